This design comes from an exercise in tuning for small area on the open sky130 flow, not from production work.
At most, simulation tests tie the RTL to the original design; equivalence was not proved.
The runs stand in the order in which they began. Some may have run side by side, so a run need not build on the results above it, and the first need not be the original design.
Some runs may be left out. An edit can pass the tests and still lose a function that they never use.
Only the layout flow was run in runs 10 to 12; the RTL was not checked for function there.

$ cat flow/config.mk
export PLATFORM = sky130hd
export DESIGN_NAME = i2c_master
export DESIGN_NICKNAME = i2c_master
export VERILOG_FILES = /design/flow/design.v
export SDC_FILE = /design/flow/constraint.sdc
export NUM_CORES = 4
export LEC_CHECK = 0
export CAP_MARGIN = 20
export CORE_MARGIN = 2
export CORE_UTILIZATION = 40
export SLEW_MARGIN = 20
$ cat flow/constraint.sdc
create_clock -name core_clock -period 10.0 [get_ports {i_clk}]
set_input_delay 2.0000 -clock core_clock [delete_from_list [all_inputs] [get_ports {i_clk}]]
set_output_delay 2.0000 -clock core_clock [all_outputs]
set_load 0.01 [all_outputs]
$ cat flow/design.v
`timescale 1ns / 1ps
module flex_counter #(
    parameter MAX_COUNT = 255,
    parameter WIDTH = 8 
)(
    input wire clk,
    input wire rst,
    input wire cen,     
    output reg maxcnt,  
    output reg [WIDTH-1 : 0] count
);
always @(posedge clk) begin
    if(rst) begin
        count <= 0;
        maxcnt <= 1'b0;
    end else begin
        if(cen) begin
            if(count < MAX_COUNT) begin
                count <= count + 1;
                maxcnt <= 1'b0;
            end else begin
                count <= 0;
                maxcnt <= 1'b1;
            end
        end
    end
end
endmodule
`timescale 1ns / 1ps
module i2c_filter (
    input wire i_clk,
    input wire i_rst,
    input wire i_in,
    output wire o_out
);
reg ff1,ff2,ff3,out_inv;
assign o_out = ~out_inv;
always @(posedge i_clk) begin
    if(i_rst) begin
        ff1 <= 1'b0;
        ff2 <= 1'b0;
        ff3 <= 1'b0;
    end else begin
        ff1 <= ~i_in;
        ff2 <= ff1;
        ff3 <= ff2;
    end
end
always @(posedge i_clk) begin
    if(i_rst) begin
        out_inv <= 1'b0;
    end else begin
        if(ff3 == ff2) out_inv <= ff3;
    end
end
endmodule
`timescale 1ns / 1ps
module i2c_start_generator (
    input wire i_clk,
    input wire i_rst,
    input wire i_tick,
    input wire i_start,
    output reg o_sda,
    output reg o_scl,
    output reg o_done
);
localparam IDLE  = 3'b000;     
localparam STEP1 = 3'b001;     
localparam STEP2 = 3'b010;
localparam STEP3 = 3'b011;
localparam STEP4 = 3'b100;
localparam STEP5 = 3'b101;
reg[2:0] state;
always @(*) begin
    o_done = 1'b0;
    o_scl  = 1'b1;
    o_sda  = 1'b1;
    case(state)
        STEP2:  o_sda = 1'b0;
        STEP3:  begin
                    o_sda = 1'b0;
                    o_scl = 1'b0;
                end
        STEP4:  begin
                    o_sda  = 1'b0;
                    o_scl  = 1'b0;
                    o_done = 1'b1;
                end
        STEP5:  begin
                    o_sda  = 1'b0;
                    o_scl  = 1'b0;
                    o_done = 1'b0;
                end
        default: ;
    endcase
end
always @(posedge i_clk) begin
    if(i_rst) begin
        state  <= IDLE;
    end else begin
        case(state)
            IDLE:   if(i_start) state <= STEP1;
            STEP1:  if(i_tick) state <= STEP2;
            STEP2:  if(i_tick) state <= STEP3;
            STEP3:  if(i_tick) state <= STEP4;
            STEP4:  state <= STEP5;
            STEP5:  state <= IDLE;
            default: state <= IDLE;
        endcase
    end
end
endmodule
`timescale 1ns / 1ps
module i2c_stop_generator (
    input wire i_clk,
    input wire i_rst,
    input wire i_tick,
    input wire i_start,
    output reg o_sda,
    output reg o_scl,
    output reg o_done
);
localparam IDLE  = 3'b000;     
localparam STEP1 = 3'b001;     
localparam STEP2 = 3'b010;
localparam STEP3 = 3'b011;
localparam STEP4 = 3'b100;
localparam STEP5 = 3'b101;
reg[2:0] state;
always @(*) begin
    o_done = 1'b0;
    o_scl  = 1'b0;
    o_sda  = 1'b0;
    case(state)
        STEP2:  begin
                    o_sda = 1'b0;
                    o_scl = 1'b0;
                end
        STEP3:  begin
                    o_sda = 1'b0;
                    o_scl = 1'b1;
                end
        STEP4:  begin
                    o_sda  = 1'b1;
                    o_scl  = 1'b1;
                    o_done = 1'b1;
                end
        STEP5:  begin
                    o_done = 1'b0;
                end
        default: ;
    endcase
end
always @(posedge i_clk) begin
    if(i_rst) begin
        state  <= IDLE;
    end else begin
        case(state)
            IDLE:   if(i_start) state <= STEP1;
            STEP1:  if(i_tick) state <= STEP2;
            STEP2:  if(i_tick) state <= STEP3;
            STEP3:  if(i_tick) state <= STEP4;
            STEP4:  state <= STEP5;
            STEP5:  state <= IDLE;
            default: state <= IDLE;
        endcase
    end
end
endmodule
`timescale 1ns / 1ps
module i2c_tx_byte_controller (
    input wire i_clk,
    input wire i_rst,
    input wire i_tick,
    input wire i_tx_start,
    input wire [7:0] i_tx_data,
    input wire i_scl,
    input wire i_sda,
    output reg o_tx_done,
    output reg o_tx_error,     
    output reg o_sda_disable,  
    output reg o_scl_disable,
    output reg o_sda,
    output reg o_scl
);
localparam integer TOTAL_BITS = 8;
reg [1:0] step;
reg [3:0] state;   
reg [7:0] tx_data;
reg ack_recv;
always @(*) begin
    if(step == 1 || step == 2) begin
        o_scl_disable = 1'b1;
    end else begin
        o_scl_disable = 1'b0;
    end
    if(state == 9) begin
        o_sda_disable = 1'b1;
    end else begin
        o_sda_disable = 1'b0;
    end
end
always @(posedge i_clk) begin
    if(i_rst) begin
        step          <= 0;
        state         <= 0;
        o_sda         <= 1'b0;
        o_scl         <= 1'b0;
        o_tx_done     <= 1'b0;
        o_tx_error    <= 1'b0;
        ack_recv      <= 1'b0;
        tx_data       <= 1'b0;
    end else begin
        if(state == 0) begin
            o_tx_done     <= 1'b0;
            o_tx_error    <= 1'b0;
            o_sda         <= 1'b1;
            o_scl         <= 1'b0;
            ack_recv      <= 1'b0;
            if(i_tx_start) begin
                step     <= 0;
                tx_data  <= i_tx_data << 1;
                state    <= state + 1;
                o_sda    <= i_tx_data[TOTAL_BITS-1];
            end
        end else if(state >= 1 && state <= 8) begin
            if(i_tick) begin
                case(step)
                    2'd0:   begin
                                o_scl <= 1'b1;
                                step <= step + 1;
                            end
                    2'd1:   if(i_scl) step <= step + 1;  
                    2'd2:   begin
                                o_scl <= 1'b0;
                                step <= step + 1;
                            end
                    2'd3:   begin
                                state <= state + 1;
                                step <= step + 1;
                                tx_data <= tx_data << 1;
                                if(state < 8) o_sda <= tx_data[TOTAL_BITS-1];
                            end
                    default: ;
                endcase
            end
        end else if(state == 9) begin  
            if(i_tick) begin
                case(step)
                    2'd0:   begin
                                o_scl <= 1'b1;
                                step <= step + 1;
                            end
                    2'd1:   begin
                                if(i_scl) step <= step + 1;  
                            end
                    2'd2:   begin
                                if(~i_sda) ack_recv <= 1'b1;
                                o_scl <= 1'b0;
                                step <= step + 1;
                            end
                    2'd3:   begin
                                state <= 0;
                                step <= step + 1;
                                if(ack_recv) begin
                                    o_sda <= 1'b1;
                                    o_tx_done <= 1'b1;
                                end else begin
                                    o_tx_error <= 1'b1;
                                end
                            end
                    default: ;
                endcase
            end
        end else begin
            state <= 0;
        end
    end
end
endmodule
`timescale 1ns / 1ps
module i2c_rx_byte_controller (
    input wire i_clk,
    input wire i_rst,
    input wire i_tick,
    input wire i_rx_start,  
    input wire i_scl,
    input wire i_sda,
    input wire i_send_nack,  
    output reg o_rx_done,    
    output reg o_rx_error,    
    output reg o_sda_disable,  
    output reg o_scl_disable,
    output reg o_sda,
    output reg o_scl,
    output reg [7:0] o_rx_data
);
localparam integer TOTAL_BITS = 8;
reg [1:0] step;
reg [3:0] state;   
always @(*) begin
    if(step == 1 || step == 2) begin
        o_scl_disable = 1'b1;
    end else begin
        o_scl_disable = 1'b0;
    end
    if(state == 9) begin
        o_sda_disable = 1'b0;
    end else begin
        o_sda_disable = 1'b1;
    end
end
always @(posedge i_clk) begin
    if(i_rst) begin
        step          <= 0;
        state         <= 0;
        o_sda         <= 1'b0;
        o_scl         <= 1'b0;
        o_rx_done     <= 1'b0;
        o_rx_error    <= 1'b0;
        o_rx_data     <= 0;
    end else begin
        if(state == 0) begin
            o_rx_done     <= 1'b0;
            o_rx_error    <= 1'b0;
            o_sda         <= 1'b1;
            o_scl         <= 1'b0;
            if(i_rx_start) begin
                step     <= 0;
                state    <= state + 1;
            end
        end else if(state >= 1 && state <= 8) begin
            if(i_tick) begin
                case(step)
                    2'd0:   begin
                                o_scl <= 1'b1;
                                step <= step + 1;
                            end
                    2'd1:   if(i_scl) step <= step + 1;  
                    2'd2:   begin
                                o_rx_data <= {o_rx_data[6:0], i_sda};
                                o_scl <= 1'b0;
                                step <= step + 1;
                            end
                    2'd3:   begin
                                state <= state + 1;
                                step <= step + 1;
                            end
                    default: ;
                endcase
            end
        end else if(state == 9) begin  
            if(i_tick) begin
                case(step)
                    2'd0:   begin
                                o_scl <= 1'b1;
                                if(i_send_nack) begin
                                    o_sda <= 1'b1;
                                end else begin
                                    o_sda <= 1'b0;
                                end
                                step <= step + 1;
                            end
                    2'd1:   begin
                                if(i_scl) step <= step + 1;  
                            end
                    2'd2:   begin
                                o_scl <= 1'b0;
                                step <= step + 1;
                            end
                    2'd3:   begin
                                state <= 0;
                                step <= step + 1;
                                o_rx_done <= 1'b1;
                            end
                    default: ;
                endcase
            end
        end else begin
            state <= 0;
        end
    end
end
endmodule
`timescale 1ns / 1ps
module i2c_master #(
    parameter SYS_CLOCK_FREQ_HZ = 100_000_000,   
    parameter FAST_MODE_ENABLED = 0              
)(
    input wire       i_clk,
    input wire       i_rst,
    input wire [9:0] i_slave_addr,        
    input wire [7:0] i_byte_cnt,          
    input wire [3:0] i_control_reg,       
    input wire [3:0] i_mode_reg,          
    input wire [7:0] i_tx_data,           
    output reg        o_rx_data_valid,
    output reg        o_tx_data_needed,   
    output wire [7:0] o_rx_data,
    output reg  [4:0] o_status_reg,       
    output wire o_sda,
    output wire o_sda_oe,
    input  wire i_sda,
    output wire o_scl,
    output wire o_scl_oe,
    input  wire i_scl
);
localparam integer I2C_STANDARD_MODE_FREQ_HZ = 100_000;
localparam integer I2C_FAST_MODE_FREQ_HZ     = 400_000;
localparam integer MODE_FREQ  = (FAST_MODE_ENABLED) ? I2C_FAST_MODE_FREQ_HZ : I2C_STANDARD_MODE_FREQ_HZ;
localparam integer TICK_MAX   = (SYS_CLOCK_FREQ_HZ / (4*MODE_FREQ)) - 1;
localparam integer TICK_WIDTH = $clog2(TICK_MAX + 1);
wire tick;
flex_counter #(.MAX_COUNT(TICK_MAX), .WIDTH(TICK_WIDTH)) tick_generator 
    (.clk(i_clk), .rst(i_rst), .cen(1'b1), .maxcnt(tick), .count());
reg sda;
reg scl;
wire sda_in, scl_in, sda_flt, scl_flt;
assign sda_in = i_sda;
assign scl_in = i_scl;
i2c_filter sda_filter (.i_clk(i_clk), .i_rst(i_rst), .i_in(sda_in), .o_out(sda_flt));
i2c_filter scl_filter (.i_clk(i_clk), .i_rst(i_rst), .i_in(scl_in), .o_out(scl_flt));
localparam [4:0] BUSY_MASK     = 5'b10000;
localparam [4:0] TX_DONE_MASK  = 5'b01000;
localparam [4:0] RX_DONE_MASK  = 5'b00100;
localparam [4:0] TX_ERROR_MASK = 5'b00010;
localparam [4:0] RX_ERROR_MASK = 5'b00001;
localparam IDLE  = 8'd0;
localparam START = 8'd1;
localparam STOP  = 8'd2;
localparam OP_WRITE_7BIT_START    = 8'd3;
localparam OP_WRITE_7BIT_ADDR     = 8'd4;
localparam OP_WRITE_7BIT_DATA     = 8'd5;
localparam OP_WRITE_7BIT_REQ_DATA = 8'd6;
localparam OP_READ_7BIT_START        = 8'd7;
localparam OP_READ_7BIT_DEV_ADDR_1   = 8'd8;
localparam OP_READ_7BIT_DEV_ADDR_2   = 8'd9;
localparam OP_READ_7BIT_REG_ADDR     = 8'd10;
localparam OP_READ_7BIT_REPEAT_START = 8'd11;
localparam OP_READ_7BIT_DATA_1       = 8'd12;
localparam OP_READ_7BIT_DATA_2       = 8'd13;
reg [9:0] slave_addr;
reg [7:0] byte_cnt;
reg [7:0] tx_data;
reg [7:0] state;
reg [3:0] mode_reg;
wire start_trans, clear_status, addr_10bit_mode, read_mode, raw_read;
assign start_trans     = i_control_reg[3];   
assign clear_status    = i_control_reg[2];   
assign addr_10bit_mode = mode_reg[3];        
assign read_mode       = mode_reg[2];        
assign raw_read        = mode_reg[1];        
wire [7:0] addr10_byte1, addr10_byte2, addr10_read;
assign addr10_byte1 = {5'b11110, slave_addr[9:8], 1'b0};
assign addr10_byte2 = slave_addr[7:0];
assign addr10_read  = {5'b11110, slave_addr[9:8], read_mode};
wire tx_ctrl_sda_out, tx_ctrl_scl_out;
wire tx_ctrl_sda_disable, tx_ctrl_scl_disable;
wire tx_ctrl_done, tx_ctrl_error;
reg tx_ctrl_start;
reg [7:0] tx_ctrl_tx_data;
i2c_tx_byte_controller tx_controller (
    .i_clk(i_clk),
    .i_rst(i_rst),
    .i_tick(tick),
    .i_tx_start(tx_ctrl_start),
    .i_tx_data(tx_ctrl_tx_data),
    .i_scl(scl_flt),
    .i_sda(sda_flt),
    .o_tx_done(tx_ctrl_done),
    .o_tx_error(tx_ctrl_error),
    .o_sda_disable(tx_ctrl_sda_disable),
    .o_scl_disable(tx_ctrl_scl_disable),
    .o_sda(tx_ctrl_sda_out),
    .o_scl(tx_ctrl_scl_out)
);
wire rx_ctrl_sda_out, rx_ctrl_scl_out;
wire rx_ctrl_sda_disable, rx_ctrl_scl_disable;
wire rx_ctrl_done, rx_ctrl_error;
reg rx_ctrl_start;
reg rx_ctrl_send_nack;
i2c_rx_byte_controller rx_controller (
    .i_clk(i_clk),
    .i_rst(i_rst),
    .i_tick(tick),
    .i_rx_start(rx_ctrl_start),
    .i_scl(scl_flt),
    .i_sda(sda_flt),
    .i_send_nack(rx_ctrl_send_nack),
    .o_rx_done(rx_ctrl_done),
    .o_rx_error(rx_ctrl_error),
    .o_sda_disable(rx_ctrl_sda_disable),
    .o_scl_disable(rx_ctrl_scl_disable),
    .o_sda(rx_ctrl_sda_out),
    .o_scl(rx_ctrl_scl_out),
    .o_rx_data(o_rx_data)
);
reg start_gen_start;
wire start_gen_sda, start_gen_scl, start_gen_done;
i2c_start_generator start_gen (
    .i_clk(i_clk),
    .i_rst(i_rst),
    .i_tick(tick),
    .i_start(start_gen_start),
    .o_sda(start_gen_sda),
    .o_scl(start_gen_scl),
    .o_done(start_gen_done)
);
reg stop_gen_start;
wire stop_gen_sda, stop_gen_scl, stop_gen_done;
i2c_stop_generator stop_gen (
    .i_clk(i_clk),
    .i_rst(i_rst),
    .i_tick(tick),
    .i_start(stop_gen_start),
    .o_sda(stop_gen_sda),
    .o_scl(stop_gen_scl),
    .o_done(stop_gen_done)
);
wire sda_disable_on_read, scl_disable_on_read;
assign sda_disable_on_read = ((state == OP_READ_7BIT_DATA_1) && rx_ctrl_sda_disable);
assign scl_disable_on_read = ((state == OP_READ_7BIT_DATA_1) && rx_ctrl_scl_disable);
assign o_sda_oe = ((state != IDLE) && ~tx_ctrl_sda_disable && ~sda_disable_on_read);
assign o_scl_oe = ((state != IDLE) && ~tx_ctrl_scl_disable && ~scl_disable_on_read);
assign o_sda    = sda;
assign o_scl    = scl;
always @(*) begin
    sda = 1'b1;
    scl = 1'b1;
    case(state)
        OP_WRITE_7BIT_START,
        OP_READ_7BIT_DATA_2,
        OP_READ_7BIT_START: 
        begin
            sda = 1'b0;
            scl = 1'b0;
        end
        START,
        OP_READ_7BIT_REPEAT_START:
        begin
            sda = start_gen_sda;
            scl = start_gen_scl;
        end
        OP_WRITE_7BIT_ADDR,
        OP_WRITE_7BIT_DATA,
        OP_WRITE_7BIT_REQ_DATA,
        OP_READ_7BIT_DEV_ADDR_1,
        OP_READ_7BIT_DEV_ADDR_2,
        OP_READ_7BIT_REG_ADDR:
        begin
            sda = tx_ctrl_sda_out;
            scl = tx_ctrl_scl_out;
        end
        OP_READ_7BIT_DATA_1:
        begin
            sda = rx_ctrl_sda_out;
            scl = rx_ctrl_scl_out;
        end
        STOP:   
        begin
            sda = stop_gen_sda;
            scl = stop_gen_scl;
        end
        default: ;
    endcase
end
always @(posedge i_clk) begin
    if(state == IDLE && start_trans) begin
        mode_reg   <= i_mode_reg;
        slave_addr <= i_slave_addr;
        tx_data    <= i_tx_data;
    end
end
always @(posedge i_clk) begin
    if(i_rst) begin
        state <= IDLE;
        o_tx_data_needed  <= 1'b0;
        o_rx_data_valid   <= 1'b0;
        start_gen_start   <= 1'b0;
        stop_gen_start    <= 1'b0;
        byte_cnt          <= 0;  
        tx_ctrl_start     <= 1'b0;
        tx_ctrl_tx_data   <= 0;
        o_status_reg      <= 5'b00000;
        rx_ctrl_send_nack <= 1'b0;
        rx_ctrl_start     <= 1'b0;
    end else begin
        case(state)
            IDLE: begin
                o_status_reg[4:2] <= 3'b000;
                o_tx_data_needed <= 1'b0;
                o_rx_data_valid <= 1'b0;
                if(start_trans) begin
                    byte_cnt <= i_byte_cnt;
                    state <= START;
                    start_gen_start <= 1'b1;
                    o_status_reg <= (o_status_reg | BUSY_MASK);
                end
            end
            START: begin
                start_gen_start <= 1'b0;
                if(start_gen_done) begin
                    case({addr_10bit_mode, read_mode})
                        2'b00: state <= OP_WRITE_7BIT_START;   
                        2'b01: state <= OP_READ_7BIT_START;    
                        default: state <= IDLE;
                    endcase
                end
            end
            STOP: begin
                stop_gen_start <= 1'b0;
                if(stop_gen_done) begin
                    state <= IDLE;
                end
            end
            OP_WRITE_7BIT_START: begin  
                tx_ctrl_start   <= 1'b1;
                tx_ctrl_tx_data <= {slave_addr[6:0], 1'b0};
                state           <= OP_WRITE_7BIT_ADDR;
            end
            OP_WRITE_7BIT_ADDR: begin
                tx_ctrl_start <= 1'b0;
                if(tx_ctrl_done) begin
                    tx_ctrl_start <= 1'b1;
                    tx_ctrl_tx_data <= tx_data;
                    byte_cnt <= byte_cnt - 1;
                    state <= OP_WRITE_7BIT_DATA;
                end
                if(tx_ctrl_error) begin
                    state <= STOP;
                    stop_gen_start <= 1'b1;
                    o_status_reg <= o_status_reg | TX_ERROR_MASK;
                end
            end
            OP_WRITE_7BIT_DATA: begin
                tx_ctrl_start <= 1'b0;
                if(tx_ctrl_done) begin
                    if(byte_cnt != 0) begin
                        o_tx_data_needed <= 1'b1;
                        state <= OP_WRITE_7BIT_REQ_DATA;
                    end else begin
                        state <= STOP;
                        stop_gen_start <= 1'b1;
                        o_status_reg <= o_status_reg | TX_DONE_MASK;
                    end
                end
                if(tx_ctrl_error) begin
                    state <= STOP;
                    stop_gen_start <= 1'b1;
                    o_status_reg <= o_status_reg | TX_ERROR_MASK;
                end
            end
            OP_WRITE_7BIT_REQ_DATA: begin
                o_tx_data_needed <= 1'b0;
                tx_ctrl_tx_data <= i_tx_data;
                tx_ctrl_start <= 1'b1;
                byte_cnt <= byte_cnt - 1;
                state <= OP_WRITE_7BIT_DATA;
            end
            OP_READ_7BIT_START: begin
                tx_ctrl_start <= 1'b1;
                if(raw_read) begin
                    tx_ctrl_tx_data <= {slave_addr[6:0], 1'b1};
                end else begin
                    tx_ctrl_tx_data <= {slave_addr[6:0], 1'b0};
                end
                state <= OP_READ_7BIT_DEV_ADDR_1;
            end
            OP_READ_7BIT_DEV_ADDR_1: begin
                tx_ctrl_start <= 1'b0;
                if(tx_ctrl_done) begin
                    if(raw_read) begin
                        if(byte_cnt == 1) begin
                            rx_ctrl_send_nack <= 1'b1;
                        end else begin
                            rx_ctrl_send_nack <= 1'b0;
                        end
                        state <= OP_READ_7BIT_DATA_1;
                        rx_ctrl_start <= 1'b1;
                        byte_cnt <= byte_cnt - 1;
                    end else begin
                        state <= OP_READ_7BIT_REG_ADDR;
                        tx_ctrl_start <= 1'b1;
                        tx_ctrl_tx_data <= tx_data;
                    end
                end
                if(tx_ctrl_error) begin
                    state <= STOP;
                    stop_gen_start <= 1'b1;
                    o_status_reg <= o_status_reg | TX_ERROR_MASK;
                end
            end
            OP_READ_7BIT_REG_ADDR: begin
                tx_ctrl_start <= 1'b0;
                if(tx_ctrl_done) begin
                    state <= OP_READ_7BIT_REPEAT_START;
                    start_gen_start <= 1'b1;
                end
                if(tx_ctrl_error) begin
                    state <= STOP;
                    stop_gen_start <= 1'b1;
                    o_status_reg <= o_status_reg | TX_ERROR_MASK;
                end
            end
            OP_READ_7BIT_REPEAT_START: begin
                start_gen_start <= 1'b0;
                if(start_gen_done) begin
                    tx_ctrl_start <= 1'b1;
                    tx_ctrl_tx_data <= {slave_addr[6:0], 1'b1};
                    state <= OP_READ_7BIT_DEV_ADDR_2;
                end
            end
            OP_READ_7BIT_DEV_ADDR_2: begin
                tx_ctrl_start <= 1'b0;
                if(tx_ctrl_done) begin
                    if(byte_cnt == 1) begin
                        rx_ctrl_send_nack <= 1'b1;
                    end else begin
                        rx_ctrl_send_nack <= 1'b0;
                    end
                    state <= OP_READ_7BIT_DATA_1;
                    rx_ctrl_start <= 1'b1;
                    byte_cnt <= byte_cnt - 1;
                end
                if(tx_ctrl_error) begin
                    state <= STOP;
                    stop_gen_start <= 1'b1;
                    o_status_reg <= o_status_reg | TX_ERROR_MASK;
                end
            end
            OP_READ_7BIT_DATA_1: begin
                rx_ctrl_start <= 1'b0;
                if(rx_ctrl_done) begin
                    o_rx_data_valid <= 1'b1;
                    state <= OP_READ_7BIT_DATA_2;
                end
                if(rx_ctrl_error) begin
                    state <= STOP;
                    o_rx_data_valid <= 1'b0;
                    stop_gen_start <= 1'b1;
                    o_status_reg <= o_status_reg | RX_ERROR_MASK;
                end
            end
            OP_READ_7BIT_DATA_2: begin
                o_rx_data_valid <= 1'b0;
                byte_cnt <= byte_cnt - 1;
                if(byte_cnt != 0) begin
                    rx_ctrl_start <= 1'b1;
                    state <= OP_READ_7BIT_DATA_1;
                    if(byte_cnt == 1) begin
                        rx_ctrl_send_nack <= 1'b1;
                    end else begin
                        rx_ctrl_send_nack <= 1'b0;
                    end
                end else begin
                    state <= STOP;
                    stop_gen_start <= 1'b1;
                    o_status_reg <= o_status_reg | RX_DONE_MASK;
                end
            end
            default: state <= IDLE;
        endcase
    end
end
endmodule
$ cat flow/run.sh
#!/bin/bash
# synth_recipe.tcl (not shown) runs the flow's synth.tcl, then flattens the netlist and writes it again
# the make line also repeats each setting of config.mk as NAME=value (left out here)
make -C /OpenROAD-flow-scripts/flow DESIGN_CONFIG=/design/flow/config.mk WORK_HOME=/design/flow/orfs CLKGATE_MAP_FILE= SYNTH_SCRIPT=/design/flow/synth_recipe.tcl finish
==> impl_results.md, run 1 <==
* Fraction of layout cells with a size suffix above 1 at 8.21%
* Net Count, Synth at about 700
* EDFF count, synth at 18
* DRT Pass-1 Iters at 5
* Min-delay worst type: register to register
* Largest net degree at the start of global routing at 73
* P&R area growth vs syn at 14.0%
* Yosys warnings at 7
* Vias per inst at 5.59
* Synthesized area at 0.00571 mm^2
* CP required at approximately 8000 ps
* Vias post-DR at ~4,700
* Synth Area per Inst at 8.86 um^2
* GRT overflow at 0
* CP endpoint kind: output pin
* CTS root buffer: clkbuf_16
* Final setup fails at 0
* Placer Congestion at roughly 0.85
* Fill cells at about 1,400
* H-tree depth at 3
* DRC viols at 0
* Final Hold Fails at 0
* Max-Cap Viols at 0
* M3 GR Usage at 4.61%
* Post-Synth Simple-Gate Area at between 20 and 25%
* Hold depth at 1
* First-pass GRT wire length at 21.3 mm
* Post-CTS Repair Setup Buffers at 0
* CTS tree: done
* Sequential share of the synthesized area at 40.7%
* GR Util met1 at 22.5%
* GR peak layer: met2
* Post-synthesis mux area share at 3.88%
* Setup Skew at 9.06 ps
* Post-synth cell types at between 80 and 90
* Die W at 123 um
* Yosys reg bits at 107
* # IOs at 57
* Placeable core area at between 0.01 and 0.015 mm^2
* Hold_buf cts at 0
* TNS Setup at 0 ps
* Compound-gate portion of the synthesized area at 22.3%
* Adder-cell share of the synthesized area at between 4 and 5%
* Max_slew headroom at about a third
* Outcome: no timing/DRC/antenna violations
* Critical path class: register to output pin
* Initial Utilization at 41.0%
* Fmax at 202 MHz
* Storage element area at between 0.002 and 0.0025 mm^2
* PortBufs at 48
* Startpoint Class: register
* Post-cts resize count at 0
* # rows at 43
* All-layer global routing usage at between 10% and 20%
* Commonest non-fill, non-tap cell in the layout: dfxtp_1
* Number of global-route vias before repair at 4,437
* Post-synthesis instance total at 645
* Reg clk slew, reported paths at 70 ps
* Xor/xnor share of the synthesized area at 1.38%
* Clk sinks at about 110
* Worst Max-Slew Pin Slew at approximately 1000 ps
* Worst EP arrival at about 3000 ps
* Die H at 123 um
* DRT iter0 DRCs at 259
* Die area at 0.0153 mm^2
* Multi-input gate area at 0.00305 mm^2
* Met2 Use GR at 29.2%
* Fin crit period at 4960 ps
* Post-DRT Antenna Nets at 0
* CTS Buf Count at 9
* WL/cell at 15.5 um
* Reg2reg path depth at 2
* HPWL Detailed at 9.16 mm
* Crit share post-route at between 40% and 50%
* Final net count at 723
* Unrepaired setup endpoints after global routing: no
* Post-Route WL at 13.2 mm
* N_diodes at 0
* Initial antenna violation count at 0
* Clock Path Buffers at 2
* Clk latency of the worst-skew pair at roughly 360 ps
* Critical path peak fanout at 30
* Post-synth ARST share at 0%
* Largest family of logic cells by synthesized area: compound AO/OA/AOI/OAI gates
* Commonest non-fill, non-tap cells in the layout: 89 x dfxtp_1, 87 x nor2_1, 47 x nand2_1, 47 x clkdlybuf4s50_1, 42 x a21oi_1
* Final slew viol count at 0
* Commonest register cell after synthesis: dfxtp_1
-- final cells by class --
cell class                      instances  area share (%)
Timing Repair Buffer                   54            7.99
Clock inverter                          7           0.980
Clock buffer                            9            3.46
Sequential cell                       107            35.7
Inverter                               28            1.61
Tap cell                              180            3.46
Multi-Input combinational cell        465            46.8
-- routing by layer --
| metal | share of wire, % | wire, um |
|---|---|---|
| met1 | 47 | 6140 |
| met2 | 47 | 6210 |
| met3 | 4.4 | 586 |
| met4 | 1.9 | 247 |
| met5 | 0 | 0 |
-- kinds of logic (layout without fill, tap and decap cells) --
kind of cell               count (synthesis)  count (layout)
other                                      1               1
DFF                                      107             107
AOI/OAI and AO/OA                        174             174
adders and majority gates                 20              20
and+or+nand+nor                          240             240
muxes                                     21              21
xor gates and xnor gates                   9               9
buffers and inverters                     73              98
-- worst paths after layout --
check	startpoint	slack (ps)	to
worst max-delay path	state[1]	5040	o_sda
worst min-delay path	scl_filter.ff1	440	scl_filter.ff2
worst max register to register	state[1]	7350	tx_data[5]
worst min register to register	scl_filter.ff1	440	scl_filter.ff2
-- cell usage after synthesis (10+ instances only) --
library cell  number  area (um^2)
dfxtp_1           89         1780
nor2_1            87          327
nand2_1           47          176
a21oi_1           42          210
inv_1             27          101
o21ai_0           23          115
clkbuf_1          20         75.1
ha_1              20          250
edfxtp_1          18          541
a211oi_1          17          128
buf_2             16         80.1
mux2i_1           15          150
nand2b_1          15         93.8
nor3_1            12         60.1
nand3_1           10         50.1
nor2b_1           10         62.6
-- critical path: stages (launching register included) --
cell             delay (ps)
dfxtp_1                 640
nor2_1                  560
o21ai_0                 230
o31a_1                  330
o22ai_1                 150
a21o_1                  150
clkdlybuf4s50_1         540
-- through the flow --
stage | cell area [um^2] | setup WS, ps | utilization [%] | instances | hold WS [ps]
after CTS | 6510 | 5080 | 46.7 | 850 | 452
after global placement | 6220 | 5510 | 44.7 | 834 | 430
final | 6510 | 5040 | 46.7 | 850 | 445
after global routing | 6510 | 4840 | 46.7 | 850 | 456
after detailed placement | 6220 | 5490 | 44.7 | 834 | 428
after floorplan | 5710 | 6460 | - | 645 | 414
Power of run 1 is not shown: the default activity estimate is doubtful for this run.
==> run 2: changes to the inputs <==
==> flow/design.v (replaced) <==
`timescale 1ns / 1ps
module i2c_master #(
    parameter SYS_CLOCK_FREQ_HZ = 100_000_000,
    parameter FAST_MODE_ENABLED = 0
)(
    input wire       i_clk,
    input wire       i_rst,
    input wire [9:0] i_slave_addr,
    input wire [7:0] i_byte_cnt,
    input wire [3:0] i_control_reg,
    input wire [3:0] i_mode_reg,
    input wire [7:0] i_tx_data,
    output wire       o_rx_data_valid,
    output wire       o_tx_data_needed,
    output wire [7:0] o_rx_data,
    output wire [4:0] o_status_reg,
    output wire o_sda,
    output wire o_sda_oe,
    input  wire i_sda,
    output wire o_scl,
    output wire o_scl_oe,
    input  wire i_scl
);
reg [7:0] tcnt;
wire tick = (tcnt == 8'd250);
always @(posedge i_clk) begin
    if (i_rst)     tcnt <= 8'd0;
    else if (tick) tcnt <= 8'd1;
    else           tcnt <= tcnt + 8'd1;
end
reg [2:0] sf, cf;
reg sflt, cflt;
always @(posedge i_clk) begin
    if (i_rst) begin
        sf <= 3'b000; cf <= 3'b000; sflt <= 1'b1; cflt <= 1'b1;
    end else begin
        sf <= {sf[1:0], ~i_sda};
        cf <= {cf[1:0], ~i_scl};
        if (sf[2] == sf[1]) sflt <= ~sf[2];
        if (cf[2] == cf[1]) cflt <= ~cf[2];
    end
end
wire start_trans = i_control_reg[3];
localparam [3:0] IDLE = 4'd0, START = 4'd1, STOP = 4'd2, WS = 4'd3, RS = 4'd4,
                 WADDR = 4'd5, WDATA = 4'd6, REQ = 4'd7, DEV = 4'd8, REGA = 4'd9,
                 RSTART = 4'd10, RD1 = 4'd11, RD2 = 4'd12;
reg [3:0] m;
reg [3:0] b;      
reg [1:0] s;      
reg [7:0] h;      
reg [7:0] l;      
reg [7:0] cnt;
reg rd, ten, ack;
reg busy, txd, rxd, txe;
wire gen    = (m == START) || (m == RSTART) || (m == STOP);
wire addr_s = (m == WADDR) || (m == DEV);
wire data_s = (m == WDATA) || (m == REGA);
wire tx_s   = addr_s || data_s;
wire bit_s  = tx_s || (m == RD1);
wire cnt0   = (cnt == 8'd0);
wire g4     = (b == 4'd1) && (s == 2'd3);
wire b10    = (b == 4'd10);
assign o_tx_data_needed = (m == REQ);
assign o_rx_data_valid  = (m == RD2);
assign o_rx_data        = l;
assign o_status_reg     = {busy, txd, rxd, txe, 1'b0};
assign o_sda_oe = (m != IDLE) && !(tx_s && b == 4'd9) && !((m == RD1) && b != 4'd9);
assign o_scl_oe = (m != IDLE) && !(bit_s && (s == 2'd1 || s == 2'd2));
reg sda;
always @(*) begin
    case (m)
        START, RSTART: sda = (s == 2'd0);
        STOP:          sda = (s == 2'd3);
        WADDR, DEV:    sda = (b == 4'd0 || (b10 && ack)) ? 1'b1 : h[7];
        WDATA, REGA:   sda = (b == 4'd0 || (b10 && ack)) ? 1'b1 : l[7];
        REQ:           sda = 1'b1;
        RD1:           sda = (s == 2'd0) || cnt0;
        default:       sda = 1'b0;
    endcase
end
assign o_sda = sda;
assign o_scl = (m == START || m == RSTART) ? ~s[1] : (m == STOP) ? s[1] : 1'b0;
wire adv = tick && (s != 2'd1 || cflt || gen);
always @(posedge i_clk) begin
    if (i_rst) begin
        m <= IDLE; b <= 4'd0; s <= 2'd0;
        busy <= 1'b0; txd <= 1'b0; rxd <= 1'b0; txe <= 1'b0;
    end else begin
        if (m == IDLE || m == WS || m == RS || m == REQ || m == RD2) begin
            b <= 4'd0; s <= 2'd0;
        end else if (b == 4'd0) begin
            b <= 4'd1; s <= 2'd0;
        end else if (adv && !(gen && g4)) begin
            s <= s + 2'd1;
            if (s == 2'd3) b <= b + 4'd1;
        end
        case (m)
            IDLE: begin
                busy <= start_trans;
                if (!start_trans) begin txd <= 1'b0; rxd <= 1'b0; end
                if (start_trans) m <= START;
            end
            START: if (g4) begin
                m <= ten ? IDLE : rd ? RS : WS;
                b <= 4'd0; s <= 2'd0;
            end
            RSTART: if (g4) begin
                m <= DEV; b <= 4'd0; s <= 2'd0;
            end
            STOP: if (g4) begin
                m <= IDLE; b <= 4'd0; s <= 2'd0;
            end
            WS: m <= WADDR;
            RS: m <= DEV;
            REQ: m <= WDATA;
            RD2: begin
                if (cnt0) begin m <= STOP; rxd <= 1'b1; end
                else m <= RD1;
            end
            RD1: if (b10) begin m <= RD2; b <= 4'd0; s <= 2'd0; end
            default: ;
        endcase
        if (tx_s && b10) begin
            b <= 4'd0; s <= 2'd0;
            if (!ack) begin
                m <= STOP; txe <= 1'b1;
            end else begin
                case (m)
                    WADDR: m <= WDATA;
                    WDATA: if (cnt0) begin m <= STOP; txd <= 1'b1; end else m <= REQ;
                    DEV:   m <= h[7] ? RD1 : REGA;
                    default: m <= RSTART;    
                endcase
            end
        end
    end
end
wire tx_shift = adv && s == 2'd3 && b != 4'd0 && b < 4'd8;
always @(posedge i_clk) begin
    if (m == IDLE && start_trans) begin
        h   <= {i_slave_addr[6:0], i_mode_reg[2] & i_mode_reg[1]};
        l   <= i_tx_data;
        cnt <= i_byte_cnt;
        rd  <= i_mode_reg[2];
        ten <= i_mode_reg[3];
    end else begin
        if (addr_s && tx_shift) h <= {h[6:0], h[7]};
        if (addr_s && b10)      h <= {h[6:0], 1'b1};
        if (data_s && tx_shift) l <= {l[6:0], 1'b0};
        if (m == RD1 && adv && s == 2'd2 && b != 4'd0 && b < 4'd9) l <= {l[6:0], sflt};
        if (m == REQ) l <= i_tx_data;
        if (tx_s && b == 4'd9 && adv && s == 2'd2) ack <= ~sflt;
        if ((m == WADDR && b10 && ack) || (m == DEV && b10 && ack && h[7]) || m == REQ || (m == RD2 && !cnt0)) cnt <= cnt - 8'd1;
    end
end
endmodule
==> run 2 against run 1 <==
Effect of this change:
- sequential share of layout area is 0.17 points higher
- routed wire length is 47% lower
- global-route usage is 1.1 points lower
- critical path depth stayed put
- design area is 40% lower
- synthesized cell count is 48% lower
- die area is 43% lower
- hold slack worse by 3.2 ps
- highest routed layer unchanged
==> impl_results.md, run 2 <==
* Outcome: no timing/DRC/antenna violations
* WL/cell at between 10 and 15 um
* Hold Crit Endpoint: cf[1]
* R2r endpoint: l[6]
* DRT iter0 DRCs at 228
* H-tree depth at 3
* Post-synth cell types at 60
* Post-synth ARST share at 0%
* Clk latency of the worst-skew pair at 340 ps
* Most common cell in the netlist: nor2_1
* Startpoint Class: register
* Inst Count DP at between 400 and 500
* CTS tree: done
* Number of global-route vias before repair at 2,309
* Area contributors post-synth: edfxtp_1 25%, dfxtp_1 19%, nor2_1 4.8%
* Commonest register cell after synthesis: dfxtp_1
* Yosys top cell by area: edfxtp_1
* Sequential share of the synthesized area at 44.2%
* Fmax at 210 MHz
* Synth top area share at 25.4%
* Final cell count without fillers at ~480
* Placer Congestion at approximately 0.91
* Commonest cells in the synthesized netlist: 41 x nor2_1, 30 x dfxtp_1, 28 x a21oi_1
* R2R setup slack at 6820 ps
* Final Hold Fails at 0
* Commonest non-fill, non-tap cells in the layout: 48 x clkdlybuf4s50_1, 41 x nor2_1, 30 x dfxtp_1, 28 x a21oi_1, 27 x edfxtp_1
* GRT overflow at 0
* Critical path class: register to output pin
* Net Count, Synth at approximately 390
* Clock Path Buffers at 2
* Max_slew headroom at 50.7%
* Die area at 0.00871 mm^2
* Fraction of layout cells with a size suffix above 1 at 10.5%
* Vias post-DR at 2,528
* Final setup fails at 0
* Post-CTS Repair Setup Buffers at 0
* CTS root buffer: clkbuf_8
* EDFF count, synth at 27
* Commonest non-fill, non-tap cell in the layout: clkdlybuf4s50_1
* Worst EP arrival at approximately 2800 ps
* Max-Cap Viols at 0
* Post-DRT Antenna Nets at 0
* Worst Max-Slew Pin Slew at 737 ps
* HPWL Detailed at between 5 and 6 mm
* Critical path peak fanout at 20
* Die W at 93.3 um
* Synth Area per Inst at between 9 and 10 um^2
* First-pass GRT wire length at 11.3 mm
* DRC viols at 0
* CP endpoint kind: output pin
* All-layer global routing usage at 16.7%
* Reg2reg path depth at 6
* Unrepaired setup endpoints after global routing: no
* DRT Pass-1 Iters at 4
* Yosys warnings at 1
* P&R area growth vs syn at 23.4%
* Post-synthesis instance total at 335
* Post-cts resize count at 0
* Setup Skew at 7.33 ps
* CP required at 8000 ps
* Vias per inst at roughly 5.2
* # IOs at 57
* Final net count at roughly 430
* Hold depth at 1
* Die H at 93.3 um
* Placeable core area at 0.00773 mm^2
* PortBufs at 48
* Min-delay worst type: register to register
* Synthesized area at 0.00319 mm^2
* Final slew viol count at 0
* TNS Setup at 0 ps
* N_diodes at 0
* Fin crit period at between 4000 and 5000 ps
* Largest net degree at the start of global routing at 23
* Yosys reg bits at 57
* Reg clk slew, reported paths at 70 ps
* Initial antenna violation count at 0
* Crit share post-route at 47.7%
* # rows at 32
* CTS Buf Count at 9
* Initial Utilization at between 40% and 50%
* Post-Route WL at 6.93 mm
* Post-layout util at between 50% and 60%
* Hold_buf cts at 0
* Min-delay src: cf[0]
* Worst r2r src: m[1]
* Clk sinks at 57
[run 2: cell types whose count changed in the layout (fill, tap and decap cells not counted), sizes merged, moves of 11 or more]
cell and change:
dfxtp -59, nor2 -46, nand2 -28, inv -18
o21ai -18, a211oi -16, a21oi -15, mux2i -11
[run 2: worst max-delay path by stage]
stage                           from    end  slack (ps)  depth (start not counted)
floorplan                       m[2]  o_sda        6410                          6
global placement    i_control_reg[3]   l[4]        5270                          5
detailed placement  i_control_reg[3]   l[5]        5240                          5
CTS                             m[1]  o_sda        5230                          6
global route                    m[1]  o_sda        5080                          6
finish                          m[1]  o_sda        5230                          6
[run 2: critical path, stage by stage (launching register included)]
cell and delay, ps:
dfxtp_1 760, nor4bb_1 450, a31oi_1 120, mux2i_1 220
a31oi_1 100, a211o_1 310, clkdlybuf4s50_1 490
[run 2: through the flow]
step	hold slack, ps	setup WS [ps]	area [um^2]
finish	442	5230	3940
global route	460	5080	3940
detailed placement	428	5240	3710
global placement	416	5270	3710
CTS	445	5230	3940
floorplan	414	6410	3190
[run 2: routing by layer]
layer,wire (um),track usage (%),up-vias
met3,389,4.92,10
met2,3120,24.5,65
li1,-,-,1275
met4,98,5.64,0
met1,3320,23.5,1178
met5,0,0,-
[run 2: cells by family after synthesis]
family / synth area share (%)
AOI/OAI and AO/OA: 14.9
xor gates and xnor gates: 4.39
adders and majority gates: 5.02
buffers and inverters: 4.55
DFF: 44.2
muxes: 6.19
other: 0.117
and+or+nand+nor: 20.6
[run 2: final cells by class]
| type | instances | area [um^2] |
|---|---|---|
| clock buffer | 9 | 124 |
| clock inverter | 7 | 103 |
| fill | 735 | 3790 |
| inverter | 14 | 52.6 |
| multi-input combinational | 245 | 1640 |
| sequential | 57 | 1410 |
| tap | 102 | 128 |
| timing repair buffer | 48 | 480 |
Power of run 2 is not shown: the default activity estimate is doubtful for this run.
==> run 3: changes to the inputs <==
==> flow/design.v (replaced) <==
`timescale 1ns / 1ps
module i2c_master #(
    parameter SYS_CLOCK_FREQ_HZ = 100_000_000,
    parameter FAST_MODE_ENABLED = 0
)(
    input wire       i_clk,
    input wire       i_rst,
    input wire [9:0] i_slave_addr,
    input wire [7:0] i_byte_cnt,
    input wire [3:0] i_control_reg,
    input wire [3:0] i_mode_reg,
    input wire [7:0] i_tx_data,
    output wire       o_rx_data_valid,
    output wire       o_tx_data_needed,
    output wire [7:0] o_rx_data,
    output wire [4:0] o_status_reg,
    output wire o_sda,
    output wire o_sda_oe,
    input  wire i_sda,
    output wire o_scl,
    output wire o_scl_oe,
    input  wire i_scl
);
reg [7:0] lf;
wire tick = (lf == 8'h27);
always @(posedge i_clk) begin
    if (i_rst)     lf <= 8'hff;
    else if (tick) lf <= 8'hfe;
    else           lf <= {lf[6:0], lf[7] ^ lf[5] ^ lf[4] ^ lf[3]};
end
reg [2:0] sf, cf;
reg sflt, cflt;
always @(posedge i_clk) begin
    if (i_rst) begin
        sf <= 3'b000; cf <= 3'b000; sflt <= 1'b1; cflt <= 1'b1;
    end else begin
        sf <= {sf[1:0], ~i_sda};
        cf <= {cf[1:0], ~i_scl};
        if (sf[2] == sf[1]) sflt <= ~sf[2];
        if (cf[2] == cf[1]) cflt <= ~cf[2];
    end
end
wire start_trans = i_control_reg[3];
localparam [2:0] IDLE = 3'b000, START = 3'b001, STOP = 3'b010, RSTART = 3'b011,
                 ADDR = 3'b100, DATA = 3'b101, RD = 3'b110;
localparam [1:0] S0 = 2'b00, S1 = 2'b01, S2 = 2'b11, S3 = 2'b10;
reg [2:0] m;
reg [3:0] b;      
reg [1:0] s;      
reg [6:0] h;      
reg [7:0] l;      
reg [7:0] cnt;
reg rd, rw, ack;
reg txd, rxd, txe;
wire idle  = (m == IDLE);
wire gen   = ~m[2] & (m[1] | m[0]);
wire bits  = m[2];
wire tx    = m[2] & ~m[1];
wire isrd  = m[2] & m[1];
wire cnt0  = (cnt == 8'd0);
wire bz    = (b == 4'd0);
wire b9    = (b == 4'd9);
wire b10   = (b == 4'd10);
wire ten   = ~rd & rw;
wire adv   = (bz && s == S3) || (tick && (s != S1 || cflt || gen));
wire done  = bits && b10 && s == S0;
wire nxt   = bits && b10 && s == S3;
assign o_tx_data_needed = (m == DATA) && nxt;
assign o_rx_data_valid  = isrd && nxt;
assign o_rx_data        = l;
assign o_status_reg     = {~idle | b[0], txd, rxd, txe, 1'b0};
assign o_sda_oe = ~idle && !(tx && b9) && !(isrd && !b9 && !nxt);
assign o_scl_oe = ~idle && !(bits && s[0]);
wire g01  = (bz && s == S3) || (b[0] && s == S0);
wire abit = b[3] ? rw : h[3'd7 - b[2:0]];
reg sda;
always @(*) begin
    case (m)
        START, RSTART: sda = g01;
        STOP:          sda = b[0] && s == S3;
        ADDR:          sda = (bz || (b10 && ack)) ? 1'b1 : abit;
        DATA:          sda = (bz || (b10 && ack)) ? 1'b1 : l[7];
        RD:            sda = b9 && (s == S0 || cnt0);
        default:       sda = 1'b0;
    endcase
end
assign o_sda = sda;
assign o_scl = (m == STOP) ? (b[0] && s[1]) : (gen && (g01 || (b[0] && s == S1)));
always @(posedge i_clk) begin
    if (i_rst) begin
        m <= IDLE; b <= 4'd0; s <= S3;
        txd <= 1'b0; rxd <= 1'b0; txe <= 1'b0;
    end else begin
        if (adv) begin
            s <= {s[0], ~s[1]};
            if (s == S3) b <= b + 4'd1;
        end
        if (idle) begin
            b <= 4'd0; s <= S3;
            if (start_trans) m <= START;
            else begin txd <= 1'b0; rxd <= 1'b0; end
        end
        if (gen && b[0] && s == S3) begin           
            if (m == STOP || (m == START && ten)) begin
                m <= IDLE; b <= 4'd1; s <= S3;
            end else if (m == START) begin
                b <= 4'd0; s <= S0;
            end else begin
                m <= ADDR; b <= 4'd0; s <= S3;
            end
        end
        if (m == START && bz && s == S0) begin      
            m <= ADDR; b <= 4'd0; s <= S3;
        end
        if (done) begin
            b <= 4'd0; s <= S3;
            if (tx && !ack) begin
                m <= STOP; txe <= 1'b1;
            end else if (m == ADDR) begin
                m <= (rd && rw) ? RD : DATA;
            end else if (m == DATA && rd) begin
                m <= RSTART;
            end else if (m == DATA && cnt0) begin
                m <= STOP; txd <= 1'b1;
            end else begin
                b <= 4'd10; s <= S3;
            end
        end
        if (nxt) begin
            b <= 4'd0; s <= S3;
            if (isrd && cnt0) begin m <= STOP; rxd <= 1'b1; end
        end
    end
end
wire ld = idle && start_trans;
always @(posedge i_clk) begin
    if (ld) begin
        h   <= i_slave_addr[6:0];
        cnt <= i_byte_cnt;
        rd  <= ~i_mode_reg[3] & i_mode_reg[2];
        rw  <= i_mode_reg[3] | (i_mode_reg[2] & i_mode_reg[1]);
    end else begin
        if (m == RSTART) rw <= 1'b1;
        if (tx && b9 && s == S2 && tick) ack <= ~sflt;
        if ((m == ADDR && done && ack && !(rd && !rw)) || nxt) cnt <= cnt - 8'd1;
    end
    if (ld || (m == DATA && nxt)) l <= i_tx_data;
    else if (adv && !bz && ((m == DATA && s == S3 && !b[3]) ||
                            (isrd && s == S2 && (!b[3] || b == 4'd8))))
        l <= {l[6:0], sflt};
end
endmodule
==> flow/flow/run.sh (new file) <==
#!/bin/bash
# Standard ORFS layout, with the port buffers made from the smallest buffer cell.
set -euo pipefail
bash standard.sh BUFFER_PORTS_ARGS="-buffer_cell sky130_fd_sc_hd__buf_1" finish > flow_standard.log 2>&1
==> flow/standard.sh (new file) <==
#!/bin/bash
# synth_recipe.tcl (not shown) runs the flow's synth.tcl, then flattens the netlist and writes it again
# the make line also repeats each setting of config.mk as NAME=value (left out here)
make -C /OpenROAD-flow-scripts/flow DESIGN_CONFIG=/design/flow/config.mk WORK_HOME=/design/flow/orfs CLKGATE_MAP_FILE= SYNTH_SCRIPT=/design/flow/synth_recipe.tcl "${@:-finish}"
--- a/flow/config.mk
+++ b/flow/config.mk
@@ -8,4 +8,5 @@
 export CAP_MARGIN = 20
 export CORE_MARGIN = 2
 export CORE_UTILIZATION = 40
+export CTS_BUF_LIST = sky130_fd_sc_hd__clkbuf_8
 export SLEW_MARGIN = 20
removed: flow/run.sh
==> run 3 against run 2 <==
Effect of this change:
- routed wire length is 11% lower
- via count shrank 11%
- hold slack gained 3.3 ps
- fmax decreased by 2.5%
- cell count fell by 11%
- core utilization shrank 4.9 points
- register-to-register slack is essentially flat
- largest cell class unchanged
- die area fell by 10%
- clock skew is 2.2 ps higher
- worst setup slack got worse by 120 ps
==> impl_results.md, run 3 <==
* Post-synthesis instance total at around 300
* Reg clk slew, reported paths at 90 ps
* Vias per inst at 5.27
* Commonest non-fill, non-tap cell in the layout: buf_1
* Max Used Layer: met4
* CP required at 8000 ps
* Worst r2r src: m[0]
* Commonest register cell after synthesis: dfxtp_1
* Finished Cell Area at 0.00314 mm^2
* WL/cell at 14.4 um
* Min-delay src: sf[0]
* Worst Max-Slew Pin Slew at 937 ps
* Placer Congestion at approximately 0.9
* Net Count, Synth at ~340
* Yosys top cell by area: edfxtp_1
* Biggest regs: cnt (8), l (8), lf (8)
* Die area at approximately 0.0078 mm^2
* CTS root buffer: clkbuf_8
* Final Hold Fails at 0
* TNS Setup at 0 ps
* Post-synth cell types at 69
* DRC viols at 0
* Crit-path slowest cell: or4b_2
* Outcome: no timing/DRC/antenna violations
* CTS tree: done
* Final slew viol count at 0
* N_diodes at 0
* Largest net degree at the start of global routing at 27
* Placeable core area at a little under 0.007 mm^2
* Clock Path Buffers at 2
* Crit path buffers/inverters at 2
* Post-Route WL at 6.14 mm
* Vias post-DR at between 2,000 and 2,500
* Fraction of layout cells with a size suffix above 1 at 9.64%
* HPWL Detailed at 4.32 mm
* Commonest cells in the synthesized netlist: 31 x nand2_1, 29 x nor2_1, 28 x dfxtp_1
* Number of global-route vias before repair at 2,124
* DRT Pass-1 Iters at 4
* Unrepaired setup endpoints after global routing: no
* Post-DP Area at 0.00306 mm^2
* Clk sinks at 54
* CTS Buf Count at 5
* Initial Utilization at 41.7%
* Synth top area share at 27.4%
* P&R area growth vs syn at 10.4%
* PortBufs at between 40 and 50
* Startpoint Class: register
* GRT overflow at 0
* EDFF count, synth at 26
* Min-delay worst type: register to register
* Metal2 WL at 2.84 mm
* Synthesized area at about 0.0028 mm^2
* Post-synth ARST share at 0%
* Die W at 88.4 um
* Max-Cap Viols at 0
* Yosys reg bits at 54
* Post-CTS Repair Setup Buffers at 0
* CP endpoint kind: output pin
* Final setup fails at 0
* DRT iter0 DRCs at 158
* Clk latency of the worst-skew pair at 310 ps
* # IOs at 57
* Fin crit period at approximately 4900 ps
* Critical-path cell list: inv_1 -> ha_1 -> or4b_2 -> nor4_2 -> nor2_1 -> o32ai_1 -> a311o_1 -> buf_1
* Hold depth at 1
* Area contributors post-synth: edfxtp_1 27%, dfxtp_1 20%, nand2_1 4.1%
* Critical path peak fanout at 7
* All-layer global routing usage at 17.0%
* Top delay family on crit path: simple AND/OR/NAND/NOR gates
* Post-cts resize count at 0
* R2r endpoint: l[1]
* R2R setup slack at just under 7000 ps
* Reg2reg path depth at 5
* Fmax at 204 MHz
* Yosys warnings at 1
* Max incr delay on CP at 630 ps
* Synth Area per Inst at 9.65 um^2
* Setup Skew at approximately 9.5 ps
* Hold_buf cts at 0
* Sequential share of the synthesized area at 47.1%
* Critical path class: register to output pin
* Max_slew headroom at 37.1%
* Hold Crit Endpoint: sf[1]
* Initial antenna violation count at 0
* Worst EP arrival at 2890 ps
* Crit share post-route at a little under 50%
* Met3 WL at 285 um
* Commonest non-fill, non-tap cells in the layout: 48 x buf_1, 31 x nand2_1, 29 x nor2_1, 28 x dfxtp_1, 26 x edfxtp_1
* Final net count at 374
* Die H at roughly 90 um
* Post-DRT Antenna Nets at 0
* H-tree depth at 2
* Hold slack final at 445 ps
* First-pass GRT wire length at 10.3 mm
* Most common cell in the netlist: nand2_1
* M1 WL at between 2 and 3 mm
* # rows at 30
[run 3: layout make-up]
class	instances	area [um^2]
Fill cell	690	3690
Sequential cell	54	1340
Clock buffer	5	68.8
Inverter	8	30.0
Clock inverter	3	17.5
Multi-Input combinational cell	214	1390
Tap cell	96	120
Timing Repair Buffer	48	180
[run 3: kinds of logic after synthesis]
kind of cell,Yosys count,synth area share (%)
and+or+nand+nor,125,23.5
DFF,54,47.1
muxes,11,4.66
adders and majority gates,6,2.55
buffers and inverters,27,4.22
xor gates and xnor gates,9,2.77
AOI/OAI and AO/OA,62,15.1
other,1,0.132
[run 3: worst register-to-register path: stages, from the launching register on]
cell      delay, ps
dfxtp_1         770
nor3_1          330
nand2_1         190
clkinv_1        610
or2_2           670
a41o_1          370
[run 3: per-layer routing]
layer,track usage [%],vias up
li1,-,1134
met1,24.5,1056
met2,25.9,58
met3,3.54,6
met4,4.96,0
met5,0,-
[run 3: worst max-delay path by stage]
| stage | from | to | slack (ps) | cells past startpoint |
|---|---|---|---|---|
| floorplan | cnt[0] | o_sda | 5900 | 7 |
| global placement | cnt[0] | o_sda | 5470 | 8 |
| detailed placement | cnt[0] | o_sda | 5490 | 8 |
| CTS | cnt[0] | o_sda | 5110 | 8 |
| global route | cnt[0] | o_sda | 4920 | 8 |
| finish | cnt[0] | o_sda | 5110 | 8 |
[run 3: stage by stage]
step / setup WS [ps] / std cells / util, %
floorplan: 5900 / 295 / -
global placement: 5470 / 420 / 44.8
detailed placement: 5490 / 420 / 44.8
CTS: 5110 / 428 / 46.0
global route: 4920 / 428 / 46.0
finish: 5110 / 428 / 46.0
Power of run 3 is not shown: the default activity estimate is doubtful for this run.
==> run 4: changes to the inputs <==
==> flow/run.sh (new file) <==
#!/bin/bash
# synth_recipe.tcl (not shown) runs the flow's synth.tcl, then flattens the netlist and writes it again
# the make line also repeats each setting of config.mk as NAME=value (left out here)
make -C /OpenROAD-flow-scripts/flow DESIGN_CONFIG=/design/flow/config.mk WORK_HOME=/design/flow/orfs CLKGATE_MAP_FILE= SYNTH_SCRIPT=/design/flow/synth_recipe.tcl finish
removed: flow/flow/run.sh
removed: flow/standard.sh
==> run 4 against run 3 <==
Effect of this change:
- fmax decreased by 1.9%
- die area unchanged
- flip-flop and latch count unchanged
- critical path depth increased by 1
- synthesized area unchanged
- core utilization increased by 4.9 points
- first-iteration DRC count increased by 58%
- highest routed layer unchanged
- via count decreased by 0.13%
==> impl_results.md, run 4 <==
* Outcome: no timing/DRC/antenna violations
* Yosys warnings at 1
* Final Hold Fails at 0
* Sequential share of the synthesized area at 47.1%
* Final slew viol count at 0
* Commonest non-fill, non-tap cell in the layout: clkdlybuf4s50_1
* # rows at 30
* CTS tree: done
* Hold_buf cts at 0
* Area contributors post-synth: edfxtp_1 27%, dfxtp_1 20%, nand2_1 4.1%
* Hold Crit Endpoint: cf[1]
* Post-synth cell types at 69
* R2r endpoint: l[6]
* Adder-cell share of the synthesized area at 2.55%
* First-pass GRT wire length at 10.6 mm
* HPWL Detailed at 4.56 mm
* GRT overflow at 0
* Clock Path Buffers at 2
* Final setup fails at 0
* All-layer global routing usage at between 10% and 20%
* Max incr delay on CP at 630 ps
* Crit-path slowest cell: or4b_2
* EDFF count, synth at 26
* Initial antenna violation count at 0
* Compound-gate portion of the synthesized area at around 15%
* CP Depth at 9
* Die H at 88.4 um
* Clk latency of the worst-skew pair at 310 ps
* Synth top area share at between 20% and 30%
* Hold depth at 1
* Die area at 0.00781 mm^2
* Crit path buffers/inverters at 3
* Finished Cell Area at 0.00348 mm^2
* Post-Route WL at 6.43 mm
* Vias per inst at 5.25
* Post-DRT Antenna Nets at 0
* WL/cell at 15.0 um
* Reg2reg path depth at 5
* Fmax at roughly 200 MHz
* Clk sinks at between 50 and 60
* Post-Synth Simple-Gate Area at 23.5%
* Max_slew headroom at 37.9%
* Hold slack final at 451 ps
* Critical-path cell list: inv_1 -> ha_1 -> or4b_2 -> nor4_2 -> buf_4 -> nor2_1 -> o32ai_1 -> a311o_1 -> clkdlybuf4s50_1
* Fraction of layout cells with a size suffix above 1 at 10.2%
* Min-delay src: cf[0]
* # IOs at 57
* Commonest cells in the synthesized netlist: 31 x nand2_1, 29 x nor2_1, 28 x dfxtp_1
* Net Count, Synth at 338
* Post-CTS Repair Setup Buffers at 0
* Critical path peak fanout at 7
* Crit share post-route at roughly half
* Fin crit period at roughly 5000 ps
* Number of global-route vias before repair at 2,176
* Worst Max-Slew Pin Slew at 924 ps
* TNS Setup at 0 ps
* Most common cell in the netlist: nand2_1
* Die W at 88.4 um
* PortBufs at 48
* H-tree depth at 2
* Largest family of logic cells by synthesized area: simple AND/OR/NAND/NOR gates
* Placeable core area at 0.00683 mm^2
* Yosys top cell by area: edfxtp_1
* Synthesized area at 0.00285 mm^2
* Critical path class: register to output pin
* Largest net degree at the start of global routing at 27
* Biggest regs: cnt (8), l (8), lf (8)
* Synth Area per Inst at 9.65 um^2
* DRT Pass-1 Iters at 4
* Xor/xnor share of the synthesized area at 2.77%
* Worst EP arrival at 2990 ps
* Commonest register cell after synthesis: dfxtp_1
* Post-synthesis mux area share at 4.66%
* CTS Buf Count at 5
* Final net count at 375
* DRT iter0 DRCs at approximately 250
* Unrepaired setup endpoints after global routing: no
* Commonest non-fill, non-tap cells in the layout: 48 x clkdlybuf4s50_1, 31 x nand2_1, 29 x nor2_1, 28 x dfxtp_1, 26 x edfxtp_1
* Vias post-DR at approximately 2,300
* Yosys reg bits at 54
* Min-delay worst type: register to register
* Post-cts resize count at 0
* R2R setup slack at slightly below 7000 ps
* Top delay family on crit path: simple AND/OR/NAND/NOR gates
* P&R area growth vs syn at 22.3%
* Post-DP Area at between 0.003 and 0.004 mm^2
* CTS root buffer: clkbuf_8
* Initial Utilization at 41.7%
* DRC viols at 0
* Reg clk slew, reported paths at roughly 100 ps
* Setup Skew at 7.01 ps
* Post-synthesis instance total at 295
* Startpoint Class: register
* Worst r2r src: m[2]
* Post-layout util at just over 50%
* Max-Cap Viols at 0
* Post-synth ARST share at 0%
* Placer Congestion at approximately 0.87
* N_diodes at 0
* CP endpoint kind: output pin
* CP required at 8000 ps
run 4: worst max-delay path by stage:
stage | endpoint | start
2_1_floorplan | o_sda | cnt[0]
3_3_place_gp | o_sda | cnt[0]
3_5_place_dp | o_sda | cnt[0]
4_1_cts | o_sda | cnt[0]
5_1_grt | o_sda | cnt[0]
6_report | o_sda | cnt[0]
run 4: worst reg2reg max path, delay by kind of cell (launching register included):
family	cells	cell delay (ps)
compound gates	1	370
buf+inv	1	580
flops	1	750
simple gates	3	1170
run 4: metrics by stage:
step,cells,worst slack (ps)
2_1_floorplan,295,5900
3_3_place_gp,421,5360
3_5_place_dp,421,5390
4_1_cts,429,5000
5_1_grt,429,4830
6_report,429,5010
run 4: layout make-up:
| type | instances | area, um^2 |
|---|---|---|
| fillers | 691 | 3350 |
| inverters | 8 | 30.0 |
| flip-flops and latches | 54 | 1340 |
| repair buffers | 49 | 488 |
| well taps | 96 | 120 |
| multi-input cells | 214 | 1390 |
| clock inverters | 3 | 47.5 |
| clock buffers | 5 | 68.8 |
run 4: kinds of logic after synthesis:
group	Yosys count
fa+ha+maj	6
compound gates	62
xor+xnor	9
buf+inv	27
other cells	1
simple gates	125
flops	54
mux	11
run 4: per-layer routing:
layer / track usage, % / part of all wire, % / vias to the layer above
met4: 5.79 / 0.96 / 0
met1: 24.3 / 48 / 1043
met5: 0 / 0 / -
met3: 3.17 / 5.0 / 4
met2: 27.8 / 46 / 64
li1: - / - / 1140
Power of run 4 is not shown: the default activity estimate is doubtful for this run.
==> run 5: changes to the inputs <==
==> flow/flow/run.sh (new file) <==
#!/bin/bash
# Standard ORFS layout with two changes: the combinational logic of the standard synthesis is
# re-mapped by ABC for area (flip-flops untouched), and the port buffers use the smallest buffer.
set -euo pipefail
R=orfs/results/sky130hd/i2c_master/base
LIB=$FLOW_HOME/platforms/sky130hd/lib/sky130_fd_sc_hd__tt_025C_1v80.lib
YOSYS=$FLOW_HOME/../tools/install/yosys/bin/yosys
[[ -x $YOSYS ]] || YOSYS=yosys
bash standard.sh synth > log_synth.log 2>&1
python3 flow/filtlib.py "$LIB" lib.lib > log_filtlib.log 2>&1
cp $R/1_2_yosys.v in.v
"$YOSYS" -s flow/resyn.ys > log_resyn.log 2>&1
cp out.v $R/1_2_yosys.v
rm -f $R/1_synth.odb $R/1_synth.sdc
bash standard.sh BUFFER_PORTS_ARGS="-buffer_cell sky130_fd_sc_hd__buf_1" finish > log_finish.log 2>&1
==> flow/flow/area.abc (new file) <==
strash
dch -f
map -a
mfs2
strash
dch -f
map -a
topo
==> flow/flow/filtlib.py (new file) <==
import re,sys
# usage: filtlib.py in.lib out.lib : drop cells matching dont-use patterns
src=open(sys.argv[1]).read()
bad=re.compile(r'sky130_fd_sc_hd__(lpflow_|probe|probec_)')
out=[];i=0
for m in re.finditer(r'\n\s*cell\s*\(\s*"?([\w]+)"?\s*\)\s*\{',src):
    pass
pos=0;res=[]
pat=re.compile(r'\n(\s*)cell\s*\(\s*"?([\w]+)"?\s*\)\s*\{')
while True:
    m=pat.search(src,pos)
    if not m: res.append(src[pos:]); break
    # find matching brace
    depth=0;j=m.end()-1
    while True:
        c=src[j]
        if c=='{': depth+=1
        elif c=='}':
            depth-=1
            if depth==0: break
        j+=1
    if bad.match(m.group(2)):
        res.append(src[pos:m.start()])
    else:
        res.append(src[pos:j+1])
    pos=j+1
open(sys.argv[2],'w').write(''.join(res))
==> flow/flow/resyn.ys (new file) <==
# Re-map the combinational logic of the standard synthesis for area.
# The flip-flop cells are kept as they are (same instances, names and types).
read_liberty -overwrite -ignore_miss_func lib.lib
read_verilog in.v
hierarchy -top i2c_master
setattr -mod -set keep_hierarchy 1 sky130_fd_sc_hd__df* sky130_fd_sc_hd__edf* sky130_fd_sc_hd__sdf* sky130_fd_sc_hd__dl* sky130_fd_sc_hd__sedf*
flatten
rename -hide w:*.*
opt -purge
abc -liberty lib.lib -script flow/area.abc
opt_clean -purge
hilomap -singleton -hicell sky130_fd_sc_hd__conb_1 HI -locell sky130_fd_sc_hd__conb_1 LO
insbuf -buf sky130_fd_sc_hd__buf_1 A X
splitnets
opt_clean -purge
setattr -mod -set blackbox 1 sky130_fd_sc_hd__*
hierarchy -top i2c_master
stat -liberty lib.lib
write_verilog -noattr -noexpr -nohex -nodec out.v
==> flow/standard.sh (new file) <==
#!/bin/bash
# synth_recipe.tcl (not shown) runs the flow's synth.tcl, then flattens the netlist and writes it again
# the make line also repeats each setting of config.mk as NAME=value (left out here)
make -C /OpenROAD-flow-scripts/flow DESIGN_CONFIG=/design/flow/config.mk WORK_HOME=/design/flow/orfs CLKGATE_MAP_FILE= SYNTH_SCRIPT=/design/flow/synth_recipe.tcl "${@:-finish}"
removed: flow/run.sh
==> run 5 against run 4 <==
Effect of this change:
- still clean
- highest routed layer unchanged
- sequential share of layout area is 7.7 points higher
- die area down 10%
- design area is 17% lower
- clock skew is 2.6 ps higher
- critical path type unchanged
==> impl_results.md, run 5 <==
* Metal2 WL at 2.61 mm
* Met3 WL at 384 um
* Clock Path Buffers at 2
* Worst Max-Slew Pin Slew at about 950 ps
* Net Count, Synth at 344
* Die area at 0.00701 mm^2
* Clk sinks at 54
* Crit path buffers/inverters at 8
* Vias per inst at 5.28
* P&R area growth vs syn at 14.1%
* CTS Buf Count at 5
* Critical path peak fanout at 4
* Post-CTS Repair Setup Buffers at 0
* Commonest non-fill, non-tap cells in the layout: 57 x nor2_1, 49 x clkinv_1, 48 x buf_1, 39 x nand2_1, 34 x a21oi_1
* Post-layout util at 46.5%
* Worst EP arrival at a little under 3000 ps
* DRT iter0 DRCs at 224
* Post-cts resize count at 0
* DRT Pass-1 Iters at 6
* Setup Skew at 9.58 ps
* # IOs at 57
* Commonest non-fill, non-tap cell in the layout: nor2_1
* Initial Utilization at 40.8%
* Unrepaired setup endpoints after global routing: no
* Final net count at around 400
* Post-DRT Antenna Nets at 0
* Fin crit period at 4980 ps
* Final cell count without fillers at approximately 440
* Max Used Layer: met4
* Reg clk slew, reported paths at about 100 ps
* Min-delay worst type: register to register
* Post-Route WL at 5.91 mm
* Max incr delay on CP at 430 ps
* CTS root buffer: clkbuf_8
* CTS tree: done
* Fill cells at 640
* Die W at 83.7 um
* Die H at around 84 um
* TNS Setup at 0 ps
* Largest net degree at the start of global routing at 18
* GRT overflow at 0
* N_diodes at 0
* CP required at 8000 ps
* Number of global-route vias before repair at 2,063
* Placeable core area at 0.00624 mm^2
* Initial antenna violation count at 0
* Final setup fails at 0
* Crit share post-route at 49.8%
* H-tree depth at 2
* Startpoint Class: register
* Post-synthesis instance total at 306
* Fraction of layout cells with a size suffix above 1 at 5.31%
* PortBufs at 48
* DRC viols at 0
* All-layer global routing usage at ~17%
* Placer Congestion at roughly 0.97
* Clk latency of the worst-skew pair at 320 ps
* Final Hold Fails at 0
* Hold_buf cts at 0
* CP endpoint kind: output pin
* Synthesized area at between 0.002 and 0.003 mm^2
* Post-DP Area at 0.00281 mm^2
* Vias post-DR at 2,297
* Synth Area per Inst at 8.31 um^2
* Finished Cell Area at 0.00290 mm^2
* Outcome: no timing/DRC/antenna violations
* Critical-path cell list: nor2_1 -> clkinv_1 -> nor2_1 -> clkinv_1 -> nor2_1 -> clkinv_1 -> nor2_1 -> clkinv_1 -> nor2_1 -> clkinv_1 -> nor2_1 -> clkinv_1 -> nor2_1 -> clkinv_1 -> nand2_1 -> nand4_1 -> o311ai_0 -> buf_1
* WL/cell at 13.6 um
* HPWL Detailed at ~4.4 mm
* Biggest regs: cnt (8), l (8), lf (8)
* Final slew viol count at 0
* Critical path class: register to output pin
* First-pass GRT wire length at just under 10 mm
* Crit-path slowest cell: edfxtp_1
* Inst Count DP at 427
* Max_slew headroom at between 30% and 40%
* Yosys warnings at 1
* Fmax at 201 MHz
* # rows at 29
* M1 WL at around 2.7 mm
* Top delay family on crit path: simple AND/OR/NAND/NOR gates
* Max-Cap Viols at 0
-- run 5: layout make-up --
| cell class | instances | area (um^2) | area share (%) |
|---|---|---|---|
| Sequential cell | 54 | 1340 | 46.2 |
| Multi-Input combinational cell | 199 | 1010 | 34.8 |
| Inverter | 49 | 184 | 6.34 |
| Timing Repair Buffer | 48 | 180 | 6.21 |
| Tap cell | 77 | 96.3 | 3.32 |
| Clock buffer | 5 | 68.8 | 2.37 |
| Clock inverter | 3 | 20.0 | 0.690 |
-- run 5: metal layers --
layer	up-vias	global-route usage [%]
li1	1149	-
met1	1019	23.4
met2	106	27.1
met3	23	3.56
met4	0	6.74
met5	-	0
-- run 5: final timing paths --
path	startpoint	end	slack (ps)	cells past startpoint
min	sf[0]	sf[1]	400	2
min reg2reg	sf[0]	sf[1]	400	2
max reg2reg	m[2]	l[7]	6010	7
max	cnt[0]	o_sda	5020	18
-- run 5: metrics by stage --
stage               setup WS (ps)  hold slack, ps
floorplan                    5930             383
global placement             5330             387
detailed placement           5260             393
CTS                          5030             408
global route                 4570             425
finish                       5020             403
-- run 5: worst min-delay path: cells and delay by family, from the launching register on --
kind	cells	cell delay, ps
DFF	1	310
and+or+nand+nor	1	30
buffers and inverters	1	30
Power of run 5 is not shown: the default activity estimate is doubtful for this run.
==> run 6: changes to the inputs <==
==> flow/flow/run.sh (replaced) <==
#!/bin/bash
# Standard ORFS layout with two changes: the combinational logic of the standard synthesis is
# re-mapped by ABC for area (flip-flops untouched, result proven equal to the standard
# synthesis, else the standard netlist is kept), and the port buffers use the smallest buffer.
set -euo pipefail
R=orfs/results/sky130hd/i2c_master/base
LIB=$FLOW_HOME/platforms/sky130hd/lib/sky130_fd_sc_hd__tt_025C_1v80.lib
YOSYS=$FLOW_HOME/../tools/install/yosys/bin/yosys
[[ -x $YOSYS ]] || YOSYS=yosys
bash standard.sh synth > log_synth.log 2>&1
python3 flow/filtlib.py "$LIB" lib.lib > log_filtlib.log 2>&1
cp $R/1_2_yosys.v in.v
best=in.v
besta=$(grep -h "Chip area" $R/../../../../reports/sky130hd/i2c_master/base/synth_stat.txt 2>/dev/null | awk '{print $NF}' | tail -1)
besta=${besta:-1e9}
for i in 1 2 3; do
  sed -e "s#@SCRIPT@#flow/s$i.abc#; s#@OUT@#out$i.v#" flow/resyn.ys > resyn$i.ys
  "$YOSYS" -s resyn$i.ys > log_resyn$i.log 2>&1 || continue
  sed -e "s#@OUT@#out$i.v#" flow/eq.ys > eq$i.ys
  "$YOSYS" -s eq$i.ys > log_eq$i.log 2>&1 || continue
  a=$(grep "Chip area" log_resyn$i.log | awk '{print $NF}' | tail -1)
  if python3 -c "import sys; sys.exit(0 if float('$a') < float('$besta') else 1)"; then
    best=out$i.v; besta=$a
  fi
done
echo "netlist used: $best ($besta)" > log_choice.log
cp $best $R/1_2_yosys.v
rm -f $R/1_synth.odb $R/1_synth.sdc
bash standard.sh BUFFER_PORTS_ARGS="-buffer_cell sky130_fd_sc_hd__buf_1" finish > log_finish.log 2>&1
==> flow/flow/eq.ys (new file) <==
# Prove the re-mapped netlist equal to the standard synthesis, flip-flop for flip-flop.
read_liberty -ignore_miss_func lib.lib
read_verilog in.v
rename i2c_master gold
read_verilog @OUT@
rename i2c_master gate
hierarchy -check
flatten gold gate
rename -hide w:_*
opt_clean
equiv_make gold gate equiv
hierarchy -top equiv
equiv_simple -undef
equiv_induct -undef
equiv_status -assert
--- a/flow/flow/resyn.ys
+++ b/flow/flow/resyn.ys
@@ -7,7 +7,7 @@
 flatten
 rename -hide w:*.*
 opt -purge
-abc -liberty lib.lib -script flow/area.abc
+abc -liberty lib.lib -script @SCRIPT@
 opt_clean -purge
 hilomap -singleton -hicell sky130_fd_sc_hd__conb_1 HI -locell sky130_fd_sc_hd__conb_1 LO
 insbuf -buf sky130_fd_sc_hd__buf_1 A X
@@ -16,4 +16,4 @@
 setattr -mod -set blackbox 1 sky130_fd_sc_hd__*
 hierarchy -top i2c_master
 stat -liberty lib.lib
-write_verilog -noattr -noexpr -nohex -nodec out.v
+write_verilog -noattr -noexpr -nohex -nodec @OUT@
==> flow/flow/s1.abc (new file) <==
strash
dch -f
amap
mfs2
strash
dch -f
amap
topo
==> flow/flow/s2.abc (new file) <==
strash
dch -f
map -a
mfs2
strash
dch -f
map -a
topo
==> flow/flow/s3.abc (new file) <==
strash
dch -f
map -a
mfs2
strash
dch -f
map -a
&get -n
&nf -R 1000
&put
topo
removed: flow/flow/area.abc
==> run 6 against run 5 <==
Effect of this change:
- clock skew up 0.79 ps
- first-iteration DRC count down 45%
- core utilization up 1.4 points
- register-to-register slack better by 150 ps
- still clean
==> impl_results.md, run 6 <==
* Startpoint Class: register
* First-pass GRT wire length at just over 9 mm
* Vias per inst at 5.25
* Outcome: no timing/DRC/antenna violations
* Initial antenna violation count at 0
* Fill cells at 587
* Post-synthesis instance total at about 280
* HPWL Detailed at around 4 mm
* Post-cts resize count at 0
* All-layer global routing usage at 16.1%
* Worst setup margin at 5120 ps
* Post-DRT Antenna Nets at 0
* H-tree depth at 2
* Clk sinks at 54
* CTS root buffer: clkbuf_8
* Final Hold Fails at 0
* Synthesized area at between 0.002 and 0.003 mm^2
* Fin crit period at ~4900 ps
* Critical path class: register to output pin
* Reg clk slew, reported paths at approximately 100 ps
* Post-Route WL at 5.48 mm
* CP endpoint kind: output pin
* # rows at 28
* PortBufs at 48
* Placeable core area at 0.00599 mm^2
* DRC viols at 0
* Synth Area per Inst at between 8 and 9 um^2
* Largest net degree at the start of global routing at 18
* Die W at about 83 um
* Die H at roughly 83 um
* DRT iter0 DRCs at roughly 120
* WL/cell at 13.4 um
* Final slew viol count at 0
* CTS Buf Count at 5
* Critical path peak fanout at 5
* DRT Pass-1 Iters at 4
* Worst EP arrival at 2880 ps
* TNS Setup at 0 ps
* P&R area growth vs syn at 14.5%
* Clock Path Buffers at 2
* Clk latency of the worst-skew pair at 310 ps
* Commonest non-fill, non-tap cell in the layout: nor2_1
* Critical-path cell list: or2_0 -> nor3_1 -> nand2_1 -> nor2_1 -> nand2_1 -> nor2_1 -> a21oi_1 -> o41ai_1 -> buf_1
* CP required at about 8000 ps
* Vias post-DR at 2,153
* Die area at 0.00691 mm^2
* Post-layout util at between 40 and 50%
* Final cell count without fillers at approximately 400
* GRT overflow at 0
* Placer Congestion at 0.900
* Fmax at 205 MHz
* Post-CTS Repair Setup Buffers at 0
* CTS tree: done
* Net Count, Synth at 319
* Fraction of layout cells with a size suffix above 1 at 2.99%
* Max-Cap Viols at 0
* Setup Skew at 10.4 ps
* Worst Max-Slew Pin Slew at 771 ps
* Number of global-route vias before repair at 2,043
* Final setup fails at 0
* Final net count at 372
* # IOs at 57
* Crit-path slowest cell: o41ai_1
* Crit share post-route at between 40% and 50%
* Initial Utilization at 41.8%
* Commonest non-fill, non-tap cells in the layout: 50 x nor2_1, 48 x buf_1, 37 x clkinv_1, 28 x dfxtp_1, 26 x edfxtp_1
* Pre-CTS setup slack at 5350 ps
* Yosys warnings at 1
* N_diodes at 0
* Hold_buf cts at 0
* Biggest regs: cnt (8), l (8), lf (8)
* Unrepaired setup endpoints after global routing: no
* Max incr delay on CP at 500 ps
* Min-delay worst type: register to register
* Max_slew headroom at about half
* Inst Count DP at 402
## run 6: final timing paths
kind,start,cells after the start,end,slack [ps]
worst min register to register,lf[6],1,lf[7],430
worst max-delay path,cnt[0],9,o_sda,5120
worst min-delay path,lf[6],1,lf[7],430
worst max register to register,m[1],8,l[1],6160
## run 6: final cells by class
type / instances / area, um^2 / area share [%]
flip-flops and latches: 54 / 1340 / 46.8
well taps: 75 / 93.8 / 3.27
clock inverters: 3 / 21.3 / 0.742
clock buffers: 5 / 68.8 / 2.40
multi-input cells: 186 / 1010 / 35.2
inverters: 37 / 139 / 4.84
repair buffers: 50 / 195 / 6.81
## run 6: per-layer routing
metal / GRT usage, % / share of wire [%] / up-vias
met4: 6.41 / 2.0 / 0
met3: 3.58 / 4.7 / 10
li1: - / - / 1115
met1: 21.8 / 51 / 963
met2: 25.1 / 43 / 65
met5: 0 / 0 / -
## run 6: stage by stage
step / hold slack [ps] / cell area [um^2]
floorplan: 399 / 2500
global placement: 418 / 2780
detailed placement: 423 / 2780
CTS: 441 / 2870
global route: 447 / 2870
finish: 428 / 2870
## run 6: worst max-delay path, delay by kind of cell (launching register included)
family / cells / cell delay [ps]
buf+inv: 1 / 200
compound gates: 2 / 580
flops: 1 / 420
simple gates: 6 / 1370
Power of run 6 is not shown: the default activity estimate is doubtful for this run.
==> run 7: changes to the inputs <==
--- a/flow/config.mk
+++ b/flow/config.mk
@@ -8,5 +8,7 @@
 export CAP_MARGIN = 20
 export CORE_MARGIN = 2
 export CORE_UTILIZATION = 40
-export CTS_BUF_LIST = sky130_fd_sc_hd__clkbuf_8
+export CTS_BUF_LIST = sky130_fd_sc_hd__clkbuf_16
+export CTS_CLUSTER_DIAMETER = 300
+export CTS_CLUSTER_SIZE = 60
 export SLEW_MARGIN = 20
==> run 7 against run 6 <==
Effect of this change:
- still clean
- design area rose by 2.0%
- cell count unchanged
- core utilization rose by 0.94 points
- critical path depth unchanged
- count of clock-buffer cells in the layout unchanged
- synthesized area did not move
- first-iteration DRC count up 18%
- critical path type unchanged
==> impl_results.md, run 7 <==
* Outcome: no timing/DRC/antenna violations
* DRT iter0 DRCs at 145
* Worst Max-Slew Pin Slew at slightly above 700 ps
* DRC viols at 0
* Clock Path Buffers at 2
* Fmax at 207 MHz
* Die area at 0.00691 mm^2
* Placeable core area at 0.00599 mm^2
* Commonest non-fill, non-tap cells in the layout: 50 x nor2_1, 48 x buf_1, 37 x clkinv_1, 28 x dfxtp_1, 26 x edfxtp_1
* Fin crit period at 4840 ps
* Synth Area per Inst at 8.91 um^2
* N_diodes at 0
* CTS Buf Count at 5
* GRT overflow at 0
* Worst r2r src: m[0]
* Critical path class: register to output pin
* CTS tree: done
* H-tree depth at 2
* WL/cell at 13.3 um
* HPWL Detailed at 4.11 mm
* Post-Route WL at 5.47 mm
* Unrepaired setup endpoints after global routing: no
* Post-synthesis instance total at 281
* Fraction of layout cells with a size suffix above 1 at 2.99%
* Final Hold Fails at 0
* Setup Skew at 6.93 ps
* Max-Cap Viols at 0
* Placer Congestion at ~0.9
* Largest net degree at the start of global routing at 18
* CTS root buffer: clkbuf_16
* # IOs at 57
* Final setup fails at 0
* Yosys warnings at 1
* Startpoint Class: register
* Die W at 83.1 um
* Final slew viol count at 0
* Commonest non-fill, non-tap cell in the layout: nor2_1
* Vias post-DR at 2,151
* First-pass GRT wire length at about 9.1 mm
* Clk latency of the worst-skew pair at around 290 ps
* Initial antenna violation count at 0
* Hold_buf cts at 0
* All-layer global routing usage at between 10% and 20%
* Max_slew headroom at 52.3%
* Number of global-route vias before repair at 2,029
* CP endpoint kind: output pin
* Post-DRT Antenna Nets at 0
* PortBufs at 48
* Min-delay src: lf[6]
* Vias per inst at 5.25
* Critical path launch point: cnt[0]
* # rows at 28
* DRT Pass-1 Iters at 4
* Net Count, Synth at 319
* Fill cells at 583
* Worst EP arrival at 2840 ps
* Biggest regs: cnt (8), l (8), lf (8)
* Post-cts resize count at 0
* Reg clk slew, reported paths at around 70 ps
* Crit share post-route at 48.4%
* Initial Utilization at 41.8%
* Die H at 83.1 um
* TNS Setup at 0 ps
* P&R area growth vs syn at 16.8%
* Final net count at 372
* Synthesized area at 0.00250 mm^2
* Critical path peak fanout at 5
* Clk sinks at 54
* Min-delay worst type: register to register
* CP required at 8000 ps
* Post-CTS Repair Setup Buffers at 0
run 7: area by class of cell:
cell class | count | area (um^2) | share of cell area, %
tap | 75 | 93.8 | 3.21
multi-input combinational | 186 | 1010 | 34.5
sequential | 54 | 1340 | 45.9
timing repair buffer | 50 | 195 | 6.68
inverter | 37 | 139 | 4.75
clock inverter | 3 | 21.3 | 0.727
clock buffer | 5 | 125 | 4.28
run 7: final timing paths:
check             endpoint  slack, ps  cells after the start
setup / recovery     o_sda       5160                      9
hold / removal       lf[7]        430                      1
setup reg to reg      l[1]       6210                      8
hold reg to reg      lf[7]        430                      1
run 7: worst max-delay path: stages (launching register included):
cell and delay, ps:
edfxtp_1 410, or2_0 290, nor3_1 280, nand2_1 140, nor2_1 190, nand2_1 110
nor2_1 340, a21oi_1 80, o41ai_1 500, buf_1 200
run 7: per-stage QoR:
stage | std cells | util [%] | instance area (um^2) | setup slack [ps] | hold WS [ps]
floorplan | 281 | - | 2500 | 5970 | 399
global placement | 402 | 46.4 | 2780 | 5360 | 418
detailed placement | 402 | 46.4 | 2780 | 5350 | 423
CTS | 410 | 48.8 | 2920 | 5220 | 434
global route | 410 | 48.8 | 2920 | 4930 | 445
finish | 410 | 48.8 | 2920 | 5160 | 428
run 7: per-layer routing:
metal / track usage (%) / vias up / share of wire [%]
met4: 6.41 / 0 / 1.8
met2: 25.3 / 70 / 43
met1: 21.9 / 960 / 48
li1: - / 1114 / -
met5: 0 / - / 0
met3: 3.58 / 7 / 6.8
Power of run 7 is not shown: the default activity estimate is doubtful for this run.
==> run 8: changes to the inputs <==
--- a/flow/config.mk
+++ b/flow/config.mk
@@ -8,7 +8,7 @@
 export CAP_MARGIN = 20
 export CORE_MARGIN = 2
 export CORE_UTILIZATION = 40
-export CTS_BUF_LIST = sky130_fd_sc_hd__clkbuf_16
-export CTS_CLUSTER_DIAMETER = 300
-export CTS_CLUSTER_SIZE = 60
+export CTS_BUF_LIST = sky130_fd_sc_hd__clkbuf_4 sky130_fd_sc_hd__clkbuf_8
+export CTS_CLUSTER_DIAMETER = 100
+export CTS_CLUSTER_SIZE = 20
 export SLEW_MARGIN = 20
==> run 8 against run 7 <==
Effect of this change:
- non-clock buffer count did not move
- critical path depth unchanged
- synthesized cell count stayed put
- hold slack is essentially flat
- core utilization is 0.94 points lower
- clock skew is 3.4 ps higher
- routed wire length grew 0.26%
- design area fell by 1.9%
- flip-flop and latch count did not move
- sequential share of layout area is 0.90 points higher
==> impl_results.md, run 8 <==
* Net Count, Synth at 319
* Biggest regs: cnt (8), l (8), lf (8)
* Yosys warnings at 1
* TNS Setup at 0 ps
* Placer Congestion at 0.900
* Crit path buffers/inverters at 1
* Final slew viol count at 0
* Hold_buf cts at 0
* WL/cell at 13.4 um
* Crit-path slowest cell: o41ai_1
* Largest net degree at the start of global routing at 18
* Max-Cap Viols at 0
* H-tree depth at 2
* CP endpoint kind: output pin
* Critical path class: register to output pin
* Initial antenna violation count at 0
* Die H at 83.1 um
* Clk sinks at 54
* All-layer global routing usage at roughly 16%
* Critical-path cell list: or2_0 -> nor3_1 -> nand2_1 -> nor2_1 -> nand2_1 -> nor2_1 -> a21oi_1 -> o41ai_1 -> buf_1
* Max_slew headroom at 48.4%
* Startpoint Class: register
* Inst Count DP at 402
* GRT overflow at 0
* Final cell count without fillers at 410
* Commonest non-fill, non-tap cell in the layout: nor2_1
* Critical path peak fanout at 5
* Min-delay worst type: register to register
* Max incr delay on CP at 500 ps
* Synthesized area at 0.00250 mm^2
* Post-layout util at 47.9%
* Post-cts resize count at 0
* P&R area growth vs syn at 14.5%
* Post-synthesis instance total at approximately 280
* Post-DRT Antenna Nets at 0
* Synth Area per Inst at 8.91 um^2
* Unrepaired setup endpoints after global routing: no
* Post-CTS Repair Setup Buffers at 0
* Fraction of layout cells with a size suffix above 1 at 2.99%
* Placeable core area at 0.00599 mm^2
* # IOs at 57
* CTS root buffer: clkbuf_8
* CP required at around 8000 ps
* Final Hold Fails at 0
* Initial Utilization at 41.8%
* Top delay family on crit path: simple AND/OR/NAND/NOR gates
* # rows at 28
* N_diodes at 0
* DRT iter0 DRCs at 123
* Final setup fails at 0
* Setup Skew at 10.4 ps
* Vias post-DR at 2,153
* Number of global-route vias before repair at 2,043
* Die area at 0.00691 mm^2
* Die W at 83.1 um
* Post-Route WL at 5.48 mm
* PortBufs at between 40 and 50
* Fin crit period at 4880 ps
* Clock Path Buffers at 2
* Final net count at 372
* Outcome: no timing/DRC/antenna violations
* Crit share post-route at 48.8%
* Reg clk slew, reported paths at around 100 ps
* First-pass GRT wire length at 9.12 mm
* Commonest non-fill, non-tap cells in the layout: 50 x nor2_1, 48 x buf_1, 37 x clkinv_1, 28 x dfxtp_1, 26 x edfxtp_1
* DRT Pass-1 Iters at 4
* HPWL Detailed at 4.11 mm
* CTS tree: done
* CTS Buf Count at 5
* Worst Max-Slew Pin Slew at 771 ps
* DRC viols at 0
* Fmax at 205 MHz
* Vias per inst at 5.25
* Worst EP arrival at 2880 ps
* Clk latency of the worst-skew pair at 310 ps
-- run 8: per-layer routing --
layer  vias to the layer above  track usage (%)  wire length [um]
met5                         -                0                 0
met4                         0             6.41               110
met3                        10             3.58               258
met2                        65             25.1              2340
met1                       963             21.8              2770
li1                       1115                -                 -
-- run 8: through the flow --
step / hold WS [ps] / instance area [um^2] / worst slack (ps)
finish: 428 / 2870 / 5120
global route: 447 / 2870 / 4910
CTS: 441 / 2870 / 5190
detailed placement: 423 / 2780 / 5350
global placement: 418 / 2780 / 5360
floorplan: 399 / 2500 / 5970
-- run 8: worst register-to-register path: stages (launching register included) --
cell      delay (ps)
dfxtp_1          470
clkinv_1         340
nand2_1          210
nor2_1           170
nand2_1          460
clkinv_1         550
nor2_1           760
clkinv_1         370
o22a_1           260
-- run 8: layout make-up --
class                      instances  area (um^2)
clock inverter                     3         21.3
sequential                        54         1340
timing repair buffer              50          195
multi-input combinational        186         1010
tap                               75         93.8
inverter                          37          139
fill                             587         3120
clock buffer                       5         68.8
-- run 8: path summary, 6_finish.rpt --
path,start,end,slack (ps),cells after the start
hold / removal,lf[6],lf[7],430,1
hold reg to reg,lf[6],lf[7],430,1
setup / recovery,cnt[0],o_sda,5120,9
setup reg to reg,m[1],l[1],6160,8
Power of run 8 is not shown: the default activity estimate is doubtful for this run.
==> run 9: changes to the inputs <==
--- a/flow/config.mk
+++ b/flow/config.mk
@@ -8,7 +8,7 @@
 export CAP_MARGIN = 20
 export CORE_MARGIN = 2
 export CORE_UTILIZATION = 40
-export CTS_BUF_LIST = sky130_fd_sc_hd__clkbuf_4 sky130_fd_sc_hd__clkbuf_8
-export CTS_CLUSTER_DIAMETER = 100
-export CTS_CLUSTER_SIZE = 20
+export CTS_BUF_LIST = sky130_fd_sc_hd__clkbuf_8
+export CTS_CLUSTER_DIAMETER = 200
+export CTS_CLUSTER_SIZE = 30
 export SLEW_MARGIN = 20
==> run 9 against run 8 <==
Effect of this change:
- critical path depth did not move
- via count did not move
- first-iteration DRC count is the same
- register-to-register slack about the same
- fmax unchanged
- synthesized area did not move
- cell count is the same
- sequential share of layout area unchanged
- critical endpoint unchanged
- highest routed layer unchanged
==> impl_results.md, run 9 <==
* Outcome: no timing/DRC/antenna violations
* Final slew viol count at 0
* Fill cells at a little under 600
* PortBufs at 48
* Biggest regs: cnt (8), l (8), lf (8)
* Commonest non-fill, non-tap cells in the layout: 50 x nor2_1, 48 x buf_1, 37 x clkinv_1, 28 x dfxtp_1, 26 x edfxtp_1
* Final setup fails at 0
* Synth Area per Inst at 8.91 um^2
* Post-Route WL at 5.48 mm
* DRT Pass-1 Iters at 4
* Post-cts resize count at 0
* Largest net degree at the start of global routing at 18
* Critical path class: register to output pin
* H-tree depth at 2
* Max-Cap Viols at 0
* Post-DRT Antenna Nets at 0
* Critical path peak fanout at 5
* Die area at just under 0.007 mm^2
* TNS Setup at 0 ps
* Fmax at 205 MHz
* First-pass GRT wire length at 9.12 mm
* CP endpoint kind: output pin
* Vias post-DR at 2,153
* Fin crit period at 4880 ps
* DRC viols at 0
* Yosys warnings at 1
* Max_slew headroom at 48.4%
* Commonest non-fill, non-tap cell in the layout: nor2_1
* CP required at ~8000 ps
* Worst EP arrival at 2880 ps
* Hold slack final at ~430 ps
* Clk sinks at 54
* HPWL Detailed at 4.11 mm
* # rows at 28
* Startpoint Class: register
* Number of global-route vias before repair at 2,043
* Post-layout util at 47.9%
* Multi-input gate area at 0.00101 mm^2
* Min-delay worst type: register to register
* Reg clk slew, reported paths at 100 ps
* All-layer global routing usage at 16.1%
* Die H at 83.1 um
* Fraction of layout cells with a size suffix above 1 at 2.99%
* Placer Congestion at 0.900
* Die W at 83.1 um
* Clock Path Buffers at 2
* N_diodes at 0
* Post-CTS Repair Setup Buffers at 0
* Final net count at ~370
* DRT iter0 DRCs at 123
* Unrepaired setup endpoints after global routing: no
* Crit share post-route at 48.8%
* Final Hold Fails at 0
* Hold_buf cts at 0
* # IOs at between 50 and 60
* CTS Buf Count at 5
* WL/cell at 13.4 um
* Worst Max-Slew Pin Slew at 771 ps
* Initial antenna violation count at 0
* Initial Utilization at between 40% and 50%
* CTS tree: done
* Net Count, Synth at approximately 320
* Vias per inst at 5.25
* CTS root buffer: clkbuf_8
* P&R area growth vs syn at 14.5%
* Post-synthesis instance total at 281
* Placeable core area at about 0.0060 mm^2
* Storage element area at 0.00134 mm^2
* Synthesized area at 0.00250 mm^2
* Clk latency of the worst-skew pair at between 300 and 400 ps
* Setup Skew at 10.4 ps
* GRT overflow at 0
## run 9: cell counts in the layout (fill, tap and decap cells not counted)
Identical to the previous run, type by type.
## run 9: layer usage
layer  up-vias  part of all wire, %  global-route usage [%]
met1       963                   51                    21.8
met5         -                    0                       0
met4         0                  2.0                    6.41
met2        65                   43                    25.1
met3        10                  4.7                    3.58
li1       1115                    -                       -
## run 9: area by class of cell
| cell class | count | area share, % |
|---|---|---|
| inverter | 37 | 4.84 |
| tap | 75 | 3.27 |
| multi-input combinational | 186 | 35.2 |
| sequential | 54 | 46.8 |
| clock buffer | 5 | 2.40 |
| timing repair buffer | 50 | 6.81 |
| clock inverter | 3 | 0.742 |
## run 9: final timing paths
kind | endpoint | cells past startpoint | from | slack (ps)
max | o_sda | 9 | cnt[0] | 5120
min | lf[7] | 1 | lf[6] | 430
max reg2reg | l[1] | 8 | m[1] | 6160
min reg2reg | lf[7] | 1 | lf[6] | 430
## run 9: per-stage QoR
step,instance area [um^2],cells,worst slack (ps)
final,2870,410,5120
after global routing,2870,410,4910
after CTS,2870,410,5190
after detailed placement,2780,402,5350
after global placement,2780,402,5360
after floorplan,2500,281,5970
## run 9: critical path: stages, from the launching register on
cell      delay [ps]
edfxtp_1         420
or2_0            290
nor3_1           290
nand2_1          140
nor2_1           190
nand2_1          110
nor2_1           350
a21oi_1           80
o41ai_1          500
buf_1            200
Power of run 9 is not shown: the default activity estimate is doubtful for this run.
==> run 10: changes to the inputs <==
--- a/flow/design.v
+++ b/flow/design.v
@@ -50,7 +50,7 @@
 reg [6:0] h;      
 reg [7:0] l;      
 reg [7:0] cnt;
-reg rd, rw, ack;
+reg rd, rw;
 reg txd, rxd, txe;
 wire idle  = (m == IDLE);
 wire gen   = ~m[2] & (m[1] | m[0]);
@@ -59,8 +59,9 @@
 wire isrd  = m[2] & m[1];
 wire cnt0  = (cnt == 8'd0);
 wire bz    = (b == 4'd0);
-wire b9    = (b == 4'd9);
-wire b10   = (b == 4'd10);
+wire b9    = b[3] & b[0];           
+wire ack   = ~b[2];
+wire b10   = b[3] & b[1];           
 wire ten   = ~rd & rw;
 wire adv   = (bz && s == S3) || (tick && (s != S1 || cflt || gen));
 wire done  = bits && b10 && s == S0;
@@ -94,6 +95,7 @@
         if (adv) begin
             s <= {s[0], ~s[1]};
             if (s == S3) b <= b + 4'd1;
+            if (tx && b9 && s == S2) b[2] <= sflt;    
         end
         if (idle) begin
             b <= 4'd0; s <= S3;
@@ -132,21 +134,20 @@
         end
     end
 end
-wire ld = idle && start_trans;
+wire ld   = idle && start_trans;
+wire ldl  = ld || (m == DATA && nxt);
+wire shl  = adv && !bz && ((m == DATA && s == S3 && !b[3]) ||
+                           (isrd && s == S2 && (!b[3] || b == 4'd8)));
+wire decc = (m == ADDR && done && ack && !(rd && !rw)) || nxt;
 always @(posedge i_clk) begin
     if (ld) begin
         h   <= i_slave_addr[6:0];
-        cnt <= i_byte_cnt;
         rd  <= ~i_mode_reg[3] & i_mode_reg[2];
         rw  <= i_mode_reg[3] | (i_mode_reg[2] & i_mode_reg[1]);
     end else begin
         if (m == RSTART) rw <= 1'b1;
-        if (tx && b9 && s == S2 && tick) ack <= ~sflt;
-        if ((m == ADDR && done && ack && !(rd && !rw)) || nxt) cnt <= cnt - 8'd1;
     end
-    if (ld || (m == DATA && nxt)) l <= i_tx_data;
-    else if (adv && !bz && ((m == DATA && s == S3 && !b[3]) ||
-                            (isrd && s == S2 && (!b[3] || b == 4'd8))))
-        l <= {l[6:0], sflt};
+    l   <= ({8{ldl}} & i_tx_data) | ({8{shl}} & {l[6:0], sflt}) | ({8{~(ldl | shl)}} & l);
+    cnt <= ({8{ld}} & i_byte_cnt) | ({8{decc}} & (cnt - 8'd1)) | ({8{~(ld | decc)}} & cnt);
 end
 endmodule
--- a/flow/flow/run.sh
+++ b/flow/flow/run.sh
@@ -26,4 +26,4 @@
 echo "netlist used: $best ($besta)" > log_choice.log
 cp $best $R/1_2_yosys.v
 rm -f $R/1_synth.odb $R/1_synth.sdc
-bash standard.sh BUFFER_PORTS_ARGS="-buffer_cell sky130_fd_sc_hd__buf_1" finish > log_finish.log 2>&1
+bash standard.sh BUFFER_PORTS_ARGS="-buffer_cell sky130_fd_sc_hd__buf_1" "CTS_ARGS=-sink_clustering_enable -repair_clock_nets -buf_list sky130_fd_sc_hd__clkbuf_8 -root_buf sky130_fd_sc_hd__clkbuf_8 -dont_use_dummy_load -sink_clustering_size 30 -sink_clustering_max_diameter 200" finish > log_finish.log 2>&1
--- a/flow/config.mk
+++ b/flow/config.mk
@@ -9,6 +9,4 @@
 export CORE_MARGIN = 2
 export CORE_UTILIZATION = 40
 export CTS_BUF_LIST = sky130_fd_sc_hd__clkbuf_8
-export CTS_CLUSTER_DIAMETER = 200
-export CTS_CLUSTER_SIZE = 30
 export SLEW_MARGIN = 20
==> run 10 against run 9 <==
Effect of this change:
- still clean on timing, DRC and antenna
- die area decreased by 4.0%
- global-route usage up 2.2 points
- core utilization decreased by 0.99 points
- worst setup slack better by 360 ps
- routed wire length is 5.6% higher
- count of clock-buffer cells in the layout stayed put
- sequential share of layout area shrank 4.8 points
- via count increased by 6.1%
- critical endpoint unchanged
==> impl_results.md, run 10 <==
* HPWL Detailed at 4.21 mm
* Number of global-route vias before repair at roughly 2,000
* TNS Setup at 0 ps
* Clock Path Buffers at 2
* Post-DRT Antenna Nets at 0
* Crit share post-route at 45.2%
* CP required at 8000 ps
* Clk latency of the worst-skew pair at 310 ps
* Final slew viol count at 0
* Max-Cap Viols at 0
* Commonest non-fill, non-tap cell in the layout: buf_1
* Net Count, Synth at 338
* DRT Pass-1 Iters at 5
* Critical path peak fanout at 4
* Final Hold Fails at 0
* Critical path class: register to output pin
* Final setup fails at 0
* Finished Cell Area at 0.00274 mm^2
* Max_slew headroom at 50.3%
* Vias per inst at 5.36
* Vias post-DR at 2,284
* Reg clk slew, reported paths at ~100 ps
* Die W at roughly 80 um
* Post-synthesis instance total at 300
* Synthesized area at 0.00240 mm^2
* Unrepaired setup endpoints after global routing: no
* Fin crit period at around 4500 ps
* GRT overflow at 0
* Yosys warnings at 1
* DRT iter0 DRCs at approximately 310
* Post-layout util at a little under half
* Placer Congestion at 1.01
* Post-DP Area at between 0.002 and 0.003 mm^2
* Min-delay worst type: register to register
* Outcome: no timing/DRC/antenna violations
* Setup Skew at ~22 ps
* Fraction of layout cells with a size suffix above 1 at 1.99%
* CTS root buffer: clkbuf_8
* # rows at 28
* Fmax at 221 MHz
* Hold_buf cts at 0
* Post-Route WL at 5.79 mm
* CTS tree: done
* DRC viols at 0
* First-pass GRT wire length at 9.33 mm
* Post-CTS Repair Setup Buffers at 0
* P&R area growth vs syn at 14.3%
* CTS Buf Count at 5
* Initial antenna violation count at 0
* Die area at about 0.0066 mm^2
* H-tree depth at 2
* All-layer global routing usage at 18.3%
* # IOs at 57
* Worst Max-Slew Pin Slew at approximately 740 ps
* N_diodes at 0
* Final net count at 391
* WL/cell at 13.6 um
* Biggest regs: cnt (8), l (8), lf (8)
* Clk sinks at between 50 and 60
* Startpoint Class: register
* Post-cts resize count at 0
* Worst EP arrival at 2520 ps
* CP endpoint kind: output pin
* Placeable core area at 0.00585 mm^2
* Synth Area per Inst at 8.00 um^2
* Largest net degree at the start of global routing at 27
* Commonest non-fill, non-tap cells in the layout: 48 x buf_1, 46 x nor2_1, 44 x dfxtp_1, 42 x clkinv_1, 29 x o21ai_0
* PortBufs at 48
* Initial Utilization at between 40 and 50%
* Die H at 81.5 um
-- run 10: layer usage --
layer / routed length, um / track usage, % / part of all wire [%]
met5: 0 / 0 / 0
met4: 124 / 7.29 / 2.1
met3: 336 / 4.40 / 5.8
met2: 2560 / 27.3 / 44
met1: 2770 / 25.4 / 48
-- run 10: layout make-up --
type | instances | area (um^2)
fillers | 597 | 3110
multi-input cells | 201 | 1080
clock buffers | 5 | 68.8
inverters | 42 | 158
well taps | 75 | 93.8
flip-flops and latches | 53 | 1150
repair buffers | 50 | 195
-- run 10: worst paths after layout --
check | startpoint | to | slack [ps] | depth (start not counted)
min | sf[0] | sf[1] | 440 | 1
min reg2reg | sf[0] | sf[1] | 440 | 1
max | cnt[1] | o_sda | 5480 | 10
max reg2reg | m[2] | cnt[7] | 6900 | 8
-- run 10: through the flow --
step                      cells  hold slack, ps  setup WS [ps]
after global placement      421             417           5890
after CTS                   426             442           5510
after detailed placement    421             427           5850
after floorplan             300             412           6180
after global routing        426             462           5160
final                       426             438           5480
-- run 10: worst max-delay path: stages (launching register included) --
cell and delay [ps]:
dfxtp_1 340, nor3_1 300, nand2_1 170, nor3_1 200
nand2_1 110, nor2_1 230, clkinv_1 180, nor3_1 160
nor4_1 70, o21ai_0 260, buf_1 190
Power of run 10 is not shown: the default activity estimate is doubtful for this run.
==> run 11: changes to the inputs <==
--- a/flow/flow/run.sh
+++ b/flow/flow/run.sh
@@ -26,4 +26,4 @@
 echo "netlist used: $best ($besta)" > log_choice.log
 cp $best $R/1_2_yosys.v
 rm -f $R/1_synth.odb $R/1_synth.sdc
-bash standard.sh BUFFER_PORTS_ARGS="-buffer_cell sky130_fd_sc_hd__buf_1" "CTS_ARGS=-sink_clustering_enable -repair_clock_nets -buf_list sky130_fd_sc_hd__clkbuf_8 -root_buf sky130_fd_sc_hd__clkbuf_8 -dont_use_dummy_load -sink_clustering_size 30 -sink_clustering_max_diameter 200" finish > log_finish.log 2>&1
+bash standard.sh BUFFER_PORTS_ARGS="-buffer_cell sky130_fd_sc_hd__buf_1" "CTS_ARGS=-sink_clustering_enable -repair_clock_nets -buf_list sky130_fd_sc_hd__clkbuf_4 -root_buf sky130_fd_sc_hd__clkbuf_8 -dont_use_dummy_load -sink_clustering_size 12 -sink_clustering_max_diameter 100" finish > log_finish.log 2>&1
==> run 11 against run 10 <==
Effect of this change:
- worst setup slack unchanged
- via count unchanged
- die area unchanged
- largest cell class unchanged
- non-clock buffer count unchanged
- first-iteration DRC count unchanged
- fmax unchanged
- clock skew unchanged
- highest routed layer unchanged
- register-to-register slack about the same
- global-route usage unchanged
- routed wire length unchanged
==> impl_results.md, run 11 <==
* Outcome: no timing/DRC/antenna violations
* Critical path peak fanout at 4
* Max-Cap Viols at 0
* Vias per inst at 5.36
* Post-DRT Antenna Nets at 0
* Fraction of layout cells with a size suffix above 1 at 1.99%
* GRT overflow at 0
* Critical Path Most Common Cell: nor3_1
* Initial Utilization at 41.0%
* HPWL Detailed at ~4.2 mm
* Crit-path slowest cell: dfxtp_1
* Biggest regs: cnt (8), l (8), lf (8)
* R2R setup slack at 6900 ps
* Die H at 81.5 um
* CP endpoint kind: output pin
* CTS tree: done
* Reg2reg path depth at 8
* Die area at around 0.0066 mm^2
* Fin crit period at 4520 ps
* Hold_buf cts at 0
* First-pass GRT wire length at 9.33 mm
* Storage element area at 0.00115 mm^2
* Net Count, Synth at 338
* Commonest non-fill, non-tap cell in the layout: buf_1
* Max incr delay on CP at 340 ps
* Multi-input gate area at around 0.0011 mm^2
* Worst Max-Slew Pin Slew at 741 ps
* Min-delay worst type: register to register
* Critical path class: register to output pin
* Final setup fails at 0
* Crit path to: o_sda
* DRC viols at 0
* Critical-path cell list: nor3_1 -> nand2_1 -> nor3_1 -> nand2_1 -> nor2_1 -> clkinv_1 -> nor3_1 -> nor4_1 -> o21ai_0 -> buf_1
* Post-CTS Repair Setup Buffers at 0
* PortBufs at 48
* Placeable core area at 0.00585 mm^2
* Fmax at approximately 220 MHz
* Crit share post-route at 45.2%
* Clk sinks at 53
* N_diodes at 0
* Largest net degree at the start of global routing at 27
* Number of global-route vias before repair at 2,014
* Clk latency of the worst-skew pair at 310 ps
* Clock Path Buffers at 2
* DRT Pass-1 Iters at 5
* Initial antenna violation count at 0
* CP required at 8000 ps
* Final net count at between 300 and 400
* TNS Setup at 0 ps
* Fill cells at 597
* Unrepaired setup endpoints after global routing: no
* CTS root buffer: clkbuf_8
* P&R area growth vs syn at 14.3%
* Final Hold Fails at 0
* Worst r2r src: m[2]
* H-tree depth at 2
* CTS Buf Count at 5
* Synth Area per Inst at 8.00 um^2
* DRT iter0 DRCs at 313
* R2r endpoint: cnt[7]
* Reg clk slew, reported paths at 100 ps
* # IOs at 57
* Post-cts resize count at 0
* Yosys warnings at 1
* Post-Route WL at 5.79 mm
* Startpoint Class: register
* WL/cell at 13.6 um
* Vias post-DR at 2,284
* Commonest non-fill, non-tap cells in the layout: 48 x buf_1, 46 x nor2_1, 44 x dfxtp_1, 42 x clkinv_1, 29 x o21ai_0
* Final slew viol count at 0
* Synthesized area at 0.00240 mm^2
* # rows at 28
* Setup Skew at 22.5 ps
* Worst EP arrival at 2520 ps
* Max_slew headroom at 50.3%
* All-layer global routing usage at 18.3%
* Critical path launch point: cnt[1]
* Post-synthesis instance total at 300
* Placer Congestion at 1.01
* Die W at between 80 and 90 um
==> run 11: how the worst min path moves through the flow <==
stage	slack, ps	startpoint	depth (start not counted)	to
floorplan	410	cf[1]	2	cf[2]
global placement	420	cf[0]	1	cf[1]
detailed placement	430	cf[1]	2	cf[2]
CTS	440	cf[1]	2	cf[2]
global route	460	cf[1]	2	cf[2]
finish	440	sf[0]	1	sf[1]
==> run 11: area by class of cell <==
| cell class | count | area share (%) |
|---|---|---|
| multi-input cells | 201 | 39.2 |
| flip-flops and latches | 53 | 42.0 |
| repair buffers | 50 | 7.12 |
| inverters | 42 | 5.75 |
| well taps | 75 | 3.42 |
| clock buffers | 5 | 2.51 |
==> run 11: critical path, delay by kind of cell, from the launching register on <==
family	cells	cell delay (ps)
AO/OA/AOI/OAI	1	260
buffers and inverters	2	370
flip-flops	1	340
AND/OR/NAND/NOR	7	1240
==> run 11: layer usage <==
metal	share of wire, %	wire length (um)	track usage, %
met5	0	0	0
met4	2.1	124	7.29
met3	5.8	336	4.40
met2	44	2560	27.3
met1	48	2770	25.4
==> run 11: metrics by stage <==
stage / setup slack [ps] / hold WS [ps] / instance area [um^2] / util (%) / cells
after global routing: 5160 / 462 / 2740 / 46.9 / 426
after detailed placement: 5850 / 427 / 2670 / 45.7 / 421
after global placement: 5890 / 417 / 2670 / 45.7 / 421
after CTS: 5510 / 442 / 2740 / 46.9 / 426
after floorplan: 6180 / 412 / 2400 / - / 300
final: 5480 / 438 / 2740 / 46.9 / 426
Power of run 11 is not shown: the default activity estimate is doubtful for this run.
==> run 12: changes to the inputs <==
--- a/flow/flow/run.sh
+++ b/flow/flow/run.sh
@@ -26,4 +26,4 @@
 echo "netlist used: $best ($besta)" > log_choice.log
 cp $best $R/1_2_yosys.v
 rm -f $R/1_synth.odb $R/1_synth.sdc
-bash standard.sh BUFFER_PORTS_ARGS="-buffer_cell sky130_fd_sc_hd__buf_1" "CTS_ARGS=-sink_clustering_enable -repair_clock_nets -buf_list sky130_fd_sc_hd__clkbuf_4 -root_buf sky130_fd_sc_hd__clkbuf_8 -dont_use_dummy_load -sink_clustering_size 12 -sink_clustering_max_diameter 100" finish > log_finish.log 2>&1
+bash standard.sh BUFFER_PORTS_ARGS="-buffer_cell sky130_fd_sc_hd__buf_1" "CTS_ARGS=-repair_clock_nets -buf_list sky130_fd_sc_hd__clkbuf_16 -root_buf sky130_fd_sc_hd__clkbuf_16 -dont_use_dummy_load" finish > log_finish.log 2>&1
==> run 12 against run 11 <==
Effect of this change:
- register-to-register slack improved by 20 ps
- first-iteration DRC count fell by 8.3%
- worst setup slack improved by 13 ps
- hold slack got worse by 1.7 ps
- critical path depth did not move
- design area rose by 2.1%
- via count rose by 1.5%
- cell count did not move
- flip-flop and latch count did not move
- routed wire length rose by 1.2%
- clock skew fell by 10 ps
- synthesized area did not move
- critical path type unchanged
==> impl_results.md, run 12 <==
* CP Depth at 10
* DRT Pass-1 Iters at 6
* Critical-path cell list: nor3_1 -> nand2_1 -> nor3_1 -> nand2_1 -> nor2_1 -> clkinv_1 -> nor3_1 -> nor4_1 -> o21ai_0 -> buf_1
* Die area at 0.00663 mm^2
* Commonest non-fill, non-tap cell in the layout: buf_1
* Post-Route WL at 5.86 mm
* WL/cell at roughly 14 um
* Final slew viol count at 0
* Worst EP arrival at between 2000 and 3000 ps
* N_diodes at 0
* R2r endpoint: cnt[7]
* Worst Max-Slew Pin Slew at between 700 and 800 ps
* CP endpoint kind: output pin
* Placer Congestion at around 1
* TNS Setup at 0 ps
* H-tree depth at 2
* Final net count at 391
* Commonest non-fill, non-tap cells in the layout: 48 x buf_1, 46 x nor2_1, 44 x dfxtp_1, 42 x clkinv_1, 29 x o21ai_0
* Max_slew headroom at 49.4%
* Initial Utilization at 41.0%
* Unrepaired setup endpoints after global routing: no
* Top delay family on crit path: simple AND/OR/NAND/NOR gates
* Clock Path Buffers at 2
* Clk sinks at 53
* Worst r2r src: m[2]
* GR Util met1 at 25.9%
* Critical path peak fanout at 4
* Number of global-route vias before repair at 2,014
* P&R area growth vs syn at 16.6%
* Fraction of layout cells with a size suffix above 1 at approximately 2%
* Vias per inst at 5.44
* Critical path class: register to output pin
* PortBufs at 48
* Reg2reg path depth at 8
* Die W at 81.5 um
* Hold_buf cts at 0
* Crit share post-route at 45.0%
* CP required at ~8000 ps
* Min-delay worst type: register to register
* Crit path to: o_sda
* Setup Skew at 12.5 ps
* Placeable core area at 0.00585 mm^2
* Critical Path Most Common Cell: nor3_1
* DRT iter0 DRCs at 287
* R2R setup slack at 6920 ps
* Vias post-DR at 2,318
* Outcome: no timing/DRC/antenna violations
* Post-cts resize count at 0
* Startpoint Class: register
* Largest net degree at the start of global routing at 27
* Max incr delay on CP at approximately 330 ps
* GRT overflow at 0
* Post-CTS Repair Setup Buffers at 0
* DRC viols at 0
* Post-DRT Antenna Nets at 0
* Initial antenna violation count at 0
* Final Hold Fails at 0
* Die H at 81.5 um
* Synth Area per Inst at between 7 and 8 um^2
* Final setup fails at 0
* Critical path launch point: cnt[1]
* # rows at 28
* Synthesized area at ~0.0024 mm^2
* Crit path buffers/inverters at 2
* CTS Buf Count at 5
* HPWL Detailed at 4.21 mm
* Yosys warnings at 1
* Crit-path slowest cell: dfxtp_1
* Net Count, Synth at 338
* # IOs at 57
* CTS root buffer: clkbuf_16
* GR peak layer: met2
* Clk latency of the worst-skew pair at 290 ps
* Fin crit period at 4500 ps
* Met2 Use GR at 27.0%
* Reg clk slew, reported paths at 70 ps
* CTS tree: done
* First-pass GRT wire length at 9.34 mm
* Min-delay src: cf[1]
* M3 GR Usage at 4.07%
* All-layer global routing usage at 18.2%
* Biggest regs: cnt (8), l (8), lf (8)
* Fmax at 222 MHz
* Max-Cap Viols at 0
* Post-synthesis instance total at 300
-- run 12: worst reg2reg max path, cell delays in order (launching register included) --
cell	delay, ps
dfxtp_1	530
clkinv_1	280
nor3_1	610
nand3_1	190
o21ai_0	510
clkinv_1	330
o21ai_0	210
o21ai_0	110
a22o_1	200
-- run 12: area by class of cell --
type	count	area [um^2]
Fill cell	589	3050
Sequential cell	53	1150
Multi-Input combinational cell	201	1080
Timing Repair Buffer	50	195
Inverter	42	158
Clock buffer	5	125
Tap cell	75	93.8
-- run 12: routing by layer --
layer	vias up	share of wire, %
li1	1177	-
met4	0	1.9
met5	-	0
met1	1034	47
met3	13	7.1
met2	94	44
-- run 12: how the worst min path moves through the flow --
stage,endpoint,slack [ps],depth (start not counted)
2_1_floorplan,cf[2],410,2
3_3_place_gp,cf[1],420,1
3_5_place_dp,cf[2],430,2
4_1_cts,cf[2],440,2
5_1_grt,cf[2],460,2
6_report,cf[2],440,2
-- run 12: through the flow --
stage / instances / area, um^2 / util [%] / hold WS, ps / setup slack (ps)
finish: 426 / 2800 / 47.8 / 436 / 5500
global route: 426 / 2800 / 47.8 / 457 / 5190
CTS: 426 / 2800 / 47.8 / 438 / 5540
detailed placement: 421 / 2670 / 45.7 / 427 / 5850
global placement: 421 / 2670 / 45.7 / 417 / 5890
floorplan: 300 / 2400 / - / 412 / 6180
Power of run 12 is not shown: the default activity estimate is doubtful for this run.
==> run 13: changes to the inputs <==
--- a/flow/design.v
+++ b/flow/design.v
@@ -21,23 +21,25 @@
     output wire o_scl_oe,
     input  wire i_scl
 );
-reg [7:0] lf;
-wire tick = (lf == 8'h27);
+localparam [7:0] TINV = ~8'h27;
+reg  [7:0] q;
+wire [7:0] lf = q ^ TINV;
+wire tick = &q;
 always @(posedge i_clk) begin
-    if (i_rst)     lf <= 8'hff;
-    else if (tick) lf <= 8'hfe;
-    else           lf <= {lf[6:0], lf[7] ^ lf[5] ^ lf[4] ^ lf[3]};
+    if (i_rst)     q <= 8'hff ^ TINV;
+    else if (tick) q <= 8'hfe ^ TINV;
+    else           q <= {lf[6:0], lf[7] ^ lf[5] ^ lf[4] ^ lf[3]} ^ TINV;
 end
 reg [2:0] sf, cf;
 reg sflt, cflt;
 always @(posedge i_clk) begin
     if (i_rst) begin
-        sf <= 3'b000; cf <= 3'b000; sflt <= 1'b1; cflt <= 1'b1;
+        sf <= 3'b111; cf <= 3'b111; sflt <= 1'b1; cflt <= 1'b1;
     end else begin
-        sf <= {sf[1:0], ~i_sda};
-        cf <= {cf[1:0], ~i_scl};
-        if (sf[2] == sf[1]) sflt <= ~sf[2];
-        if (cf[2] == cf[1]) cflt <= ~cf[2];
+        sf <= {sf[1:0], i_sda};
+        cf <= {cf[1:0], i_scl};
+        sflt <= (sf[2] & sf[1]) | (sflt & (sf[2] | sf[1]));
+        cflt <= (cf[2] & cf[1]) | (cflt & (cf[2] | cf[1]));
     end
 end
 wire start_trans = i_control_reg[3];
--- a/flow/flow/run.sh
+++ b/flow/flow/run.sh
@@ -1,7 +1,8 @@
 #!/bin/bash
 # Standard ORFS layout with two changes: the combinational logic of the standard synthesis is
 # re-mapped by ABC for area (flip-flops untouched, result proven equal to the standard
-# synthesis, else the standard netlist is kept), and the port buffers use the smallest buffer.
+# synthesis, else the standard netlist is kept), the port buffers use the smallest buffer, and
+# clock tree synthesis adds no dummy loads.
 set -euo pipefail
 R=orfs/results/sky130hd/i2c_master/base
 LIB=$FLOW_HOME/platforms/sky130hd/lib/sky130_fd_sc_hd__tt_025C_1v80.lib
@@ -26,4 +27,6 @@
 echo "netlist used: $best ($besta)" > log_choice.log
 cp $best $R/1_2_yosys.v
 rm -f $R/1_synth.odb $R/1_synth.sdc
-bash standard.sh BUFFER_PORTS_ARGS="-buffer_cell sky130_fd_sc_hd__buf_1" "CTS_ARGS=-repair_clock_nets -buf_list sky130_fd_sc_hd__clkbuf_16 -root_buf sky130_fd_sc_hd__clkbuf_16 -dont_use_dummy_load" finish > log_finish.log 2>&1
+bash standard.sh BUFFER_PORTS_ARGS="-buffer_cell sky130_fd_sc_hd__buf_1" \
+  "CTS_ARGS=-sink_clustering_enable -repair_clock_nets -buf_list sky130_fd_sc_hd__clkbuf_8 -root_buf sky130_fd_sc_hd__clkbuf_8 -dont_use_dummy_load" \
+  finish > log_finish.log 2>&1
==> run 13 against run 12 <==
Effect of this change:
- clock skew grew 7.0 ps
- register-to-register slack lost 60 ps
- global-route usage increased by 0.14 points
- fmax grew 0.52%
- hold slack got worse by 14 ps
- synthesized area decreased by 0.78%
- worst setup slack better by 23 ps
- critical path depth shrank 5
- via count fell by 3.9%
- critical endpoint is now o_tx_data_needed
- routed wire length down 6.2%
==> impl_results.md, run 13 <==
* Outcome: no timing/DRC/antenna violations
* PortBufs at 48
* Placeable core area at 0.00585 mm^2
* All-layer global routing usage at a little under a fifth
* Post-cts resize count at 0
* Fin crit period at 4480 ps
* Die area at 0.00659 mm^2
* # rows at 28
* Unrepaired setup endpoints after global routing: no
* Min-delay worst type: register to register
* First-pass GRT wire length at 9.42 mm
* Critical path peak fanout at 15
* Fraction of layout cells with a size suffix above 1 at 1.47%
* Final Hold Fails at 0
* Post-CTS Repair Setup Buffers at 0
* Placer Congestion at about 0.93
* Crit share post-route at around 45%
* Commonest non-fill, non-tap cell in the layout: buf_1
* Reg2reg path depth at 9
* Die H at 81.2 um
* CTS tree: done
* Critical path class: register to output pin
* Biggest regs: cnt (8), l (8), q (8)
* WL/cell at 13.2 um
* Synth Area per Inst at around 8.2 um^2
* CTS root buffer: clkbuf_8
* Vias post-DR at 2,228
* Multi-input gate area at 0.00107 mm^2
* Worst EP arrival at 2480 ps
* Setup Skew at 19.5 ps
* Max-Cap Viols at 0
* Fmax at about 220 MHz
* Initial Utilization at 40.7%
* Final net count at 381
* Post-DRT Antenna Nets at 0
* Vias per inst at 5.36
* Net Count, Synth at 330
* N_diodes at 0
* Commonest non-fill, non-tap cells in the layout: 48 x buf_1, 44 x dfxtp_1, 40 x nor2_1, 38 x clkinv_1, 27 x nand2_1
* TNS Setup at 0 ps
* Number of global-route vias before repair at between 2,000 and 2,500
* DRT Pass-1 Iters at 4
* Hold depth at 1
* Final setup fails at 0
* CTS Buf Count at 5
* CP endpoint kind: output pin
* Worst Max-Slew Pin Slew at 983 ps
* Reg clk slew, reported paths at 100 ps
* Storage element area at approximately 0.0012 mm^2
* Yosys warnings at 1
* GRT overflow at 0
* Largest net degree at the start of global routing at 28
* Clock Path Buffers at 2
* DRC viols at 0
* Initial antenna violation count at 0
* Synthesized area at approximately 0.0024 mm^2
* Post-Route WL at 5.50 mm
* Post-synthesis instance total at around 300
* Clk sinks at 53
* Die W at 81.2 um
* H-tree depth at 2
* Max_slew headroom at 33.8%
* Startpoint Class: register
* DRT iter0 DRCs at 175
* # IOs at 57
* P&R area growth vs syn at 13.8%
* Hold_buf cts at 0
* HPWL Detailed at 4.08 mm
* CP required at 8000 ps
* Clk latency of the worst-skew pair at 310 ps
* Fill cells at 583
* Final slew viol count at 0
-- run 13: layout make-up --
type / count / share of cell area, %
multi-input cells: 197 / 39.6
clock buffers: 5 / 2.54
flip-flops and latches: 53 / 42.5
inverters: 38 / 5.27
well taps: 75 / 3.46
repair buffers: 48 / 6.65
-- run 13: through the flow --
stage               instance area, um^2  hold slack (ps)  utilization [%]  setup slack (ps)  instances
floorplan                          2380              391                -              6320        292
finish                             2710              422             46.3              5520        416
global route                       2710              447             46.3              5270        416
CTS                                2710              428             46.3              5530        416
detailed placement                 2640              402             45.1              5890        411
global placement                   2640              394             45.1              5860        411
-- run 13: routing by layer --
| layer | wire (um) | GRT usage [%] | up-vias |
|---|---|---|---|
| met4 | 96 | 7.46 | 0 |
| met1 | 2670 | 24.8 | 997 |
| met2 | 2420 | 28.4 | 72 |
| li1 | - | - | 1151 |
| met3 | 312 | 4.00 | 8 |
| met5 | 0 | 0 | - |
-- run 13: final timing paths --
path,startpoint,end,slack (ps)
max,m[2],o_tx_data_needed,5520
min reg2reg,sf[0],sf[1],420
min,sf[0],sf[1],420
max reg2reg,m[1],m[0],6860
-- run 13: worst max-delay path: stages (launching register included) --
cell,delay [ps]
dfxtp_1,660
clkinv_1,290
nor3_1,330
clkinv_1,220
nor2_1,460
buf_1,200
Power of run 13 is not shown: the default activity estimate is doubtful for this run.
==> run 14: changes to the inputs <==
==> flow/flow/run.sh (replaced) <==
#!/bin/bash
# Standard ORFS layout with these changes: the combinational logic of the standard synthesis is
# re-mapped by ABC for area (flip-flops untouched; a few scripts, a few rounds, each result
# proven equal to the standard synthesis, the smallest kept), the port buffers use the smallest
# buffer, and clock tree synthesis adds no dummy loads.
set -euo pipefail
R=orfs/results/sky130hd/i2c_master/base
LIB=$FLOW_HOME/platforms/sky130hd/lib/sky130_fd_sc_hd__tt_025C_1v80.lib
YOSYS=$FLOW_HOME/../tools/install/yosys/bin/yosys
[[ -x $YOSYS ]] || YOSYS=yosys
bash standard.sh synth > log_synth.log 2>&1
python3 flow/filtlib.py "$LIB" lib.lib > log_filtlib.log 2>&1
cp $R/1_2_yosys.v std.v
best=std.v
besta=1e9
for round in 1 2 3; do
  cur=$best
  for i in 1 4 6 7; do
    o=r${round}_s$i
    sed -e "s#@IN@#$cur#; s#@SCRIPT@#flow/s$i.abc#; s#@OUT@#$o.v#" flow/resyn.ys > $o.ys
    timeout 600 "$YOSYS" -s $o.ys > log_$o.log 2>&1 || continue
    sed -e "s#@OUT@#$o.v#" flow/eq.ys > eq_$o.ys
    timeout 600 "$YOSYS" -s eq_$o.ys > log_eq_$o.log 2>&1 || continue
    a=$(grep "Chip area" log_$o.log | awk '{print $NF}' | tail -1)
    if python3 -c "import sys; sys.exit(0 if float('$a') < float('$besta') else 1)"; then
      best=$o.v; besta=$a
    fi
  done
  echo "round $round: $best ($besta)" >> log_choice.log
done
cp $best $R/1_2_yosys.v
rm -f $R/1_synth.odb $R/1_synth.sdc
bash standard.sh BUFFER_PORTS_ARGS="-buffer_cell sky130_fd_sc_hd__buf_1" \
  "CTS_ARGS=-sink_clustering_enable -repair_clock_nets -buf_list sky130_fd_sc_hd__clkbuf_8 -root_buf sky130_fd_sc_hd__clkbuf_8 -dont_use_dummy_load" \
  finish > log_finish.log 2>&1
--- a/flow/flow/eq.ys
+++ b/flow/flow/eq.ys
@@ -1,6 +1,6 @@
 # Prove the re-mapped netlist equal to the standard synthesis, flip-flop for flip-flop.
 read_liberty -ignore_miss_func lib.lib
-read_verilog in.v
+read_verilog std.v
 rename i2c_master gold
 read_verilog @OUT@
 rename i2c_master gate
--- a/flow/flow/resyn.ys
+++ b/flow/flow/resyn.ys
@@ -1,7 +1,7 @@
 # Re-map the combinational logic of the standard synthesis for area.
 # The flip-flop cells are kept as they are (same instances, names and types).
 read_liberty -overwrite -ignore_miss_func lib.lib
-read_verilog in.v
+read_verilog @IN@
 hierarchy -top i2c_master
 setattr -mod -set keep_hierarchy 1 sky130_fd_sc_hd__df* sky130_fd_sc_hd__edf* sky130_fd_sc_hd__sdf* sky130_fd_sc_hd__dl* sky130_fd_sc_hd__sedf*
 flatten
==> flow/flow/s4.abc (new file) <==
strash
dc2
dch -f
amap
mfs2
strash
dch -f
amap
topo
==> flow/flow/s6.abc (new file) <==
strash
&get -n
&dch -f
&nf -R 1000
&put
mfs2
strash
dch -f
amap
topo
==> flow/flow/s7.abc (new file) <==
strash
dch -f
map -a
mfs2
strash
dch -f
amap
topo
removed: flow/flow/s2.abc
removed: flow/flow/s3.abc
==> run 14 against run 13 <==
Effect of this change:
- routed wire length shrank 1.0%
- synthesized cell count decreased by 1.7%
- clock skew is 1.7 ps higher
- non-clock buffer count is 3 higher
- cell count is 1.2% lower
- hold slack worse by 6.2 ps
- global-route usage down 0.14 points
- flip-flop and latch count unchanged
- via count is 3.4% lower
- sequential share of layout area increased by 0.66 points
==> impl_results.md, run 14 <==
* DRT iter0 DRCs at approximately 160
* Final net count at approximately 380
* Yosys warnings at 1
* DRC viols at 0
* Vias per inst at 5.24
* CTS Buf Count at 5
* First-pass GRT wire length at about 9.1 mm
* Post-CTS Repair Setup Buffers at 0
* Die H at 80.1 um
* Largest net degree at the start of global routing at 26
* GR Util met1 at around 27%
* Initial Utilization at 41.8%
* Biggest regs: cnt (8), l (8), q (8)
* Post-synthesis instance total at between 200 and 300
* Post-Route WL at 5.44 mm
* WL/cell at about 13 um
* Fill cells at 588
* Critical path peak fanout at 5
* Worst Max-Slew Pin Slew at 850 ps
* CTS tree: done
* Fraction of layout cells with a size suffix above 1 at ~2.7%
* Met2 Use GR at 25.1%
* Worst EP arrival at 2290 ps
* # IOs at between 50 and 60
* Post-DRT Antenna Nets at 0
* Max_slew headroom at between 40% and 50%
* P&R area growth vs syn at 15.2%
* Min-delay worst type: register to register
* Crit share post-route at a little over two fifths
* Fmax at roughly 230 MHz
* H-tree depth at 2
* M3 GR Usage at roughly 5%
* Die W at 80.1 um
* Clk sinks at 53
* DRT Pass-1 Iters at 5
* Clock Path Buffers at 2
* Initial antenna violation count at 0
* Final slew viol count at 0
* GR peak layer: met1
* All-layer global routing usage at a little under a fifth
* Finished Cell Area at 0.00267 mm^2
* Number of global-route vias before repair at 1,853
* CP endpoint kind: output pin
* Critical path class: register to output pin
* Commonest non-fill, non-tap cell in the layout: buf_1
* Setup Skew at 21.2 ps
* Reg clk slew, reported paths at roughly 100 ps
* Final setup fails at 0
* Synth Area per Inst at around 8.1 um^2
* Startpoint Class: register
* CTS root buffer: clkbuf_8
* N_diodes at 0
* Final Hold Fails at 0
* PortBufs at 48
* Post-DP Area at 0.00260 mm^2
* Net Count, Synth at 325
* Outcome: no timing/DRC/antenna violations
* Commonest non-fill, non-tap cells in the layout: 48 x buf_1, 47 x nor2_1, 44 x dfxtp_1, 37 x clkinv_1, 31 x nand2_1
* Vias post-DR at 2,152
* Unrepaired setup endpoints after global routing: no
* Fin crit period at approximately 4300 ps
* Die area at about 0.0064 mm^2
* Placeable core area at 0.00554 mm^2
* TNS Setup at 0 ps
* GRT overflow at 0
* Clk latency of the worst-skew pair at 310 ps
* Hold_buf cts at 0
* Synthesized area at around 0.0023 mm^2
* CP required at 8000 ps
* Hold slack final at approximately 420 ps
* Placer Congestion at 0.933
* HPWL Detailed at 4.15 mm
* Max-Cap Viols at 0
* Post-cts resize count at 0
* # rows at 27
[run 14: layout make-up]
type / instances / area [um^2] / area share [%]
multi-input cells: 193 / 1020 / 38.1
clock buffers: 5 / 68.8 / 2.58
inverters: 37 / 139 / 5.21
flip-flops and latches: 53 / 1150 / 43.2
well taps: 72 / 90.1 / 3.38
repair buffers: 51 / 203 / 7.60
[run 14: worst max-delay path, cell delays in order (launching register included)]
cell	delay, ps
dfxtp_1	330
clkinv_1	60
nand3_1	90
nor4_1	760
nor2_1	90
nor4_1	230
a21oi_1	60
o21ai_0	190
buf_1	180
[run 14: worst paths after layout]
kind         startpoint      to  slack (ps)  depth (start not counted)
max              cnt[3]   o_sda        5710                          8
max reg2reg        s[1]  cnt[7]        7280                         13
min reg2reg        q[2]    q[3]         420                          1
min                q[2]    q[3]         420                          1
[run 14: per-layer routing]
metal / up-vias / part of all wire, %
li1: 1125 / -
met1: 954 / 51
met2: 65 / 42
met3: 8 / 6.0
met4: 0 / 1.4
met5: - / 0
[run 14: metrics by stage]
step / setup WS (ps) / util [%] / std cells
floorplan: 6140 / - / 287
global placement: 5960 / 46.9 / 406
detailed placement: 5980 / 46.9 / 406
CTS: 5640 / 48.1 / 411
global route: 5340 / 48.1 / 411
finish: 5710 / 48.1 / 411
Power of run 14 is not shown: the default activity estimate is doubtful for this run.
==> run 15: changes to the inputs <==
--- a/flow/flow/run.sh
+++ b/flow/flow/run.sh
@@ -31,5 +31,5 @@
 cp $best $R/1_2_yosys.v
 rm -f $R/1_synth.odb $R/1_synth.sdc
 bash standard.sh BUFFER_PORTS_ARGS="-buffer_cell sky130_fd_sc_hd__buf_1" \
-  "CTS_ARGS=-sink_clustering_enable -repair_clock_nets -buf_list sky130_fd_sc_hd__clkbuf_8 -root_buf sky130_fd_sc_hd__clkbuf_8 -dont_use_dummy_load" \
+  "CTS_ARGS=-sink_clustering_enable -buf_list sky130_fd_sc_hd__clkbuf_4 -root_buf sky130_fd_sc_hd__clkbuf_8 -dont_use_dummy_load" \
   finish > log_finish.log 2>&1
==> run 15 against run 14 <==
Effect of this change:
- still clean
- fmax unchanged
- clock skew stayed put
- design area stayed put
- cell count is the same
- first-iteration DRC count unchanged
- register-to-register slack is essentially flat
- count of clock-buffer cells in the layout is the same
- worst setup slack did not move
- die area unchanged
- routed wire length unchanged
- critical path depth stayed put
- hold slack is the same
- critical path type unchanged
- largest cell class unchanged
==> impl_results.md, run 15 <==
* Outcome: no timing/DRC/antenna violations
* Post-cts resize count at 0
* Post-Route WL at between 5 and 6 mm
* WL/cell at 13.2 um
* Die H at ~80 um
* CTS root buffer: clkbuf_8
* Crit-path slowest cell: nor4_1
* Setup Skew at 21.2 ps
* Multi-input gate area at 0.00102 mm^2
* Clock Path Buffers at 2
* Final net count at roughly 380
* Crit share post-route at 42.9%
* Worst setup margin at between 5000 and 6000 ps
* Reg2reg path depth at 13
* Number of global-route vias before repair at roughly 1,900
* Initial Utilization at 41.8%
* First-pass GRT wire length at 9.06 mm
* Min-delay worst type: register to register
* Hold_buf cts at 0
* PortBufs at 48
* Critical path class: register to output pin
* Commonest non-fill, non-tap cell in the layout: buf_1
* CP endpoint kind: output pin
* Top delay family on crit path: simple AND/OR/NAND/NOR gates
* Post-CTS Repair Setup Buffers at 0
* CP Depth at 8
* Reg clk slew, reported paths at approximately 100 ps
* All-layer global routing usage at 18.2%
* Fmax at 233 MHz
* Fin crit period at between 4000 and 5000 ps
* Pre-CTS setup slack at ~6000 ps
* Yosys warnings at 1
* Storage element area at between 0.001 and 0.0015 mm^2
* Unrepaired setup endpoints after global routing: no
* GRT overflow at 0
* Clk latency of the worst-skew pair at 310 ps
* H-tree depth at 2
* Net Count, Synth at 325
* Vias post-DR at 2,152
* CTS Buf Count at 5
* Worst EP arrival at 2290 ps
* HPWL Detailed at slightly above 4 mm
* Clk sinks at 53
* Commonest non-fill, non-tap cells in the layout: 48 x buf_1, 47 x nor2_1, 44 x dfxtp_1, 37 x clkinv_1, 31 x nand2_1
* Max-Cap Viols at 0
* Initial antenna violation count at 0
* Final slew viol count at 0
* Die W at 80.1 um
* Vias per inst at roughly 5.2
* Die area at 0.00641 mm^2
* Critical Path Most Common Cell: nor4_1
* Largest net degree at the start of global routing at 26
* Finished Cell Area at 0.00267 mm^2
* Max incr delay on CP at between 700 and 800 ps
* DRC viols at 0
* Synthesized area at 0.00231 mm^2
* Startpoint Class: register
* CP required at ~8000 ps
* Biggest regs: cnt (8), l (8), q (8)
* Post-DRT Antenna Nets at 0
* Crit path buffers/inverters at 2
* DRT iter0 DRCs at 155
* # rows at 27
* P&R area growth vs syn at 15.2%
* Placer Congestion at between 0.9 and 1
* # IOs at 57
* TNS Setup at 0 ps
* Critical path peak fanout at 5
* DRT Pass-1 Iters at 5
* N_diodes at 0
* Fill cells at 588
* Post-DP Area at 0.00260 mm^2
* Max_slew headroom at 42.8%
* Critical-path cell list: clkinv_1 -> nand3_1 -> nor4_1 -> nor2_1 -> nor4_1 -> a21oi_1 -> o21ai_0 -> buf_1
* Placeable core area at ~0.0055 mm^2
* Final setup fails at 0
* Final Hold Fails at 0
* CTS tree: done
* Synth Area per Inst at about 8.1 um^2
* Post-synthesis instance total at between 200 and 300
* Hold depth at 1
* Worst Max-Slew Pin Slew at 850 ps
* Fraction of layout cells with a size suffix above 1 at ~2.7%
[run 15: cell type report]
class / count / share of cell area (%)
flip-flops and latches: 53 / 43.2
clock buffers: 5 / 2.58
well taps: 72 / 3.38
repair buffers: 51 / 7.60
multi-input cells: 193 / 38.1
inverters: 37 / 5.21
[run 15: layer usage]
layer	up-vias	global-route usage, %	share of wire (%)
met3	8	4.94	6.0
li1	1125	-	-
met4	0	6.44	1.4
met2	65	25.1	42
met1	954	27.1	51
met5	-	0	0
[run 15: worst paths after layout]
kind | from | end | slack (ps)
hold / removal | q[2] | q[3] | 420
setup reg to reg | s[1] | cnt[7] | 7280
setup / recovery | cnt[3] | o_sda | 5710
hold reg to reg | q[2] | q[3] | 420
[run 15: per-stage QoR]
step                      hold slack (ps)  utilization, %  std cells
final                                 416            48.1        411
after global placement                392            46.9        406
after detailed placement              397            46.9        406
after global routing                  434            48.1        411
after CTS                             411            48.1        411
after floorplan                       385               -        287
Power of run 15 is not shown: the default activity estimate is doubtful for this run.
==> run 16: changes to the inputs <==
--- a/flow/flow/run.sh
+++ b/flow/flow/run.sh
@@ -31,5 +31,5 @@
 cp $best $R/1_2_yosys.v
 rm -f $R/1_synth.odb $R/1_synth.sdc
 bash standard.sh BUFFER_PORTS_ARGS="-buffer_cell sky130_fd_sc_hd__buf_1" \
-  "CTS_ARGS=-sink_clustering_enable -buf_list sky130_fd_sc_hd__clkbuf_4 -root_buf sky130_fd_sc_hd__clkbuf_8 -dont_use_dummy_load" \
+  "CTS_ARGS=-sink_clustering_enable -repair_clock_nets -buf_list sky130_fd_sc_hd__clkbuf_4 -root_buf sky130_fd_sc_hd__clkbuf_8 -tree_buf sky130_fd_sc_hd__clkbuf_4 -dont_use_dummy_load" \
   finish > log_finish.log 2>&1
==> run 16 against run 15 <==
Effect of this change:
- critical path depth did not move
- register-to-register slack barely moved
- die area did not move
- design area did not move
- via count did not move
- worst setup slack did not move
- core utilization did not move
- count of clock-buffer cells in the layout did not move
- non-clock buffer count did not move
- critical path type unchanged
==> impl_results.md, run 16 <==
* Outcome: no timing/DRC/antenna violations
* Worst setup margin at 5710 ps
* First-pass GRT wire length at 9.06 mm
* Max_slew headroom at around 43%
* DRT iter0 DRCs at 155
* Die H at 80.1 um
* Critical path class: register to output pin
* Die area at 0.00641 mm^2
* Initial Utilization at about two fifths
* CP required at 8000 ps
* Clk sinks at 53
* Post-cts resize count at 0
* Startpoint Class: register
* HPWL Detailed at 4.15 mm
* Worst EP arrival at 2290 ps
* Min-delay src: q[2]
* Clock Path Buffers at 2
* Post-Route WL at 5.44 mm
* Final setup fails at 0
* Clk latency of the worst-skew pair at 310 ps
* Initial antenna violation count at 0
* Fin crit period at 4290 ps
* Number of global-route vias before repair at 1,853
* Final slew viol count at 0
* Synth Area per Inst at between 8 and 9 um^2
* DRT Pass-1 Iters at 5
* Post-DRT Antenna Nets at 0
* Final Hold Fails at 0
* Synthesized area at 0.00231 mm^2
* Largest net degree at the start of global routing at 26
* Critical Path Most Common Cell: nor4_1
* R2r endpoint: cnt[7]
* Vias per inst at 5.24
* Reg2reg path depth at 13
* Min-delay worst type: register to register
* Hold Crit Endpoint: q[3]
* Yosys warnings at 1
* Max-Cap Viols at 0
* Biggest regs: cnt (8), l (8), q (8)
* CTS tree: done
* Setup Skew at 21.2 ps
* Hold depth at 1
* All-layer global routing usage at 18.2%
* N_diodes at 0
* CP endpoint kind: output pin
* Post-CTS Repair Setup Buffers at 0
* Placer Congestion at 0.933
* H-tree depth at 2
* Placeable core area at 0.00554 mm^2
* Unrepaired setup endpoints after global routing: no
* WL/cell at around 13 um
* Pre-CTS setup slack at roughly 6000 ps
* Fraction of layout cells with a size suffix above 1 at 2.65%
* R2R setup slack at roughly 7300 ps
* Commonest non-fill, non-tap cells in the layout: 48 x buf_1, 47 x nor2_1, 44 x dfxtp_1, 37 x clkinv_1, 31 x nand2_1
* Max incr delay on CP at 760 ps
* Worst Max-Slew Pin Slew at 850 ps
* Crit share post-route at 42.9%
* Worst r2r src: s[1]
* # rows at 27
* Final net count at 379
* TNS Setup at 0 ps
* # IOs at 57
* Critical path peak fanout at 5
* Post-synthesis instance total at 287
* Commonest non-fill, non-tap cell in the layout: buf_1
* Fmax at about 230 MHz
* DRC viols at 0
* PortBufs at 48
* Critical-path cell list: clkinv_1 -> nand3_1 -> nor4_1 -> nor2_1 -> nor4_1 -> a21oi_1 -> o21ai_0 -> buf_1
* Hold_buf cts at 0
* CTS Buf Count at 5
* P&R area growth vs syn at 15.2%
* Reg clk slew, reported paths at 100 ps
* GRT overflow at 0
* CTS root buffer: clkbuf_8
* Crit-path slowest cell: nor4_1
* Die W at 80.1 um
* Net Count, Synth at 325
* Vias post-DR at 2,152
run 16: cell type report:
type | count | area, um^2
Clock buffer | 5 | 68.8
Fill cell | 588 | 2870
Inverter | 37 | 139
Multi-Input combinational cell | 193 | 1020
Sequential cell | 53 | 1150
Tap cell | 72 | 90.1
Timing Repair Buffer | 51 | 203
run 16: worst max path at each step:
stage | startpoint | endpoint | slack, ps | cells past startpoint
6_report | cnt[3] | o_sda | 5710 | 8
5_1_grt | cnt[3] | o_sda | 5340 | 8
4_1_cts | cnt[3] | o_sda | 5640 | 8
3_5_place_dp | cnt[3] | o_sda | 5980 | 8
3_3_place_gp | cnt[3] | o_sda | 5960 | 8
2_1_floorplan | i_control_reg[3] | l[0] | 6140 | 6
run 16: worst max-delay path: cells and delay by family, from the launching register on:
family,cells,cell delay [ps]
compound gates,2,250
flops,1,330
buf+inv,2,240
simple gates,4,1170
run 16: through the flow:
| step | std cells | area (um^2) | hold slack, ps | util (%) |
|---|---|---|---|---|
| floorplan | 287 | 2310 | 385 | - |
| global placement | 406 | 2600 | 392 | 46.9 |
| detailed placement | 406 | 2600 | 397 | 46.9 |
| CTS | 411 | 2670 | 411 | 48.1 |
| global route | 411 | 2670 | 434 | 48.1 |
| finish | 411 | 2670 | 416 | 48.1 |
run 16: metal layers:
metal | share of wire, % | track usage, %
met5 | 0 | 0
met4 | 1.4 | 6.44
met3 | 6.0 | 4.94
met2 | 42 | 25.1
met1 | 51 | 27.1
Power of run 16 is not shown: the default activity estimate is doubtful for this run.
==> run 17: changes to the inputs <==
--- a/flow/design.v
+++ b/flow/design.v
@@ -43,8 +43,7 @@
     end
 end
 wire start_trans = i_control_reg[3];
-localparam [2:0] IDLE = 3'b000, START = 3'b001, STOP = 3'b010, RSTART = 3'b011,
-                 ADDR = 3'b100, DATA = 3'b101, RD = 3'b110;
+localparam [2:0] IDLE = 3'd0, START = 3'd1, STOP = 3'd2, RSTART = 3'd3, ADDR = 3'd4, DATA = 3'd5, RD = 3'd6;
 localparam [1:0] S0 = 2'b00, S1 = 2'b01, S2 = 2'b11, S3 = 2'b10;
 reg [2:0] m;
 reg [3:0] b;      
@@ -54,11 +53,16 @@
 reg [7:0] cnt;
 reg rd, rw;
 reg txd, rxd, txe;
-wire idle  = (m == IDLE);
-wire gen   = ~m[2] & (m[1] | m[0]);
-wire bits  = m[2];
-wire tx    = m[2] & ~m[1];
-wire isrd  = m[2] & m[1];
+wire idle  = (~m[2] & ~m[1] & ~m[0]);
+wire gen   = (~m[2] & m[1]) | (~m[2] & m[0]);
+wire bits  = (m[2]);
+wire tx    = (m[2] & ~m[1]);
+wire isrd  = (m[2] & m[1]);
+wire is_data = (m[2] & m[0]);
+wire is_addr = (m[2] & ~m[1] & ~m[0]);
+wire is_start = (~m[2] & ~m[1] & m[0]);
+wire is_stop = (~m[2] & m[1] & ~m[0]);
+wire is_rs = (m[1] & m[0]);
 wire cnt0  = (cnt == 8'd0);
 wire bz    = (b == 4'd0);
 wire b9    = b[3] & b[0];           
@@ -68,7 +72,7 @@
 wire adv   = (bz && s == S3) || (tick && (s != S1 || cflt || gen));
 wire done  = bits && b10 && s == S0;
 wire nxt   = bits && b10 && s == S3;
-assign o_tx_data_needed = (m == DATA) && nxt;
+assign o_tx_data_needed = is_data && nxt;
 assign o_rx_data_valid  = isrd && nxt;
 assign o_rx_data        = l;
 assign o_status_reg     = {~idle | b[0], txd, rxd, txe, 1'b0};
@@ -88,7 +92,7 @@
     endcase
 end
 assign o_sda = sda;
-assign o_scl = (m == STOP) ? (b[0] && s[1]) : (gen && (g01 || (b[0] && s == S1)));
+assign o_scl = is_stop ? (b[0] && s[1]) : (gen && (g01 || (b[0] && s == S1)));
 always @(posedge i_clk) begin
     if (i_rst) begin
         m <= IDLE; b <= 4'd0; s <= S3;
@@ -105,26 +109,26 @@
             else begin txd <= 1'b0; rxd <= 1'b0; end
         end
         if (gen && b[0] && s == S3) begin           
-            if (m == STOP || (m == START && ten)) begin
+            if (is_stop || (is_start && ten)) begin
                 m <= IDLE; b <= 4'd1; s <= S3;
-            end else if (m == START) begin
+            end else if (is_start) begin
                 b <= 4'd0; s <= S0;
             end else begin
                 m <= ADDR; b <= 4'd0; s <= S3;
             end
         end
-        if (m == START && bz && s == S0) begin      
+        if (is_start && bz && s == S0) begin      
             m <= ADDR; b <= 4'd0; s <= S3;
         end
         if (done) begin
             b <= 4'd0; s <= S3;
             if (tx && !ack) begin
                 m <= STOP; txe <= 1'b1;
-            end else if (m == ADDR) begin
+            end else if (is_addr) begin
                 m <= (rd && rw) ? RD : DATA;
-            end else if (m == DATA && rd) begin
+            end else if (is_data && rd) begin
                 m <= RSTART;
-            end else if (m == DATA && cnt0) begin
+            end else if (is_data && cnt0) begin
                 m <= STOP; txd <= 1'b1;
             end else begin
                 b <= 4'd10; s <= S3;
@@ -137,17 +141,17 @@
     end
 end
 wire ld   = idle && start_trans;
-wire ldl  = ld || (m == DATA && nxt);
-wire shl  = adv && !bz && ((m == DATA && s == S3 && !b[3]) ||
+wire ldl  = ld || (is_data && nxt);
+wire shl  = adv && !bz && ((is_data && s == S3 && !b[3]) ||
                            (isrd && s == S2 && (!b[3] || b == 4'd8)));
-wire decc = (m == ADDR && done && ack && !(rd && !rw)) || nxt;
+wire decc = (is_addr && done && ack && !(rd && !rw)) || nxt;
 always @(posedge i_clk) begin
     if (ld) begin
         h   <= i_slave_addr[6:0];
         rd  <= ~i_mode_reg[3] & i_mode_reg[2];
         rw  <= i_mode_reg[3] | (i_mode_reg[2] & i_mode_reg[1]);
     end else begin
-        if (m == RSTART) rw <= 1'b1;
+        if (is_rs) rw <= 1'b1;
     end
     l   <= ({8{ldl}} & i_tx_data) | ({8{shl}} & {l[6:0], sflt}) | ({8{~(ldl | shl)}} & l);
     cnt <= ({8{ld}} & i_byte_cnt) | ({8{decc}} & (cnt - 8'd1)) | ({8{~(ld | decc)}} & cnt);
--- a/flow/flow/run.sh
+++ b/flow/flow/run.sh
@@ -31,5 +31,5 @@
 cp $best $R/1_2_yosys.v
 rm -f $R/1_synth.odb $R/1_synth.sdc
 bash standard.sh BUFFER_PORTS_ARGS="-buffer_cell sky130_fd_sc_hd__buf_1" \
-  "CTS_ARGS=-sink_clustering_enable -repair_clock_nets -buf_list sky130_fd_sc_hd__clkbuf_4 -root_buf sky130_fd_sc_hd__clkbuf_8 -tree_buf sky130_fd_sc_hd__clkbuf_4 -dont_use_dummy_load" \
+  "CTS_ARGS=-sink_clustering_enable -repair_clock_nets -buf_list sky130_fd_sc_hd__clkbuf_8 -root_buf sky130_fd_sc_hd__clkbuf_8 -dont_use_dummy_load" \
   finish > log_finish.log 2>&1
==> run 17 against run 16 <==
Effect of this change:
- non-clock buffer count fell by 3
- register-to-register slack worse by 880 ps
- cell count fell by 1.7%
- core utilization is 0.79 points lower
- hold slack got worse by 12 ps
- synthesized area fell by 0.65%
- critical path depth down 1
- sequential share of layout area grew 0.72 points
==> impl_results.md, run 17 <==
* Outcome: no timing/DRC/antenna violations
* Final Hold Fails at 0
* Commonest non-fill, non-tap cells in the layout: 48 x buf_1, 45 x nor2_1, 44 x dfxtp_1, 36 x nand2_1, 26 x clkinv_1
* DRC viols at 0
* CTS Buf Count at 5
* Max-Cap Viols at 0
* Synth Area per Inst at 8.13 um^2
* Worst setup margin at 5460 ps
* Yosys warnings at 1
* Worst EP arrival at 4710 ps
* Min-delay src: q[5]
* Synthesized area at 0.00230 mm^2
* Largest net degree at the start of global routing at 24
* P&R area growth vs syn at 14.1%
* # IOs at 57
* CTS tree: done
* CP endpoint kind: register
* Setup Skew at 21.5 ps
* Reg clk slew, reported paths at 100 ps
* Final slew viol count at 0
* Die area at 0.00637 mm^2
* Post-synthesis instance total at 283
* Net Count, Synth at 321
* Crit share post-route at between 40% and 50%
* Fin crit period at 4540 ps
* Post-cts resize count at 0
* DRT Pass-1 Iters at 4
* Hold_buf cts at 0
* TNS Setup at 0 ps
* Final setup fails at 0
* Worst r2r src: m[0]
* HPWL Detailed at 4.06 mm
* Post-DRT Antenna Nets at 0
* Placer Congestion at 0.908
* Initial antenna violation count at 0
* H-tree depth at 2
* Clk latency of the worst-skew pair at 310 ps
* First-pass GRT wire length at 8.89 mm
* CTS root buffer: clkbuf_8
* Post-layout util at 47.4%
* Fraction of layout cells with a size suffix above 1 at 1.51%
* Vias post-DR at 2,135
* Startpoint Class: input pin
* Pre-CTS setup slack at 5080 ps
* Max_slew headroom at approximately a third
* M3 GR Usage at 4.52%
* Die H at between 70 and 80 um
* WL/cell at 13.4 um
* Min-delay worst type: register to register
* Critical path peak fanout at 23
* Worst Max-Slew Pin Slew at 1000 ps
* Post-CTS Repair Setup Buffers at 0
* DRT iter0 DRCs at 167
* Final net count at 372
* Fmax at 220 MHz
* Unrepaired setup endpoints after global routing: no
* All-layer global routing usage at 17.9%
* Met2 Use GR at 28.2%
* Die W at 79.8 um
* PortBufs at 48
* Critical path class: input pin to register
* # rows at 27
* Post-Route WL at 5.41 mm
* Clk sinks at 53
* Critical path launch point: i_control_reg[3]
* Placeable core area at 0.00554 mm^2
* Biggest regs: cnt (8), l (8), q (8)
* Vias per inst at 5.28
* GR peak layer: met2
* CP required at 10,170 ps
* N_diodes at 0
* GRT overflow at 0
* Initial Utilization at 41.5%
* Commonest non-fill, non-tap cell in the layout: buf_1
* GR Util met1 at 23.7%
* Clock Path Buffers at 2
* Number of global-route vias before repair at 1,927
run 17: cell types whose count changed in the layout (fill, tap and decap cells not counted), moves of 3 or more:
cell	delta
a21oi_1	-6
o31ai_1	-5
clkinv_1	-11
a22oi_1	+10
nand2_1	+5
a31oi_1	+4
a2111oi_0	-4
o22ai_1	-3
nor4_1	-6
o221a_1	-3
o21ai_0	+5
buf_4	-3
or3_1	+3
run 17: cell type report:
class,instances,area (um^2)
Fill cell,589,2920
Sequential cell,53,1150
Multi-Input combinational cell,200,1040
Timing Repair Buffer,48,180
Inverter,26,97.6
Tap cell,72,90.1
Clock buffer,5,68.8
run 17: through the flow:
step                cell area [um^2]  instances  hold WS (ps)
floorplan                       2300        283           385
global placement                2550        399           391
detailed placement              2550        399           399
CTS                             2620        404           406
global route                    2620        404           427
finish                          2620        404           403
run 17: worst max-delay path, cell delays in order:
cell and delay, ps:
buf_1 90, nand2_1 240, clkinv_1 640, nor3_1 1010, clkinv_1 480, nand2_1 170
o21ai_0 80
run 17: path summary, 6_finish.rpt:
check / endpoint / slack (ps) / cells after the start
worst min register to register: q[6] / 400 / 1
worst max-delay path: l[6] / 5460 / 7
worst min-delay path: q[6] / 400 / 1
worst max register to register: l[6] / 6400 / 9
run 17: layer usage:
metal / vias to the layer above / share of wire [%]
met4: 0 / 1.4
met3: 6 / 5.4
li1: 1094 / -
met5: - / 0
met1: 986 / 47
met2: 49 / 46
Power of run 17 is not shown: the default activity estimate is doubtful for this run.
==> run 18: changes to the inputs <==
--- a/flow/design.v
+++ b/flow/design.v
@@ -87,7 +87,7 @@
         STOP:          sda = b[0] && s == S3;
         ADDR:          sda = (bz || (b10 && ack)) ? 1'b1 : abit;
         DATA:          sda = (bz || (b10 && ack)) ? 1'b1 : l[7];
-        RD:            sda = b9 && (s == S0 || cnt0);
+        RD:            sda = ~b[1] && (s == S0 || cnt0);    
         default:       sda = 1'b0;
     endcase
 end
==> run 18 against run 17 <==
Effect of this change:
- worst setup slack improved by 150 ps
- cell count fell by 3.0%
- via count shrank 1.8%
- largest cell class unchanged
==> impl_results.md, run 18 <==
* TNS Setup at 0 ps
* Post-DRT Antenna Nets at 0
* Final Hold Fails at 0
* Synth Area per Inst at between 8 and 9 um^2
* DRT iter0 DRCs at 157
* Synthesized area at around 0.0023 mm^2
* CP endpoint kind: output pin
* All-layer global routing usage at roughly 18%
* Met2 Use GR at between 20% and 30%
* # IOs at 57
* Post-Route WL at 5.25 mm
* Largest net degree at the start of global routing at 19
* Die H at approximately 80 um
* Vias per inst at 5.35
* Commonest non-fill, non-tap cell in the layout: buf_1
* Inst Count DP at 387
* Clk sinks at 53
* PortBufs at between 40 and 50
* Final slew viol count at 0
* Initial Utilization at 41.5%
* Final setup fails at 0
* Critical path peak fanout at 7
* Vias post-DR at approximately 2,100
* Net Count, Synth at a little over 300
* Biggest regs: cnt (8), l (8), q (8)
* Die area at 0.00634 mm^2
* P&R area growth vs syn at 14.8%
* Fmax at 228 MHz
* Clk latency of the worst-skew pair at 300 ps
* Startpoint Class: register
* CTS Buf Count at 5
* Max_slew headroom at 60.0%
* Final net count at between 300 and 400
* Unrepaired setup endpoints after global routing: no
* Commonest non-fill, non-tap cells in the layout: 48 x buf_1, 44 x dfxtp_1, 39 x nor2_1, 31 x clkinv_1, 25 x nand2_1
* DRC viols at 0
* Die W at about 80 um
* Min-delay worst type: register to register
* Hold depth at 1
* Pre-CTS setup slack at 5620 ps
* GR peak layer: met2
* Reg clk slew, reported paths at ~90 ps
* DRT Pass-1 Iters at 5
* Hold slack final at 421 ps
* Clock Path Buffers at 2
* Initial antenna violation count at 0
* GR Util met1 at 22.8%
* Post-cts resize count at 0
* Fin crit period at about 4400 ps
* First-pass GRT wire length at 8.70 mm
* Number of global-route vias before repair at 1,918
* Worst setup margin at between 5000 and 6000 ps
* Placer Congestion at around 0.94
* Placeable core area at between 0.005 and 0.006 mm^2
* CTS root buffer: clkbuf_8
* Post-CTS Repair Setup Buffers at 0
* Crit share post-route at a little over two fifths
* Worst EP arrival at between 2000 and 2500 ps
* Fraction of layout cells with a size suffix above 1 at 2.19%
* CP required at roughly 8000 ps
* Hold_buf cts at 0
* H-tree depth at 2
* # rows at 27
* N_diodes at 0
* Critical path class: register to output pin
* M3 GR Usage at 4.64%
* Max-Cap Viols at 0
* Reg2reg path depth at 8
* HPWL Detailed at between 3 and 4 mm
* GRT overflow at 0
* Final cell count without fillers at about 400
* Post-synthesis instance total at 269
* Worst Max-Slew Pin Slew at 595 ps
* Setup Skew at 15.5 ps
* CTS tree: done
* WL/cell at 13.4 um
* Outcome: no timing/DRC/antenna violations
* Yosys warnings at 1
[run 18: cell type report]
type | count | area (um^2)
clock buffers | 5 | 68.8
multi-input cells | 181 | 1000
repair buffers | 50 | 195
inverters | 31 | 116
fillers | 560 | 2880
well taps | 72 | 90.1
flip-flops and latches | 53 | 1150
[run 18: worst paths after layout]
path	from	endpoint	slack, ps
worst max register to register	m[1]	l[6]	6630
worst max-delay path	b[0]	o_sda	5610
worst min-delay path	cf[0]	cf[1]	420
worst min register to register	cf[0]	cf[1]	420
[run 18: critical path, cell delays in order, from the launching register on]
cell	delay, ps
dfxtp_1	400
nor2_1	200
clkinv_1	110
nor2_1	210
nand2_1	160
nor2_1	150
a21oi_1	60
o32ai_1	400
nand2_1	100
o21ai_0	100
buf_1	180
[run 18: layer usage]
metal / routed length, um / share of wire, %
met1: 2490 / 47
met3: 286 / 5.5
met4: 114 / 2.2
met5: 0 / 0
met2: 2360 / 45
[run 18: through the flow]
step	utilization, %	instance area, um^2
final	47.7	2630
after global placement	46.4	2560
after global routing	47.7	2630
after CTS	47.7	2630
after detailed placement	46.4	2560
after floorplan	-	2290
Power of run 18 is not shown: the default activity estimate is doubtful for this run.
==> run 19: changes to the inputs <==
--- a/flow/flow/run.sh
+++ b/flow/flow/run.sh
@@ -1,7 +1,7 @@
 #!/bin/bash
 # Standard ORFS layout with these changes: the combinational logic of the standard synthesis is
-# re-mapped by ABC for area (flip-flops untouched; a few scripts, a few rounds, each result
-# proven equal to the standard synthesis, the smallest kept), the port buffers use the smallest
+# re-mapped by ABC for area (flip-flops untouched; a few scripts, some with &deepsyn, over a few
+# rounds, each result proven equal to the standard synthesis, the smallest kept), the port buffers use the smallest
 # buffer, and clock tree synthesis adds no dummy loads.
 set -euo pipefail
 R=orfs/results/sky130hd/i2c_master/base
@@ -13,11 +13,12 @@
 cp $R/1_2_yosys.v std.v
 best=std.v
 besta=1e9
-for round in 1 2 3; do
+for round in 1 2 3 4 5 6; do
+  case $round in 3|5) list="d1 d2";; *) list="s1 s4 s6 s7";; esac
   cur=$best
-  for i in 1 4 6 7; do
-    o=r${round}_s$i
-    sed -e "s#@IN@#$cur#; s#@SCRIPT@#flow/s$i.abc#; s#@OUT@#$o.v#" flow/resyn.ys > $o.ys
+  for i in $list; do
+    o=r${round}_$i
+    sed -e "s#@IN@#$cur#; s#@SCRIPT@#flow/$i.abc#; s#@OUT@#$o.v#" flow/resyn.ys > $o.ys
     timeout 600 "$YOSYS" -s $o.ys > log_$o.log 2>&1 || continue
     sed -e "s#@OUT@#$o.v#" flow/eq.ys > eq_$o.ys
     timeout 600 "$YOSYS" -s eq_$o.ys > log_eq_$o.log 2>&1 || continue
==> flow/flow/d1.abc (new file) <==
strash
dch -f
map -a
mfs2
strash
&get -n
&deepsyn -T 60
&put
dch -f
amap
topo
==> flow/flow/d2.abc (new file) <==
strash
&get -n
&deepsyn -T 60
&put
dch -f
map -a
mfs2
strash
dch -f
amap
topo
==> run 19 against run 18 <==
Effect of this change:
- flip-flop and latch count unchanged
- register-to-register slack improved by 470 ps
- die area down 2.7%
- worst setup slack better by 110 ps
- count of clock-buffer cells in the layout is the same
- fmax rose by 2.6%
- core utilization shrank 0.74 points
- cell count down 4.1%
- hold slack got worse by 10 ps
- largest cell class unchanged
- critical path depth decreased by 2
==> impl_results.md, run 19 <==
* Fraction of layout cells with a size suffix above 1 at 1.97%
* Clk latency of the worst-skew pair at 300 ps
* Max incr delay on CP at 470 ps
* Hold depth at 1
* CTS root buffer: clkbuf_8
* Die W at roughly 80 um
* Max_slew headroom at 56.0%
* DRT iter0 DRCs at 142
* # IOs at 57
* Fmax at 234 MHz
* Placer Congestion at between 0.9 and 1
* Clock Path Buffers at 2
* CP required at around 8000 ps
* Worst Max-Slew Pin Slew at 656 ps
* Yosys warnings at 1
* WL/cell at 12.9 um
* P&R area growth vs syn at 14.9%
* HPWL Detailed at 3.64 mm
* Crit share post-route at 42.8%
* Outcome: no timing/DRC/antenna violations
* Vias per inst at 5.31
* Largest net degree at the start of global routing at 18
* GRT overflow at 0
* Post-DRT Antenna Nets at 0
* All-layer global routing usage at 16.8%
* Startpoint Class: register
* Setup Skew at 5.82 ps
* PortBufs at 48
* Biggest regs: cnt (8), l (8), q (8)
* Fin crit period at 4280 ps
* Reg clk slew, reported paths at 80 ps
* Final net count at 344
* Post-CTS Repair Setup Buffers at 0
* Net Count, Synth at between 200 and 300
* Placeable core area at 0.00544 mm^2
* DRT Pass-1 Iters at 7
* Reg2reg path depth at 7
* CP endpoint kind: output pin
* Die H at 78.5 um
* CTS tree: done
* Initial antenna violation count at 0
* DRC viols at 0
* First-pass GRT wire length at between 8 and 9 mm
* Commonest non-fill, non-tap cells in the layout: 48 x buf_1, 44 x dfxtp_1, 41 x nor2_1, 32 x clkinv_1, 16 x nand2_1
* Clk sinks at 53
* CTS Buf Count at 5
* Hold slack final at a little over 400 ps
* Post-cts resize count at 0
* Max-Cap Viols at 0
* Synth Area per Inst at slightly below 9 um^2
* Unrepaired setup endpoints after global routing: no
* # rows at 27
* Final slew viol count at 0
* Post-Route WL at 4.85 mm
* Critical-path cell list: clkinv_1 -> o21ai_0 -> o311ai_0 -> a31oi_1 -> o22ai_1 -> o221a_1 -> o32ai_1 -> buf_1
* Worst EP arrival at 2280 ps
* Post-synthesis instance total at 254
* Final Hold Fails at 0
* Finished Cell Area at 0.00255 mm^2
* Crit-path slowest cell: dfxtp_1
* Final setup fails at 0
* Critical path class: register to output pin
* Hold_buf cts at 0
* Post-layout util at between 40% and 50%
* Die area at between 0.006 and 0.007 mm^2
* H-tree depth at 2
* Initial Utilization at 40.9%
* Number of global-route vias before repair at 1,828
* Min-delay worst type: register to register
* Critical path peak fanout at 7
* Post-DP Area at ~0.0025 mm^2
* Vias post-DR at 1,996
* Synthesized area at 0.00222 mm^2
* N_diodes at 0
* TNS Setup at 0 ps
* Commonest non-fill, non-tap cell in the layout: buf_1
[run 19: cell count changes in the layout (fill, tap and decap cells not counted), moves of 5 or more]
cell      before  now
and3_1         9    2
a21oi_1       11    6
a221o_1        9    1
nand2_1       25   16
a222oi_1       0    8
[run 19: worst max-delay path, delay by kind of cell (launching register included)]
kind | cells | cell delay [ps]
buffers and inverters | 2 | 450
AOI/OAI and AO/OA | 6 | 1060
DFF | 1 | 470
[run 19: through the flow]
step | setup slack, ps | cells
2_1_floorplan | 6430 | 254
5_1_grt | 5590 | 376
6_report | 5720 | 376
4_1_cts | 5700 | 376
3_3_place_gp | 6030 | 371
3_5_place_dp | 6040 | 371
[run 19: area by class of cell]
type	instances	area [um^2]
fill	545	2890
clock buffer	5	68.8
multi-input combinational	165	936
tap	72	90.1
sequential	53	1150
timing repair buffer	49	188
inverter	32	120
[run 19: layer usage]
metal  vias to the layer above  track usage, %  part of all wire, %  wire length [um]
met4                         0            4.21                  1.1                51
met3                         5            3.91                  7.2               350
met1                       902            24.3                   49              2390
met5                         -               0                    0                 0
met2                        77            25.1                   42              2060
li1                       1012               -                    -                 -
[run 19: path summary, 6_finish.rpt]
kind | start | to | slack [ps]
worst max-delay path | b[0] | o_sda | 5720
worst min-delay path | q[2] | q[3] | 410
worst max register to register | m[2] | l[6] | 7100
worst min register to register | q[2] | q[3] | 410
Power of run 19 is not shown: the default activity estimate is doubtful for this run.
==> run 20: changes to the inputs <==
--- a/flow/flow/run.sh
+++ b/flow/flow/run.sh
@@ -13,15 +13,22 @@
 cp $R/1_2_yosys.v std.v
 best=std.v
 besta=1e9
+# one candidate: re-map $1 with script $2 into $3.v, then prove it equal to the standard synthesis
+cand() {
+  sed -e "s#@IN@#$1#; s#@SCRIPT@#flow/$2.abc#; s#@OUT@#$3.v#" flow/resyn.ys > $3.ys
+  timeout 900 "$YOSYS" -s $3.ys > log_$3.log 2>&1 || return 0
+  sed -e "s#@OUT@#$3.v#" flow/eq.ys > eq_$3.ys
+  timeout 900 "$YOSYS" -s eq_$3.ys > log_eq_$3.log 2>&1 && touch $3.ok
+  return 0
+}
 for round in 1 2 3 4 5 6; do
-  case $round in 3|5) list="d1 d2";; *) list="s1 s4 s6 s7";; esac
+  case $round in 3|5) list="d1 d2 d3 d4";; *) list="s1 s4 s6 s7";; esac
   cur=$best
+  for i in $list; do cand $cur $i r${round}_$i & done
+  wait
   for i in $list; do
     o=r${round}_$i
-    sed -e "s#@IN@#$cur#; s#@SCRIPT@#flow/$i.abc#; s#@OUT@#$o.v#" flow/resyn.ys > $o.ys
-    timeout 600 "$YOSYS" -s $o.ys > log_$o.log 2>&1 || continue
-    sed -e "s#@OUT@#$o.v#" flow/eq.ys > eq_$o.ys
-    timeout 600 "$YOSYS" -s eq_$o.ys > log_eq_$o.log 2>&1 || continue
+    [[ -f $o.ok ]] || continue
     a=$(grep "Chip area" log_$o.log | awk '{print $NF}' | tail -1)
     if python3 -c "import sys; sys.exit(0 if float('$a') < float('$besta') else 1)"; then
       best=$o.v; besta=$a
==> flow/flow/d3.abc (new file) <==
strash
dch -f
map -a
mfs2
strash
&get -n
&deepsyn -T 60 -S 7
&put
dch -f
amap
topo
==> flow/flow/d4.abc (new file) <==
strash
&get -n
&deepsyn -T 60 -S 7
&put
dch -f
map -a
mfs2
strash
dch -f
amap
topo
==> run 20 against run 19 <==
Effect of this change:
- routed wire length is 0.37% higher
- synthesized cell count is 2.0% higher
- design area is 0.54% lower
- count of clock-buffer cells in the layout stayed put
- still clean
- first-iteration DRC count is 17% lower
- register-to-register slack worse by 490 ps
==> impl_results.md, run 20 <==
* Final slew viol count at 0
* Fill cells at between 500 and 600
* Finished Cell Area at 0.00254 mm^2
* Max-Cap Viols at 0
* # rows at 27
* Vias per inst at 5.22
* Outcome: no timing/DRC/antenna violations
* Multi-input gate area at 915 um^2
* Worst EP arrival at 2670 ps
* Clk latency of the worst-skew pair at approximately 300 ps
* DRT Pass-1 Iters at 4
* CTS root buffer: clkbuf_8
* Post-DP Area at 0.00247 mm^2
* Worst Max-Slew Pin Slew at between 600 and 700 ps
* Final Hold Fails at 0
* P&R area growth vs syn at 15.0%
* Post-synthesis instance total at around 260
* CTS Buf Count at 5
* Vias post-DR at 1,989
* Synthesized area at 0.00221 mm^2
* Final setup fails at 0
* Post-Route WL at between 4 and 5 mm
* Post-DRT Antenna Nets at 0
* Storage element area at 0.00115 mm^2
* Post-cts resize count at 0
* Initial antenna violation count at 0
* N_diodes at 0
* Placeable core area at approximately 0.0054 mm^2
* Placer Congestion at around 0.84
* Startpoint Class: register
* DRC viols at 0
* Critical path peak fanout at 8
* M3 GR Usage at under 10%
* Commonest non-fill, non-tap cells in the layout: 48 x buf_1, 44 x dfxtp_1, 34 x clkinv_1, 34 x nor2_1, 21 x nand2_1
* Setup Skew at 16.2 ps
* TNS Setup at 0 ps
* GR Util met1 at between 20% and 30%
* Clock Path Buffers at 2
* Die H at just under 80 um
* GRT overflow at 0
* CTS tree: done
* Hold slack final at between 400 and 500 ps
* Fin crit period at 4670 ps
* Pre-CTS setup slack at about 5600 ps
* Clk sinks at 53
* Met2 Use GR at 24.1%
* Min-delay worst type: register to register
* Max_slew headroom at between 50 and 60%
* First-pass GRT wire length at 8.16 mm
* CP required at 8000 ps
* HPWL Detailed at about 3.6 mm
* Net Count, Synth at roughly 300
* PortBufs at 48
* WL/cell at 12.8 um
* # IOs at 57
* Biggest regs: cnt (8), l (8), q (8)
* Yosys warnings at 1
* GR peak layer: met1
* Critical path class: register to output pin
* Die W at 78.3 um
* Hold_buf cts at 0
* Die area at 0.00613 mm^2
* Crit share post-route at 46.7%
* Commonest non-fill, non-tap cell in the layout: buf_1
* CP endpoint kind: output pin
* Number of global-route vias before repair at 1,715
* Synth Area per Inst at 8.53 um^2
* Fmax at 214 MHz
* H-tree depth at 2
* DRT iter0 DRCs at 118
* Largest net degree at the start of global routing at 18
* Final net count at roughly 350
* All-layer global routing usage at between 10% and 20%
* Post-CTS Repair Setup Buffers at 0
* Worst setup margin at 5330 ps
* Fraction of layout cells with a size suffix above 1 at 1.94%
* Reg clk slew, reported paths at 90 ps
* Unrepaired setup endpoints after global routing: no
* Initial Utilization at approximately two fifths
## run 20: through the flow
stage | utilization (%) | cells
floorplan | - | 259
global placement | 45.7 | 376
detailed placement | 45.7 | 376
CTS | 47.0 | 381
global route | 47.0 | 381
finish | 47.0 | 381
## run 20: routing by layer
layer | routed length (um) | vias up
met1 | 2390 | 885
met4 | 79 | 0
met2 | 2090 | 72
met5 | 0 | -
li1 | - | 1025
met3 | 307 | 7
## run 20: cell type report
cell class	count	share of cell area (%)
clock buffers	5	2.71
inverters	34	5.02
multi-input cells	168	36.0
flip-flops and latches	53	45.3
well taps	72	3.55
repair buffers	49	7.39
## run 20: path summary, 6_finish.rpt
| check | startpoint | to | slack, ps | cells after the start |
|---|---|---|---|---|
| worst min-delay path | q[2] | q[3] | 410 | 1 |
| worst max register to register | m[1] | l[6] | 6610 | 10 |
| worst max-delay path | b[0] | o_sda | 5330 | 10 |
| worst min register to register | q[2] | q[3] | 410 | 1 |
## run 20: critical path, cell delays in order (launching register included)
cell and delay, ps:
dfxtp_1 490, clkinv_1 300, a22oi_1 230, o22ai_1 90, a21oi_1 170, nor2_1 60, a211oi_1 220, a21oi_1 60
o311ai_0 400, o21ai_0 190, buf_1 160
Power of run 20 is not shown: the default activity estimate is doubtful for this run.
==> run 21: changes to the inputs <==
--- a/flow/design.v
+++ b/flow/design.v
@@ -48,10 +48,10 @@
 reg [2:0] m;
 reg [3:0] b;      
 reg [1:0] s;      
-reg [6:0] h;      
+reg [7:0] h;      
 reg [7:0] l;      
 reg [7:0] cnt;
-reg rd, rw;
+reg rd;
 reg txd, rxd, txe;
 wire idle  = (~m[2] & ~m[1] & ~m[0]);
 wire gen   = (~m[2] & m[1]) | (~m[2] & m[0]);
@@ -68,7 +68,8 @@
 wire b9    = b[3] & b[0];           
 wire ack   = ~b[2];
 wire b10   = b[3] & b[1];           
-wire ten   = ~rd & rw;
+wire ten   = ~rd & h[0];           
+wire rw    = h[7];                 
 wire adv   = (bz && s == S3) || (tick && (s != S1 || cflt || gen));
 wire done  = bits && b10 && s == S0;
 wire nxt   = bits && b10 && s == S3;
@@ -79,13 +80,12 @@
 assign o_sda_oe = ~idle && !(tx && b9) && !(isrd && !b9 && !nxt);
 assign o_scl_oe = ~idle && !(bits && s[0]);
 wire g01  = (bz && s == S3) || (b[0] && s == S0);
-wire abit = b[3] ? rw : h[3'd7 - b[2:0]];
 reg sda;
 always @(*) begin
     case (m)
         START, RSTART: sda = g01;
         STOP:          sda = b[0] && s == S3;
-        ADDR:          sda = (bz || (b10 && ack)) ? 1'b1 : abit;
+        ADDR:          sda = (bz || (b10 && ack)) ? 1'b1 : h[7];
         DATA:          sda = (bz || (b10 && ack)) ? 1'b1 : l[7];
         RD:            sda = ~b[1] && (s == S0 || cnt0);    
         default:       sda = 1'b0;
@@ -144,15 +144,12 @@
 wire ldl  = ld || (is_data && nxt);
 wire shl  = adv && !bz && ((is_data && s == S3 && !b[3]) ||
                            (isrd && s == S2 && (!b[3] || b == 4'd8)));
+wire shh  = is_addr && ((adv && s == S3 && !bz && !b[3]) || done);
 wire decc = (is_addr && done && ack && !(rd && !rw)) || nxt;
 always @(posedge i_clk) begin
-    if (ld) begin
-        h   <= i_slave_addr[6:0];
-        rd  <= ~i_mode_reg[3] & i_mode_reg[2];
-        rw  <= i_mode_reg[3] | (i_mode_reg[2] & i_mode_reg[1]);
-    end else begin
-        if (is_rs) rw <= 1'b1;
-    end
+    if (ld) rd <= ~i_mode_reg[3] & i_mode_reg[2];
+    h   <= ({8{ld}} & {i_slave_addr[6:0], i_mode_reg[3] | (i_mode_reg[2] & i_mode_reg[1])}) |
+           ({8{shh}} & {h[6:0], h[7] | done}) | ({8{~(ld | shh)}} & h);
     l   <= ({8{ldl}} & i_tx_data) | ({8{shl}} & {l[6:0], sflt}) | ({8{~(ldl | shl)}} & l);
     cnt <= ({8{ld}} & i_byte_cnt) | ({8{decc}} & (cnt - 8'd1)) | ({8{~(ld | decc)}} & cnt);
 end
==> run 21 against run 20 <==
Effect of this change:
- via count increased by 4.3%
- still clean
- non-clock buffer count unchanged
- largest cell class unchanged
- core utilization decreased by 0.093 points
- synthesized cell count increased by 6.2%
==> impl_results.md, run 21 <==
* Met2 Use GR at 27.3%
* Reg2reg path depth at 10
* CP required at 8000 ps
* Placeable core area at 0.00541 mm^2
* Die H at 78.2 um
* Final setup fails at 0
* PortBufs at 48
* Clock Path Buffers at 2
* Worst EP arrival at about 2300 ps
* DRC viols at 0
* DRT iter0 DRCs at 190
* Max_slew headroom at 41.3%
* All-layer global routing usage at 17.4%
* M3 GR Usage at about 4.3%
* Clk sinks at 53
* Startpoint Class: register
* Outcome: no timing/DRC/antenna violations
* Fin crit period at 4310 ps
* Pre-CTS setup slack at between 5000 and 6000 ps
* HPWL Detailed at 3.92 mm
* Final cell count without fillers at between 300 and 400
* Post-DRT Antenna Nets at 0
* Initial antenna violation count at 0
* Crit share post-route at 43.1%
* Top delay family on crit path: simple AND/OR/NAND/NOR gates
* Worst setup margin at 5690 ps
* GRT overflow at 0
* Final net count at 365
* Critical path peak fanout at 8
* CTS root buffer: clkbuf_8
* Placer Congestion at 0.851
* Final Hold Fails at 0
* Post-Route WL at 5.10 mm
* H-tree depth at 2
* Number of global-route vias before repair at approximately 1,900
* Fmax at 232 MHz
* Post-cts resize count at 0
* CP Depth at 5
* Net Count, Synth at between 300 and 400
* Post-CTS Repair Setup Buffers at 0
* Setup Skew at 29.1 ps
* Worst Max-Slew Pin Slew at 872 ps
* Inst Count DP at 392
* P&R area growth vs syn at 15.0%
* Unrepaired setup endpoints after global routing: no
* # IOs at 57
* CTS tree: done
* WL/cell at ~13 um
* N_diodes at 0
* Hold slack final at 415 ps
* Critical-path cell list: clkinv_1 -> nor4_1 -> nand2_1 -> a31oi_1 -> buf_1
* GR peak layer: met2
* Commonest non-fill, non-tap cells in the layout: 52 x dfxtp_1, 48 x buf_1, 41 x clkinv_1, 38 x nor2_1, 27 x nand2_1
* Initial Utilization at between 40% and 50%
* Largest net degree at the start of global routing at 20
* DRT Pass-1 Iters at 4
* GR Util met1 at roughly 23%
* Synth Area per Inst at 8.01 um^2
* Die area at ~0.0061 mm^2
* CTS Buf Count at 5
* Fraction of layout cells with a size suffix above 1 at between 1.5 and 2%
* Hold_buf cts at 0
* Die W at 78.2 um
* Vias post-DR at 2,074
* Max incr delay on CP at approximately 650 ps
* Reg clk slew, reported paths at 80 ps
* Crit path buffers/inverters at 2
* Hold depth at 1
* Yosys warnings at 1
* TNS Setup at 0 ps
* Post-synthesis instance total at between 200 and 300
* Max-Cap Viols at 0
* First-pass GRT wire length at 8.46 mm
* Min-delay worst type: register to register
* CP endpoint kind: output pin
* Clk latency of the worst-skew pair at 310 ps
* Crit-path slowest cell: nor4_1
* Critical path class: register to output pin
* Synthesized area at 0.00220 mm^2
* Commonest non-fill, non-tap cell in the layout: dfxtp_1
* Vias per inst at approximately 5.2
* Final slew viol count at 0
* # rows at 27
-- run 21: per-stage QoR --
step / cell area [um^2] / util, %
finish: 2530 / 46.9
detailed placement: 2470 / 45.6
floorplan: 2200 / -
global route: 2530 / 46.9
CTS: 2530 / 46.9
global placement: 2470 / 45.6
-- run 21: worst paths after layout --
| path | slack [ps] | startpoint | to |
|---|---|---|---|
| hold reg to reg | 420 | q[2] | q[3] |
| hold / removal | 420 | q[2] | q[3] |
| setup / recovery | 5690 | m[2] | o_sda_oe |
| setup reg to reg | 6440 | q[5] | l[7] |
-- run 21: area by class of cell --
class,count,area [um^2]
inverter,41,154
fill,580,2870
multi-input combinational,177,963
tap,72,90.1
clock buffer,5,68.8
sequential,53,1070
timing repair buffer,49,188
-- run 21: routing by layer --
layer  vias up  wire length (um)
li1       1077                 -
met1       940              2480
met5         -                 0
met4         0                68
met2        51              2220
met3         6               330
Power of run 21 is not shown: the default activity estimate is doubtful for this run.

[port drivers added, routing unchanged]
The results above use ideal ports. As a check the final layouts listed here were re-extracted and re-timed, cells and wires unchanged. Step 1 (the two cells are an assumption about what drives the block):
set clk [get_ports {i_clk}]
set_driving_cell -lib_cell sky130_fd_sc_hd__clkbuf_16 $clk
set_driving_cell -lib_cell sky130_fd_sc_hd__buf_2 [delete_from_list [all_inputs] $clk]
Step 2 adds t to the input delays and takes it off the output delays; t is the mean of the earliest and latest rising clock arrival at the registers after step 1. Input paths then give back, and output paths get back, about the clock's delay inside the block. a / b / c = no drivers / after step 1 / after step 2; a / b = the first two.
run	shift t [ns]	setup slack, ns	hold slack, ns	clock arrival spread, ns	pins driven straight from the clock port
run 1	0.396	5.040 / 5.000 / 5.396	0.445 / 0.445 / 0.445	0.011 / 0.011	1
run 2	0.365	5.227 / 5.194 / 5.531	0.442 / 0.442 / 0.442	0.007 / 0.008	1
run 3	0.332	5.106 / 5.077 / 5.409	0.445 / 0.445 / 0.445	0.010 / 0.010	1
run 4	0.340	5.013 / 4.984 / 5.324	0.451 / 0.451 / 0.451	0.007 / 0.007	1
run 5	0.342	5.021 / 4.993 / 5.335	0.403 / 0.403 / 0.403	0.010 / 0.009	1
run 6	0.331	5.123 / 5.092 / 5.329	0.428 / 0.428 / 0.428	0.011 / 0.011	1
run 7	0.320	5.160 / 5.126 / 5.364	0.428 / 0.428 / 0.428	0.007 / 0.007	1
run 8	0.331	5.123 / 5.092 / 5.329	0.428 / 0.428 / 0.428	0.011 / 0.011	1
run 9	0.331	5.123 / 5.092 / 5.329	0.428 / 0.428 / 0.428	0.011 / 0.011	1
run 10	0.327	5.483 / 5.455 / 5.781	0.438 / 0.438 / 0.438	0.022 / 0.023	1
run 11	0.327	5.483 / 5.455 / 5.781	0.438 / 0.438 / 0.438	0.022 / 0.023	1
run 12	0.316	5.496 / 5.462 / 5.778	0.436 / 0.436 / 0.436	0.012 / 0.012	1
run 13	0.330	5.519 / 5.488 / 5.818	0.422 / 0.422 / 0.422	0.019 / 0.019	1
run 14	0.322	5.710 / 5.682 / 6.004	0.416 / 0.416 / 0.416	0.022 / 0.022	1
run 15	0.322	5.710 / 5.682 / 6.004	0.416 / 0.416 / 0.416	0.022 / 0.022	1
run 16	0.322	5.710 / 5.682 / 6.004	0.416 / 0.416 / 0.416	0.022 / 0.022	1
run 17	0.327	5.460 / 5.467 / 5.140	0.403 / 0.403 / 0.403	0.021 / 0.021	1
run 18	0.324	5.609 / 5.581 / 5.623	0.421 / 0.421 / 0.421	0.016 / 0.016	1
run 19	0.323	5.722 / 5.696 / 6.019	0.411 / 0.411 / 0.411	0.006 / 0.006	1
run 20	0.323	5.328 / 5.299 / 5.586	0.406 / 0.406 / 0.406	0.016 / 0.016	1
run 21	0.324	5.693 / 5.665 / 5.897	0.415 / 0.415 / 0.415	0.029 / 0.029	1
After both steps every run listed still meets setup and hold. The setup slack of run 17, which loses most, moves by +0.007 ns with the drivers and by -0.320 ns with both steps.
